From an optimization exercise on the open Yosys and OpenROAD flow, aimed at small area and a short achievable clock period; shortcuts taken in it are not production practice. Where RTL was checked, it was by simulation tests only, not by an equivalence proof against the original. The runs stand in the order in which they began. Some may have run side by side, so a run need not build on the results above it, and the first need not be the original design. Not every run is shown, and edits may drop behaviour that the tests do not exercise. Function not checked in runs 1 and 3 to 5: the RTL went through the layout flow alone. In runs 19 to 23 the design's own scripts or RTL, not TritonCTS, make the clock network. No driver is modelled on the clock port, so clock power and skew are understated where the tree is cut down; a real chip needs a root buffer or a tree.

**flow/design.v**
```verilog
module detect_module 
(
    CLK, RSTn,
	 RX_Pin_In,
	 H2L_Sig
);
    input CLK;
	 input RSTn;
	 input RX_Pin_In;
	 output H2L_Sig;
	 reg H2L_F1;
	 reg H2L_F2;
	 always @ ( posedge CLK or negedge RSTn )
	     if( !RSTn )
		      begin
				    H2L_F1 <= 1'b1;
					 H2L_F2 <= 1'b1;
				end
		  else
		      begin
				    H2L_F1 <= RX_Pin_In;
					 H2L_F2 <= H2L_F1;
				end
	assign H2L_Sig = H2L_F2 & !H2L_F1;
endmodule
module rx_bps_module
(
    CLK, RSTn,
	 Count_Sig, 
	 BPS_CLK
);
    input CLK;
	 input RSTn;
	 input Count_Sig;
	 output BPS_CLK;
	 reg [12:0]Count_BPS;
	 always @ ( posedge CLK or negedge RSTn )
	    if( !RSTn )
		     Count_BPS <= 13'd0;
		 else if( Count_BPS == 13'd5207 )
		     Count_BPS <= 13'd0;
		 else if( Count_Sig )
		     Count_BPS <= Count_BPS + 1'b1;
		 else
		     Count_BPS <= 13'd0;
    assign BPS_CLK = ( Count_BPS == 12'd2604 ) ? 1'b1 : 1'b0;
endmodule
module rx_control_module
(
    CLK, RSTn,
	 H2L_Sig, RX_Pin_In, BPS_CLK, RX_En_Sig,
    Count_Sig, RX_Data, RX_Done_Sig
);
    input CLK;
	 input RSTn;
	 input H2L_Sig;
	 input RX_En_Sig;
	 input RX_Pin_In;
	 input BPS_CLK;
	 output Count_Sig;
	 output [7:0]RX_Data;
	 output RX_Done_Sig;
	 reg [3:0]i;
	 reg [7:0]rData;
	 reg isCount;
	 reg isDone;
	 always @ ( posedge CLK or negedge RSTn )
	     if( !RSTn )
		      begin 
		          i <= 4'd0;
					 rData <= 8'd0;
					 isCount <= 1'b0;
					 isDone <= 1'b0;	 
				end
		  else if( RX_En_Sig )
		      case ( i )
			       4'd0 :
					 if( H2L_Sig ) begin i <= i + 1'b1; isCount <= 1'b1; end
					 4'd1 : 
					 if( BPS_CLK ) begin i <= i + 1'b1; end
					 4'd2, 4'd3, 4'd4, 4'd5, 4'd6, 4'd7, 4'd8, 4'd9 :
					 if( BPS_CLK ) begin i <= i + 1'b1; rData[ i - 2 ] <= RX_Pin_In; end
					 4'd10 :
					 if( BPS_CLK ) begin i <= i + 1'b1; end
					 4'd11 :
					 if( BPS_CLK ) begin i <= i + 1'b1; end
					 4'd12 :
					 begin i <= i + 1'b1; isDone <= 1'b1; isCount <= 1'b0; end
					 4'd13 :
					 begin i <= 4'd0; isDone <= 1'b0; end
				endcase
	 assign Count_Sig = isCount;
	 assign RX_Data = rData;
	 assign RX_Done_Sig = isDone;
endmodule
module rx_module
(
    CLK, RSTn,
    RX_Pin_In, RX_En_Sig,
	 RX_Done_Sig, RX_Data
);
    input CLK;
	 input RSTn;
	 input RX_Pin_In;
	 input RX_En_Sig;
	 output [7:0]RX_Data;
	 output RX_Done_Sig;
	 wire H2L_Sig;
	 detect_module U1
	 (
	     .CLK( CLK ),
		  .RSTn( RSTn ),
		  .RX_Pin_In( RX_Pin_In ),     
		  .H2L_Sig( H2L_Sig )          
	 );
	 wire BPS_CLK;
	 rx_bps_module U2
	 (
	     .CLK( CLK ),
		  .RSTn( RSTn ),
		  .Count_Sig( Count_Sig ),    
		  .BPS_CLK( BPS_CLK )         
	 );
	 wire Count_Sig;
	 rx_control_module U3
	 (
	     .CLK( CLK ),
		  .RSTn( RSTn ),
		  .H2L_Sig( H2L_Sig ),       
		  .RX_En_Sig( RX_En_Sig ),   
		  .RX_Pin_In( RX_Pin_In ),   
		  .BPS_CLK( BPS_CLK ),       
		  .Count_Sig( Count_Sig ),     
		  .RX_Data( RX_Data ),         
		  .RX_Done_Sig( RX_Done_Sig )  
	 );
endmodule
module control_module
(
    CLK, RSTn,
	RX_Done_Sig,
	RX_Data,
	RX_En_Sig,
	RX_Data_Out,
	RX_Valid_Out
);
    input CLK;
	input RSTn;
	input RX_Done_Sig;
	input [7:0]RX_Data;
	output RX_En_Sig;
	output [7:0]RX_Data_Out;
	output RX_Valid_Out;
	reg [7:0]rData_0;
	reg isEn;
	reg isValid;
    always @ ( posedge CLK or negedge RSTn )
	    if( !RSTn )
		    begin rData_0 <= 8'd0; isEn <= 1'b0; isValid <= 1'b0; end
		else if( RX_Done_Sig )     
		    begin rData_0 <= RX_Data; isEn <= 1'b0; isValid <= 1'b1; end
		else begin isEn <= 1'b1; isValid <= 1'b0; end
	assign RX_Data_Out  = rData_0 ;
	assign RX_En_Sig = isEn;
	assign RX_Valid_Out = isValid;
endmodule
module rx_module_demo
(
    CLK, RSTn,
	RX_Pin_In,
	RX_Data_Out,
	RX_Valid_Out
);
    input CLK;
	input RSTn;
	input RX_Pin_In;
    output [7:0]RX_Data_Out;
    output RX_Valid_Out;
	wire RX_Done_Sig;
	wire [7:0]RX_Data;
	rx_module U1
	(
	    .CLK( CLK ),
		.RSTn( RSTn ),
		.RX_Pin_In( RX_Pin_In ),    
		.RX_En_Sig( RX_En_Sig ),    
		.RX_Done_Sig( RX_Done_Sig ),   
		.RX_Data( RX_Data )            
	);
	wire RX_En_Sig;
	wire [7:0]Output_Data;
	wire Output_Valid;
	control_module U2
	(
	    .CLK( CLK ),
	    .RSTn( RSTn ),
		.RX_Done_Sig( RX_Done_Sig ),   
		.RX_Data( RX_Data ),           
		.RX_En_Sig( RX_En_Sig ),       
		.RX_Data_Out( Output_Data ),   
		.RX_Valid_Out( Output_Valid )  
	);
	 assign RX_Data_Out = Output_Data;
	 assign RX_Valid_Out = Output_Valid;
endmodule
module data_pro
(
	input clk,
	input rstn,
	input [7:0] data_in,
	input data_valid,
	output [15:0] delay_set_a, 
	output [15:0] delay_set_b,
	output [15:0] delay_set_c, 
	output [15:0] delay_set_d,
	output [15:0] duty_cycle,
	output [15:0] sub_clk_feq,
	output [15:0] sub_clk_scl
);
	reg [7:0] funct;
	reg [15:0] data;
	reg [1:0] state;
	reg update;
	reg [15:0] delay_set_a_reg;
	reg [15:0] delay_set_b_reg;
	reg [15:0] delay_set_c_reg;
	reg [15:0] delay_set_d_reg;
	reg [15:0] duty_cycle_reg;
	reg [15:0] sub_clk_feq_reg;
	reg [15:0] sub_clk_scl_reg;
	always @(posedge clk or negedge rstn) begin		 
		if (!rstn) begin
			funct <= 8'd0;
			data <= 15'd0;
			state <= 2'd0;
			update <= 1'b0;
		end
		else if (data_valid) begin
			case (state)							 
				2'd0: begin					 
					funct <= data_in;
					state <= state + 1;
					update <= 1'b0;
				end
				2'd1: begin					 
					data[15:8] <= data_in;
					state <= state +1;
					update <= 1'b0;
				end
				2'd2: begin 					 
					data[7:0] <= data_in;
					state <= 2'd0;
					update <= 1'b1;
				end
				default: begin
					funct <= 8'd0;
					data[15:0] <= 15'd0;
					state <= 2'd0;
					update <= 1'b0;
				end
			endcase
		end
		else begin
			update <= 1'b0;
		end
	end
	always @(posedge clk or negedge rstn) begin		 
		if (!rstn) begin
			delay_set_a_reg <= 15'd0;				 
			delay_set_b_reg <= 15'd10;
			delay_set_c_reg <= 15'd20;
			delay_set_d_reg <= 15'd30;
			duty_cycle_reg <= 15'd5;
			sub_clk_scl_reg <= 15'd1000;
			sub_clk_feq_reg <= 15'd10;
		end
		else if (update) begin
			case (funct)
				8'd65: delay_set_a_reg <= data;
				8'd66: delay_set_b_reg <= data;
				8'd67: delay_set_c_reg <= data;
				8'd68: delay_set_d_reg <= data;
				8'd69: duty_cycle_reg <= data;
				8'd70: if (data != 16'd0) sub_clk_feq_reg <= data;	 
				8'd83: if (data != 16'd0) sub_clk_scl_reg <= data;
				8'd0: ;
				default: ;
			endcase
		end
	end
	assign delay_set_a = delay_set_a_reg;
	assign delay_set_b = delay_set_b_reg;
	assign delay_set_c = delay_set_c_reg;
	assign delay_set_d = delay_set_d_reg;
	assign duty_cycle = duty_cycle_reg;
	assign sub_clk_feq = sub_clk_feq_reg;
	assign sub_clk_scl = sub_clk_scl_reg;
endmodule
module ch_output_module
(
	input clk,
	input rstn,
	input [15:0] sub_clk_feq,
	input [15:0] sub_clk_scl,
	input [15:0] duty_cycle,
	input [15:0] delay_set,
	output ch_output
);
	reg ch_output_reg;
	reg [15:0] sub_clk_count;
	reg [15:0] subsub_clk_count;
	reg [15:0] subsub_count;
	wire [15:0] sub_clk_sum;
	wire [15:0] subsub_clk_sum;
	assign sub_clk_sum = 50000000 / sub_clk_feq;
	assign subsub_clk_sum = 50000000 / sub_clk_scl;
	always @(posedge clk or negedge rstn) begin 
		if (!rstn) begin
			ch_output_reg <= 0;
			sub_clk_count <= 0;
			subsub_clk_count <=0;
			subsub_count <= 0;
		end else if (sub_clk_count >= sub_clk_sum) begin
			sub_clk_count <= 0;
			subsub_clk_count <= 0;
			subsub_count <=0;
			if (delay_set == 0) begin 
				ch_output_reg <= 1;
			end else begin
				ch_output_reg <= 0;
			end
		end else if (subsub_clk_count >= subsub_clk_sum) begin
			subsub_clk_count <= 0;
			subsub_count <= subsub_count + 1;
			if ( (subsub_count < delay_set - 1) & (delay_set != 0) ) begin
				ch_output_reg <= 0;
			end else if (subsub_count < (delay_set + duty_cycle - 1) ) begin 
				ch_output_reg <= 1;
			end else if (subsub_count >= (delay_set + duty_cycle - 1) ) begin 
				ch_output_reg <= 0;
			end
		end else begin
			sub_clk_count <= sub_clk_count + 1;
			subsub_clk_count <= subsub_clk_count + 1;
		end
	end
	assign ch_output = ch_output_reg;
endmodule
module abcd_output
(
	input clk,						 
	input rstn,
	input rx_pin_in,
	output ch_a_output, ch_b_output, ch_c_output, ch_d_output
);
	wire [7:0] rx_data_out;			 
	wire rx_valid;					 
	wire [15:0] delay_set_a;		 
	wire [15:0] delay_set_b;
	wire [15:0] delay_set_c;
	wire [15:0] delay_set_d;		
	wire [15:0] duty_cycle;			 
	wire [15:0] sub_clk_feq;
	wire [15:0] sub_clk_scl;
	rx_module_demo u1				 
	(
		.CLK(clk),
		.RSTn(rstn),
		.RX_Pin_In(rx_pin_in),		 
		.RX_Data_Out(rx_data_out),	 
		.RX_Valid_Out(rx_valid)
	);
	data_pro u2						 
	(
		.clk(clk),
		.rstn(rstn),
		.data_in(rx_data_out),		 
		.data_valid(rx_valid),
		.delay_set_a(delay_set_a),	 
		.delay_set_b(delay_set_b),
		.delay_set_c(delay_set_c),
		.delay_set_d(delay_set_d),
		.duty_cycle(duty_cycle),	 
		.sub_clk_feq(sub_clk_feq),	 
		.sub_clk_scl(sub_clk_scl)	 
	);
	ch_output_module u_a
	(
		.clk(clk),
		.sub_clk_feq(sub_clk_feq),
		.sub_clk_scl(sub_clk_scl),
		.rstn(rstn),
		.delay_set(delay_set_a),
		.duty_cycle(duty_cycle),
		.ch_output(ch_a_output)
	);
	ch_output_module u_b
	(
		.clk(clk),
		.sub_clk_feq(sub_clk_feq),
		.sub_clk_scl(sub_clk_scl),
		.rstn(rstn),
		.delay_set(delay_set_b),
		.duty_cycle(duty_cycle),
		.ch_output(ch_b_output)
	);
	ch_output_module u_c
	(
		.clk(clk),
		.sub_clk_feq(sub_clk_feq),
		.sub_clk_scl(sub_clk_scl),
		.rstn(rstn),
		.delay_set(delay_set_c),
		.duty_cycle(duty_cycle),
		.ch_output(ch_c_output)
	);
	ch_output_module u_d
	(
		.clk(clk),
		.sub_clk_feq(sub_clk_feq),
		.sub_clk_scl(sub_clk_scl),
		.rstn(rstn),
		.delay_set(delay_set_d),
		.duty_cycle(duty_cycle),
		.ch_output(ch_d_output)
	);
endmodule
```
**flow/constraint.sdc**
```tcl
create_clock -name core_clock -period 110.0 [get_ports {clk}]
set_input_delay 22.0000 -clock core_clock [delete_from_list [all_inputs] [get_ports {clk}]]
set_output_delay 22.0000 -clock core_clock [all_outputs]
set_load 0.01 [all_outputs]
```
**flow/run.sh**
```bash
#!/bin/bash
# synth_recipe.tcl (not shown) runs the flow's synth.tcl, then flattens the netlist and writes it again
# the make line also repeats each setting of config.mk as NAME=value (left out here)
make -C /OpenROAD-flow-scripts/flow DESIGN_CONFIG=/design/flow/config.mk WORK_HOME=/design/flow/orfs CLKGATE_MAP_FILE= SYNTH_SCRIPT=/design/flow/synth_recipe.tcl finish
```
**flow/config.mk**
```make
export PLATFORM = sky130hd
export DESIGN_NAME = abcd_output
export DESIGN_NICKNAME = abcd_output
export VERILOG_FILES = /design/flow/design.v
export SDC_FILE = /design/flow/constraint.sdc
export NUM_CORES = 4
export LEC_CHECK = 0
export CAP_MARGIN = 20
export CORE_MARGIN = 2
export CORE_UTILIZATION = 40
export SLEW_MARGIN = 20
```
==> run notes, run 1 <==
Status
The run finished with no timing, DRC or antenna violations.

Yosys
The most used standard cell by instance count after synthesis is sky130_fd_sc_hd__ha_1. The number of standard cells after synthesis is 9973. The largest area contributor in the netlist is sky130_fd_sc_hd__ha_1. Counting instances in the post-synthesis netlist gives the leading cell types as sky130_fd_sc_hd__ha_1, sky130_fd_sc_hd__nor2_1, sky130_fd_sc_hd__nand2_1, sky130_fd_sc_hd__a21oi_1, sky130_fd_sc_hd__o21ai_0.

The net count after synthesis is 11051. The number of library cell types mapped by synthesis is 136. Each instance of the synthesized netlist takes up on average 7.44 um2. After synthesis, the share of flip-flops with an asynchronous set or reset is 1.00. Yosys printed 6 warnings. Yosys mapped a number of flops with a built-in enable equal to 0. The cell area that synthesis handed to floorplanning was 0.0742 mm2. By area the synthesized netlist is led by sky130_fd_sc_hd__ha_1, sky130_fd_sc_hd__dfrtp_1, sky130_fd_sc_hd__xnor2_1. The share of synthesized area in the top cell type comes to 0.181. For this run, the leading register cell type out of synthesis is sky130_fd_sc_hd__dfrtp_1.

After synthesis the netlist holds a flip-flop and latch count of 374. Of the synthesized area, sequential elements account for 0.127.

STA
The setup TNS is 0 ps. The worst pin sits at a relative slew slack of 0.254. The actual slew at the worst max-slew pin is 1120 ps. Setup repair after global routing left no endpoint under its margin.

Clock skew on the completed layout was measured at 72.0 ps. The number of hold violations in the final report is 0. The achievable clock frequency is 9.94 MHz. The final critical-path share of the clock period is 0.915.

Setup violations remaining at the end of the flow were counted as 0. The time the worst path needs with I/O delays and setup is 100630 ps. The number of pins with negative max-slew slack in the final report came to 0.

Worst setup path
STA classifies the critical path startpoint as a flop. At the worst endpoint, the required time is 110450 ps. The critical path is of the flop to flop type. STA classifies the critical path endpoint as a flop. The slowest stage of the critical path belongs to the cell sky130_fd_sc_hd__a21oi_1. The highest fanout seen on the critical path is 36. The arrival time at the worst endpoint is 101080 ps. On the worst path, the slowest cell contributes a delay of 870 ps. The cell with the most instances on the worst path is sky130_fd_sc_hd__o21ai_0.

Floorplan
The initial standard-cell utilization of the core is 0.401. Measured along the y axis, the die boundary spans 435 um. The number of top-level design ports is 7. The number of core rows is 158. The core region is 0.185 mm2. The die area is 0.189 mm2. From left edge to right edge, the die measures 435 um.

GRT
The number of global-route vias before repair is 69418. The initial antenna violation count was 5. The total grt overflow is 0. The first-pass GRT wire length is 370000 um.

Entering global routing, the biggest net connects 114 pins. For this run, the total global-route usage over all layers was measured as 0.237.

Place
The global placer's final weighted congestion is 0.949. The half-perimeter wire length after placement is 178000 um. Input and output buffers added on the ports amount to 6.

Route
The length of the first detailed-routing pass in iterations is 6. The wire length per cell is 18.7 um. The via count is 73554.

The number of violations reported at the end of detailed-routing iteration 0 is 5411. After detailed routing, the number of vias per cell comes to 5.95. For this run, design rule violations remaining after detail routing come to 0.

The detail route stage leaves a number of antenna-violating nets equal to 0. After detailed routing, the total wire length is 231000 um.

Finish
The final layout contains 10928 nets. The sequential cell area in the final layout is 0.00939 mm2. The synthesis-to-layout area growth is 6.03%. The share of layout cells above drive strength 1 is 0.0690.

The fill cell total of the finished layout is 18783. In the final layout, the multi-input gates occupy 0.0620 mm2.

Clock tree
The CTS tree is done. In this run, CTS created clock tree buffers numbering 45. The source-to-sink clock delay at the later pin of the worst-skew pair is 660 ps. After clock tree synthesis, the clock-pin slew on the worst setup and hold paths is 60 ps. Counting along the longest clock path gives a buffer depth of 3. Counting every sink on the clock net gives 374. The tree is rooted in a sky130_fd_sc_hd__clkbuf_16. The H-tree depth reported by CTS is 2.

Hold path
The class of the tightest hold or removal check is flop to flop.

Run
Across the run, the number of max-cap violations was 0.
==> cells by family after synthesis <==
family | synth area share
AND/OR/NAND/NOR | 0.242
AO/OA/AOI/OAI | 0.263
adder cells (fa/ha/maj) | 0.182
XOR/XNOR | 0.0989
buffers and inverters | 0.0392
flip-flops | 0.127
multiplexers | 0.0491
==> worst paths after layout <==
path / cells after the start / start / slack [ps] / endpoint
max: 446 / u2.sub_clk_feq_reg[0] / 9370 / u_b.ch_output_reg
min: 0 / u1.U1.U1.H2L_F1 / 360 / u1.U1.U1.H2L_F2
max reg2reg: 446 / u2.sub_clk_feq_reg[0] / 9370 / u_b.ch_output_reg
min reg2reg: 0 / u1.U1.U1.H2L_F1 / 360 / u1.U1.U1.H2L_F2
max in group asynchronous: 2 / rstn / 86920 / u2.sub_clk_feq_reg[12]
min in group asynchronous: 1 / rstn / 21430 / u_c.subsub_count[15]
==> placed cells by master (no fill, tap or decap), types with 92 or more instances in the layout <==
master	n
sky130_fd_sc_hd__nand4_1	114
sky130_fd_sc_hd__o21a_1	172
sky130_fd_sc_hd__nor2b_1	159
sky130_fd_sc_hd__dfrtp_1	352
sky130_fd_sc_hd__and3_1	107
sky130_fd_sc_hd__inv_1	456
sky130_fd_sc_hd__xor2_1	335
sky130_fd_sc_hd__a21o_1	335
sky130_fd_sc_hd__o21ai_0	681
sky130_fd_sc_hd__nand2b_1	275
sky130_fd_sc_hd__o211ai_1	108
sky130_fd_sc_hd__nand2_1	841
sky130_fd_sc_hd__nor2_1	995
sky130_fd_sc_hd__or3_1	97
sky130_fd_sc_hd__and2_1	93
sky130_fd_sc_hd__ha_1	1071
sky130_fd_sc_hd__nor3_1	248
sky130_fd_sc_hd__a21oi_1	761
sky130_fd_sc_hd__mux2_2	252
sky130_fd_sc_hd__xnor2_1	500
sky130_fd_sc_hd__buf_4	92
sky130_fd_sc_hd__o31ai_1	148
sky130_fd_sc_hd__nand3_1	304
sky130_fd_sc_hd__a211oi_1	100
==> routing by layer <==
metal | vias to the layer above | global-route usage | share of wire
met4 | 0 | 0.0565 | 0.024
met3 | 333 | 0.0164 | 0.051
li1 | 36374 | - | -
met2 | 1885 | 0.394 | 0.45
met1 | 34962 | 0.332 | 0.47
met5 | - | 0 | 0
==> repair_timing <==
action,in CTS,in global routing
hold buffers,0,0
setup buffers,0,4
endpoints found under the setup margin,0,196
gates resized for setup,0,8
==> per-stage QoR <==
stage / hold slack [ps] / cell area, um2 / setup WS (ps) / utilization / instances
3_5_place_dp: 354 / 77000 / 7860 / 0.416 / 12276
2_1_floorplan: 351 / 74200 / 19050 / - / 9973
5_1_grt: 374 / 78600 / 105 / 0.425 / 12365
6_report: 362 / 78600 / 9370 / 0.425 / 12368
4_1_cts: 363 / 78500 / 7350 / 0.425 / 12358
3_3_place_gp: 352 / 77000 / 8730 / 0.416 / 12276
==> cell type report <==
cell class	count	share of cell area
Antenna cell	3	0.0000955
Clock buffer	61	0.0160
Inverter	477	0.0229
Timing Repair inverter	1	0.0000637
Sequential cell	374	0.119
Tap cell	2480	0.0395
Clock inverter	21	0.00371
Multi-Input combinational cell	8850	0.788
Timing Repair Buffer	101	0.0101
==> critical path, delay by kind of cell (launching register included) <==
family | cells | cell delay [ps]
AND/OR/NAND/NOR | 135 | 26940
AO/OA/AOI/OAI | 247 | 52900
multiplexers | 4 | 1400
flip-flops | 1 | 660
adder cells (fa/ha/maj) | 32 | 10450
buffers and inverters | 28 | 7890
Power of run 1 is not shown: the default activity estimate is doubtful for this run.
==> run 2: changes to the inputs <==
==> flow/design.v (replaced) <==
module abcd_output
(
	input clk,
	input rstn,
	input rx_pin_in,
	output ch_a_output, ch_b_output, ch_c_output, ch_d_output
);
	reg h2l_f1, h2l_f2;
	always @(posedge clk or negedge rstn)
		if (!rstn) begin
			h2l_f1 <= 1'b1;
			h2l_f2 <= 1'b1;
		end else begin
			h2l_f1 <= rx_pin_in;
			h2l_f2 <= h2l_f1;
		end
	wire h2l = h2l_f2 & ~h2l_f1;
	reg [3:0] st;							 
	reg [12:0] cnt;
	wire counting = (st != 4'd0) && (st <= 4'd12);
	wire bps = (cnt == 13'd2604);
	wire cnt_wrap = (cnt == 13'd5207);
	always @(posedge clk or negedge rstn)
		if (!rstn)
			cnt <= 13'd0;
		else if (counting && !cnt_wrap)
			cnt <= cnt + 1'b1;
		else
			cnt <= 13'd0;
	always @(posedge clk or negedge rstn)
		if (!rstn)
			st <= 4'd0;
		else case (st)
			4'd0, 4'd15: st <= h2l ? 4'd1 : 4'd0;
			4'd12, 4'd13, 4'd14: st <= st + 1'b1;
			default: if (bps) st <= st + 1'b1;
		endcase
	reg [7:0] rdata;
	wire sample = bps && (st >= 4'd2) && (st <= 4'd9);
	always @(posedge clk)
		if (sample)
			rdata <= {rx_pin_in, rdata[7:1]};
	wire byte_ev = (st == 4'd15);			 
	reg [1:0] cst;							 
	reg [2:0] func;							 
	reg [7:0] data_hi;
	wire [2:0] func_code =
		(rdata[7:3] == 5'b01000 && rdata[2:0] != 3'd7) ? rdata[2:0] :
		(rdata == 8'd83) ? 3'd7 : 3'd0;
	always @(posedge clk or negedge rstn)
		if (!rstn)
			cst <= 2'd0;
		else if (byte_ev)
			cst <= (cst == 2'd1) ? 2'd2 : (cst == 2'd0) ? 2'd1 : 2'd0;
	always @(posedge clk) begin
		if (byte_ev && cst == 2'd0) func <= func_code;
		if (byte_ev && cst == 2'd1) data_hi <= rdata;
	end
	wire [15:0] value = {data_hi, rdata};
	wire commit = byte_ev && (cst == 2'd2);
	localparam [31:0] DIVIDEND = 32'd50000000;
	wire dwin = (st == 4'd10) && (cnt[12:5] == 8'h80);
	wire dbit = DIVIDEND[~cnt[4:0]];
	reg [15:0] rem;
	reg [15:0] quo;
	wire [16:0] r2 = {rem, dbit};
	wire [17:0] diff = {1'b0, r2} - {2'b0, value};
	wire ge = ~diff[17];
	always @(posedge clk) begin
		rem <= dwin ? (ge ? diff[15:0] : r2[15:0]) : 16'd0;
		if (dwin) quo <= {quo[14:0], ge};
	end
	reg [15:0] delay_a, delay_b, delay_c, delay_d, duty, frame_len, tick_len;
	wire nz = (value != 16'd0);
	always @(posedge clk or negedge rstn)
		if (!rstn) begin
			delay_a <= 16'd0;
			delay_b <= 16'd10;
			delay_c <= 16'd20;
			delay_d <= 16'd30;
			duty <= 16'd5;
			frame_len <= 16'd19264;			 
			tick_len <= 16'd50000;			 
		end else if (commit) begin
			case (func)
				3'd1: delay_a <= value;
				3'd2: delay_b <= value;
				3'd3: delay_c <= value;
				3'd4: delay_d <= value;
				3'd5: duty <= value;
				3'd6: if (nz) frame_len <= quo;
				3'd7: if (nz) tick_len <= quo;
				default: ;
			endcase
		end
	reg [15:0] fcnt, tcnt, tnum;
	reg oa, ob, oc, od;
	wire frame = (fcnt >= frame_len);
	wire tick = (tcnt >= tick_len);
	wire [16:0] m = {1'b0, tnum} + 17'd1;
	wire dd0 = (duty == 16'd0);
	function chan;
		input [16:0] m;
		input [15:0] dly;
		input [15:0] duty;
		input dd0;
		reg [16:0] x;
		begin
			x = m - {1'b0, dly};
			chan = (x < {1'b0, duty}) | (dd0 & (dly == 16'd0));
		end
	endfunction
	always @(posedge clk or negedge rstn)
		if (!rstn) begin
			fcnt <= 16'd0;
			tcnt <= 16'd0;
			tnum <= 16'd0;
			oa <= 1'b0; ob <= 1'b0; oc <= 1'b0; od <= 1'b0;
		end else if (frame) begin
			fcnt <= 16'd0;
			tcnt <= 16'd0;
			tnum <= 16'd0;
			oa <= (delay_a == 16'd0);
			ob <= (delay_b == 16'd0);
			oc <= (delay_c == 16'd0);
			od <= (delay_d == 16'd0);
		end else if (tick) begin
			tcnt <= 16'd0;
			tnum <= m[15:0];
			oa <= chan(m, delay_a, duty, dd0);
			ob <= chan(m, delay_b, duty, dd0);
			oc <= chan(m, delay_c, duty, dd0);
			od <= chan(m, delay_d, duty, dd0);
		end else begin
			fcnt <= fcnt + 1'b1;
			tcnt <= tcnt + 1'b1;
		end
	assign ch_a_output = oa;
	assign ch_b_output = ob;
	assign ch_c_output = oc;
	assign ch_d_output = od;
endmodule
==> run 2 against run 1 <==
Still clean on timing, DRC and antenna; wire length shrank 84%; sequential share of layout area increased by 23 points; first-iteration DRC count shrank 86%; utilization grew 1.7 points; clock skew shrank 30 ps; die area shrank 79%; critical path depth fell by 445; final area shrank 78%; register-to-register slack better by 95000 ps; count of clock-buffer cells in the layout shrank 20; critical endpoint is now ch_b_output.
==> run notes, run 2 <==
Finish
Leaving out fill and tap cells, the most frequent cells in the layout are sky130_fd_sc_hd__ha_1, sky130_fd_sc_hd__nand2_1, sky130_fd_sc_hd__dfrtp_1. The leading cell type in the layout, fill and taps excluded is sky130_fd_sc_hd__ha_1. The area of the multi-input gates is 0.00872 mm2 (-86%). The net count reported at finish was 1860 (-83%). The fill cell total of the finished layout is 3689 (-80%).

The share of layout cells above drive strength 1 is 0.0792 (+0.0102). The antenna diode instance count is 0 (-3). The synthesis-to-layout area growth is 9.79%. The sequential cell area in the final layout is 0.00603 mm2 (-36%). The final non-filler cell total is 2210 (-82%).

Worst setup path
The worst setup path is launched from a flop. The number of buffer and inverter instances along the worst setup path is 1 (-96%). The required time reported for the critical path endpoint was 88000 ps (-22450 ps). On the critical path, the stage with the largest delay is an instance of sky130_fd_sc_hd__clkdlybuf4s50_1. The arrival time at the worst endpoint is 1460 ps (-99620 ps). The worst setup path is of the flop to output port kind. The worst setup path is captured at an output port. The worst stage delay on the critical path is 540 ps (-330 ps). Walking the worst path, the cells encountered are clkdlybuf4s50_1. The highest fanout seen on the critical path is 2 (-94%). In this design, the largest share of critical-path delay is due to buffers and inverters.

Yosys
The most used standard cell by instance count after synthesis is sky130_fd_sc_hd__ha_1. The largest total area in the synthesized netlist belongs to sky130_fd_sc_hd__dfrtp_1. The number of flops mapped to enable cells by yosys is 35 (+35). The total standard cell area after synthesis is 0.0155 mm2 (-79%).

The number of library cell types mapped by synthesis is 83 (-39%). The most used flip-flop cell after synthesis is sky130_fd_sc_hd__dfrtp_1. The fraction of registers with async set or reset after synthesis is 0.784 (-0.216).

After synthesis, the cell types taking the most area are sky130_fd_sc_hd__dfrtp_1, sky130_fd_sc_hd__ha_1, sky130_fd_sc_hd__edfxtp_1. The post-synthesis sequential area ratio came to 0.389 (+0.262). The total number of yosys warnings is 1 (-5). The average size of a mapped cell came to 9.31 um2 (+25%). The top cell type's share of synthesized area is 0.262 (+0.0808). The flip-flop and latch count after synthesis is 236 (-37%). The number of standard cells after synthesis is 1664 (-83%). The net count after synthesis is 1854 (-83%).

By count the netlist is led by sky130_fd_sc_hd__ha_1, sky130_fd_sc_hd__nand2_1, sky130_fd_sc_hd__dfrtp_1, sky130_fd_sc_hd__inv_1, sky130_fd_sc_hd__nor2_1.

Clock tree
The number of setup buffers added after CTS came to 0 (unchanged). The hold buffer count at CTS is 0 (unchanged). The number of buffers inserted during clock tree synthesis came to 28 (-38%). The number of clock sinks is 236 (-37%). Clock tree synthesis selected as its root buffer the cell sky130_fd_sc_hd__clkbuf_16. The H-tree depth reported by CTS was 1 (-1). The source-to-sink clock delay at the later pin of the worst-skew pair was 580 ps (-80 ps). TritonCTS built the clock tree. The count of instances resized after the clock tree is built is 0 (unchanged). The buffer levels on the longest clock path is 3 (unchanged). The clock transition at the register clock pins on the worst setup and hold paths after CTS is 60 ps (about the same).

STA
The worst-case clock skew was 41.5 ps (-30.5 ps). The worst hold slack after final layout is 356 ps (-6.27 ps). The final worst slack is 86540 ps (+77170 ps). The achievable clock frequency is 42.6 MHz (+330%). The number of pins with negative max-slew slack in the final report is 0 (unchanged). The final critical-path share of the clock period came to 0.213 (-0.702).

The tightest slew margin relative to the limit is 0.291 (+0.0372). Setup repair after global routing left no endpoint under its margin. The actual slew at the worst max-slew pin was 1060 ps (-54.6 ps). The number of hold violations in the final report is 0 (unchanged). The time the worst path needs with I/O delays and setup came to 23460 ps (-77170 ps). The number of failing setup endpoints in the final timing report came to 0 (unchanged). The setup TNS is 0 ps (unchanged).

Status
The flow ran to the end and the layout has no timing, DRC or antenna violations.

Place
The post-placement worst setup slack came to 86650 ps (+78790 ps). The total placed cells including tap cells came to 2157 (-82%). The global placer's final weighted congestion is 0.837 (-12%). The half-perimeter wire length after placement is 28200 um (-84%). The number of I/O port buffers is 6 (unchanged).

Floorplan
The initial standard-cell utilization of the core is 0.403 (+0.00177). The placeable core area was 0.0385 mm2 (-79%). The x dimension of the die is 201 um (-54%).

The die area is 0.0403 mm2 (-79%). The vertical die dimension is 201 um (-54%). The number of top-level design ports is 7 (unchanged). The number of core rows was 72 (-54%).

GRT
The met2 global-route usage is 0.301 (-0.0928). The number of global-route vias before repair was 11706 (-83%). The met1 usage in global routing is 0.260 (-0.0718). The maximum number of pins on one net before global-route repair is 75 (-34%). The global-route track usage on met3 is 0.0278 (+0.0114). The first-pass GRT wire length is 60700 um (-84%). The initial antenna violation count is 0 (-5). The global routing stage identified its most utilized layer as met2. The total global routing track utilization is 0.186 (-0.0504). The total grt overflow is 0 (unchanged).

Route
The via count was 11797 (-84%). The final routed DRC violation total is 0 (unchanged). The length of the first detailed-routing pass in iterations is 5 (-1). The post-route antenna net violation count is 0 (unchanged).

The total wirelength of the detailed-routed design is 37100 um (-84%). The per-cell via count in the routed design came to 5.34 (-10%). The wire length per cell is 16.8 um (-10%). The number of violations reported at the end of detailed-routing iteration 0 is 777 (-86%).

Hold path
The min-delay analysis places its worst path in the category flop to flop.

Run
The number of violations of the max-capacitance limit is 0 (unchanged).
-- run 2: path summary, 6_finish.rpt --
path                       startpoint  cells after the start  slack [ps]           to
max                                ob                      1       86540  ch_b_output
min                            h2l_f1                      0         360       h2l_f2
max reg2reg                   tnum[0]                     18      104700           oc
min reg2reg                    h2l_f1                      0         360       h2l_f2
max in group asynchronous        rstn                      2       87280     fcnt[10]
min in group asynchronous        rstn                      1       21380   delay_a[1]
-- run 2: kinds of logic (layout without fill, tap and decap cells) --
logic type                 after synthesis  count (layout)  synth area share
buffers and inverters                  195             223            0.0498
DFF                                    236             236             0.389
adders and majority gates              187             187             0.153
muxes                                   37              37            0.0262
and+or+nand+nor                        529             529             0.164
xor gates and xnor gates               126             126            0.0712
AOI/OAI and AO/OA                      354             354             0.147
-- run 2: routing by layer --
metal  wire length, um  up-vias  part of all wire
li1                  -     5865                 -
met5                 0        -                 0
met2             16500      232              0.45
met1             17900     5637              0.48
met3              1800       63             0.049
met4               844        0             0.023
-- run 2: cell type report --
class	instances	area share
tap	518	0.0381
sequential	236	0.354
clock inverter	11	0.00551
multi-input combinational	1233	0.513
inverter	154	0.0340
clock buffer	41	0.0470
timing repair buffer	17	0.00860
-- run 2: per-stage QoR --
step	util	instance area (um2)
final	0.442	17000
after global routing	0.442	17000
after CTS	0.442	17000
after detailed placement	0.419	16100
after global placement	0.419	16100
after floorplan	-	15500
Power of run 2 is not shown: the default activity estimate is doubtful for this run.
==> run 3: changes to the inputs <==
--- a/flow/design.v
+++ b/flow/design.v
@@ -59,16 +59,19 @@
 	wire [15:0] value = {data_hi, rdata};
 	wire commit = byte_ev && (cst == 2'd2);
 	localparam [31:0] DIVIDEND = 32'd50000000;
-	wire dwin = (st == 4'd10) && (cnt[12:5] == 8'h80);
-	wire dbit = DIVIDEND[~cnt[4:0]];
+	wire [4:0] cl = cnt[4:0];
+	wire [4:0] bidx = 5'd25 - (cl - 5'd22);
+	wire dbit = DIVIDEND[bidx] & st[0] & st[3];
+	wire rclr = (cl == 5'd21);
 	reg [15:0] rem;
 	reg [15:0] quo;
 	wire [16:0] r2 = {rem, dbit};
-	wire [17:0] diff = {1'b0, r2} - {2'b0, value};
-	wire ge = ~diff[17];
+	wire ge;
+	wire [16:0] diff;
+	sub17 u_div (.a(r2), .b(value), .ge(ge), .d(diff));
 	always @(posedge clk) begin
-		rem <= dwin ? (ge ? diff[15:0] : r2[15:0]) : 16'd0;
-		if (dwin) quo <= {quo[14:0], ge};
+		rem <= rclr ? 16'd0 : (ge ? diff[15:0] : r2[15:0]);
+		quo <= {quo[14:0], ge};
 	end
 	reg [15:0] delay_a, delay_b, delay_c, delay_d, duty, frame_len, tick_len;
 	wire nz = (value != 16'd0);
@@ -95,48 +98,114 @@
 		end
 	reg [15:0] fcnt, tcnt, tnum;
 	reg oa, ob, oc, od;
-	wire frame = (fcnt >= frame_len);
-	wire tick = (tcnt >= tick_len);
-	wire [16:0] m = {1'b0, tnum} + 17'd1;
-	wire dd0 = (duty == 16'd0);
-	function chan;
-		input [16:0] m;
-		input [15:0] dly;
-		input [15:0] duty;
-		input dd0;
-		reg [16:0] x;
-		begin
-			x = m - {1'b0, dly};
-			chan = (x < {1'b0, duty}) | (dd0 & (dly == 16'd0));
-		end
-	endfunction
+	wire frame, tick;
+	cmp_ge #(16) u_fr (.a(fcnt), .b(frame_len), .ge(frame));
+	cmp_ge #(16) u_tk (.a(tcnt), .b(tick_len), .ge(tick));
+	wire [15:0] fcnt_inc, tcnt_inc, tnum_inc;
+	wire fcnt_co, tcnt_co, m16;
+	incr #(16) u_fi (.a(fcnt), .s(fcnt_inc), .co(fcnt_co));
+	incr #(16) u_ti (.a(tcnt), .s(tcnt_inc), .co(tcnt_co));
+	incr #(16) u_ni (.a(tnum), .s(tnum_inc), .co(m16));	 
+	wire [15:0] w;
+	wire w16, wpos;
+	sub17 u_w (.a({m16, tnum_inc}), .b(duty), .d({w16, w}), .ge(wpos));
+	wire duty0 = ~|duty;
+	wire force1 = frame | duty0;
+	wire kill = force1 | ~wpos;
+	wire [15:0] nb1 = ~(({16{m16}} | tnum_inc) & {16{~force1}});
+	wire [15:0] nb2 = ~(({16{w16}} | w) & {16{~kill}});
+	wire g1a, g1b, g1c, g1d, g2a, g2b, g2c, g2d;
+	cmp_chain #(16) u_1a (.a(delay_a), .nb(nb1), .ci(1'b0), .co(g1a));
+	cmp_chain #(16) u_1b (.a(delay_b), .nb(nb1), .ci(1'b0), .co(g1b));
+	cmp_chain #(16) u_1c (.a(delay_c), .nb(nb1), .ci(1'b0), .co(g1c));
+	cmp_chain #(16) u_1d (.a(delay_d), .nb(nb1), .ci(1'b0), .co(g1d));
+	cmp_chain #(16) u_2a (.a(delay_a), .nb(nb2), .ci(kill), .co(g2a));
+	cmp_chain #(16) u_2b (.a(delay_b), .nb(nb2), .ci(kill), .co(g2b));
+	cmp_chain #(16) u_2c (.a(delay_c), .nb(nb2), .ci(kill), .co(g2c));
+	cmp_chain #(16) u_2d (.a(delay_d), .nb(nb2), .ci(kill), .co(g2d));
+	wire upd = frame | tick;
 	always @(posedge clk or negedge rstn)
 		if (!rstn) begin
 			fcnt <= 16'd0;
 			tcnt <= 16'd0;
 			tnum <= 16'd0;
 			oa <= 1'b0; ob <= 1'b0; oc <= 1'b0; od <= 1'b0;
-		end else if (frame) begin
-			fcnt <= 16'd0;
-			tcnt <= 16'd0;
-			tnum <= 16'd0;
-			oa <= (delay_a == 16'd0);
-			ob <= (delay_b == 16'd0);
-			oc <= (delay_c == 16'd0);
-			od <= (delay_d == 16'd0);
-		end else if (tick) begin
-			tcnt <= 16'd0;
-			tnum <= m[15:0];
-			oa <= chan(m, delay_a, duty, dd0);
-			ob <= chan(m, delay_b, duty, dd0);
-			oc <= chan(m, delay_c, duty, dd0);
-			od <= chan(m, delay_d, duty, dd0);
 		end else begin
-			fcnt <= fcnt + 1'b1;
-			tcnt <= tcnt + 1'b1;
+			fcnt <= frame ? 16'd0 : tick ? fcnt : fcnt_inc;
+			tcnt <= upd ? 16'd0 : tcnt_inc;
+			tnum <= frame ? 16'd0 : tick ? tnum_inc : tnum;
+			if (upd) begin
+				oa <= ~g1a & g2a;
+				ob <= ~g1b & g2b;
+				oc <= ~g1c & g2c;
+				od <= ~g1d & g2d;
+			end
 		end
 	assign ch_a_output = oa;
 	assign ch_b_output = ob;
 	assign ch_c_output = oc;
 	assign ch_d_output = od;
 endmodule
+module cmp_chain #(parameter N = 16)
+(
+	input [N-1:0] a,
+	input [N-1:0] nb,
+	input ci,
+	output co
+);
+	wire [N:0] c;
+	assign c[0] = ci;
+	genvar i;
+	generate for (i = 0; i < N; i = i + 1) begin : g
+		assign c[i+1] = (a[i] & nb[i]) | (c[i] & (a[i] | nb[i]));
+	end endgenerate
+	assign co = c[N];
+endmodule
+module cmp_ge #(parameter N = 16)
+(
+	input [N-1:0] a,
+	input [N-1:0] b,
+	output ge
+);
+	cmp_chain #(N) u (.a(a), .nb(~b), .ci(1'b1), .co(ge));
+endmodule
+module incr #(parameter N = 16)
+(
+	input [N-1:0] a,
+	output [N-1:0] s,
+	output co
+);
+	wire [N:0] c;
+	assign c[0] = 1'b1;
+	genvar i;
+	generate for (i = 0; i < N; i = i + 1) begin : g
+		assign s[i] = a[i] ^ c[i];
+		assign c[i+1] = a[i] & c[i];
+	end endgenerate
+	assign co = c[N];
+endmodule
+module sub_ge #(parameter N = 17)
+(
+	input [N-1:0] a,
+	input [N-1:0] b,
+	output [N-1:0] d,
+	output ge
+);
+	wire [N:0] c;
+	assign c[0] = 1'b1;
+	genvar i;
+	generate for (i = 0; i < N; i = i + 1) begin : g
+		assign d[i] = a[i] ^ ~b[i] ^ c[i];
+		assign c[i+1] = (a[i] & ~b[i]) | (c[i] & (a[i] | ~b[i]));
+	end endgenerate
+	assign ge = c[N];
+endmodule
+module sub17
+(
+	input [16:0] a,
+	input [15:0] b,
+	output [16:0] d,
+	output ge
+);
+	sub_ge #(17) u (.a(a), .b({1'b0, b}), .d(d), .ge(ge));
+endmodule
--- a/flow/config.mk
+++ b/flow/config.mk
@@ -5,7 +5,8 @@
 export SDC_FILE = /design/flow/constraint.sdc
 export NUM_CORES = 4
 export LEC_CHECK = 0
+export ABC_AREA = 1
 export CAP_MARGIN = 20
 export CORE_MARGIN = 2
-export CORE_UTILIZATION = 40
+export CORE_UTILIZATION = 60
 export SLEW_MARGIN = 20
==> run 3 against run 2 <==
Global-route usage is 7.7 points higher; count of clock-buffer cells in the layout is 4 lower; clock skew is 28 ps lower; die area is 46% lower; register-to-register slack worse by 4900 ps; first-iteration DRC count is 30% lower; synthesized cell count is 9.7% lower; still clean on timing, DRC and antenna; critical path type unchanged; non-clock buffer count is 5 lower.
==> run notes, run 3 <==
Route
The via count was 9663 (-18%). The final routed DRC violation total is 0 (unchanged). The number of violations reported at the end of detailed-routing iteration 0 came to 543 (-30%). The wire length on met3 is 1150 um (-36%). The routed length on met1 was 12900 um (-28%). The detailed route wirelength on metal2 was 12700 um (-23%).

The top routing layer in use is met4. The post-route antenna net violation count came to 0 (unchanged). The total wirelength of the detailed-routed design is 27200 um (-27%).

The length of the first detailed-routing pass in iterations was 5 (unchanged). The wire length per cell came to 15.2 um (-9.6%). The per-cell via count in the routed design is 5.39 (+0.90%).

Yosys
The most used standard cell by instance count after synthesis is sky130_fd_sc_hd__nand2_1. The total number of yosys warnings was 1 (unchanged). The largest area contributor in the netlist is sky130_fd_sc_hd__dfrtp_1. Sorting the synthesized cells by how often they occur yields sky130_fd_sc_hd__nand2_1, sky130_fd_sc_hd__inv_1, sky130_fd_sc_hd__dfrtp_1, sky130_fd_sc_hd__o21ai_0, sky130_fd_sc_hd__nor2_1.

The fraction of registers with async set or reset after synthesis is 0.784 (unchanged). The total standard cell area after synthesis is 0.0125 mm2 (-20%). The top flip-flop cell by instance count after synthesis is sky130_fd_sc_hd__dfrtp_1. The net count after synthesis is 1590 (-14%). In the post-synthesis netlist, the biggest area contributors are sky130_fd_sc_hd__dfrtp_1, sky130_fd_sc_hd__nand2_1, sky130_fd_sc_hd__inv_1. The flip-flop and latch count after synthesis is 236 (unchanged). The number of standard cells after synthesis is 1502 (-9.7%). The number of library cell types mapped by synthesis came to 50 (-40%). The number of flops mapped to enable cells by yosys came to 19 (-46%).

The average size of a mapped cell came to 8.30 um2 (-11%). The top cell type's share of synthesized area is 0.325 (+0.0638). The post-synthesis sequential area ratio came to 0.471 (+0.0821).

Clock tree
The clock transition at the register clock pins on the worst setup and hold paths after CTS is 60 ps (about the same). The H-tree depth reported by CTS is 1 (unchanged). The number of setup buffers added after CTS is 0 (unchanged). The hold buffer count at CTS was 0 (unchanged). TritonCTS built the clock tree. The buffer levels on the longest clock path came to 3 (unchanged). The number of clock sinks is 236 (unchanged). The root buffer cell is sky130_fd_sc_hd__clkbuf_16. The source-to-sink clock delay at the later pin of the worst-skew pair is 520 ps (-60 ps). The count of instances resized after the clock tree is built came to 0 (unchanged). The number of buffers inserted during clock tree synthesis is 25 (-11%).

Worst setup path
The number of gates on the worst path with buffers counted was 1 (unchanged). The required time reported for the critical path endpoint came to 88000 ps (about the same). The worst reg2reg path endpoint is oc.

STA classifies the critical path endpoint as an output port. The worst stage delay on the critical path was 530 ps (about the same). In this run the critical register-to-register path is launched from tnum[0]. The number of buffer and inverter instances along the worst setup path is 1 (unchanged).

The family of cells with the greatest summed delay on the critical path is buffers and inverters. The worst setup path is of the flop to output port kind. The source of the critical timing path is od. The slowest stage of the critical path is the sky130_fd_sc_hd__clkdlybuf4s50_1 cell. The highest fanout seen on the critical path is 2 (unchanged). Traced cell by cell, the critical path runs through clkdlybuf4s50_1. In this run the worst setup path terminates at ch_d_output.

The setup slack of the most critical reg-to-reg path is 99800 ps (-4900 ps). The number of cells on the worst reg-to-reg path came to 45 (+27). The worst setup path is launched from a flop. The arrival time at the worst endpoint came to 1390 ps (-70 ps).

STA
The tightest slew margin relative to the limit is 0.386 (+0.0951). The achievable clock frequency is 42.7 MHz (+0.29%). The worst-case clock skew came to 13.6 ps (-28.0 ps). The number of failing setup endpoints in the final timing report is 0 (unchanged). The final critical-path share of the clock period came to 0.213 (-0.000610). The actual slew at the worst max-slew pin is 919 ps (-145 ps).

The number of pins with negative max-slew slack in the final report is 0 (unchanged). The setup TNS was 0 ps (unchanged). The time the worst path needs with I/O delays and setup is 23390 ps (-67.1 ps). Setup repair after global routing left no endpoint under its margin.

The number of hold violations in the final report came to 0 (unchanged).

GRT
The first-pass GRT wire length is 47100 um (-22%). The number of global-route vias before repair is 9633 (-18%). The total global routing track utilization came to 0.263 (+0.0769). The initial antenna violation count is 0 (unchanged).

The maximum number of pins on one net before global-route repair is 106 (+41%). The total grt overflow is 0 (unchanged).

Floorplan
The die area is 0.0219 mm2 (-46%). The placeable core area came to 0.0203 mm2 (-47%). The initial standard-cell utilization of the core is 0.614 (+0.211).

The number of core rows is 52 (-28%). The x dimension of the die came to 148 um (-26%). The vertical die dimension is 148 um (-26%). The number of top-level design ports is 7 (unchanged).

Finish
The area of the multi-input gates is 0.00563 mm2 (-35%). The sequential cell area in the final layout is 0.00587 mm2 (-2.7%). The leading cell type in the layout, fill and taps excluded is sky130_fd_sc_hd__nand2_1. The synthesis-to-layout area growth came to 9.76% (about the same). In the layout the commonest cells are sky130_fd_sc_hd__nand2_1, sky130_fd_sc_hd__inv_1, sky130_fd_sc_hd__dfrtp_1.

The fill cell total of the finished layout was 1766 (-52%). The net count reported at finish came to 1594 (-14%). The share of layout cells above drive strength 1 is 0.0656 (-0.0136).

The antenna diode instance count came to 0 (unchanged).

Status
The run finished with no timing, DRC or antenna violations.

Place
The global placer's final weighted congestion was 0.866 (+3.4%). The number of I/O port buffers was 6 (unchanged). The half-perimeter wire length after placement came to 19000 um (-33%).

Hold path
The path class of the tightest hold or removal check is flop to flop.

Run
The number of violations of the max-capacitance limit is 0 (unchanged).
## run 3: area by class of cell
cell class	instances	share of cell area
repair buffers	12	0.00851
multi-input cells	1000	0.412
well taps	270	0.0247
inverters	231	0.0636
flip-flops and latches	236	0.429
clock buffers	37	0.0520
clock inverters	8	0.0101
## run 3: stage by stage
stage / utilization / hold WS [ps] / area [um2] / setup WS, ps / cells
after floorplan: - / 331 / 12500 / 87620 / 1502
after global placement: 0.629 / 333 / 12800 / 86220 / 1748
after detailed placement: 0.630 / 336 / 12800 / 86190 / 1749
after CTS: 0.672 / 348 / 13600 / 86580 / 1794
after global routing: 0.674 / 356 / 13700 / 86550 / 1794
final: 0.674 / 351 / 13700 / 86610 / 1794
## run 3: worst min path at each step
stage,start,depth (start not counted),to,slack [ps]
4_1_cts,quo[12],0,quo[13],350
5_1_grt,quo[2],0,quo[3],360
3_5_place_dp,quo[6],0,quo[7],340
6_report,quo[5],0,quo[6],350
3_3_place_gp,quo[14],0,quo[15],330
2_1_floorplan,quo[9],0,quo[10],330
## run 3: logic make-up (layout without fill, tap and decap cells)
logic type      Yosys count  after routing  share of synthesized area
simple gates            619            619                      0.204
buf+inv                 266            288                     0.0803
xor+xnor                  3              3                    0.00211
flops                   236            236                      0.471
fa+ha+maj                98             98                      0.115
compound gates          280            280                      0.127
## run 3: routing by layer
layer  vias up  GRT usage
met1      4595      0.378
li1       4857          -
met5         -          0
met2       175      0.431
met3        36     0.0356
met4         0     0.0619
Power of run 3 is not shown: the default activity estimate is doubtful for this run.
==> run 4: changes to the inputs <==
--- a/flow/config.mk
+++ b/flow/config.mk
@@ -9,4 +9,6 @@
 export CAP_MARGIN = 20
 export CORE_MARGIN = 2
 export CORE_UTILIZATION = 60
+export CTS_BUF_LIST = sky130_fd_sc_hd__clkbuf_4
+export CTS_CLUSTER_SIZE = 30
 export SLEW_MARGIN = 20
==> run 4 against run 3 <==
Synthesized cell count unchanged; count of clock-buffer cells in the layout is 65 higher; die area is the same; critical endpoint unchanged; global-route usage increased by 0.57 points; still clean; worst setup slack worse by 140 ps; clock skew is 23 ps higher; synthesized area stayed put; worst hold slack lost 1.9 ps.
==> run notes, run 4 <==
STA
The worst-case clock skew is 36.7 ps (+23.2 ps). The achievable clock frequency is 42.5 MHz (-0.60%). The actual slew at the worst max-slew pin is 906 ps (-12.9 ps). The tightest slew margin relative to the limit is 0.395 (+0.00865). The number of failing setup endpoints in the final timing report is 0 (unchanged).

The number of hold violations in the final report is 0 (unchanged). The final critical-path share of the clock period is 0.214 (+0.00128). The final worst slack is 86470 ps (-141 ps). The number of pins with negative max-slew slack in the final report is 0 (unchanged).

The time the worst path needs with I/O delays and setup was 23530 ps (+141 ps). The setup TNS was 0 ps (unchanged). Setup repair after global routing left no endpoint under its margin.

Yosys
The fraction of registers with async set or reset after synthesis is 0.784 (unchanged). The net count after synthesis is 1590 (unchanged). The largest total area in the synthesized netlist belongs to sky130_fd_sc_hd__dfrtp_1. The number of flops mapped to enable cells by yosys is 19 (unchanged). The post-synthesis sequential area ratio is 0.471 (unchanged). The top flip-flop cell by instance count after synthesis is sky130_fd_sc_hd__dfrtp_1. The number of standard cells after synthesis came to 1502 (unchanged).

By area the synthesized netlist is led by sky130_fd_sc_hd__dfrtp_1, sky130_fd_sc_hd__nand2_1, sky130_fd_sc_hd__inv_1. The most used standard cell by instance count after synthesis is sky130_fd_sc_hd__nand2_1. The top cell type's share of synthesized area is 0.325 (unchanged). The number of library cell types mapped by synthesis is 50 (unchanged). The total standard cell area after synthesis came to 0.0125 mm2 (unchanged).

The average size of a mapped cell is 8.30 um2 (unchanged). The commonest cells after synthesis are sky130_fd_sc_hd__nand2_1, sky130_fd_sc_hd__inv_1, sky130_fd_sc_hd__dfrtp_1, sky130_fd_sc_hd__o21ai_0, sky130_fd_sc_hd__nor2_1. The flip-flop and latch count after synthesis came to 236 (unchanged). The total number of yosys warnings is 1 (unchanged).

GRT
The initial antenna violation count is 1 (+1). The total grt overflow is 0 (unchanged). The maximum number of pins on one net before global-route repair is 106 (unchanged). The first-pass GRT wire length is 47600 um (+1.1%).

The number of global-route vias before repair came to 9948 (+3.3%). The total global routing track utilization came to 0.269 (+0.00569).

Finish
The leading cell type in the layout, fill and taps excluded is sky130_fd_sc_hd__nand2_1. The fill cell total of the finished layout is 1806 (+2.3%). The net count reported at finish is 1635 (+2.6%). In the layout the commonest cells are sky130_fd_sc_hd__nand2_1, sky130_fd_sc_hd__inv_1, sky130_fd_sc_hd__dfrtp_1. The area growth from synthesis to layout is 9.97%. The share of layout cells above drive strength 1 is 0.110 (+0.0444).

Floorplan
The initial standard-cell utilization of the core is 0.614 (unchanged). The number of top-level design ports is 7 (unchanged). The die area was 0.0219 mm2 (unchanged). The number of core rows is 52 (unchanged). The placeable core area came to 0.0203 mm2 (unchanged). The vertical die dimension is 148 um (unchanged). The x dimension of the die is 148 um (unchanged).

Clock tree
The root buffer cell is sky130_fd_sc_hd__clkbuf_4. The buffer levels on the longest clock path is 3 (unchanged). The count of instances resized after the clock tree is built is 0 (unchanged). The CTS tree is done.

The H-tree depth reported by CTS came to 3 (+2). The number of buffers inserted during clock tree synthesis came to 66 (+160%). The hold buffer count at CTS was 0 (unchanged). The clock transition at the register clock pins on the worst setup and hold paths after CTS was 70 ps (about the same). The number of clock sinks is 236 (unchanged).

The number of setup buffers added after CTS is 0 (unchanged). The source-to-sink clock delay at the later pin of the worst-skew pair is 660 ps (+140 ps).

Place
The global placer's final weighted congestion is 0.866 (unchanged). The post-placement worst setup slack is 86190 ps (unchanged). The half-perimeter wire length after placement is 19000 um (unchanged).

The number of I/O port buffers is 6 (unchanged).

Route
The via count was 9870 (+2.1%). The wire length per cell is 14.6 um (-3.5%). The final routed DRC violation total is 0 (unchanged). The total wirelength of the detailed-routed design is 27400 um (+0.67%).

The post-route antenna net violation count came to 0 (unchanged). The number of violations reported at the end of detailed-routing iteration 0 is 635 (+17%). The length of the first detailed-routing pass in iterations is 5 (unchanged). The per-cell via count in the routed design was 5.28 (-2.1%).

Worst setup path
The worst stage delay on the critical path is 530 ps (about the same). The setup path with the least slack is of type flop to output port. The arrival time at the worst endpoint is 1530 ps (+140 ps).

The highest fanout seen on the critical path came to 2 (unchanged). Grouping stages by cell kind, the critical path spends the most delay in buffers and inverters. Traced cell by cell, the critical path runs through clkdlybuf4s50_1. The required time reported for the critical path endpoint was 88000 ps (about the same).

The number of buffer and inverter instances along the worst setup path came to 1 (unchanged). The worst setup path is captured at an output port. STA classifies the critical path startpoint as a flop. The slowest cell on the critical path is sky130_fd_sc_hd__clkdlybuf4s50_1.

Status
The run finished with no timing, DRC or antenna violations.

Hold path
The class of the tightest hold or removal check is flop to flop.

Run
The number of violations of the max-capacitance limit came to 0 (unchanged).
run 4: cell types whose count changed in the layout (fill, tap and decap cells not counted), moves of 4 or more:
cell                        previous run  this run
sky130_fd_sc_hd__clkbuf_1              8         0
sky130_fd_sc_hd__clkbuf_16            25         0
sky130_fd_sc_hd__clkbuf_4              0       102
sky130_fd_sc_hd__clkbuf_8              5         1
sky130_fd_sc_hd__clkinv_1              3        11
run 4: path summary, 6_finish.rpt:
kind	startpoint	endpoint	slack [ps]	cells past startpoint
worst max-delay path	od	ch_d_output	86470	1
worst min-delay path	quo[7]	quo[8]	350	0
worst max register to register	tnum[0]	oc	99820	45
worst min register to register	quo[7]	quo[8]	350	0
max in group asynchronous	rstn	delay_c[3]	87310	2
min in group asynchronous	rstn	tcnt[6]	21410	1
run 4: metal layers:
layer  track usage  part of all wire
met5             0                 0
met4        0.0900             0.020
met3        0.0433             0.043
met2         0.429              0.47
met1         0.380              0.47
run 4: worst register-to-register path: cells and delay by family, from the launching register on:
kind / cells / cell delay, ps
AO/OA/AOI/OAI: 8 / 810
adder cells (fa/ha/maj): 20 / 7560
buffers and inverters: 4 / 380
flip-flops: 1 / 430
AND/OR/NAND/NOR: 13 / 900
run 4: final cells by class:
cell class,instances,area [um2],area share
Sequential cell,236,5870,0.428
Multi-Input combinational cell,1000,5630,0.411
Inverter,231,870,0.0635
Clock buffer,102,766,0.0559
Tap cell,270,338,0.0247
Timing Repair Buffer,12,116,0.00849
Clock inverter,19,106,0.00776
Antenna cell,1,2.50,0.000183
run 4: kinds of logic after synthesis:
kind of cell / after synthesis / synth area share
adders and majority gates: 98 / 0.115
DFF: 236 / 0.471
buffers and inverters: 266 / 0.0803
and+or+nand+nor: 619 / 0.204
xor gates and xnor gates: 3 / 0.00211
AOI/OAI and AO/OA: 280 / 0.127
run 4: through the flow:
| step | util | instances | hold WS (ps) | cell area (um2) |
|---|---|---|---|---|
| after floorplan | - | 1502 | 331 | 12500 |
| after global placement | 0.629 | 1748 | 333 | 12800 |
| after detailed placement | 0.630 | 1749 | 336 | 12800 |
| after global routing | 0.675 | 1871 | 360 | 13700 |
| after CTS | 0.673 | 1870 | 342 | 13700 |
| final | 0.675 | 1871 | 349 | 13700 |
Power of run 4 is not shown: the default activity estimate is doubtful for this run.
==> run 5: changes to the inputs <==
--- a/flow/config.mk
+++ b/flow/config.mk
@@ -9,6 +9,6 @@
 export CAP_MARGIN = 20
 export CORE_MARGIN = 2
 export CORE_UTILIZATION = 60
-export CTS_BUF_LIST = sky130_fd_sc_hd__clkbuf_4
-export CTS_CLUSTER_SIZE = 30
+export CTS_BUF_LIST = sky130_fd_sc_hd__clkbuf_8
+export CTS_CLUSTER_SIZE = 40
 export SLEW_MARGIN = 20
==> run 5 against run 4 <==
Synthesized cell count unchanged; sequential share of layout area down 0.19 points; worst hold slack better by 1.8 ps; count of clock-buffer cells in the layout down 47; flip-flop and latch count unchanged; first-iteration DRC count down 5.0%; cell count down 2.4%; critical path depth unchanged; critical path type unchanged; wire length down 0.40%.
==> run notes, run 5 <==
Status
The run finished with no timing, DRC or antenna violations.

Worst setup path
The number of gates on the worst path with buffers counted was 1 (unchanged). The most critical setup path has its endpoint at ch_d_output. The setup slack of the most critical reg-to-reg path is 99810 ps (about the same). The cell family contributing the most delay on the critical path is buffers and inverters.

The most critical setup path has its startpoint at od. The worst stage delay on the critical path came to 530 ps (about the same). The endpoint identified for the worst register-to-register timing path is oc. The required time reported for the critical path endpoint is 88000 ps (about the same). The worst setup path is captured at an output port. Traced cell by cell, the critical path runs through clkdlybuf4s50_1.

The highest fanout seen on the critical path is 2 (unchanged). The slowest cell on the critical path is sky130_fd_sc_hd__clkdlybuf4s50_1. The arrival time at the worst endpoint was 1430 ps (-100 ps). The number of buffer and inverter instances along the worst setup path came to 1 (unchanged). STA classifies the critical path startpoint as a flop. The startpoint identified for the worst register-to-register timing path is tnum[0]. The number of cells on the worst reg-to-reg path is 45 (unchanged).

The kind of critical path is flop to output port.

Finish
The synthesis-to-layout area growth is 10.5%. The total non-filler cell area in the finished layout was 0.0138 mm2 (+0.44%). The antenna diode instance count is 0 (-1). Leaving out fill and tap cells, the most frequent cells in the layout are sky130_fd_sc_hd__nand2_1, sky130_fd_sc_hd__inv_1, sky130_fd_sc_hd__dfrtp_1. The net count reported at finish is 1612 (-1.4%).

The fill cell total of the finished layout is 1779 (-1.5%). The fraction of the core area covered by cells at the end of the flow is 0.678 (+0.00296). The share of layout cells above drive strength 1 came to 0.0829 (-0.0271).

The leading cell type in the layout, fill and taps excluded is sky130_fd_sc_hd__nand2_1.

Clock tree
The root buffer cell is sky130_fd_sc_hd__clkbuf_8. The buffer levels on the longest clock path is 3 (unchanged). The clock transition at the register clock pins on the worst setup and hold paths after CTS is 70 ps (about the same). The number of buffers inserted during clock tree synthesis is 42 (-36%).

The CTS tree is done. The source-to-sink clock delay at the later pin of the worst-skew pair was 540 ps (-120 ps). The hold buffer count at CTS is 0 (unchanged). The count of instances resized after the clock tree is built is 0 (unchanged).

The number of clock sinks is 236 (unchanged). The H-tree depth reported by CTS was 2 (-1). The number of setup buffers added after CTS is 0 (unchanged).

Yosys
The flip-flop and latch count after synthesis is 236 (unchanged). Summed over all instances, the cell type with the most area after synthesis is sky130_fd_sc_hd__dfrtp_1. The total number of yosys warnings came to 1 (unchanged). The number of flops mapped to enable cells by yosys came to 19 (unchanged). The average size of a mapped cell was 8.30 um2 (unchanged). Counting instances in the post-synthesis netlist gives the leading cell types as sky130_fd_sc_hd__nand2_1, sky130_fd_sc_hd__inv_1, sky130_fd_sc_hd__dfrtp_1, sky130_fd_sc_hd__o21ai_0, sky130_fd_sc_hd__nor2_1. The net count after synthesis is 1590 (unchanged). The fraction of registers with async set or reset after synthesis was 0.784 (unchanged). Among all flip-flop cells after synthesis, the most frequent one is sky130_fd_sc_hd__dfrtp_1. The top cell type's share of synthesized area is 0.325 (unchanged). Ranked by total cell area, the synthesized netlist is headed by sky130_fd_sc_hd__dfrtp_1, sky130_fd_sc_hd__nand2_1, sky130_fd_sc_hd__inv_1. The total standard cell area after synthesis is 0.0125 mm2 (unchanged). Among all cell types in the netlist, the one instantiated most often is sky130_fd_sc_hd__nand2_1.

The post-synthesis sequential area ratio is 0.471 (unchanged). The number of standard cells after synthesis was 1502 (unchanged). The number of library cell types mapped by synthesis came to 50 (unchanged).

Route
The via count is 9732 (-1.4%). The length of the first detailed-routing pass in iterations is 5 (unchanged). The number of violations reported at the end of detailed-routing iteration 0 is 603 (-5.0%). The per-cell via count in the routed design came to 5.33 (+0.98%). The wire length per cell was 14.9 um (+2.0%). The final routed DRC violation total is 0 (unchanged). The total wirelength of the detailed-routed design came to 27300 um (-0.40%). The post-route antenna net violation count is 0 (unchanged).

Place
The global placer's final weighted congestion is 0.866 (unchanged). The number of I/O port buffers came to 6 (unchanged). The area of placed instances is 0.0128 mm2 (unchanged).

The half-perimeter wire length after placement is 19000 um (unchanged).

Floorplan
The die area is 0.0219 mm2 (unchanged). The vertical die dimension is 148 um (unchanged). The x dimension of the die is 148 um (unchanged).

The initial standard-cell utilization of the core is 0.614 (unchanged). The number of top-level design ports was 7 (unchanged). The placeable core area is 0.0203 mm2 (unchanged). The number of core rows was 52 (unchanged).

STA
The tightest slew margin relative to the limit is 0.381 (-0.0130). The time the worst path needs with I/O delays and setup is 23430 ps (-106 ps). The achievable clock frequency is 42.7 MHz (+0.45%). The number of failing setup endpoints in the final timing report is 0 (unchanged). The worst-case clock skew is 15.6 ps (-21.2 ps).

Setup repair after global routing left no endpoint under its margin. The actual slew at the worst max-slew pin is 926 ps (+19.5 ps). The setup TNS is 0 ps (unchanged). The number of pins with negative max-slew slack in the final report is 0 (unchanged).

The final critical-path share of the clock period is 0.213 (-0.000965). The number of hold violations in the final report is 0 (unchanged).

GRT
The maximum number of pins on one net before global-route repair is 106 (unchanged). The first-pass GRT wire length is 47200 um (-0.95%). The total grt overflow came to 0 (unchanged).

The initial antenna violation count is 0 (-1). The number of global-route vias before repair is 9686 (-2.6%). The total global routing track utilization was 0.265 (-0.00356).

Run
The number of violations of the max-capacitance limit was 0 (unchanged).

Hold path
The class of the tightest hold or removal check is flop to flop.
==> run 5: cell counts after synthesis <==
Identical to the previous run, type by type.
==> run 5: per-stage QoR <==
step / hold slack, ps / setup WS, ps / instances
global placement: 333 / 86220 / 1748
finish: 351 / 86570 / 1827
detailed placement: 336 / 86190 / 1749
floorplan: 331 / 87620 / 1502
CTS: 351 / 86540 / 1826
global route: 356 / 86520 / 1827
==> run 5: layer usage <==
| layer | up-vias | part of all wire | track usage |
|---|---|---|---|
| met5 | - | 0 | 0 |
| met4 | 0 | 0.017 | 0.0667 |
| met3 | 40 | 0.042 | 0.0436 |
| met2 | 172 | 0.46 | 0.428 |
| met1 | 4618 | 0.48 | 0.379 |
| li1 | 4902 | - | - |
==> run 5: final cells by class <==
type | instances | area, um2 | area share
Clock buffer | 55 | 757 | 0.0550
Clock inverter | 22 | 171 | 0.0125
Inverter | 231 | 870 | 0.0632
Multi-Input combinational cell | 1000 | 5630 | 0.409
Sequential cell | 236 | 5870 | 0.426
Tap cell | 270 | 338 | 0.0245
Timing Repair Buffer | 13 | 128 | 0.00927
==> run 5: how the worst min path moves through the flow <==
| stage | startpoint | to | slack (ps) | cells past startpoint |
|---|---|---|---|---|
| finish | quo[5] | quo[6] | 350 | 0 |
| detailed placement | quo[6] | quo[7] | 340 | 0 |
| CTS | quo[5] | quo[6] | 350 | 0 |
| global route | quo[2] | quo[3] | 360 | 0 |
| global placement | quo[14] | quo[15] | 330 | 0 |
| floorplan | quo[9] | quo[10] | 330 | 0 |
==> run 5: logic make-up (layout without fill, tap and decap cells) <==
group | after synthesis | in the layout | share of synthesized area
adder cells (fa/ha/maj) | 98 | 98 | 0.115
AND/OR/NAND/NOR | 619 | 619 | 0.204
XOR/XNOR | 3 | 3 | 0.00211
flip-flops | 236 | 236 | 0.471
AO/OA/AOI/OAI | 280 | 280 | 0.127
buffers and inverters | 266 | 321 | 0.0803
Power of run 5 is not shown: the default activity estimate is doubtful for this run.
==> run 6: changes to the inputs <==
==> flow/design.v (replaced) <==
module abcd_output
(
	input clk,
	input rstn,
	input rx_pin_in,
	output ch_a_output, ch_b_output, ch_c_output, ch_d_output
);
	reg h2l_f1, h2l_f2;
	always @(posedge clk or negedge rstn)
		if (!rstn) begin
			h2l_f1 <= 1'b1;
			h2l_f2 <= 1'b1;
		end else begin
			h2l_f1 <= rx_pin_in;
			h2l_f2 <= h2l_f1;
		end
	wire h2l = h2l_f2 & ~h2l_f1;
	reg [3:0] st;							 
	reg [12:0] cnt;
	wire counting = (st != 4'd0) && (st <= 4'd12);
	wire bps = (cnt == 13'd2604);
	wire cnt_wrap = (cnt == 13'd5207);
	always @(posedge clk or negedge rstn)
		if (!rstn)
			cnt <= 13'd0;
		else if (counting && !cnt_wrap)
			cnt <= cnt + 1'b1;
		else
			cnt <= 13'd0;
	always @(posedge clk or negedge rstn)
		if (!rstn)
			st <= 4'd0;
		else case (st)
			4'd0, 4'd15: st <= h2l ? 4'd1 : 4'd0;
			4'd12, 4'd13, 4'd14: st <= st + 1'b1;
			default: if (bps) st <= st + 1'b1;
		endcase
	reg [15:0] sr;
	wire sample = bps && (st >= 4'd2) && (st <= 4'd9);
	always @(posedge clk)
		if (sample)
			sr <= {rx_pin_in, sr[15:1]};
	wire [7:0] rdata = sr[15:8];
	wire byte_ev = (st == 4'd15);			 
	reg [1:0] cst;							 
	reg [2:0] func;							 
	wire [2:0] func_code =
		(rdata[7:3] == 5'b01000 && rdata[2:0] != 3'd7) ? rdata[2:0] :
		(rdata == 8'd83) ? 3'd7 : 3'd0;
	always @(posedge clk or negedge rstn)
		if (!rstn)
			cst <= 2'd0;
		else if (byte_ev)
			cst <= (cst == 2'd1) ? 2'd2 : (cst == 2'd0) ? 2'd1 : 2'd0;
	always @(posedge clk)
		if (byte_ev && cst == 2'd0)
			func <= func_code;
	wire [15:0] value = {sr[7:0], sr[15:8]};
	wire commit = byte_ev && (cst == 2'd2);
	localparam [31:0] DIVIDEND = 32'd50000000;
	wire [4:0] cl = cnt[4:0];
	wire [4:0] bidx = 5'd25 - (cl - 5'd22);
	wire dbit = DIVIDEND[bidx] & st[0] & st[3];
	wire rclr = (cl == 5'd21);
	reg [15:0] rem;
	reg [15:0] quo;
	wire [16:0] r2 = {rem, dbit};
	wire ge;
	wire [16:0] diff;
	sub_ge #(17) u_div (.a(r2), .b({1'b0, value}), .ge(ge), .d(diff));
	always @(posedge clk) begin
		rem <= rclr ? 16'd0 : (ge ? diff[15:0] : r2[15:0]);
		quo <= {quo[14:0], ge};
	end
	reg [9:0] delay_a, delay_b, delay_c, delay_d, duty;
	reg [15:0] frame_len, tick_len;
	wire nz = (value != 16'd0);
	wire [9:0] vsat = value[9:0] | {10{|value[15:10]}};
	always @(posedge clk or negedge rstn)
		if (!rstn) begin
			delay_a <= 10'd0;
			delay_b <= 10'd10;
			delay_c <= 10'd20;
			delay_d <= 10'd30;
			duty <= 10'd5;
			frame_len <= 16'd19264;			 
			tick_len <= 16'd50000;			 
		end else if (commit) begin
			case (func)
				3'd1: delay_a <= vsat;
				3'd2: delay_b <= vsat;
				3'd3: delay_c <= vsat;
				3'd4: delay_d <= vsat;
				3'd5: duty <= vsat;
				3'd6: if (nz) frame_len <= quo;
				3'd7: if (nz) tick_len <= quo;
				default: ;
			endcase
		end
	reg [15:0] fcnt, tcnt;
	reg [9:0] tnum;
	reg oa, ob, oc, od;
	wire frame, tick;
	cmp_ge #(16) u_fr (.a(fcnt), .b(frame_len), .ge(frame));
	cmp_ge #(16) u_tk (.a(tcnt), .b(tick_len), .ge(tick));
	wire [15:0] fcnt_inc, tcnt_inc;
	wire [9:0] m;
	incr #(16) u_fi (.a(fcnt), .ci(~tick), .s(fcnt_inc));
	incr #(16) u_ti (.a(tcnt), .ci(1'b1), .s(tcnt_inc));
	incr #(10) u_ni (.a(tnum), .ci(tick), .s(m));		 
	wire [9:0] w;
	wire wpos;
	sub_ge #(10) u_w (.a(m), .b(duty), .d(w), .ge(wpos));
	wire duty0 = ~|duty;
	wire force1 = frame | duty0;
	wire kill = force1 | ~wpos;
	wire [9:0] nb1 = ~(m & {10{~force1}});
	wire [9:0] nb2 = ~(w & {10{~kill}});
	wire g1a, g1b, g1c, g1d, g2a, g2b, g2c, g2d;
	cmp_chain #(10) u_1a (.a(delay_a), .nb(nb1), .ci(1'b0), .co(g1a));
	cmp_chain #(10) u_1b (.a(delay_b), .nb(nb1), .ci(1'b0), .co(g1b));
	cmp_chain #(10) u_1c (.a(delay_c), .nb(nb1), .ci(1'b0), .co(g1c));
	cmp_chain #(10) u_1d (.a(delay_d), .nb(nb1), .ci(1'b0), .co(g1d));
	cmp_chain #(10) u_2a (.a(delay_a), .nb(nb2), .ci(kill), .co(g2a));
	cmp_chain #(10) u_2b (.a(delay_b), .nb(nb2), .ci(kill), .co(g2b));
	cmp_chain #(10) u_2c (.a(delay_c), .nb(nb2), .ci(kill), .co(g2c));
	cmp_chain #(10) u_2d (.a(delay_d), .nb(nb2), .ci(kill), .co(g2d));
	wire upd = frame | tick;
	always @(posedge clk or negedge rstn)
		if (!rstn) begin
			fcnt <= 16'd0;
			tcnt <= 16'd0;
			tnum <= 10'd0;
			oa <= 1'b0; ob <= 1'b0; oc <= 1'b0; od <= 1'b0;
		end else begin
			fcnt <= frame ? 16'd0 : fcnt_inc;
			tcnt <= upd ? 16'd0 : tcnt_inc;
			tnum <= frame ? 10'd0 : m;
			if (upd) begin
				oa <= ~g1a & g2a;
				ob <= ~g1b & g2b;
				oc <= ~g1c & g2c;
				od <= ~g1d & g2d;
			end
		end
	assign ch_a_output = oa;
	assign ch_b_output = ob;
	assign ch_c_output = oc;
	assign ch_d_output = od;
endmodule
module cmp_chain #(parameter N = 16)
(
	input [N-1:0] a,
	input [N-1:0] nb,
	input ci,
	output co
);
	wire [N:0] c;
	assign c[0] = ci;
	genvar i;
	generate for (i = 0; i < N; i = i + 1) begin : g
		assign c[i+1] = (a[i] & nb[i]) | (c[i] & (a[i] | nb[i]));
	end endgenerate
	assign co = c[N];
endmodule
module cmp_ge #(parameter N = 16)
(
	input [N-1:0] a,
	input [N-1:0] b,
	output ge
);
	cmp_chain #(N) u (.a(a), .nb(~b), .ci(1'b1), .co(ge));
endmodule
module incr #(parameter N = 16)
(
	input [N-1:0] a,
	input ci,
	output [N-1:0] s
);
	wire [N:0] c;
	assign c[0] = ci;
	genvar i;
	generate for (i = 0; i < N; i = i + 1) begin : g
		assign s[i] = a[i] ^ c[i];
		assign c[i+1] = a[i] & c[i];
	end endgenerate
endmodule
module sub_ge #(parameter N = 17)
(
	input [N-1:0] a,
	input [N-1:0] b,
	output [N-1:0] d,
	output ge
);
	wire [N:0] c;
	assign c[0] = 1'b1;
	genvar i;
	generate for (i = 0; i < N; i = i + 1) begin : g
		assign d[i] = a[i] ^ ~b[i] ^ c[i];
		assign c[i+1] = (a[i] & ~b[i]) | (c[i] & (a[i] | ~b[i]));
	end endgenerate
	assign ge = c[N];
endmodule
--- a/flow/config.mk
+++ b/flow/config.mk
@@ -9,6 +9,6 @@
 export CAP_MARGIN = 20
 export CORE_MARGIN = 2
 export CORE_UTILIZATION = 60
-export CTS_BUF_LIST = sky130_fd_sc_hd__clkbuf_8
-export CTS_CLUSTER_SIZE = 40
+export CTS_CLUSTER_DIAMETER = 150
+export CTS_CLUSTER_SIZE = 60
 export SLEW_MARGIN = 20
==> run 6 against run 5 <==
Worst hold slack lost 7.4 ps; critical path depth is the same; sequential share of layout area grew 2.1 points; flip-flop and latch count shrank 36; final area shrank 19%; count of clock-buffer cells in the layout shrank 35; fmax grew 0.50%; synthesized area shrank 18%; register-to-register slack gained 2300 ps; still clean on timing, DRC and antenna.
==> run notes, run 6 <==
Status
The run finished with no timing, DRC or antenna violations.

Route
The length of the first detailed-routing pass in iterations is 6 (+1). The final routed DRC violation total came to 0 (unchanged). The wire length per cell is 13.9 um (-6.5%). The number of violations reported at the end of detailed-routing iteration 0 came to 503 (-17%).

The via count is 7366 (-24%). The per-cell via count in the routed design is 5.18 (-2.8%). The post-route antenna net violation count is 0 (unchanged). The total wirelength of the detailed-routed design is 19800 um (-27%).

Clock tree
The buffer levels on the longest clock path is 2 (-1). The number of setup buffers added after CTS is 0 (unchanged). The source-to-sink clock delay at the later pin of the worst-skew pair came to 440 ps (-100 ps).

The CTS tree is done. The H-tree depth reported by CTS is 4 (+2). The number of clock sinks is 200 (-15%). The root buffer cell chosen for the clock tree is sky130_fd_sc_hd__clkbuf_16. The number of buffers inserted during clock tree synthesis was 17 (-60%). The count of instances resized after the clock tree is built is 0 (unchanged). The clock transition at the register clock pins on the worst setup and hold paths after CTS is 70 ps (about the same). The hold buffer count at CTS was 0 (unchanged).

STA
The actual slew at the worst max-slew pin is 1000 ps (+77.0 ps). The worst-case clock skew was 12.3 ps (-3.25 ps). The setup TNS was 0 ps (unchanged). Setup repair after global routing left no endpoint under its margin.

The number of hold violations in the final report is 0 (unchanged). The achievable clock frequency is 42.9 MHz (+0.50%). The number of pins with negative max-slew slack in the final report came to 0 (unchanged). The time the worst path needs with I/O delays and setup came to 23310 ps (-116 ps). The number of failing setup endpoints in the final timing report was 0 (unchanged).

The final critical-path share of the clock period was 0.212 (-0.00106). The tightest slew margin relative to the limit is 0.330 (-0.0517). The worst hold slack after final layout came to 343 ps (-7.35 ps).

Worst setup path
The arrival time at the worst endpoint is 1310 ps (-120 ps). The family of cells with the greatest summed delay on the critical path is buffers and inverters. For this design, the slowest cell found on the critical path is sky130_fd_sc_hd__clkdlybuf4s50_1.

The required time reported for the critical path endpoint came to 88000 ps (about the same). STA classifies the critical path startpoint as a flop. The worst stage delay on the critical path is 530 ps (about the same). The source of the critical timing path is od. The reg-to-reg critical path startpoint is cnt[0]. Traced cell by cell, the critical path runs through clkdlybuf4s50_1. The highest fanout seen on the critical path came to 2 (unchanged).

The element type at the critical path end is an output port. The critical path is of the flop to output port type. The number of buffer and inverter instances along the worst setup path is 1 (unchanged).

GRT
The first-pass GRT wire length is 34800 um (-26%). The maximum number of pins on one net before global-route repair is 87 (-18%). The initial antenna violation count was 0 (unchanged). The number of global-route vias before repair is 7188 (-26%). The total grt overflow was 0 (unchanged).

The total global routing track utilization is 0.242 (-0.0236).

Finish
The library cell used most frequently in the layout, excluding fill and tap cells, is sky130_fd_sc_hd__nand2_1. The antenna diode instance count is 0 (unchanged). The synthesis-to-layout area growth is 9.02%. The fraction of the core area covered by cells at the end of the flow is 0.670 (-0.00781). The share of layout cells above drive strength 1 is 0.0815 (-0.00132).

The net count reported at finish is 1264 (-22%). In the layout the commonest cells are sky130_fd_sc_hd__nand2_1, sky130_fd_sc_hd__inv_1, sky130_fd_sc_hd__dfrtp_1.

Floorplan
The die area was 0.0180 mm2 (-18%). The number of top-level design ports was 7 (unchanged). The x dimension of the die came to 134 um (-9.3%). The initial standard-cell utilization of the core is 0.615 (+0.000900). The vertical die dimension is 134 um (-9.3%). The placeable core area came to 0.0166 mm2 (-18%).

The number of core rows is 47 (-9.6%).

Yosys
The fraction of registers with async set or reset after synthesis is 0.745 (-0.0389). The total standard cell area after synthesis came to 0.0102 mm2 (-18%). The commonest cells after synthesis are sky130_fd_sc_hd__nand2_1, sky130_fd_sc_hd__inv_1, sky130_fd_sc_hd__dfrtp_1, sky130_fd_sc_hd__o21ai_0, sky130_fd_sc_hd__nor2_1. The number of flops mapped to enable cells by yosys is 19 (unchanged). The flip-flop and latch count after synthesis is 200 (-15%). By area the synthesized netlist is led by sky130_fd_sc_hd__dfrtp_1, sky130_fd_sc_hd__nand2_1, sky130_fd_sc_hd__inv_1.

The net count after synthesis is 1259 (-21%). Summed over all instances, the cell type with the most area after synthesis is sky130_fd_sc_hd__dfrtp_1. The average size of a mapped cell is 8.61 um2 (+3.8%). The top cell type's share of synthesized area was 0.309 (-0.0161). The most used standard cell by instance count after synthesis is sky130_fd_sc_hd__nand2_1. The most used flip-flop cell after synthesis is sky130_fd_sc_hd__dfrtp_1. The post-synthesis sequential area ratio came to 0.487 (+0.0163). The number of library cell types mapped by synthesis is 45 (-10%).

The number of standard cells after synthesis came to 1184 (-21%). The total number of yosys warnings came to 1 (unchanged).

Place
The half-perimeter wire length after placement was 14000 um (-26%). The global placer's final weighted congestion is 0.777 (-10%). The number of I/O port buffers is 6 (unchanged).

Hold path
The startpoint of the lowest-slack hold path is quo[6]. The path class of the tightest hold or removal check is flop to flop.

Run
The number of violations of the max-capacitance limit is 0 (unchanged).
-- run 6: path summary, 6_finish.rpt --
kind / to / slack (ps) / cells past startpoint
worst max-delay path: ch_d_output / 86690 / 1
worst min-delay path: quo[7] / 340 / 0
worst max register to register: rem[8] / 102140 / 28
worst min register to register: quo[7] / 340 / 0
max in group asynchronous: tick_len[2] / 87010 / 2
min in group asynchronous: frame_len[10] / 21630 / 1
-- run 6: through the flow --
stage          area, um2  setup slack [ps]  cells
2_1_floorplan      10200             87620   1184
3_3_place_gp       10500             86470   1389
3_5_place_dp       10500             86460   1389
4_1_cts            11100             86670   1421
5_1_grt            11100             86630   1422
6_report           11100             86690   1422
-- run 6: kinds of logic after synthesis --
group / Yosys count / share of synthesized area
mux: 1 / 0.000982
fa+ha+maj: 72 / 0.106
xor+xnor: 4 / 0.00344
flops: 200 / 0.487
buf+inv: 257 / 0.0949
simple gates: 437 / 0.182
compound gates: 213 / 0.125
-- run 6: worst reg2reg max path: cells and delay by family, from the launching register on --
kind / cells / cell delay, ps
adders and majority gates: 17 / 6060
buffers and inverters: 5 / 720
DFF: 1 / 420
AOI/OAI and AO/OA: 3 / 350
and+or+nand+nor: 3 / 210
-- run 6: per-layer routing --
metal | track usage | part of all wire
met1 | 0.354 | 0.50
met2 | 0.379 | 0.46
met3 | 0.0491 | 0.037
met4 | 0.0480 | 0.0076
met5 | 0 | 0
-- run 6: area by class of cell --
cell class / count / area, um2
clock buffer: 20 / 500
clock inverter: 12 / 118
fill: 1419 / 5470
inverter: 231 / 867
multi-input combinational: 727 / 4270
sequential: 200 / 4970
tap: 220 / 275
timing repair buffer: 12 / 110
Power of run 6 is not shown: the default activity estimate is doubtful for this run.
==> run 7: changes to the inputs <==
--- a/flow/config.mk
+++ b/flow/config.mk
@@ -9,6 +9,4 @@
 export CAP_MARGIN = 20
 export CORE_MARGIN = 2
 export CORE_UTILIZATION = 60
-export CTS_CLUSTER_DIAMETER = 150
-export CTS_CLUSTER_SIZE = 60
 export SLEW_MARGIN = 20
==> run 7 against run 6 <==
Still clean on timing, DRC and antenna; highest routed layer unchanged; flip-flop and latch count is the same; final area is the same; clock skew is the same; worst setup slack is the same; critical path type unchanged; register-to-register slack is essentially flat; via count is the same; synthesized cell count is the same; sequential share of layout area is the same; die area is the same.
==> run notes, run 7 <==
Worst setup path
For this design, the slowest cell found on the critical path is sky130_fd_sc_hd__clkdlybuf4s50_1. The kind of critical path is flop to output port. Walking the worst path, the cells encountered are clkdlybuf4s50_1. The setup slack of the most critical reg-to-reg path is 102140 ps (about the same). The required time reported for the critical path endpoint is 88000 ps (about the same). The worst stage delay on the critical path came to 530 ps (about the same). The number of buffer and inverter instances along the worst setup path is 1 (unchanged).

The highest fanout seen on the critical path is 2 (unchanged). The endpoint identified for the worst register-to-register timing path is rem[8]. The number of cells on the worst reg-to-reg path was 28 (unchanged).

The arrival time at the worst endpoint was 1310 ps (about the same). The reg-to-reg critical path startpoint is cnt[0]. The element type at the critical path end is an output port. On the critical path the largest part of the delay comes from buffers and inverters. STA classifies the critical path startpoint as a flop.

Route
The number of violations reported at the end of detailed-routing iteration 0 is 503 (unchanged). The per-cell via count in the routed design is 5.18 (unchanged). The total wirelength of the detailed-routed design came to 19800 um (unchanged). The via count came to 7366 (unchanged). The final routed DRC violation total is 0 (unchanged). The post-route antenna net violation count was 0 (unchanged). The wire length per cell is 13.9 um (unchanged). The length of the first detailed-routing pass in iterations is 6 (unchanged).

Floorplan
The x dimension of the die is 134 um (unchanged). The die area is 0.0180 mm2 (unchanged). The number of core rows came to 47 (unchanged). The vertical die dimension came to 134 um (unchanged). The number of top-level design ports is 7 (unchanged). The initial standard-cell utilization of the core is 0.615 (unchanged). The placeable core area came to 0.0166 mm2 (unchanged).

Hold path
The number of stages on the worst hold path is 0 (unchanged). In this run the worst hold path is classified as flop to flop. In this run the most critical hold path is launched from quo[6]. The terminating pin of the worst hold path is quo[7].

Finish
The synthesis-to-layout area growth was 9.02% (unchanged). The fill cell total of the finished layout is 1419 (unchanged). The sequential cell area in the final layout is 0.00497 mm2 (unchanged). The area of the multi-input gates is 0.00427 mm2 (unchanged).

The antenna diode instance count was 0 (unchanged). The fraction of the core area covered by cells at the end of the flow is 0.670 (unchanged). The net count reported at finish is 1264 (unchanged). The library cells used most frequently in the layout, excluding fill and tap cells, are sky130_fd_sc_hd__nand2_1, sky130_fd_sc_hd__inv_1, sky130_fd_sc_hd__dfrtp_1. Leaving out fill and tap cells, the most frequent cell in the layout is sky130_fd_sc_hd__nand2_1. The share of layout cells above drive strength 1 is 0.0815 (unchanged).

Clock tree
The hold buffer count at CTS is 0 (unchanged). TritonCTS built the clock tree. The clock transition at the register clock pins on the worst setup and hold paths after CTS is 70 ps (about the same). The root buffer cell is sky130_fd_sc_hd__clkbuf_16.

The H-tree depth reported by CTS was 4 (unchanged). The source-to-sink clock delay at the later pin of the worst-skew pair is 440 ps (about the same). The number of clock sinks came to 200 (unchanged). The count of instances resized after the clock tree is built came to 0 (unchanged). The number of setup buffers added after CTS is 0 (unchanged). The buffer levels on the longest clock path is 2 (unchanged). The number of buffers inserted during clock tree synthesis is 17 (unchanged).

Run
The number of violations of the max-capacitance limit is 0 (unchanged).

Yosys
The number of flops mapped to enable cells by yosys is 19 (unchanged). The net count after synthesis is 1259 (unchanged). The post-synthesis sequential area ratio is 0.487 (unchanged).

The fraction of registers with async set or reset after synthesis is 0.745 (unchanged). The total standard cell area after synthesis is 0.0102 mm2 (unchanged). By count the netlist is led by sky130_fd_sc_hd__nand2_1, sky130_fd_sc_hd__inv_1, sky130_fd_sc_hd__dfrtp_1, sky130_fd_sc_hd__o21ai_0, sky130_fd_sc_hd__nor2_1.

The number of library cell types mapped by synthesis is 45 (unchanged). By area the synthesized netlist is led by sky130_fd_sc_hd__dfrtp_1, sky130_fd_sc_hd__nand2_1, sky130_fd_sc_hd__inv_1. The total number of yosys warnings is 1 (unchanged). The top cell type's share of synthesized area was 0.309 (unchanged). For this run, the leading register cell type out of synthesis is sky130_fd_sc_hd__dfrtp_1. The largest area contributor in the netlist is sky130_fd_sc_hd__dfrtp_1. The flip-flop and latch count after synthesis is 200 (unchanged). The average size of a mapped cell is 8.61 um2 (unchanged).

The number of standard cells after synthesis was 1184 (unchanged). The most used standard cell by instance count after synthesis is sky130_fd_sc_hd__nand2_1.

Status
The run finished with no timing, DRC or antenna violations.

Place
The half-perimeter wire length after placement is 14000 um (unchanged). The number of I/O port buffers is 6 (unchanged). The global placer's final weighted congestion is 0.777 (unchanged).

STA
The achievable clock frequency was 42.9 MHz (unchanged). The worst-case clock skew is 12.3 ps (unchanged). The tightest slew margin relative to the limit is 0.330 (unchanged).

The time the worst path needs with I/O delays and setup is 23310 ps (unchanged). The setup TNS was 0 ps (unchanged). The actual slew at the worst max-slew pin was 1000 ps (unchanged). Setup repair after global routing left no endpoint under its margin. The number of failing setup endpoints in the final timing report is 0 (unchanged). The number of hold violations in the final report is 0 (unchanged). The number of pins with negative max-slew slack in the final report is 0 (unchanged).

The final critical-path share of the clock period is 0.212 (unchanged).

GRT
The number of global-route vias before repair is 7188 (unchanged). The first-pass GRT wire length came to 34800 um (unchanged). The total global routing track utilization came to 0.242 (unchanged).

The maximum number of pins on one net before global-route repair is 87 (unchanged). In this run the most used layer during global routing was met2. The total grt overflow was 0 (unchanged).

The global-route track usage on met3 is 0.0491 (unchanged). The met2 global-route usage is 0.379 (unchanged). The initial antenna violation count is 0 (unchanged).

The met1 usage in global routing came to 0.354 (unchanged).
[run 7: cell counts in the layout (fill, tap and decap cells not counted)]
Identical to the previous run, type by type.
[run 7: worst max-delay path by stage]
stage | startpoint | end | slack (ps) | cells past startpoint
final | od | ch_d_output | 86690 | 1
after global routing | ob | ch_b_output | 86630 | 1
after CTS | od | ch_d_output | 86670 | 1
after detailed placement | rstn | tcnt[12] | 86460 | 2
after global placement | rstn | tcnt[12] | 86470 | 2
after floorplan | oa | ch_a_output | 87620 | 0
[run 7: stage by stage]
stage | setup WS, ps | instance area [um2] | hold WS (ps) | cells
2_1_floorplan | 87620 | 10200 | 331 | 1184
3_3_place_gp | 86470 | 10500 | 331 | 1389
3_5_place_dp | 86460 | 10500 | 336 | 1389
4_1_cts | 86670 | 11100 | 346 | 1421
5_1_grt | 86630 | 11100 | 348 | 1422
6_report | 86690 | 11100 | 343 | 1422
[run 7: layer usage]
layer	routed length, um	vias to the layer above
li1	-	3806
met1	9880	3446
met2	9060	104
met3	737	10
met4	150	0
met5	0	-
[run 7: cells by family (layout without fill, tap and decap cells)]
group	Yosys count	count (layout)	share of synthesized area
compound gates	213	213	0.125
fa+ha+maj	72	72	0.106
buf+inv	257	275	0.0949
simple gates	437	437	0.182
flops	200	200	0.487
mux	1	1	0.000982
xor+xnor	4	4	0.00344
[run 7: cell type report]
| cell class | instances | area share |
|---|---|---|
| well taps | 220 | 0.0248 |
| flip-flops and latches | 200 | 0.447 |
| clock buffers | 20 | 0.0450 |
| clock inverters | 12 | 0.0106 |
| inverters | 231 | 0.0780 |
| multi-input cells | 727 | 0.385 |
| repair buffers | 12 | 0.00991 |
Power of run 7 is not shown: the default activity estimate is doubtful for this run.
==> run 8: changes to the inputs <==
--- a/flow/config.mk
+++ b/flow/config.mk
@@ -8,5 +8,5 @@
 export ABC_AREA = 1
 export CAP_MARGIN = 20
 export CORE_MARGIN = 2
-export CORE_UTILIZATION = 60
+export CORE_UTILIZATION = 80
 export SLEW_MARGIN = 20
==> run 8 against run 7 <==
Clock skew shrank 5.6 ps; flip-flop and latch count is the same; count of clock-buffer cells in the layout grew 2; synthesized area is the same; sequential share of layout area grew 0.43 points; register-to-register slack lost 260 ps; utilization grew 21 points; critical path depth is the same; wire length grew 8.4%; cell count shrank 3.5%; largest cell class unchanged.
==> run notes, run 8 <==
Status
The run finished with no timing, DRC or antenna violations.

Clock tree
CTS placed an instance of sky130_fd_sc_hd__clkbuf_16 at the clock tree root. The number of clock sinks came to 200 (unchanged). The H-tree depth reported by CTS is 4 (unchanged). The hold buffer count at CTS is 0 (unchanged).

The number of setup buffers added after CTS is 0 (unchanged). The source-to-sink clock delay at the later pin of the worst-skew pair is 440 ps (about the same). The number of buffers inserted during clock tree synthesis came to 17 (unchanged).

The clock transition at the register clock pins on the worst setup and hold paths after CTS is 70 ps (about the same). TritonCTS built the clock tree. The count of instances resized after the clock tree is built is 0 (unchanged). The buffer levels on the longest clock path is 2 (unchanged).

Route
The post-route antenna net violation count is 0 (unchanged). The final routed DRC violation total is 0 (unchanged). The number of violations reported at the end of detailed-routing iteration 0 is 755 (+50%). The wire length per cell was 15.7 um (+12%).

The per-cell via count in the routed design was 5.74 (+11%). The length of the first detailed-routing pass in iterations is 5 (-1). The total wirelength of the detailed-routed design is 21500 um (+8.4%). The via count is 7874 (+6.9%).

Yosys
The total standard cell area after synthesis is 0.0102 mm2 (unchanged). The largest total area in the synthesized netlist belongs to sky130_fd_sc_hd__dfrtp_1. The total number of yosys warnings is 1 (unchanged). The top cell type's share of synthesized area is 0.309 (unchanged). The average size of a mapped cell came to 8.61 um2 (unchanged). In the post-synthesis netlist, the biggest area contributors are sky130_fd_sc_hd__dfrtp_1, sky130_fd_sc_hd__nand2_1, sky130_fd_sc_hd__inv_1. The net count after synthesis is 1259 (unchanged). The post-synthesis sequential area ratio was 0.487 (unchanged). The number of library cell types mapped by synthesis came to 45 (unchanged). The number of flops mapped to enable cells by yosys is 19 (unchanged). The fraction of registers with async set or reset after synthesis is 0.745 (unchanged).

By count the netlist is led by sky130_fd_sc_hd__nand2_1, sky130_fd_sc_hd__inv_1, sky130_fd_sc_hd__dfrtp_1, sky130_fd_sc_hd__o21ai_0, sky130_fd_sc_hd__nor2_1. In the synthesized netlist the dominant register cell turns out to be sky130_fd_sc_hd__dfrtp_1. The flip-flop and latch count after synthesis is 200 (unchanged). The number of standard cells after synthesis came to 1184 (unchanged).

The most used standard cell by instance count after synthesis is sky130_fd_sc_hd__nand2_1.

Worst setup path
The slowest cell on the critical path is sky130_fd_sc_hd__clkdlybuf4s50_1. The family of cells with the greatest summed delay on the critical path is buffers and inverters. The element type at the critical path end is an output port. The critical path starts at oc. The number of buffer and inverter instances along the worst setup path came to 1 (unchanged).

The setup slack of the most critical reg-to-reg path is 101880 ps (-260 ps). The signal on the critical path passes through clkdlybuf4s50_1. The arrival time at the worst endpoint is 1310 ps (about the same).

STA classifies the critical path startpoint as a flop. The highest fanout seen on the critical path is 2 (unchanged). The startpoint identified for the worst register-to-register timing path is cnt[0]. The critical path is of the flop to output port type.

The required time reported for the critical path endpoint came to 88000 ps (about the same). The worst stage delay on the critical path is 530 ps (about the same).

GRT
The met2 global-route usage is 0.582 (+0.204). The global routing stage identified its most utilized layer as met2. The global-route track usage on met3 is 0.0767 (+0.0276). The maximum number of pins on one net before global-route repair is 87 (unchanged).

The first-pass GRT wire length came to 35300 um (+1.5%). The number of global-route vias before repair is 7677 (+6.8%). The initial antenna violation count is 0 (unchanged). The met1 usage in global routing is 0.411 (+0.0571). The total global routing track utilization is 0.334 (+0.0929). The total grt overflow came to 0 (unchanged).

Finish
The synthesis-to-layout area growth is 7.99%. In the layout the commonest cells are sky130_fd_sc_hd__nand2_1, sky130_fd_sc_hd__inv_1, sky130_fd_sc_hd__dfrtp_1. The share of layout cells above drive strength 1 was 0.0792 (-0.00236). The final non-filler cell total is 1372 (-3.5%). The antenna diode instance count is 0 (unchanged). The net count reported at finish is 1262 (-0.16%). The library cell used most frequently in the layout, excluding fill and tap cells, is sky130_fd_sc_hd__nand2_1.

Floorplan
The number of top-level design ports is 7 (unchanged). The die area is 0.0137 mm2 (-24%). The vertical die dimension came to 117 um (-13%).

The initial standard-cell utilization of the core was 0.814 (+0.200). The placeable core area is 0.0125 mm2 (-25%). The number of core rows came to 41 (-13%). The x dimension of the die is 117 um (-13%).

STA
The actual slew at the worst max-slew pin is 1090 ps (+91.3 ps). The time the worst path needs with I/O delays and setup is 23310 ps (-1.20 ps). The setup TNS came to 0 ps (unchanged).

The worst hold slack after final layout came to 349 ps (+5.18 ps). The number of pins with negative max-slew slack in the final report is 0 (unchanged). The tightest slew margin relative to the limit is 0.271 (-0.0590). The number of failing setup endpoints in the final timing report is 0 (unchanged). The number of hold violations in the final report is 0 (unchanged). The achievable clock frequency is 42.9 MHz (about the same).

Setup repair after global routing left no endpoint under its margin. The worst-case clock skew is 6.73 ps (-5.60 ps). The final critical-path share of the clock period is 0.212 (about the same).

Place
The half-perimeter wire length after placement is 13900 um (-1.0%). The total placed cells including tap cells was 1339 (-3.6%). The number of I/O port buffers is 6 (unchanged). The global placer's final weighted congestion was 0.848 (+9.2%).

Run
The number of violations of the max-capacitance limit is 0 (unchanged).

Hold path
The class of the tightest hold or removal check is flop to flop. In this run the most critical hold path is launched from quo[0].
[run 8: layout make-up]
type | count | area [um2]
Inverter | 231 | 867
Clock inverter | 10 | 91.3
Multi-Input combinational cell | 727 | 4280
Clock buffer | 22 | 485
Timing Repair Buffer | 10 | 98.8
Sequential cell | 200 | 4970
Tap cell | 172 | 215
Fill cell | 655 | 1510
[run 8: routing by layer]
layer	up-vias	share of wire
met4	0	0.024
met1	3726	0.41
li1	3790	-
met5	-	0
met3	60	0.056
met2	298	0.51
[run 8: path summary, 6_finish.rpt]
kind | end | cells past startpoint
setup / recovery | ch_c_output | 1
hold / removal | quo[1] | 0
setup reg to reg | rem[7] | 28
hold reg to reg | quo[1] | 0
max in group asynchronous | delay_a[5] | 2
min in group asynchronous | cnt[9] | 1
[run 8: kinds of logic after synthesis]
family	count (synthesis)	synth area share
mux	1	0.000982
compound gates	213	0.125
fa+ha+maj	72	0.106
buf+inv	257	0.0949
flops	200	0.487
simple gates	437	0.182
xor+xnor	4	0.00344
[run 8: through the flow]
stage,area (um2),util,worst slack [ps]
5_1_grt,11000,0.879,86610
2_1_floorplan,10200,-,87620
3_5_place_dp,10400,0.831,86430
4_1_cts,11000,0.877,86680
6_report,11000,0.879,86690
3_3_place_gp,10400,0.831,86460
[run 8: worst register-to-register path, delay by kind of cell, from the launching register on]
family / cells / cell delay, ps
fa+ha+maj: 17 / 6200
buf+inv: 5 / 750
flops: 1 / 410
compound gates: 3 / 400
simple gates: 3 / 280
Power of run 8 is not shown: the default activity estimate is doubtful for this run.
==> run 9: changes to the inputs <==
==> flow/flow/run.sh (new file) <==
#!/bin/bash
# Own layout flow: the standard ORFS flow with
#  - a stronger area-oriented ABC script for the synthesis's logic mapping
#    (registers are mapped before ABC, so they are the standard synthesis's),
#  - the CTS and port-buffer options given in flow/opts.sh.
# Each step's full output goes to a log file in this folder and in orfs/logs.
set -euo pipefail
W=$PWD
rm -rf "$W/scripts_mod"
cp -r "$FLOW_HOME/scripts" "$W/scripts_mod"
cp "$W/flow/abc_area.script" "$W/scripts_mod/abc_area.script"
source "$W/flow/opts.sh"
bash "$W/standard.sh" SCRIPTS_DIR="$W/scripts_mod" "${EXTRA_ARGS[@]}" finish > "$W/standard_flow.log" 2>&1
==> flow/flow/abc_area.script (new file) <==
strash
dc2
&get -n
&dch -f
&nf -a -p
&put
==> flow/flow/opts.sh (new file) <==
EXTRA_ARGS=()
==> flow/standard.sh (new file) <==
#!/bin/bash
# synth_recipe.tcl (not shown) runs the flow's synth.tcl, then flattens the netlist and writes it again
# the make line also repeats each setting of config.mk as NAME=value (left out here)
make -C /OpenROAD-flow-scripts/flow DESIGN_CONFIG=/design/flow/config.mk WORK_HOME=/design/flow/orfs CLKGATE_MAP_FILE= SYNTH_SCRIPT=/design/flow/synth_recipe.tcl "${@:-finish}"
--- a/flow/config.mk
+++ b/flow/config.mk
@@ -8,5 +8,5 @@
 export ABC_AREA = 1
 export CAP_MARGIN = 20
 export CORE_MARGIN = 2
-export CORE_UTILIZATION = 80
+export CORE_UTILIZATION = 60
 export SLEW_MARGIN = 20
removed: flow/run.sh
==> run 9 against run 8 <==
Global-route usage down 10 points; clock skew up 6.1 ps; worst hold slack better by 14 ps; flip-flop and latch count unchanged; largest cell class unchanged; utilization down 21 points; critical endpoint is now ch_a_output; still clean on timing, DRC and antenna.
==> run notes, run 9 <==
Worst setup path
The worst stage delay on the critical path is 530 ps (about the same). Tracing the worst setup path back leads to its startpoint at oa. The family of cells with the greatest summed delay on the critical path is buffers and inverters. The worst register-to-register path ends at oc. The number of cells on the worst reg-to-reg path is 34 (+21%). Walking the worst path, the cells encountered are clkdlybuf4s50_1. The number of buffer and inverter instances along the worst setup path is 1 (unchanged). The number of gates on the worst path with buffers counted came to 1 (unchanged). The required time reported for the critical path endpoint was 88000 ps (about the same). The kind of critical path is flop to output port.

The setup slack of the most critical reg-to-reg path is 100920 ps (-960 ps). The critical path ends at ch_a_output. The highest fanout seen on the critical path is 2 (unchanged). The slowest cell on the critical path is sky130_fd_sc_hd__clkdlybuf4s50_1.

The arrival time at the worst endpoint is 1310 ps (about the same). The worst setup path is launched from a flop. The worst register-to-register path begins at tcnt[0]. The worst setup path is captured at an output port.

Route
The wire length per cell is 15.0 um (-4.0%). The number of violations reported at the end of detailed-routing iteration 0 is 477 (-37%). The final routed DRC violation total is 0 (unchanged). The total wirelength of the detailed-routed design is 17600 um (-18%).

The via count is 6663 (-15%). The per-cell via count in the routed design is 5.68 (-1.0%). The post-route antenna net violation count was 0 (unchanged). The length of the first detailed-routing pass in iterations is 5 (unchanged).

Yosys
The top cell type's share of synthesized area is 0.332 (+0.0223). The average size of a mapped cell is 10.4 um2 (+21%). The number of standard cells after synthesis is 915 (-23%). The total standard cell area after synthesis was 0.00951 mm2 (-6.7%). The number of library cell types mapped by synthesis is 54 (+20%). Among all cell types in the netlist, the one instantiated most often is sky130_fd_sc_hd__dfrtp_1. The net count after synthesis is 990 (-21%). The number of flops mapped to enable cells by yosys is 19 (unchanged).

The post-synthesis sequential area ratio is 0.523 (+0.0352). The largest area contributor in the netlist is sky130_fd_sc_hd__dfrtp_1. Yosys attributes the largest share of cell area to sky130_fd_sc_hd__dfrtp_1, sky130_fd_sc_hd__dfxtp_1, sky130_fd_sc_hd__dfstp_2. The fraction of registers with async set or reset after synthesis is 0.745 (unchanged). The total number of yosys warnings was 1 (unchanged). The commonest cells after synthesis are sky130_fd_sc_hd__dfrtp_1, sky130_fd_sc_hd__nor2_1, sky130_fd_sc_hd__clkinv_1, sky130_fd_sc_hd__a21oi_1, sky130_fd_sc_hd__nand2_1. The most used flip-flop cell after synthesis is sky130_fd_sc_hd__dfrtp_1. The flip-flop and latch count after synthesis is 200 (unchanged).

STA
The number of pins with negative max-slew slack in the final report is 0 (unchanged). The actual slew at the worst max-slew pin is 998 ps (-95.6 ps). The worst hold slack after final layout is 362 ps (+13.5 ps). The setup TNS is 0 ps (unchanged). The final critical-path share of the clock period is 0.212 (about the same). The number of hold violations in the final report is 0 (unchanged). The achievable clock frequency came to 42.9 MHz (about the same). The final worst slack was 86690 ps (+3.20 ps). The time the worst path needs with I/O delays and setup is 23310 ps (-3.20 ps).

The tightest slew margin relative to the limit came to 0.332 (+0.0608). Setup repair after global routing left no endpoint under its margin. The worst-case clock skew was 12.8 ps (+6.11 ps). The number of failing setup endpoints in the final timing report is 0 (unchanged).

Clock tree
The count of instances resized after the clock tree is built is 0 (unchanged). The number of clock sinks came to 200 (unchanged). The source-to-sink clock delay at the later pin of the worst-skew pair is 430 ps (about the same). The clock transition at the register clock pins on the worst setup and hold paths after CTS is 70 ps (about the same). The number of setup buffers added after CTS came to 0 (unchanged). The number of buffers inserted during clock tree synthesis is 17 (unchanged).

TritonCTS built the clock tree. The tree is rooted in a sky130_fd_sc_hd__clkbuf_16. The H-tree depth reported by CTS is 4 (unchanged). The hold buffer count at CTS came to 0 (unchanged). The buffer levels on the longest clock path is 2 (unchanged).

Finish
Leaving out fill and tap cells, the most frequent cell in the layout is sky130_fd_sc_hd__dfrtp_1. The antenna diode instance count came to 0 (unchanged). The top cell types in the final layout, fill and taps aside, are sky130_fd_sc_hd__dfrtp_1, sky130_fd_sc_hd__nor2_1, sky130_fd_sc_hd__clkinv_1. The net count reported at finish came to 1019 (-19%). The fill cell total of the finished layout was 1250 (+91%). The sequential cell area in the final layout was 0.00497 mm2 (unchanged).

The fraction of the core area covered by cells at the end of the flow is 0.671 (-0.208). The area of the multi-input gates is 0.00427 mm2 (-0.29%). Compared with the post-synthesis result, the final layout area differs by 11.0%. The share of layout cells above drive strength 1 came to 0.0669 (-0.0123).

GRT
The maximum number of pins on one net before global-route repair is 85 (-2.3%). The first-pass GRT wire length came to 30600 um (-13%). The total global routing track utilization is 0.230 (-0.105). The total grt overflow came to 0 (unchanged). The initial antenna violation count is 0 (unchanged).

The number of global-route vias before repair is 6530 (-15%).

Status
The flow ran to the end and the layout has no timing, DRC or antenna violations.

Floorplan
The x dimension of the die is 130 um (+11%). The vertical die dimension is 130 um (+11%). The die area is 0.0169 mm2 (+23%).

The placeable core area is 0.0157 mm2 (+26%). The number of top-level design ports is 7 (unchanged). The initial standard-cell utilization of the core is 0.605 (-0.209). The number of core rows came to 46 (+12%).

Hold path
The class of the tightest hold or removal check is flop to flop.

Place
The number of I/O port buffers came to 6 (unchanged). The post-placement worst setup slack is 86390 ps (-40.0 ps). The half-perimeter wire length after placement is 12600 um (-8.9%). The global placer's final weighted congestion came to 0.868 (+2.3%).

Run
The number of violations of the max-capacitance limit is 0 (unchanged).
==> run 9: cell families after synthesis <==
logic type | count (synthesis) | share of synthesized area
compound gates | 233 | 0.152
xor+xnor | 5 | 0.00461
fa+ha+maj | 81 | 0.123
buf+inv | 82 | 0.0324
flops | 200 | 0.523
mux | 14 | 0.0166
simple gates | 300 | 0.148
==> run 9: metal layers <==
metal / track usage / vias to the layer above / part of all wire
met4: 0.0696 / 0 / 0.012
met3: 0.0439 / 19 / 0.036
met1: 0.315 / 3221 / 0.47
met5: 0 / - / 0
met2: 0.377 / 136 / 0.48
li1: - / 3287 / -
==> run 9: final cells by class <==
class / count / share of cell area
inverters: 82 / 0.0292
well taps: 216 / 0.0256
repair buffers: 10 / 0.00901
flip-flops and latches: 200 / 0.471
clock buffers: 20 / 0.0453
clock inverters: 12 / 0.0153
multi-input cells: 633 / 0.405
==> run 9: how the worst min path moves through the flow <==
stage / slack, ps / start / depth (start not counted) / endpoint
floorplan: 340 / quo[0] / 0 / quo[1]
global placement: 350 / quo[3] / 0 / quo[4]
detailed placement: 360 / quo[7] / 0 / quo[8]
CTS: 370 / quo[7] / 0 / quo[8]
global route: 370 / h2l_f1 / 0 / h2l_f2
finish: 360 / quo[7] / 0 / quo[8]
==> run 9: per-stage QoR <==
| stage | cell area [um2] | cells |
|---|---|---|
| 6_report | 10600 | 1173 |
| 5_1_grt | 10600 | 1173 |
| 4_1_cts | 10500 | 1173 |
| 3_5_place_dp | 9890 | 1141 |
| 3_3_place_gp | 9880 | 1141 |
| 2_1_floorplan | 9510 | 915 |
Power of run 9 is not shown: the default activity estimate is doubtful for this run.
==> run 10: changes to the inputs <==
==> flow/flow/opts.sh (replaced) <==
EXTRA_ARGS=(
  "CTS_ARGS=-sink_clustering_enable -repair_clock_nets -buf_list sky130_fd_sc_hd__clkbuf_8 -root_buf sky130_fd_sc_hd__clkbuf_16 -sink_clustering_size 20 -sink_clustering_max_diameter 60 -dont_use_dummy_load"
  "BUFFER_PORTS_ARGS=-buffer_cell sky130_fd_sc_hd__buf_2"
)
==> run 10 against run 9 <==
Die area is the same; still clean; global-route usage grew 0.20 points; non-clock buffer count is the same; critical path depth grew 1; largest cell class unchanged; sequential share of layout area grew 2.0 points; first-iteration DRC count shrank 35%; count of clock-buffer cells in the layout shrank 3; worst hold slack lost 1.6 ps; worst setup slack gained 350 ps.
==> run notes, run 10 <==
Hold path
The class of the tightest hold or removal check is flop to flop. The startpoint of the lowest-slack hold path is quo[6]. The terminating pin of the worst hold path is quo[7]. The number of stages on the worst hold path is 0 (unchanged).

GRT
The first-pass GRT wire length is 30900 um (+1.1%). The total global routing track utilization is 0.232 (+0.00195). The initial antenna violation count was 0 (unchanged). The total grt overflow is 0 (unchanged). The number of global-route vias before repair is 6586 (+0.86%). The maximum number of pins on one net before global-route repair is 96 (+13%).

Yosys
The number of flops mapped to enable cells by yosys is 19 (unchanged). By area, the combinational part of the netlist is dominated by compound AO/OA/AOI/OAI gates. The top cell type's share of synthesized area is 0.332 (unchanged). The total number of yosys warnings is 1 (unchanged).

The average size of a mapped cell is 10.4 um2 (unchanged). The xor/xnor share of the synthesized area was 0.00461 (unchanged). The most used standard cell by instance count after synthesis is sky130_fd_sc_hd__dfrtp_1. The simple-gate share of the synthesized area is 0.148 (unchanged). The post-synthesis sequential area ratio is 0.523 (unchanged). The total standard cell area after synthesis is 0.00951 mm2 (unchanged). The net count after synthesis is 990 (unchanged). The share of synthesized area spent on multiplexers came to 0.0166 (unchanged). By area the synthesized netlist is led by sky130_fd_sc_hd__dfrtp_1, sky130_fd_sc_hd__dfxtp_1, sky130_fd_sc_hd__dfstp_2. The number of library cell types mapped by synthesis is 54 (unchanged).

The largest area contributor in the netlist is sky130_fd_sc_hd__dfrtp_1. The compound-gate portion of the synthesized area is 0.152 (unchanged). The most used flip-flop cell after synthesis is sky130_fd_sc_hd__dfrtp_1.

The flip-flop and latch count after synthesis came to 200 (unchanged). The fraction of registers with async set or reset after synthesis came to 0.745 (unchanged). By count the netlist is led by sky130_fd_sc_hd__dfrtp_1, sky130_fd_sc_hd__nor2_1, sky130_fd_sc_hd__clkinv_1, sky130_fd_sc_hd__a21oi_1, sky130_fd_sc_hd__nand2_1. The arithmetic-cell share of the synthesized area counting full adders, half adders and majority gates came to 0.123 (unchanged). The number of standard cells after synthesis is 915 (unchanged).

STA
The achievable clock frequency came to 43.6 MHz (+1.5%). The number of failing setup endpoints in the final timing report came to 0 (unchanged). The actual slew at the worst max-slew pin is 1030 ps (+28.8 ps).

The worst-case clock skew is 33.4 ps (+20.5 ps). The setup TNS is 0 ps (unchanged). The number of hold violations in the final report is 0 (unchanged). Setup repair after global routing left no endpoint under its margin. The final critical-path share of the clock period is 0.209 (-0.00317). The number of pins with negative max-slew slack in the final report was 0 (unchanged). The tightest slew margin relative to the limit is 0.315 (-0.0163). The time the worst path needs with I/O delays and setup is 22960 ps (-349 ps).

Route
The length of the first detailed-routing pass in iterations is 5 (unchanged). The wire length per cell is 15.5 um (+3.2%). The total wirelength of the detailed-routed design is 18000 um (+1.9%).

The via count is 6691 (+0.42%). The number of violations reported at the end of detailed-routing iteration 0 is 311 (-35%). The final routed DRC violation total is 0 (unchanged).

The per-cell via count in the routed design is 5.78 (+1.7%). The post-route antenna net violation count is 0 (unchanged).

Worst setup path
The setup slack of the most critical reg-to-reg path is 100930 ps (about the same). The kind of cell with the highest combined delay along the critical path is buffers and inverters. The required time reported for the critical path endpoint is 110410 ps (+22410 ps).

The critical path goes through buf_6 > buf_4. The endpoint identified for the worst register-to-register timing path is oc. The highest fanout seen on the critical path is 95 (+93).

The worst setup path is launched from an input pin. The worst stage delay on the critical path is 700 ps (+170 ps). The element type at the critical path end is an async pin. The worst setup path is of the input pin to async pin kind.

The number of cells on the worst reg-to-reg path is 34 (unchanged). The number of buffer and inverter instances along the worst setup path is 2 (+1). The slowest cell on the critical path is sky130_fd_sc_hd__buf_4. The reg-to-reg critical path startpoint is tcnt[0]. The arrival time at the worst endpoint came to 23370 ps (+22060 ps).

Clock tree
The buffer levels on the longest clock path is 2 (unchanged). The hold buffer count at CTS is 0 (unchanged). The number of clock sinks is 200 (unchanged). The number of setup buffers added after CTS was 0 (unchanged). The H-tree depth reported by CTS was 4 (unchanged). The count of instances resized after the clock tree is built is 0 (unchanged).

The CTS tree is done. The root buffer cell is sky130_fd_sc_hd__clkbuf_16. The source-to-sink clock delay at the later pin of the worst-skew pair is 380 ps (-50 ps). The number of buffers inserted during clock tree synthesis is 17 (unchanged).

The clock transition at the register clock pins on the worst setup and hold paths after CTS came to 80 ps (about the same).

Finish
The synthesis-to-layout area growth is 6.51%. The library cell used most frequently in the layout, excluding fill and tap cells, is sky130_fd_sc_hd__dfrtp_1. The share of layout cells above drive strength 1 came to 0.0573 (-0.00955). The net count reported at finish was 1019 (unchanged). The antenna diode instance count is 0 (unchanged).

In the layout the commonest cells are sky130_fd_sc_hd__dfrtp_1, sky130_fd_sc_hd__nor2_1, sky130_fd_sc_hd__clkinv_1.

Place
The global placer's final weighted congestion was 0.864 (-0.47%). The half-perimeter wire length after placement was 12900 um (+1.7%). The number of I/O port buffers was 6 (unchanged).

Status
The flow ran to the end and the layout has no timing, DRC or antenna violations.

Run
The number of violations of the max-capacitance limit is 0 (unchanged).

Floorplan
The x dimension of the die is 130 um (unchanged). The vertical die dimension came to 130 um (unchanged). The die area came to 0.0169 mm2 (unchanged). The number of top-level design ports is 7 (unchanged). The placeable core area came to 0.0157 mm2 (unchanged). The number of core rows is 46 (unchanged). The initial standard-cell utilization of the core is 0.605 (unchanged).
-- run 10: cell counts after synthesis --
Identical to the previous run, type by type.
-- run 10: worst max path at each step --
stage / startpoint / endpoint / slack, ps / cells past startpoint
3_3_place_gp: rstn / delay_a[3] / 86640 / 2
5_1_grt: rstn / duty[4] / 86770 / 2
2_1_floorplan: oa / ch_a_output / 87610 / 0
3_5_place_dp: rstn / delay_a[3] / 86570 / 2
6_report: rstn / delay_b[5] / 87040 / 2
4_1_cts: rstn / delay_b[5] / 86960 / 2
-- run 10: layout make-up --
class | instances | area [um2]
Clock buffer | 17 | 245
Fill cell | 1313 | 5590
Inverter | 82 | 308
Multi-Input combinational cell | 633 | 4270
Sequential cell | 200 | 4970
Tap cell | 216 | 270
Timing Repair Buffer | 10 | 66.3
-- run 10: cells by family (layout without fill, tap and decap cells) --
| kind of cell | after synthesis | after routing |
|---|---|---|
| AO/OA/AOI/OAI | 233 | 233 |
| multiplexers | 14 | 14 |
| XOR/XNOR | 5 | 5 |
| buffers and inverters | 82 | 109 |
| AND/OR/NAND/NOR | 300 | 300 |
| flip-flops | 200 | 200 |
| adder cells (fa/ha/maj) | 81 | 81 |
-- run 10: per-layer routing --
| metal | part of all wire | wire, um | vias up | track usage |
|---|---|---|---|---|
| met2 | 0.49 | 8810 | 129 | 0.386 |
| met5 | 0 | 0 | - | 0 |
| met3 | 0.034 | 612 | 24 | 0.0381 |
| met1 | 0.46 | 8240 | 3272 | 0.310 |
| li1 | - | - | 3266 | - |
| met4 | 0.017 | 307 | 0 | 0.0860 |
-- run 10: through the flow --
stage | instance area [um2] | setup slack (ps) | cells | utilization | hold slack [ps]
after floorplan | 9510 | 87610 | 915 | - | 341
after global placement | 9860 | 86640 | 1141 | 0.627 | 356
after detailed placement | 9870 | 86570 | 1141 | 0.628 | 355
after CTS | 10100 | 86960 | 1158 | 0.643 | 361
after global routing | 10100 | 86770 | 1158 | 0.645 | 373
final | 10100 | 87040 | 1158 | 0.645 | 361
Power of run 10 is not shown: the default activity estimate is doubtful for this run.
==> run 11: changes to the inputs <==
--- a/flow/design.v
+++ b/flow/design.v
@@ -16,14 +16,14 @@
 		end
 	wire h2l = h2l_f2 & ~h2l_f1;
 	reg [3:0] st;							 
-	reg [12:0] cnt;
+	reg [12:0] cnt;							 
 	wire counting = (st != 4'd0) && (st <= 4'd12);
-	wire bps = (cnt == 13'd2604);
-	wire cnt_wrap = (cnt == 13'd5207);
+	wire bps = (st == 4'd1) ? (cnt[11] & cnt[9] & cnt[5] & cnt[3] & cnt[2])
+	                         : (cnt[12] & cnt[10] & cnt[6] & cnt[4] & cnt[2] & cnt[1] & cnt[0]);
 	always @(posedge clk or negedge rstn)
 		if (!rstn)
 			cnt <= 13'd0;
-		else if (counting && !cnt_wrap)
+		else if (counting && !bps)
 			cnt <= cnt + 1'b1;
 		else
 			cnt <= 13'd0;
@@ -59,21 +59,22 @@
 	wire commit = byte_ev && (cst == 2'd2);
 	localparam [31:0] DIVIDEND = 32'd50000000;
 	wire [4:0] cl = cnt[4:0];
-	wire [4:0] bidx = 5'd25 - (cl - 5'd22);
-	wire dbit = DIVIDEND[bidx] & st[0] & st[3];
-	wire rclr = (cl == 5'd21);
-	reg [15:0] rem;
-	reg [15:0] quo;
-	wire [16:0] r2 = {rem, dbit};
-	wire ge;
-	wire [16:0] diff;
-	sub_ge #(17) u_div (.a(r2), .b({1'b0, value}), .ge(ge), .d(diff));
+	wire [4:0] bidx = 5'd26 - cl;
+	wire dbit = DIVIDEND[bidx] & st[0] & st[1];
+	wire rclr = (cl == 5'd0) && st[0] && st[1];	 
+	reg [15:0] nrem;
+	reg [15:0] nquo;
+	wire [16:0] nr2 = {nrem, ~dbit};
+	wire [16:0] sum;
+	wire co;
+	add_c #(17) u_div (.a(nr2), .b({1'b0, value}), .s(sum), .co(co));
+	wire ge = ~co;
 	always @(posedge clk) begin
-		rem <= rclr ? 16'd0 : (ge ? diff[15:0] : r2[15:0]);
-		quo <= {quo[14:0], ge};
+		nrem <= rclr ? 16'hffff : (ge ? sum[15:0] : nr2[15:0]);
+		nquo <= {nquo[14:0], co};
 	end
 	reg [9:0] delay_a, delay_b, delay_c, delay_d, duty;
-	reg [15:0] frame_len, tick_len;
+	reg [15:0] nframe, ntick;				 
 	wire nz = (value != 16'd0);
 	wire [9:0] vsat = value[9:0] | {10{|value[15:10]}};
 	always @(posedge clk or negedge rstn)
@@ -83,8 +84,8 @@
 			delay_c <= 10'd20;
 			delay_d <= 10'd30;
 			duty <= 10'd5;
-			frame_len <= 16'd19264;			 
-			tick_len <= 16'd50000;			 
+			nframe <= ~16'd19264;			 
+			ntick <= ~16'd50000;			 
 		end else if (commit) begin
 			case (func)
 				3'd1: delay_a <= vsat;
@@ -92,8 +93,8 @@
 				3'd3: delay_c <= vsat;
 				3'd4: delay_d <= vsat;
 				3'd5: duty <= vsat;
-				3'd6: if (nz) frame_len <= quo;
-				3'd7: if (nz) tick_len <= quo;
+				3'd6: if (nz) nframe <= nquo;
+				3'd7: if (nz) ntick <= nquo;
 				default: ;
 			endcase
 		end
@@ -101,8 +102,8 @@
 	reg [9:0] tnum;
 	reg oa, ob, oc, od;
 	wire frame, tick;
-	cmp_ge #(16) u_fr (.a(fcnt), .b(frame_len), .ge(frame));
-	cmp_ge #(16) u_tk (.a(tcnt), .b(tick_len), .ge(tick));
+	cmp_chain #(16) u_fr (.a(fcnt), .nb(nframe), .ci(1'b1), .co(frame));
+	cmp_chain #(16) u_tk (.a(tcnt), .nb(ntick), .ci(1'b1), .co(tick));
 	wire [15:0] fcnt_inc, tcnt_inc;
 	wire [9:0] m;
 	incr #(16) u_fi (.a(fcnt), .ci(~tick), .s(fcnt_inc));
@@ -163,13 +164,21 @@
 	end endgenerate
 	assign co = c[N];
 endmodule
-module cmp_ge #(parameter N = 16)
+module add_c #(parameter N = 17)
 (
 	input [N-1:0] a,
 	input [N-1:0] b,
-	output ge
-);
-	cmp_chain #(N) u (.a(a), .nb(~b), .ci(1'b1), .co(ge));
+	output [N-1:0] s,
+	output co
+);
+	wire [N:0] c;
+	assign c[0] = 1'b0;
+	genvar i;
+	generate for (i = 0; i < N; i = i + 1) begin : g
+		assign s[i] = a[i] ^ b[i] ^ c[i];
+		assign c[i+1] = (a[i] & b[i]) | (c[i] & (a[i] | b[i]));
+	end endgenerate
+	assign co = c[N];
 endmodule
 module incr #(parameter N = 16)
 (
==> flow/flow/abc_area.script (replaced) <==
strash
balance -l;resub -K 6 -l;rewrite -l;resub -K 6 -N 2 -l;refactor -l;resub -K 8 -l;balance -l;resub -K 8 -N 2 -l;rewrite -l;resub -K 10 -l;rewrite -z -l;resub -K 10 -N 2 -l;balance -l;resub -K 12 -l;refactor -z -l;resub -K 12 -N 2 -l;rewrite -z -l;balance -l
&get -n
&dch -f
&nf -a -p -R 1000
&put
==> flow/flow/opts.sh (replaced) <==
# make variables passed to standard.sh (they override the ones it sets)
EXTRA_ARGS=(
  "ADDER_MAP_FILE="
  "CTS_ARGS=-sink_clustering_enable -repair_clock_nets -buf_list sky130_fd_sc_hd__clkbuf_8 -root_buf sky130_fd_sc_hd__clkbuf_16 -sink_clustering_size 30 -sink_clustering_max_diameter 100 -dont_use_dummy_load"
  "BUFFER_PORTS_ARGS=-buffer_cell sky130_fd_sc_hd__buf_2"
)
==> run 11 against run 10 <==
Global-route usage grew 0.42 points; worst hold slack lost 17 ps; utilization grew 1.5 points; count of clock-buffer cells in the layout stayed put; highest routed layer unchanged; final area fell by 5.0%; flip-flop and latch count is the same; worst setup slack gained 56 ps; die area fell by 5.0%; critical path depth is 1 lower; non-clock buffer count is 1 higher; cell count fell by 5.8%; largest cell class unchanged.
==> run notes, run 11 <==
Yosys
The average size of a mapped cell is 10.3 um2 (-1.3%). The net count after synthesis is 882 (-11%). Ranked by instance count, the synthesized netlist is headed by sky130_fd_sc_hd__dfrtp_1, sky130_fd_sc_hd__a21oi_1, sky130_fd_sc_hd__nor2_1, sky130_fd_sc_hd__o21ai_0, sky130_fd_sc_hd__nand2_1. The fraction of registers with async set or reset after synthesis is 0.745 (unchanged). The largest area contributor in the netlist is sky130_fd_sc_hd__dfrtp_1. The post-synthesis sequential area ratio was 0.552 (+0.0298). The number of flops mapped to enable cells by yosys is 19 (unchanged). The number of library cell types mapped by synthesis is 43 (-20%). The number of standard cells after synthesis is 879 (-3.9%).

The most used standard cell by instance count after synthesis is sky130_fd_sc_hd__dfrtp_1. The flip-flop and latch count after synthesis came to 200 (unchanged). Yosys attributes the largest share of cell area to sky130_fd_sc_hd__dfrtp_1, sky130_fd_sc_hd__dfstp_2, sky130_fd_sc_hd__dfxtp_1. The top flip-flop cell by instance count after synthesis is sky130_fd_sc_hd__dfrtp_1.

The top cell type's share of synthesized area is 0.322 (-0.00971). The total standard cell area after synthesis came to 0.00902 mm2 (-5.2%). The total number of yosys warnings is 1 (unchanged).

Route
The total wirelength of the detailed-routed design was 17700 um (-1.7%). The length of the first detailed-routing pass in iterations is 5 (unchanged). The post-route antenna net violation count is 0 (unchanged). The final routed DRC violation total is 0 (unchanged). The wire length per cell is 16.2 um (+4.3%). The via count was 6556 (-2.0%).

The number of violations reported at the end of detailed-routing iteration 0 is 375 (+21%). The per-cell via count in the routed design is 6.01 (+4.0%).

STA
The worst-case clock skew came to 29.1 ps (-4.30 ps). The number of hold violations in the final report is 0 (unchanged). The tightest slew margin relative to the limit is 0.367 (+0.0518). The number of failing setup endpoints in the final timing report is 0 (unchanged).

The worst hold slack after final layout is 344 ps (-16.5 ps). The final critical-path share of the clock period is 0.208 (-0.000514). The achievable clock frequency came to 43.7 MHz (+0.25%).

The time the worst path needs with I/O delays and setup came to 22900 ps (-56.5 ps). The actual slew at the worst max-slew pin is 947 ps (-80.3 ps). Setup repair after global routing left no endpoint under its margin. The setup TNS is 0 ps (unchanged). The number of pins with negative max-slew slack in the final report is 0 (unchanged).

GRT
The initial antenna violation count is 0 (unchanged). The maximum number of pins on one net before global-route repair is 87 (-9.4%). The number of global-route vias before repair is 6409 (-2.7%). The total global routing track utilization is 0.236 (+0.00422). The first-pass GRT wire length is 30700 um (-0.65%). The total grt overflow is 0 (unchanged).

Clock tree
The clock transition at the register clock pins on the worst setup and hold paths after CTS was 90 ps (about the same). The count of instances resized after the clock tree is built is 0 (unchanged). The root buffer cell is sky130_fd_sc_hd__clkbuf_16. The source-to-sink clock delay at the later pin of the worst-skew pair is 390 ps (about the same). The number of buffers inserted during clock tree synthesis was 17 (unchanged).

The CTS tree is done. The number of setup buffers added after CTS is 0 (unchanged). The hold buffer count at CTS came to 0 (unchanged). The H-tree depth reported by CTS is 4 (unchanged). The number of clock sinks is 200 (unchanged). The buffer levels on the longest clock path is 2 (unchanged).

Floorplan
The initial standard-cell utilization of the core was 0.618 (+0.0130). The number of core rows is 44 (-4.3%). The vertical die dimension is 127 um (-2.5%). The number of top-level design ports is 7 (unchanged). The x dimension of the die is 127 um (-2.5%). The die area is 0.0160 mm2 (-5.0%). The placeable core area came to 0.0146 mm2 (-7.2%).

Place
The global placer's final weighted congestion is 0.858 (-0.72%). The half-perimeter wire length after placement was 12400 um (-3.2%). The number of I/O port buffers is 6 (unchanged).

Worst setup path
The startpoint kind of the worst setup timing path is a flop. The signal on the critical path passes through buf_2. The slowest cell on the critical path is sky130_fd_sc_hd__dfrtp_1. The required time reported for the critical path endpoint is 88000 ps (-22410 ps).

The family of cells with the greatest summed delay on the critical path is flip-flops. The worst stage delay on the critical path is 390 ps (-310 ps). The arrival time at the worst endpoint was 900 ps (-22470 ps). The highest fanout seen on the critical path is 2 (-98%). STA classifies the critical path endpoint as an output port. The number of buffer and inverter instances along the worst setup path was 1 (-1). The setup path with the least slack is of type flop to output port.

Run
The number of violations of the max-capacitance limit is 0 (unchanged).

Finish
The share of layout cells above drive strength 1 is 0.0739 (+0.0165). The antenna diode instance count is 0 (unchanged). In the layout the commonest cells are sky130_fd_sc_hd__dfrtp_1, sky130_fd_sc_hd__a21oi_1, sky130_fd_sc_hd__nor2_1. From synthesis to final layout, the design area changed by 6.69%. The leading cell type in the layout, fill and taps excluded is sky130_fd_sc_hd__dfrtp_1. The fill cell total of the finished layout is 1187 (-9.6%). The net count reported at finish came to 912 (-11%).

Hold path
The class of the tightest hold or removal check is flop to flop.

Status
The flow ran to the end and the layout has no timing, DRC or antenna violations.
[run 11: cell count changes in the layout (fill, tap and decap cells not counted), moves of 11 or more]
cell                       delta
sky130_fd_sc_hd__xnor2_1     +33
sky130_fd_sc_hd__a31oi_1     -11
sky130_fd_sc_hd__and2_0      -19
sky130_fd_sc_hd__nand2_1     -11
sky130_fd_sc_hd__fa_1        -24
sky130_fd_sc_hd__ha_1        -48
sky130_fd_sc_hd__xor2_1      +22
sky130_fd_sc_hd__nor2b_1     -14
sky130_fd_sc_hd__mux2_1      +18
sky130_fd_sc_hd__clkinv_1    -80
sky130_fd_sc_hd__nor3_1      +12
sky130_fd_sc_hd__a21oi_1     +36
sky130_fd_sc_hd__o21ai_0     +31
sky130_fd_sc_hd__maj3_1      +20
[run 11: cell type report]
cell class,instances,area [um2],share of cell area
clock buffers,17,245,0.0255
well taps,184,230,0.0239
flip-flops and latches,200,4980,0.518
inverters,2,7.51,0.000780
multi-input cells,677,4080,0.424
repair buffers,11,81.3,0.00845
[run 11: path summary, 6_finish.rpt]
kind / to / slack [ps] / from / cells past startpoint
worst max-delay path: ch_b_output / 87100 / ob / 1
worst min-delay path: nquo[7] / 340 / nquo[6] / 0
worst max register to register: ob / 101670 / tcnt[1] / 40
worst min register to register: nquo[7] / 340 / nquo[6] / 0
max in group asynchronous: tnum[3] / 87210 / rstn / 2
min in group asynchronous: oa / 21610 / rstn / 1
[run 11: logic make-up (layout without fill, tap and decap cells)]
logic type	after synthesis	in the layout	synth area share
XOR/XNOR	60	60	0.0583
flip-flops	200	200	0.552
AND/OR/NAND/NOR	289	289	0.146
buffers and inverters	2	30	0.000833
multiplexers	32	32	0.0400
adder cells (fa/ha/maj)	29	29	0.0322
AO/OA/AOI/OAI	267	267	0.170
[run 11: layer usage]
layer | up-vias | global-route usage | share of wire
li1 | 3271 | - | -
met1 | 3158 | 0.332 | 0.47
met2 | 109 | 0.369 | 0.48
met3 | 18 | 0.0586 | 0.038
met4 | 0 | 0.0666 | 0.013
met5 | - | 0 | 0
[run 11: metrics by stage]
step / util / area, um2 / instances / setup slack [ps]
after floorplan: - / 9020 / 879 / 87620
after global placement: 0.640 / 9340 / 1073 / 86450
after detailed placement: 0.642 / 9360 / 1074 / 86370
after CTS: 0.659 / 9610 / 1091 / 86770
after global routing: 0.659 / 9620 / 1091 / 86990
final: 0.659 / 9620 / 1091 / 87100
Power of run 11 is not shown: the default activity estimate is doubtful for this run.
==> run 12: changes to the inputs <==
==> flow/flow/opts.sh (replaced) <==
# make variables passed to standard.sh (they override the ones it sets)
EXTRA_ARGS=(
  "ADDER_MAP_FILE="
  "CTS_ARGS=-sink_clustering_enable -repair_clock_nets -buf_list sky130_fd_sc_hd__clkbuf_8 -root_buf sky130_fd_sc_hd__clkbuf_16 -sink_clustering_size 20 -sink_clustering_max_diameter 60 -dont_use_dummy_load"
  "BUFFER_PORTS_ARGS=-buffer_cell sky130_fd_sc_hd__buf_2"
)
==> run 12 against run 11 <==
Worst setup slack is the same; non-clock buffer count is the same; utilization did not move; worst hold slack stayed put; sequential share of layout area unchanged; flip-flop and latch count stayed put; via count did not move; synthesized area unchanged; largest cell class unchanged.
==> run notes, run 12 <==
Clock tree
The root buffer cell is sky130_fd_sc_hd__clkbuf_16. The count of instances resized after the clock tree is built was 0 (unchanged). TritonCTS built the clock tree. The clock transition at the register clock pins on the worst setup and hold paths after CTS is 90 ps (about the same).

The source-to-sink clock delay at the later pin of the worst-skew pair is 390 ps (about the same). The H-tree depth reported by CTS was 4 (unchanged). The number of clock sinks is 200 (unchanged).

The number of buffers inserted during clock tree synthesis is 17 (unchanged). The number of setup buffers added after CTS came to 0 (unchanged). The buffer levels on the longest clock path is 2 (unchanged). The hold buffer count at CTS is 0 (unchanged).

Yosys
The total number of yosys warnings is 1 (unchanged). The xor/xnor share of the synthesized area is 0.0583 (unchanged). The largest area contributor in the netlist is sky130_fd_sc_hd__dfrtp_1. The post-synthesis sequential area ratio came to 0.552 (unchanged). The arithmetic-cell share of the synthesized area counting full adders, half adders and majority gates came to 0.0322 (unchanged).

The net count after synthesis is 882 (unchanged). After synthesis, the cell types taking the most area are sky130_fd_sc_hd__dfrtp_1, sky130_fd_sc_hd__dfstp_2, sky130_fd_sc_hd__dfxtp_1. The simple-gate share of the synthesized area came to 0.146 (unchanged). The flip-flop and latch count after synthesis is 200 (unchanged). The number of standard cells after synthesis was 879 (unchanged). The total standard cell area after synthesis came to 0.00902 mm2 (unchanged). The compound-gate portion of the synthesized area is 0.170 (unchanged). After synthesis, the largest family of logic cells by area is compound AO/OA/AOI/OAI gates. The share of synthesized area spent on multiplexers is 0.0400 (unchanged). The top cell type's share of synthesized area is 0.322 (unchanged). The most used standard cell by instance count after synthesis is sky130_fd_sc_hd__dfrtp_1. The number of library cell types mapped by synthesis is 43 (unchanged).

Ranked by instance count, the synthesized netlist is headed by sky130_fd_sc_hd__dfrtp_1, sky130_fd_sc_hd__a21oi_1, sky130_fd_sc_hd__nor2_1, sky130_fd_sc_hd__o21ai_0, sky130_fd_sc_hd__nand2_1. The average size of a mapped cell came to 10.3 um2 (unchanged). Among all flip-flop cells after synthesis, the most frequent one is sky130_fd_sc_hd__dfrtp_1. The fraction of registers with async set or reset after synthesis was 0.745 (unchanged). The number of flops mapped to enable cells by yosys is 19 (unchanged).

Worst setup path
The required time reported for the critical path endpoint was 88000 ps (about the same). The number of cells on the worst reg-to-reg path is 40 (unchanged). The arrival time at the worst endpoint is 900 ps (about the same).

The number of buffer and inverter instances along the worst setup path was 1 (unchanged). The startpoint kind of the worst setup timing path is a flop. The element type at the critical path end is an output port. The highest fanout seen on the critical path came to 2 (unchanged). The number of gates on the worst path with buffers counted was 1 (unchanged). The worst stage delay on the critical path is 390 ps (about the same). The signal on the critical path passes through buf_2. Broken down by cell family, the worst path's largest delay share belongs to flip-flops. The slowest stage of the critical path is the sky130_fd_sc_hd__dfrtp_1 cell. The critical path in this run is classified as flop to output port.

GRT
The total global routing track utilization is 0.236 (unchanged). The maximum number of pins on one net before global-route repair is 87 (unchanged). The total grt overflow is 0 (unchanged). The first-pass GRT wire length came to 30700 um (unchanged).

The number of global-route vias before repair is 6409 (unchanged). The initial antenna violation count is 0 (unchanged).

STA
The actual slew at the worst max-slew pin is 947 ps (unchanged). The time the worst path needs with I/O delays and setup was 22900 ps (unchanged). The setup TNS was 0 ps (unchanged). The number of hold violations in the final report is 0 (unchanged).

The tightest slew margin relative to the limit was 0.367 (unchanged). The worst-case clock skew is 29.1 ps (unchanged). Setup repair after global routing left no endpoint under its margin.

The number of failing setup endpoints in the final timing report was 0 (unchanged). The final critical-path share of the clock period is 0.208 (unchanged). The achievable clock frequency came to 43.7 MHz (unchanged).

The number of pins with negative max-slew slack in the final report is 0 (unchanged).

Floorplan
The initial standard-cell utilization of the core is 0.618 (unchanged). The number of core rows is 44 (unchanged). The placeable core area came to 0.0146 mm2 (unchanged). The x dimension of the die was 127 um (unchanged).

The die area is 0.0160 mm2 (unchanged). The vertical die dimension is 127 um (unchanged). The number of top-level design ports is 7 (unchanged).

Finish
The synthesis-to-layout area growth is 6.69% (unchanged). The antenna diode instance count is 0 (unchanged). The total non-filler cell area in the finished layout is 0.00962 mm2 (unchanged).

In the layout the commonest cells are sky130_fd_sc_hd__dfrtp_1, sky130_fd_sc_hd__a21oi_1, sky130_fd_sc_hd__nor2_1. The share of layout cells above drive strength 1 is 0.0739 (unchanged). The leading cell type in the layout, fill and taps excluded is sky130_fd_sc_hd__dfrtp_1. The net count reported at finish was 912 (unchanged). The final non-filler cell total is 1091 (unchanged).

Place
The half-perimeter wire length after placement is 12400 um (unchanged). The number of I/O port buffers was 6 (unchanged). The area of placed instances is 0.00936 mm2 (unchanged). The global placer's final weighted congestion is 0.858 (unchanged). The total placed cells including tap cells is 1074 (unchanged).

Hold path
The number of stages on the worst hold path came to 0 (unchanged). The path class of the tightest hold or removal check is flop to flop.

Route
The wire length per cell is 16.2 um (unchanged). The length of the first detailed-routing pass in iterations is 5 (unchanged). The via count is 6556 (unchanged). The total wirelength of the detailed-routed design is 17700 um (unchanged). The final routed DRC violation total is 0 (unchanged).

The per-cell via count in the routed design is 6.01 (unchanged). The number of violations reported at the end of detailed-routing iteration 0 was 375 (unchanged). The post-route antenna net violation count is 0 (unchanged).

Run
The number of violations of the max-capacitance limit is 0 (unchanged).

Status
The flow ran to the end and the layout has no timing, DRC or antenna violations.
## run 12: layer usage
| metal | vias to the layer above | share of wire | track usage |
|---|---|---|---|
| met5 | - | 0 | 0 |
| met4 | 0 | 0.013 | 0.0666 |
| met3 | 18 | 0.038 | 0.0586 |
| met2 | 109 | 0.48 | 0.369 |
| met1 | 3158 | 0.47 | 0.332 |
| li1 | 3271 | - | - |
## run 12: area by class of cell
cell class	count	area, um2
clock buffers	17	245
fillers	1187	4970
inverters	2	7.51
multi-input cells	677	4080
flip-flops and latches	200	4980
well taps	184	230
repair buffers	11	81.3
## run 12: worst reg2reg max path, delay by kind of cell, from the launching register on
family | cells | cell delay, ps
and+or+nand+nor | 8 | 1650
DFF | 1 | 430
adders and majority gates | 5 | 2010
AOI/OAI and AO/OA | 26 | 3950
xor gates and xnor gates | 1 | 210
## run 12: worst paths after layout
| kind | endpoint | slack (ps) | start |
|---|---|---|---|
| worst max register to register | ob | 101670 | tcnt[1] |
| worst min-delay path | nquo[7] | 340 | nquo[6] |
| max in group asynchronous | tnum[3] | 87210 | rstn |
| worst max-delay path | ch_b_output | 87100 | ob |
| min in group asynchronous | oa | 21610 | rstn |
| worst min register to register | nquo[7] | 340 | nquo[6] |
## run 12: per-stage QoR
stage               hold slack, ps   util  worst slack, ps
floorplan                      338      -            87620
global placement               351  0.640            86450
detailed placement             350  0.642            86370
CTS                            348  0.659            86770
global route                   358  0.659            86990
finish                         344  0.659            87100
## run 12: kinds of logic (layout without fill, tap and decap cells)
group                      Yosys count  in the layout
muxes                               32             32
AOI/OAI and AO/OA                  267            267
adders and majority gates           29             29
buffers and inverters                2             30
DFF                                200            200
xor gates and xnor gates            60             60
and+or+nand+nor                    289            289
Power of run 12 is not shown: the default activity estimate is doubtful for this run.
==> run 13: changes to the inputs <==
==> flow/flow/opts.sh (replaced) <==
EXTRA_ARGS=(
  "ADDER_MAP_FILE="
  "CTS_ARGS=-sink_clustering_enable -repair_clock_nets -buf_list {sky130_fd_sc_hd__clkbuf_4 sky130_fd_sc_hd__clkbuf_8} -root_buf sky130_fd_sc_hd__clkbuf_16 -dont_use_dummy_load"
  "BUFFER_PORTS_ARGS=-buffer_cell sky130_fd_sc_hd__buf_2"
)
==> run 13 against run 12 <==
Still clean; fmax is the same; count of clock-buffer cells in the layout is the same; non-clock buffer count is the same; register-to-register slack is essentially flat; wire length is the same; critical path type unchanged; largest cell class unchanged; highest routed layer unchanged.
==> run notes, run 13 <==
Floorplan
The number of core rows is 44 (unchanged). The vertical die dimension was 127 um (unchanged). The x dimension of the die was 127 um (unchanged).

The initial standard-cell utilization of the core is 0.618 (unchanged). The number of top-level design ports came to 7 (unchanged). The die area is 0.0160 mm2 (unchanged). The placeable core area is 0.0146 mm2 (unchanged).

Place
The global placer's final weighted congestion is 0.858 (unchanged). The post-placement worst setup slack was 86370 ps (unchanged). The number of I/O port buffers was 6 (unchanged).

The half-perimeter wire length after placement came to 12400 um (unchanged).

Status
The flow ran to the end and the layout has no timing, DRC or antenna violations.

Yosys
Among all flip-flop cells after synthesis, the most frequent one is sky130_fd_sc_hd__dfrtp_1. In the synthesized netlist, the cells that appear most often are sky130_fd_sc_hd__dfrtp_1, sky130_fd_sc_hd__a21oi_1, sky130_fd_sc_hd__nor2_1, sky130_fd_sc_hd__o21ai_0, sky130_fd_sc_hd__nand2_1. The number of flops mapped to enable cells by yosys is 19 (unchanged). By area the synthesized netlist is led by sky130_fd_sc_hd__dfrtp_1, sky130_fd_sc_hd__dfstp_2, sky130_fd_sc_hd__dfxtp_1. The total standard cell area after synthesis came to 0.00902 mm2 (unchanged).

The number of library cell types mapped by synthesis is 43 (unchanged). The number of standard cells after synthesis is 879 (unchanged). The largest area contributor in the netlist is sky130_fd_sc_hd__dfrtp_1. The flip-flop and latch count after synthesis is 200 (unchanged).

The fraction of registers with async set or reset after synthesis is 0.745 (unchanged). The post-synthesis sequential area ratio is 0.552 (unchanged). The total number of yosys warnings came to 1 (unchanged). The net count after synthesis is 882 (unchanged). The most used standard cell by instance count after synthesis is sky130_fd_sc_hd__dfrtp_1. The average size of a mapped cell is 10.3 um2 (unchanged). The top cell type's share of synthesized area is 0.322 (unchanged).

STA
The setup TNS is 0 ps (unchanged). The worst-case clock skew was 29.1 ps (unchanged). The actual slew at the worst max-slew pin is 947 ps (unchanged). The tightest slew margin relative to the limit is 0.367 (unchanged). Setup repair after global routing left no endpoint under its margin. The number of failing setup endpoints in the final timing report came to 0 (unchanged). The time the worst path needs with I/O delays and setup came to 22900 ps (unchanged).

The number of pins with negative max-slew slack in the final report is 0 (unchanged). The final critical-path share of the clock period was 0.208 (unchanged). The final worst slack was 87100 ps (unchanged).

The number of hold violations in the final report is 0 (unchanged). The achievable clock frequency came to 43.7 MHz (unchanged).

Route
The length of the first detailed-routing pass in iterations is 5 (unchanged). The number of violations reported at the end of detailed-routing iteration 0 is 375 (unchanged). The via count is 6556 (unchanged). The total wirelength of the detailed-routed design is 17700 um (unchanged). The per-cell via count in the routed design is 6.01 (unchanged). The final routed DRC violation total is 0 (unchanged). The wire length per cell came to 16.2 um (unchanged). The post-route antenna net violation count came to 0 (unchanged).

Worst setup path
STA classifies the critical path startpoint as a flop. The number of buffer and inverter instances along the worst setup path is 1 (unchanged). The worst stage delay on the critical path came to 390 ps (about the same).

The critical path goes through buf_2. In this design, the largest share of critical-path delay is due to flip-flops. The required time reported for the critical path endpoint is 88000 ps (about the same). The kind of critical path is flop to output port.

The arrival time at the worst endpoint is 900 ps (about the same). On the critical path, the stage with the largest delay is an instance of sky130_fd_sc_hd__dfrtp_1. The worst setup path is captured at an output port. The highest fanout seen on the critical path is 2 (unchanged).

Run
The number of violations of the max-capacitance limit came to 0 (unchanged).

Clock tree
The cell sitting at the root of the clock tree is a sky130_fd_sc_hd__clkbuf_16. The H-tree depth reported by CTS is 4 (unchanged). The count of instances resized after the clock tree is built is 0 (unchanged). The buffer levels on the longest clock path came to 2 (unchanged).

The source-to-sink clock delay at the later pin of the worst-skew pair came to 390 ps (about the same). The clock transition at the register clock pins on the worst setup and hold paths after CTS is 90 ps (about the same). TritonCTS built the clock tree. The hold buffer count at CTS is 0 (unchanged). The number of clock sinks is 200 (unchanged). The number of buffers inserted during clock tree synthesis came to 17 (unchanged). The number of setup buffers added after CTS is 0 (unchanged).

GRT
The maximum number of pins on one net before global-route repair is 87 (unchanged). The number of global-route vias before repair is 6409 (unchanged). The initial antenna violation count is 0 (unchanged). The total global routing track utilization is 0.236 (unchanged). The total grt overflow is 0 (unchanged). The first-pass GRT wire length is 30700 um (unchanged).

Finish
The share of layout cells above drive strength 1 is 0.0739 (unchanged). The leading cell type in the layout, fill and taps excluded is sky130_fd_sc_hd__dfrtp_1. The antenna diode instance count was 0 (unchanged). The synthesis-to-layout area growth is 6.69% (unchanged). The net count reported at finish is 912 (unchanged). In the layout the commonest cells are sky130_fd_sc_hd__dfrtp_1, sky130_fd_sc_hd__a21oi_1, sky130_fd_sc_hd__nor2_1.

Hold path
In this run the worst hold path is classified as flop to flop.
==> run 13: cells by family after synthesis <==
kind of cell,after synthesis,share of synthesized area
mux,32,0.0400
compound gates,267,0.170
simple gates,289,0.146
fa+ha+maj,29,0.0322
buf+inv,2,0.000833
xor+xnor,60,0.0583
flops,200,0.552
==> run 13: area by class of cell <==
type,count,area [um2]
sequential,200,4980
fill,1187,4970
multi-input combinational,677,4080
clock buffer,17,245
tap,184,230
timing repair buffer,11,81.3
inverter,2,7.51
==> run 13: final timing paths <==
kind / start / endpoint / slack, ps / cells after the start
min in group asynchronous: rstn / oa / 21610 / 1
worst min register to register: nquo[6] / nquo[7] / 340 / 0
worst min-delay path: nquo[6] / nquo[7] / 340 / 0
worst max register to register: tcnt[1] / ob / 101670 / 40
max in group asynchronous: rstn / tnum[3] / 87210 / 2
worst max-delay path: ob / ch_b_output / 87100 / 1
==> run 13: layer usage <==
layer | wire length [um] | track usage | part of all wire
met5 | 0 | 0 | 0
met1 | 8290 | 0.332 | 0.47
met2 | 8480 | 0.369 | 0.48
met3 | 666 | 0.0586 | 0.038
met4 | 226 | 0.0666 | 0.013
==> run 13: per-stage QoR <==
step	cell area (um2)	util	hold slack, ps	instances
after floorplan	9020	-	338	879
final	9620	0.659	344	1091
after CTS	9610	0.659	348	1091
after detailed placement	9360	0.642	350	1074
after global routing	9620	0.659	358	1091
after global placement	9340	0.640	351	1073
Power of run 13 is not shown: the default activity estimate is doubtful for this run.
==> run 14: changes to the inputs <==
==> flow/flow/opts.sh (replaced) <==
EXTRA_ARGS=(
  "ADDER_MAP_FILE="
  "CTS_ARGS=-sink_clustering_enable -repair_clock_nets -buf_list sky130_fd_sc_hd__clkbuf_8 -root_buf sky130_fd_sc_hd__clkbuf_16 -sink_clustering_size 25 -sink_clustering_max_diameter 300 -sink_clustering_levels 1 -dont_use_dummy_load"
  "BUFFER_PORTS_ARGS=-buffer_cell sky130_fd_sc_hd__buf_2"
)
==> run 14 against run 13 <==
Still clean on timing, DRC and antenna; global-route usage is the same; first-iteration DRC count is the same; flip-flop and latch count is the same; clock skew is the same; wire length is the same; synthesized cell count is the same; final area is the same; count of clock-buffer cells in the layout is the same; via count is the same; synthesized area is the same; non-clock buffer count is the same; critical path depth is the same; highest routed layer unchanged.
==> run notes, run 14 <==
Yosys
By area the synthesized netlist is led by sky130_fd_sc_hd__dfrtp_1, sky130_fd_sc_hd__dfstp_2, sky130_fd_sc_hd__dfxtp_1. The total number of yosys warnings is 1 (unchanged). The post-synthesis sequential area ratio is 0.552 (unchanged).

The number of library cell types mapped by synthesis is 43 (unchanged). The most used standard cell by instance count after synthesis is sky130_fd_sc_hd__dfrtp_1. The fraction of registers with async set or reset after synthesis is 0.745 (unchanged). The top cell type's share of synthesized area is 0.322 (unchanged). The number of flops mapped to enable cells by yosys came to 19 (unchanged). The number of standard cells after synthesis is 879 (unchanged). The commonest cells after synthesis are sky130_fd_sc_hd__dfrtp_1, sky130_fd_sc_hd__a21oi_1, sky130_fd_sc_hd__nor2_1, sky130_fd_sc_hd__o21ai_0, sky130_fd_sc_hd__nand2_1.

The synthesized design spends more area on one cell type than any other, namely sky130_fd_sc_hd__dfrtp_1. The top flip-flop cell by instance count after synthesis is sky130_fd_sc_hd__dfrtp_1. The average size of a mapped cell is 10.3 um2 (unchanged). The flip-flop and latch count after synthesis came to 200 (unchanged). The net count after synthesis was 882 (unchanged). The total standard cell area after synthesis was 0.00902 mm2 (unchanged).

STA
The achievable clock frequency is 43.7 MHz (unchanged). The setup TNS is 0 ps (unchanged). Setup repair after global routing left no endpoint under its margin. The final worst slack is 87100 ps (unchanged). The number of failing setup endpoints in the final timing report was 0 (unchanged). The actual slew at the worst max-slew pin came to 947 ps (unchanged). The time the worst path needs with I/O delays and setup is 22900 ps (unchanged). The tightest slew margin relative to the limit is 0.367 (unchanged).

The worst-case clock skew was 29.1 ps (unchanged). The final critical-path share of the clock period is 0.208 (unchanged). The number of hold violations in the final report is 0 (unchanged). The number of pins with negative max-slew slack in the final report was 0 (unchanged).

Hold path
The class of the tightest hold or removal check is flop to flop. The number of stages on the worst hold path was 0 (unchanged).

Floorplan
The initial standard-cell utilization of the core is 0.618 (unchanged). The die area is 0.0160 mm2 (unchanged). The vertical die dimension is 127 um (unchanged).

The placeable core area is 0.0146 mm2 (unchanged). The number of top-level design ports is 7 (unchanged). The x dimension of the die is 127 um (unchanged). The number of core rows is 44 (unchanged).

Run
The number of violations of the max-capacitance limit came to 0 (unchanged).

Worst setup path
The number of gates on the worst path with buffers counted is 1 (unchanged). The startpoint kind of the worst setup timing path is a flop. The worst setup path is of the flop to output port kind. The arrival time at the worst endpoint was 900 ps (about the same). STA classifies the critical path endpoint as an output port.

The highest fanout seen on the critical path is 2 (unchanged). The critical path goes through buf_2. The worst stage delay on the critical path is 390 ps (about the same). The family of cells with the greatest summed delay on the critical path is flip-flops.

The number of buffer and inverter instances along the worst setup path is 1 (unchanged). The slowest cell on the critical path is sky130_fd_sc_hd__dfrtp_1. The number of cells on the worst reg-to-reg path is 40 (unchanged). The required time reported for the critical path endpoint is 88000 ps (about the same).

Clock tree
The count of instances resized after the clock tree is built is 0 (unchanged). The source-to-sink clock delay at the later pin of the worst-skew pair came to 390 ps (about the same). The number of clock sinks came to 200 (unchanged). The CTS tree is done. The hold buffer count at CTS is 0 (unchanged). The number of setup buffers added after CTS is 0 (unchanged). The clock transition at the register clock pins on the worst setup and hold paths after CTS is 90 ps (about the same). The H-tree depth reported by CTS came to 4 (unchanged). In this run the clock root is driven by a sky130_fd_sc_hd__clkbuf_16. The buffer levels on the longest clock path is 2 (unchanged). The number of buffers inserted during clock tree synthesis is 17 (unchanged).

Route
The wire length on met3 is 666 um (unchanged). The post-route antenna net violation count came to 0 (unchanged). The length of the first detailed-routing pass in iterations came to 5 (unchanged). The total wirelength of the detailed-routed design was 17700 um (unchanged). The number of violations reported at the end of detailed-routing iteration 0 is 375 (unchanged). The detailed route wirelength on metal2 is 8480 um (unchanged). The final routed DRC violation total is 0 (unchanged). The routed length on met1 is 8290 um (unchanged). The wire length per cell was 16.2 um (unchanged). In this run the top signal layer used is met4. The per-cell via count in the routed design is 6.01 (unchanged).

The via count is 6556 (unchanged).

Finish
The leading cell type in the layout, fill and taps excluded is sky130_fd_sc_hd__dfrtp_1. The synthesis-to-layout area growth is 6.69% (unchanged). The antenna diode instance count is 0 (unchanged). The fill cell total of the finished layout is 1187 (unchanged).

In the layout the commonest cells are sky130_fd_sc_hd__dfrtp_1, sky130_fd_sc_hd__a21oi_1, sky130_fd_sc_hd__nor2_1. The share of layout cells above drive strength 1 is 0.0739 (unchanged). The net count reported at finish is 912 (unchanged). The total non-filler cell area in the finished layout was 0.00962 mm2 (unchanged).

GRT
The first-pass GRT wire length was 30700 um (unchanged). The maximum number of pins on one net before global-route repair was 87 (unchanged). The number of global-route vias before repair is 6409 (unchanged). The total grt overflow is 0 (unchanged). The total global routing track utilization is 0.236 (unchanged).

The initial antenna violation count is 0 (unchanged).

Place
The area of placed instances is 0.00936 mm2 (unchanged). The post-placement worst setup slack was 86370 ps (unchanged). The global placer's final weighted congestion is 0.858 (unchanged). The half-perimeter wire length after placement was 12400 um (unchanged). The number of I/O port buffers is 6 (unchanged).

Status
The flow ran to the end and the layout has no timing, DRC or antenna violations.
==> run 14: cell counts in the layout (fill, tap and decap cells not counted) <==
Identical to the previous run, type by type.
==> run 14: worst paths after layout <==
| check | startpoint | end | slack (ps) |
|---|---|---|---|
| max | ob | ch_b_output | 87100 |
| min | nquo[6] | nquo[7] | 340 |
| max reg2reg | tcnt[1] | ob | 101670 |
| min reg2reg | nquo[6] | nquo[7] | 340 |
| max in group asynchronous | rstn | tnum[3] | 87210 |
| min in group asynchronous | rstn | oa | 21610 |
==> run 14: routing by layer <==
| metal | vias up | GRT usage |
|---|---|---|
| li1 | 3271 | - |
| met4 | 0 | 0.0666 |
| met2 | 109 | 0.369 |
| met3 | 18 | 0.0586 |
| met5 | - | 0 |
| met1 | 3158 | 0.332 |
==> run 14: cells by family after synthesis <==
| kind of cell | count (synthesis) | share of synthesized area |
|---|---|---|
| adder cells (fa/ha/maj) | 29 | 0.0322 |
| AND/OR/NAND/NOR | 289 | 0.146 |
| XOR/XNOR | 60 | 0.0583 |
| AO/OA/AOI/OAI | 267 | 0.170 |
| multiplexers | 32 | 0.0400 |
| flip-flops | 200 | 0.552 |
| buffers and inverters | 2 | 0.000833 |
==> run 14: layout make-up <==
class | instances | area, um2 | share of cell area
multi-input combinational | 677 | 4080 | 0.424
clock buffer | 17 | 245 | 0.0255
timing repair buffer | 11 | 81.3 | 0.00845
inverter | 2 | 7.51 | 0.000780
tap | 184 | 230 | 0.0239
sequential | 200 | 4980 | 0.518
==> run 14: metrics by stage <==
step,instances,hold slack (ps),utilization
after global placement,1073,351,0.640
after detailed placement,1074,350,0.642
final,1091,344,0.659
after CTS,1091,348,0.659
after floorplan,879,338,-
after global routing,1091,358,0.659
Power of run 14 is not shown: the default activity estimate is doubtful for this run.
==> run 15: changes to the inputs <==
==> flow/flow/opts.sh (replaced) <==
EXTRA_ARGS=(
  "ADDER_MAP_FILE="
  "CTS_ARGS=-sink_clustering_enable -repair_clock_nets -buf_list sky130_fd_sc_hd__clkbuf_16 -root_buf sky130_fd_sc_hd__clkbuf_16 -sink_clustering_size 50 -sink_clustering_max_diameter 300 -dont_use_dummy_load"
  "BUFFER_PORTS_ARGS=-buffer_cell sky130_fd_sc_hd__buf_2"
)
==> run 15 against run 14 <==
Synthesized cell count unchanged; largest cell class unchanged; still clean on timing, DRC and antenna; fmax down 0.15%; worst hold slack gained 12 ps; synthesized area unchanged.
==> run notes, run 15 <==
GRT
met2 is the most crowded layer. The initial antenna violation count is 0 (unchanged). The met2 global-route usage came to 0.378 (+0.00944).

The maximum number of pins on one net before global-route repair was 87 (unchanged). The number of global-route vias before repair is 6477 (+1.1%). The total global routing track utilization is 0.241 (+0.00485). The first-pass GRT wire length is 31300 um (+1.8%). The total grt overflow was 0 (unchanged). The global-route track usage on met3 is 0.0493 (-0.00928). The met1 usage in global routing is 0.335 (+0.00256).

Yosys
The xor/xnor share of the synthesized area is 0.0583 (unchanged). The arithmetic-cell share of the synthesized area counting full adders, half adders and majority gates is 0.0322 (unchanged). The compound-gate portion of the synthesized area was 0.170 (unchanged). After synthesis, the largest family of logic cells by area is compound AO/OA/AOI/OAI gates. The flip-flop and latch count after synthesis is 200 (unchanged).

The post-synthesis sequential area ratio is 0.552 (unchanged). The top flip-flop cell by instance count after synthesis is sky130_fd_sc_hd__dfrtp_1. The average size of a mapped cell was 10.3 um2 (unchanged). The net count after synthesis came to 882 (unchanged).

By count the netlist is led by sky130_fd_sc_hd__dfrtp_1, sky130_fd_sc_hd__a21oi_1, sky130_fd_sc_hd__nor2_1, sky130_fd_sc_hd__o21ai_0, sky130_fd_sc_hd__nand2_1. sky130_fd_sc_hd__dfrtp_1 takes more of the synthesized area than any other cell. The number of library cell types mapped by synthesis came to 43 (unchanged). The number of flops mapped to enable cells by yosys is 19 (unchanged).

By area the synthesized netlist is led by sky130_fd_sc_hd__dfrtp_1, sky130_fd_sc_hd__dfstp_2, sky130_fd_sc_hd__dfxtp_1. The number of standard cells after synthesis is 879 (unchanged). The top cell type's share of synthesized area is 0.322 (unchanged). The total number of yosys warnings is 1 (unchanged).

The total standard cell area after synthesis came to 0.00902 mm2 (unchanged). The simple-gate share of the synthesized area was 0.146 (unchanged). The fraction of registers with async set or reset after synthesis was 0.745 (unchanged). The most used standard cell by instance count after synthesis is sky130_fd_sc_hd__dfrtp_1. The share of synthesized area spent on multiplexers is 0.0400 (unchanged).

Floorplan
The die area was 0.0160 mm2 (unchanged). The number of top-level design ports is 7 (unchanged). The x dimension of the die is 127 um (unchanged).

The number of core rows came to 44 (unchanged). The initial standard-cell utilization of the core came to 0.618 (unchanged). The vertical die dimension came to 127 um (unchanged). The placeable core area came to 0.0146 mm2 (unchanged).

Worst setup path
The highest fanout seen on the critical path came to 2 (unchanged). The element type at the critical path end is an output port. STA classifies the critical path startpoint as a flop. The source of the critical timing path is ob. The slowest cell on the critical path is sky130_fd_sc_hd__dfrtp_1. The endpoint identified for the worst register-to-register timing path is ob. The family of cells with the greatest summed delay on the critical path is flip-flops. The critical path goes through buf_2. The required time reported for the critical path endpoint is 88000 ps (about the same).

The number of cells on the worst reg-to-reg path is 40 (unchanged). The setup slack of the most critical reg-to-reg path is 101640 ps (-30 ps). The number of gates on the worst path with buffers counted was 1 (unchanged). The kind of critical path is flop to output port.

The reg-to-reg critical path startpoint is tcnt[1]. The worst stage delay on the critical path is 380 ps (about the same). The number of buffer and inverter instances along the worst setup path is 1 (unchanged). The arrival time at the worst endpoint is 940 ps (+40 ps).

Clock tree
TritonCTS built the clock tree. The number of setup buffers added after CTS is 0 (unchanged). The hold buffer count at CTS is 0 (unchanged). The root buffer cell is sky130_fd_sc_hd__clkbuf_16. The source-to-sink clock delay at the later pin of the worst-skew pair is 430 ps (+40 ps). The number of clock sinks is 200 (unchanged). The number of buffers inserted during clock tree synthesis came to 17 (unchanged).

The H-tree depth reported by CTS is 4 (unchanged). The buffer levels on the longest clock path was 2 (unchanged). The clock transition at the register clock pins on the worst setup and hold paths after CTS is 70 ps (-20 ps).

The count of instances resized after the clock tree is built is 0 (unchanged).

Finish
The library cells used most frequently in the layout, excluding fill and tap cells, are sky130_fd_sc_hd__dfrtp_1, sky130_fd_sc_hd__a21oi_1, sky130_fd_sc_hd__nor2_1. The net count reported at finish is 912 (unchanged). The total non-filler cell area in the finished layout is 0.00980 mm2 (+1.9%).

The synthesis-to-layout area growth is 8.69%. The antenna diode instance count came to 0 (unchanged). The leading cell type in the layout, fill and taps excluded is sky130_fd_sc_hd__dfrtp_1. The share of layout cells above drive strength 1 is 0.0739 (unchanged).

Route
The length of the first detailed-routing pass in iterations was 5 (unchanged). The final routed DRC violation total is 0 (unchanged). The per-cell via count in the routed design is 6.05 (+0.75%). The number of violations reported at the end of detailed-routing iteration 0 is 414 (+10%). The total wirelength of the detailed-routed design is 18000 um (+1.7%). The post-route antenna net violation count is 0 (unchanged). The via count is 6605 (+0.75%).

The wire length per cell was 16.5 um (+1.7%).

Place
The half-perimeter wire length after placement came to 12400 um (unchanged). The number of I/O port buffers is 6 (unchanged). The area of placed instances is 0.00936 mm2 (unchanged). The post-placement worst setup slack is 86370 ps (unchanged). The global placer's final weighted congestion is 0.858 (unchanged).

Hold path
The terminating pin of the worst hold path is nquo[7]. The startpoint of the lowest-slack hold path is nquo[6]. The worst hold path belongs to the class flop to flop. The number of stages on the worst hold path is 0 (unchanged).

STA
The setup TNS is 0 ps (unchanged). The actual slew at the worst max-slew pin was 947 ps (+0.264 ps). The achievable clock frequency was 43.6 MHz (-0.15%). The final critical-path share of the clock period was 0.209 (+0.000321). The worst-case clock skew is 18.2 ps (-10.9 ps). The worst hold slack after final layout is 356 ps (+12.3 ps).

The tightest slew margin relative to the limit is 0.365 (-0.00175). The number of hold violations in the final report is 0 (unchanged). The time the worst path needs with I/O delays and setup is 22940 ps (+35.3 ps). The number of failing setup endpoints in the final timing report is 0 (unchanged).

The number of pins with negative max-slew slack in the final report is 0 (unchanged). Setup repair after global routing left no endpoint under its margin. The final worst slack was 87060 ps (-35.3 ps).

Status
The flow ran to the end and the layout has no timing, DRC or antenna violations.

Run
The number of violations of the max-capacitance limit is 0 (unchanged).
run 15: cell counts after synthesis:
No cell type changed its count.
run 15: how the worst max path moves through the flow:
stage / to
finish: ch_b_output
global placement: nframe[14]
global route: fcnt[15]
floorplan: ch_a_output
detailed placement: ntick[9]
CTS: fcnt[15]
run 15: cell families (layout without fill, tap and decap cells):
group,Yosys count,in the layout
xor gates and xnor gates,60,60
DFF,200,200
adders and majority gates,29,29
buffers and inverters,2,30
AOI/OAI and AO/OA,267,267
and+or+nand+nor,289,289
muxes,32,32
run 15: metrics by stage:
step                       util  instances
final                     0.672       1091
after detailed placement  0.642       1074
after global routing      0.672       1091
after global placement    0.640       1073
after floorplan               -        879
after CTS                 0.671       1091
run 15: routing by layer:
layer / routed length, um / vias to the layer above / share of wire
met5: 0 / - / 0
met4: 344 / 0 / 0.019
met3: 668 / 28 / 0.037
met2: 8610 / 129 / 0.48
met1: 8340 / 3171 / 0.46
li1: - / 3277 / -
run 15: area by class of cell:
class	count	area, um2
clock buffer	17	425
fill	1151	4790
inverter	2	7.51
multi-input combinational	677	4080
sequential	200	4980
tap	184	230
timing repair buffer	11	81.3
Power of run 15 is not shown: the default activity estimate is doubtful for this run.
==> run 16: changes to the inputs <==
==> flow/flow/opts.sh (replaced) <==
# make variables passed to standard.sh (they override the ones it sets)
EXTRA_ARGS=(
  "ADDER_MAP_FILE="
  "CTS_ARGS=-sink_clustering_enable -repair_clock_nets -buf_list sky130_fd_sc_hd__clkbuf_8 -root_buf sky130_fd_sc_hd__clkbuf_16 -sink_clustering_size 20 -sink_clustering_max_diameter 60 -dont_use_dummy_load"
  "BUFFER_PORTS_ARGS=-buffer_cell sky130_fd_sc_hd__buf_2"
)
--- a/flow/config.mk
+++ b/flow/config.mk
@@ -8,5 +8,5 @@
 export ABC_AREA = 1
 export CAP_MARGIN = 20
 export CORE_MARGIN = 2
-export CORE_UTILIZATION = 60
+export CORE_UTILIZATION = 85
 export SLEW_MARGIN = 20
==> run 16 against run 15 <==
Via count rose by 15%; still clean; wire length rose by 28%; critical endpoint is now delay_c[1]; first-iteration DRC count rose to 2.7 times the previous value; sequential share of layout area rose by 1.3 points; largest cell class unchanged; flip-flop and latch count did not move; final area fell by 2.6%; worst setup slack got worse by 95 ps; global-route usage rose by 19 points.
==> run notes, run 16 <==
Worst setup path
The worst stage delay on the critical path is 880 ps (+500 ps). The kind of critical path is input pin to async pin. The cell family contributing the most delay on the critical path is buffers and inverters. The required time reported for the critical path endpoint is 110360 ps (+22360 ps).

The arrival time at the worst endpoint was 23390 ps (+22450 ps). The highest fanout seen on the critical path is 80 (+78). STA classifies the critical path startpoint as an input pin. Traced cell by cell, the critical path runs through buf_6 > buf_4.

The number of buffer and inverter instances along the worst setup path is 2 (+1). For this design, the slowest cell found on the critical path is sky130_fd_sc_hd__buf_4. STA classifies the critical path endpoint as an async pin.

Yosys
The simple-gate share of the synthesized area is 0.146 (unchanged). The xor/xnor share of the synthesized area is 0.0583 (unchanged). The top flip-flop cell by instance count after synthesis is sky130_fd_sc_hd__dfrtp_1. The number of library cell types mapped by synthesis is 43 (unchanged). The net count after synthesis is 882 (unchanged). In the post-synthesis netlist, the cell with the most instances is sky130_fd_sc_hd__dfrtp_1. The average size of a mapped cell is 10.3 um2 (unchanged). The total standard cell area after synthesis was 0.00902 mm2 (unchanged). After synthesis, the largest family of logic cells by area is compound AO/OA/AOI/OAI gates.

After synthesis, the cell types taking the most area are sky130_fd_sc_hd__dfrtp_1, sky130_fd_sc_hd__dfstp_2, sky130_fd_sc_hd__dfxtp_1. The arithmetic-cell share of the synthesized area counting full adders, half adders and majority gates is 0.0322 (unchanged). The flip-flop and latch count after synthesis is 200 (unchanged).

The top cell type's share of synthesized area is 0.322 (unchanged). The total number of yosys warnings came to 1 (unchanged). The number of flops mapped to enable cells by yosys is 19 (unchanged). The post-synthesis sequential area ratio came to 0.552 (unchanged). sky130_fd_sc_hd__dfrtp_1 takes more of the synthesized area than any other cell. The compound-gate portion of the synthesized area is 0.170 (unchanged).

Sorting the synthesized cells by how often they occur yields sky130_fd_sc_hd__dfrtp_1, sky130_fd_sc_hd__a21oi_1, sky130_fd_sc_hd__nor2_1, sky130_fd_sc_hd__o21ai_0, sky130_fd_sc_hd__nand2_1. The fraction of registers with async set or reset after synthesis was 0.745 (unchanged). The number of standard cells after synthesis is 879 (unchanged). The share of synthesized area spent on multiplexers is 0.0400 (unchanged).

Place
The number of I/O port buffers came to 6 (unchanged). The half-perimeter wire length after placement is 14700 um (+18%). The post-placement worst setup slack was 86510 ps (+143 ps).

The total placed cells including tap cells is 1025 (-4.6%). The area of placed instances is 0.00928 mm2 (-0.92%). The global placer's final weighted congestion is 0.870 (+1.4%).

Floorplan
The x dimension of the die was 107 um (-15%). The placeable core area is 0.0103 mm2 (-29%). The die area came to 0.0114 mm2 (-29%). The number of top-level design ports is 7 (unchanged).

The vertical die dimension came to 107 um (-15%). The number of core rows is 37 (-16%). The initial standard-cell utilization of the core is 0.873 (+0.255).

Route
The length of the first detailed-routing pass in iterations is 7 (+2). The wire length per cell is 22.2 um (+35%). The per-cell via count in the routed design is 7.31 (+21%). The final routed DRC violation total is 0 (unchanged). The post-route antenna net violation count is 0 (unchanged). The via count is 7617 (+15%).

The total wirelength of the detailed-routed design is 23100 um (+28%). The number of violations reported at the end of detailed-routing iteration 0 was 1119 (+170%).

GRT
The first-pass GRT wire length is 37600 um (+20%). The initial antenna violation count is 0 (unchanged). The number of global-route vias before repair is 7654 (+18%).

The maximum number of pins on one net before global-route repair came to 81 (-6.9%). The most used routing layer is met2. The met1 usage in global routing is 0.519 (+0.184).

The global-route track usage on met3 was 0.0997 (+0.0503). The total grt overflow is 0 (unchanged). The total global routing track utilization is 0.426 (+0.185). The met2 global-route usage came to 0.733 (+0.355).

STA
The time the worst path needs with I/O delays and setup is 23030 ps (+95.2 ps). The number of pins with negative max-slew slack in the final report came to 0 (unchanged). The final worst slack is 86970 ps (-95.2 ps). The setup TNS is 0 ps (unchanged). The number of failing setup endpoints in the final timing report is 0 (unchanged). The achievable clock frequency is 43.4 MHz (-0.41%).

The final critical-path share of the clock period is 0.209 (+0.000865). The worst-case clock skew was 26.8 ps (+8.65 ps). The actual slew at the worst max-slew pin is 1060 ps (+111 ps).

The number of hold violations in the final report is 0 (unchanged). Setup repair after global routing left no endpoint under its margin. The tightest slew margin relative to the limit was 0.291 (-0.0744).

Clock tree
The clock transition at the register clock pins on the worst setup and hold paths after CTS is 100 ps (+30 ps). The source-to-sink clock delay at the later pin of the worst-skew pair is 400 ps (-30 ps). TritonCTS built the clock tree. The buffer levels on the longest clock path came to 2 (unchanged).

The number of clock sinks is 200 (unchanged). The number of setup buffers added after CTS came to 0 (unchanged). The count of instances resized after the clock tree is built came to 0 (unchanged). The H-tree depth reported by CTS was 4 (unchanged). The hold buffer count at CTS came to 0 (unchanged). The number of buffers inserted during clock tree synthesis was 17 (unchanged). The root buffer cell is sky130_fd_sc_hd__clkbuf_16.

Finish
The fill cell total of the finished layout is 370 (-68%). The leading cell type in the layout, fill and taps excluded is sky130_fd_sc_hd__dfrtp_1. The top cell types in the final layout, fill and taps aside, are sky130_fd_sc_hd__dfrtp_1, sky130_fd_sc_hd__a21oi_1, sky130_fd_sc_hd__nor2_1.

Relative to the synthesized area, the layout overhead comes to 5.90%. The antenna diode instance count came to 0 (unchanged). The share of layout cells above drive strength 1 is 0.0717 (-0.00213).

The net count reported at finish is 911 (-0.11%). The total non-filler cell area in the finished layout is 0.00955 mm2 (-2.6%). The final non-filler cell total is 1042 (-4.5%).

Hold path
The class of the tightest hold or removal check is flop to flop.

Status
The flow ran to the end and the layout has no timing, DRC or antenna violations.

Run
The number of violations of the max-capacitance limit is 0 (unchanged).
-- run 16: cell counts after synthesis --
Identical to the previous run, type by type.
-- run 16: per-stage QoR --
step | utilization | hold slack (ps)
2_1_floorplan | - | 338
3_3_place_gp | 0.899 | 345
3_5_place_dp | 0.899 | 349
4_1_cts | 0.922 | 365
5_1_grt | 0.925 | 371
6_report | 0.925 | 369
-- run 16: cell type report --
type                       instances  area (um2)  area share
clock buffer                      17         245      0.0257
tap                              136         170      0.0178
multi-input combinational        677        4080       0.427
timing repair buffer              10        66.3     0.00694
sequential                       200        4980       0.522
inverter                           2        7.51    0.000786
-- run 16: kinds of logic after synthesis --
group,Yosys count
compound gates,267
mux,32
xor+xnor,60
simple gates,289
flops,200
fa+ha+maj,29
buf+inv,2
-- run 16: path summary, 6_finish.rpt --
kind                            cells after the start  slack [ps]    start     endpoint
worst max-delay path                                2       86970     rstn   delay_c[1]
worst min-delay path                                0         370  nquo[1]      nquo[2]
worst max register to register                     40      101120  tcnt[1]           oc
worst min register to register                      0         370  nquo[1]      nquo[2]
max in group core_clock                             1       87100       oa  ch_a_output
min in group asynchronous                           1       21590     rstn      fcnt[4]
-- run 16: routing by layer --
metal,routed length (um),vias to the layer above
met3,1950,124
met2,11700,550
met4,923,0
met5,0,-
met1,8490,3669
li1,-,3274
Power of run 16 is not shown: the default activity estimate is doubtful for this run.
==> run 17: changes to the inputs <==
--- a/flow/config.mk
+++ b/flow/config.mk
@@ -8,5 +8,5 @@
 export ABC_AREA = 1
 export CAP_MARGIN = 20
 export CORE_MARGIN = 2
-export CORE_UTILIZATION = 85
+export CORE_UTILIZATION = 75
 export SLEW_MARGIN = 20
==> run 17 against run 16 <==
Final area up 0.18%; fmax up 0.44%; die area up 13%; non-clock buffer count up 1; register-to-register slack better by 710 ps; utilization down 12 points; still clean; flip-flop and latch count unchanged; first-iteration DRC count down 40%; worst hold slack worse by 11 ps; global-route usage down 12 points; worst setup slack better by 100 ps; count of clock-buffer cells in the layout unchanged.
==> run notes, run 17 <==
STA
The achievable clock frequency is 43.6 MHz (+0.44%). Setup repair after global routing left no endpoint under its margin. The actual slew at the worst max-slew pin is 974 ps (-83.8 ps).

The final worst slack came to 87070 ps (+99.9 ps). The worst-case clock skew is 17.5 ps (-9.33 ps). The number of hold violations in the final report came to 0 (unchanged). The final critical-path share of the clock period is 0.208 (-0.000908).

The number of pins with negative max-slew slack in the final report is 0 (unchanged). The setup TNS was 0 ps (unchanged). The number of failing setup endpoints in the final timing report is 0 (unchanged). The time the worst path needs with I/O delays and setup is 22930 ps (-99.9 ps). The tightest slew margin relative to the limit was 0.347 (+0.0561). The worst hold slack after final layout is 358 ps (-11.5 ps).

Worst setup path
The arrival time at the worst endpoint is 23340 ps (-50 ps). For this design, the slowest cell found on the critical path is sky130_fd_sc_hd__buf_4. By startpoint and endpoint, the worst setup path is classified as input pin to async pin. The family of cells with the greatest summed delay on the critical path is buffers and inverters. STA classifies the critical path startpoint as an input pin.

The source of the critical timing path is rstn. The required time reported for the critical path endpoint was 110410 ps (+50 ps). The number of buffer and inverter instances along the worst setup path was 2 (unchanged).

STA classifies the critical path endpoint as an async pin. Walking the worst path, the cells encountered are buf_6 > buf_4. The highest fanout seen on the critical path came to 79 (-1.3%).

The worst stage delay on the critical path is 800 ps (-80 ps). The reg-to-reg critical path startpoint is tcnt[1].

Yosys
The post-synthesis sequential area ratio is 0.552 (unchanged). The flip-flop and latch count after synthesis is 200 (unchanged). The number of library cell types mapped by synthesis is 43 (unchanged).

Summed over all instances, the cell type with the most area after synthesis is sky130_fd_sc_hd__dfrtp_1. The net count after synthesis came to 882 (unchanged). The average size of a mapped cell is 10.3 um2 (unchanged). The total standard cell area after synthesis is 0.00902 mm2 (unchanged). The number of flops mapped to enable cells by yosys came to 19 (unchanged).

The top cell type's share of synthesized area is 0.322 (unchanged). Among all cell types in the netlist, the one instantiated most often is sky130_fd_sc_hd__dfrtp_1. The total number of yosys warnings is 1 (unchanged). After synthesis, the most frequently instantiated cells are sky130_fd_sc_hd__dfrtp_1, sky130_fd_sc_hd__a21oi_1, sky130_fd_sc_hd__nor2_1, sky130_fd_sc_hd__o21ai_0, sky130_fd_sc_hd__nand2_1. Ranked by total cell area, the synthesized netlist is headed by sky130_fd_sc_hd__dfrtp_1, sky130_fd_sc_hd__dfstp_2, sky130_fd_sc_hd__dfxtp_1. In the synthesized netlist the dominant register cell turns out to be sky130_fd_sc_hd__dfrtp_1. The number of standard cells after synthesis is 879 (unchanged). The fraction of registers with async set or reset after synthesis was 0.745 (unchanged).

Place
The post-placement worst setup slack is 86550 ps (+38.3 ps). The total placed cells including tap cells was 1037 (+1.2%). The number of I/O port buffers is 6 (unchanged).

The half-perimeter wire length after placement is 12600 um (-14%). The global placer's final weighted congestion was 0.883 (+1.6%).

Finish
The final non-filler cell total is 1054 (+1.2%). The area of the multi-input gates came to 0.00408 mm2 (about the same). The share of layout cells above drive strength 1 is 0.0739 (+0.00213).

The net count reported at finish is 912 (+0.11%). In the layout the commonest cells are sky130_fd_sc_hd__dfrtp_1, sky130_fd_sc_hd__a21oi_1, sky130_fd_sc_hd__nor2_1. The fill cell total of the finished layout came to 769 (+110%).

The synthesis-to-layout area growth is 6.09%. The antenna diode instance count is 0 (unchanged). The leading cell type in the layout, fill and taps excluded is sky130_fd_sc_hd__dfrtp_1. The sequential cell area in the final layout was 0.00498 mm2 (unchanged).

Route
The wire length per cell was 17.4 um (-21%). The via count is 6766 (-11%). The per-cell via count in the routed design is 6.42 (-12%).

The final routed DRC violation total is 0 (unchanged). The post-route antenna net violation count is 0 (unchanged). The total wirelength of the detailed-routed design is 18400 um (-20%). The number of violations reported at the end of detailed-routing iteration 0 was 674 (-40%). The length of the first detailed-routing pass in iterations is 7 (unchanged).

Clock tree
The number of setup buffers added after CTS is 0 (unchanged). The H-tree depth reported by CTS is 4 (unchanged). The clock transition at the register clock pins on the worst setup and hold paths after CTS is 90 ps (about the same). The hold buffer count at CTS came to 0 (unchanged). The number of clock sinks was 200 (unchanged). The count of instances resized after the clock tree is built is 0 (unchanged).

The root buffer cell is sky130_fd_sc_hd__clkbuf_16. The CTS tree is done. The buffer levels on the longest clock path is 2 (unchanged). The number of buffers inserted during clock tree synthesis was 17 (unchanged). The source-to-sink clock delay at the later pin of the worst-skew pair came to 390 ps (about the same).

Hold path
The class of the tightest hold or removal check is flop to flop. The startpoint identified for the worst hold timing path is nquo[0].

GRT
The maximum number of pins on one net before global-route repair was 80 (-1.2%). The first-pass GRT wire length came to 31500 um (-16%). The total grt overflow is 0 (unchanged).

The initial antenna violation count is 0 (unchanged). The total global routing track utilization is 0.306 (-0.121). The number of global-route vias before repair came to 6810 (-11%).

Floorplan
The placeable core area is 0.0119 mm2 (+15%). The x dimension of the die is 114 um (+6.2%). The number of core rows was 40 (+8.1%). The number of top-level design ports is 7 (unchanged). The vertical die dimension is 114 um (+6.2%). The die area is 0.0129 mm2 (+13%).

The initial standard-cell utilization of the core came to 0.760 (-0.113).

Run
The number of violations of the max-capacitance limit came to 0 (unchanged).

Status
The run finished with no timing, DRC or antenna violations.
[run 17: path summary, 6_finish.rpt]
| path | slack, ps | cells after the start | end |
|---|---|---|---|
| max | 87070 | 2 | delay_b[5] |
| min | 360 | 0 | nquo[1] |
| max reg2reg | 101830 | 40 | ob |
| min reg2reg | 360 | 0 | nquo[1] |
| max in group core_clock | 87100 | 1 | ch_a_output |
| min in group asynchronous | 21620 | 1 | nframe[11] |
[run 17: metal layers]
metal	GRT usage	wire length (um)	vias to the layer above
li1	-	-	3266
met1	0.393	7940	3264
met2	0.523	9300	206
met3	0.0595	822	30
met4	0.108	300	0
met5	0	0	-
[run 17: kinds of logic (layout without fill, tap and decap cells)]
logic type / count (synthesis) / count (layout) / share of synthesized area
buffers and inverters: 2 / 30 / 0.000833
AOI/OAI and AO/OA: 267 / 267 / 0.170
adders and majority gates: 29 / 29 / 0.0322
xor gates and xnor gates: 60 / 60 / 0.0583
and+or+nand+nor: 289 / 289 / 0.146
DFF: 200 / 200 / 0.552
muxes: 32 / 32 / 0.0400
[run 17: cell type report]
class | count | area share
Sequential cell | 200 | 0.521
Multi-Input combinational cell | 677 | 0.426
Clock buffer | 17 | 0.0256
Tap cell | 147 | 0.0192
Timing Repair Buffer | 11 | 0.00772
Inverter | 2 | 0.000785
[run 17: per-stage QoR]
step | utilization | cell area [um2]
5_1_grt | 0.807 | 9570
6_report | 0.807 | 9570
3_5_place_dp | 0.784 | 9300
2_1_floorplan | - | 9020
3_3_place_gp | 0.784 | 9290
4_1_cts | 0.805 | 9550
Power of run 17 is not shown: the default activity estimate is doubtful for this run.
==> run 18: changes to the inputs <==
--- a/flow/design.v
+++ b/flow/design.v
@@ -5,6 +5,12 @@
 	input rx_pin_in,
 	output ch_a_output, ch_b_output, ch_c_output, ch_d_output
 );
+	reg init;
+	always @(posedge clk or negedge rstn)
+		if (!rstn)
+			init <= 1'b1;
+		else
+			init <= 1'b0;
 	reg h2l_f1, h2l_f2;
 	always @(posedge clk or negedge rstn)
 		if (!rstn) begin
@@ -20,10 +26,8 @@
 	wire counting = (st != 4'd0) && (st <= 4'd12);
 	wire bps = (st == 4'd1) ? (cnt[11] & cnt[9] & cnt[5] & cnt[3] & cnt[2])
 	                         : (cnt[12] & cnt[10] & cnt[6] & cnt[4] & cnt[2] & cnt[1] & cnt[0]);
-	always @(posedge clk or negedge rstn)
-		if (!rstn)
-			cnt <= 13'd0;
-		else if (counting && !bps)
+	always @(posedge clk)
+		if (counting && !bps)
 			cnt <= cnt + 1'b1;
 		else
 			cnt <= 13'd0;
@@ -77,33 +81,32 @@
 	reg [15:0] nframe, ntick;				 
 	wire nz = (value != 16'd0);
 	wire [9:0] vsat = value[9:0] | {10{|value[15:10]}};
-	always @(posedge clk or negedge rstn)
-		if (!rstn) begin
-			delay_a <= 10'd0;
-			delay_b <= 10'd10;
-			delay_c <= 10'd20;
-			delay_d <= 10'd30;
-			duty <= 10'd5;
-			nframe <= ~16'd19264;			 
-			ntick <= ~16'd50000;			 
-		end else if (commit) begin
-			case (func)
-				3'd1: delay_a <= vsat;
-				3'd2: delay_b <= vsat;
-				3'd3: delay_c <= vsat;
-				3'd4: delay_d <= vsat;
-				3'd5: duty <= vsat;
-				3'd6: if (nz) nframe <= nquo;
-				3'd7: if (nz) ntick <= nquo;
-				default: ;
-			endcase
-		end
+	wire wr_a = commit && func == 3'd1;
+	wire wr_b = commit && func == 3'd2;
+	wire wr_c = commit && func == 3'd3;
+	wire wr_d = commit && func == 3'd4;
+	wire wr_e = commit && func == 3'd5;
+	always @(posedge clk) begin
+		if (init | wr_a) delay_a <= init ? 10'd0 : vsat;
+		if (init | wr_b) delay_b <= init ? 10'd10 : vsat;
+		if (init | wr_c) delay_c <= init ? 10'd20 : vsat;
+		if (init | wr_d) delay_d <= init ? 10'd30 : vsat;
+		if (init | wr_e) duty <= init ? 10'd5 : vsat;
+	end
+	wire wr_f = commit && nz && func == 3'd6;
+	wire wr_s = commit && nz && func == 3'd7;
+	always @(posedge clk) begin
+		if (init | wr_f) nframe <= init ? ~16'd19264 : nquo;	 
+		if (init | wr_s) ntick <= init ? ~16'd50000 : nquo;	 
+	end
 	reg [15:0] fcnt, tcnt;
 	reg [9:0] tnum;
 	reg oa, ob, oc, od;
-	wire frame, tick;
-	cmp_chain #(16) u_fr (.a(fcnt), .nb(nframe), .ci(1'b1), .co(frame));
-	cmp_chain #(16) u_tk (.a(tcnt), .nb(ntick), .ci(1'b1), .co(tick));
+	wire frame_c, tick_c;
+	cmp_chain #(16) u_fr (.a(fcnt), .nb(nframe), .ci(1'b1), .co(frame_c));
+	cmp_chain #(16) u_tk (.a(tcnt), .nb(ntick), .ci(1'b1), .co(tick_c));
+	wire frame = frame_c & ~init;
+	wire tick = tick_c & ~init;
 	wire [15:0] fcnt_inc, tcnt_inc;
 	wire [9:0] m;
 	incr #(16) u_fi (.a(fcnt), .ci(~tick), .s(fcnt_inc));
@@ -127,22 +130,19 @@
 	cmp_chain #(10) u_2c (.a(delay_c), .nb(nb2), .ci(kill), .co(g2c));
 	cmp_chain #(10) u_2d (.a(delay_d), .nb(nb2), .ci(kill), .co(g2d));
 	wire upd = frame | tick;
+	always @(posedge clk) begin
+		fcnt <= (frame | init) ? {15'd0, init} : fcnt_inc;
+		tcnt <= (upd | init) ? {15'd0, init} : tcnt_inc;
+		tnum <= (frame | init) ? 10'd0 : m;
+	end
 	always @(posedge clk or negedge rstn)
 		if (!rstn) begin
-			fcnt <= 16'd0;
-			tcnt <= 16'd0;
-			tnum <= 10'd0;
 			oa <= 1'b0; ob <= 1'b0; oc <= 1'b0; od <= 1'b0;
-		end else begin
-			fcnt <= frame ? 16'd0 : fcnt_inc;
-			tcnt <= upd ? 16'd0 : tcnt_inc;
-			tnum <= frame ? 10'd0 : m;
-			if (upd) begin
-				oa <= ~g1a & g2a;
-				ob <= ~g1b & g2b;
-				oc <= ~g1c & g2c;
-				od <= ~g1d & g2d;
-			end
+		end else if (upd) begin
+			oa <= ~g1a & g2a;
+			ob <= ~g1b & g2b;
+			oc <= ~g1c & g2c;
+			od <= ~g1d & g2d;
 		end
 	assign ch_a_output = oa;
 	assign ch_b_output = ob;
--- a/flow/config.mk
+++ b/flow/config.mk
@@ -8,5 +8,5 @@
 export ABC_AREA = 1
 export CAP_MARGIN = 20
 export CORE_MARGIN = 2
-export CORE_UTILIZATION = 75
+export CORE_UTILIZATION = 60
 export SLEW_MARGIN = 20
==> run 18 against run 17 <==
Clock skew rose by 30 ps; synthesized area shrank 4.8%; largest cell class unchanged; final area down 3.9%; utilization down 15 points; synthesized cell count fell by 11%; via count is 9.4% lower; first-iteration DRC count down 34%; die area rose by 18%; critical path depth down 1.
==> run notes, run 18 <==
Status
The flow ran to the end and the layout has no timing, DRC or antenna violations.

Yosys
The flip-flop and latch count after synthesis is 201 (+0.50%). The number of flops mapped to enable cells by yosys is 101 (+82). The total number of yosys warnings is 1 (unchanged). The average size of a mapped cell is 10.9 um2 (+6.6%). The top flip-flop cell by instance count after synthesis is sky130_fd_sc_hd__edfxtp_1. The post-synthesis sequential area ratio is 0.594 (+0.0420). The largest area contributor in the netlist is sky130_fd_sc_hd__edfxtp_1. The total standard cell area after synthesis came to 0.00859 mm2 (-4.8%). The top cell type's share of synthesized area is 0.353 (+0.0313). By count the netlist is led by sky130_fd_sc_hd__edfxtp_1, sky130_fd_sc_hd__nor2_1, sky130_fd_sc_hd__dfxtp_1, sky130_fd_sc_hd__a21oi_1, sky130_fd_sc_hd__nand2_1.

The net count after synthesis is 788 (-11%). The number of library cell types mapped by synthesis is 47 (+9.3%). The number of standard cells after synthesis is 785 (-11%).

The most common cell in the synthesized netlist is sky130_fd_sc_hd__edfxtp_1. Ranked by total cell area, the synthesized netlist is headed by sky130_fd_sc_hd__edfxtp_1, sky130_fd_sc_hd__dfxtp_1, sky130_fd_sc_hd__a21oi_1. The fraction of registers with async set or reset after synthesis came to 0.0647 (-0.680).

Floorplan
The number of core rows is 43 (+7.5%). The number of top-level design ports came to 7 (unchanged). The die area is 0.0153 mm2 (+18%).

The initial standard-cell utilization of the core was 0.616 (-0.144). The placeable core area is 0.0139 mm2 (+17%). The vertical die dimension is 124 um (+8.8%). The x dimension of the die was 124 um (+8.8%).

STA
The achievable clock frequency came to 43.6 MHz (-0.12%). The number of pins with negative max-slew slack in the final report is 0 (unchanged). The final critical-path share of the clock period is 0.209 (+0.000250). The tightest slew margin relative to the limit is 0.328 (-0.0186).

The worst-case clock skew is 48.0 ps (+30.5 ps). The actual slew at the worst max-slew pin is 1010 ps (+33.1 ps). The number of hold violations in the final report is 0 (unchanged). The number of failing setup endpoints in the final timing report is 0 (unchanged).

The setup TNS is 0 ps (unchanged). Setup repair after global routing left no endpoint under its margin. The worst hold slack after final layout was 320 ps (-37.5 ps). The time the worst path needs with I/O delays and setup is 22960 ps (+27.5 ps).

Clock tree
The clock transition at the register clock pins on the worst setup and hold paths after CTS is 110 ps (+20 ps). The count of instances resized after the clock tree is built is 0 (unchanged). The source-to-sink clock delay at the later pin of the worst-skew pair is 470 ps (+80 ps). The CTS tree is done. The number of clock sinks is 201 (+0.50%). The number of setup buffers added after CTS is 0 (unchanged). The H-tree depth reported by CTS is 1 (-3). The cell sitting at the root of the clock tree is a sky130_fd_sc_hd__clkbuf_16.

The hold buffer count at CTS came to 0 (unchanged). The buffer levels on the longest clock path came to 3 (+1). The number of buffers inserted during clock tree synthesis is 16 (-1).

Worst setup path
Following the worst setup path forward leads to its endpoint at ch_a_output. Grouping stages by cell kind, the critical path spends the most delay in flip-flops. The number of gates on the worst path with buffers counted is 1 (-1).

The kind of critical path is flop to output port. The reg-to-reg critical path startpoint is ntick[1]. The setup slack of the most critical reg-to-reg path is 100780 ps (-1050 ps). The arrival time at the worst endpoint was 960 ps (-22380 ps). The worst reg2reg path endpoint is ob. The number of cells on the worst reg-to-reg path came to 39 (-2.5%).

The number of buffer and inverter instances along the worst setup path is 1 (-1). Traced cell by cell, the critical path runs through buf_2. The required time reported for the critical path endpoint is 88000 ps (-22410 ps).

The slowest cell on the critical path is sky130_fd_sc_hd__dfrtp_1. The startpoint kind of the worst setup timing path is a flop. The element type at the critical path end is an output port.

In this run the worst setup path begins at oa. The highest fanout seen on the critical path is 2 (-97%). The worst stage delay on the critical path is 380 ps (-420 ps).

Route
The length of the first detailed-routing pass in iterations is 5 (-2). The total wirelength of the detailed-routed design came to 16800 um (-8.3%). The final routed DRC violation total is 0 (unchanged).

The number of violations reported at the end of detailed-routing iteration 0 is 445 (-34%). The per-cell via count in the routed design was 6.16 (-4.0%). The via count was 6132 (-9.4%). The wire length per cell came to 16.9 um (-2.9%). The post-route antenna net violation count came to 0 (unchanged).

Finish
The area of the multi-input gates is 0.00350 mm2 (-14%). The antenna diode instance count is 0 (unchanged). The fill cell total of the finished layout is 1098 (+43%). The library cells used most frequently in the layout, excluding fill and tap cells, are sky130_fd_sc_hd__edfxtp_1, sky130_fd_sc_hd__nor2_1, sky130_fd_sc_hd__dfxtp_1.

The library cell used most frequently in the layout, excluding fill and tap cells, is sky130_fd_sc_hd__edfxtp_1. The sequential cell area in the final layout is 0.00510 mm2 (+2.5%). The synthesis-to-layout area growth is 7.01%. The net count reported at finish is 820 (-10%). The total non-filler cell area in the finished layout came to 0.00919 mm2 (-3.9%). The share of layout cells above drive strength 1 came to 0.0466 (-0.0272).

GRT
The number of global-route vias before repair is 5843 (-14%). The maximum number of pins on one net before global-route repair is 34 (-57%). The first-pass GRT wire length is 27800 um (-12%). The initial antenna violation count is 0 (unchanged). The total grt overflow is 0 (unchanged). The total global routing track utilization is 0.228 (-0.0772).

Place
The area of placed instances came to 0.00893 mm2 (-4.0%). The number of I/O port buffers is 6 (unchanged). The half-perimeter wire length after placement is 12000 um (-5.0%). The global placer's final weighted congestion is 0.839 (-5.0%).

Run
The number of violations of the max-capacitance limit is 0 (unchanged).

Hold path
The tightest min-delay check is of the flop to flop type.
## run 18: changes by cell type in the layout (fill, tap and decap cells not counted), moves of 11 or more
cell,previous run,this run
sky130_fd_sc_hd__dfrtp_1,116,10
sky130_fd_sc_hd__edfxtp_1,19,101
sky130_fd_sc_hd__dfxtp_1,32,87
sky130_fd_sc_hd__a21oi_1,115,67
sky130_fd_sc_hd__mux2_1,32,0
sky130_fd_sc_hd__dfstp_2,33,3
sky130_fd_sc_hd__o21ai_0,74,45
sky130_fd_sc_hd__nor2_1,112,89
sky130_fd_sc_hd__nand2b_1,3,16
sky130_fd_sc_hd__nand2_1,67,55
sky130_fd_sc_hd__or2_0,3,14
## run 18: layout make-up
class	instances	area share
flip-flops and latches	201	0.555
multi-input cells	581	0.381
clock buffers	16	0.0276
well taps	180	0.0245
repair buffers	14	0.00980
inverters	3	0.00123
## run 18: worst min-delay path by stage
stage                       start  endpoint  cells past startpoint
final                     nquo[4]   nquo[5]                      0
after floorplan           nquo[9]  nquo[10]                      0
after detailed placement  nquo[8]   nquo[9]                      0
after global placement    nquo[7]   nquo[8]                      0
after global routing      nquo[4]   nquo[5]                      0
after CTS                 nquo[4]   nquo[5]                      0
## run 18: metal layers
| layer | wire, um | vias up | track usage |
|---|---|---|---|
| li1 | - | 3005 | - |
| met3 | 621 | 22 | 0.0343 |
| met2 | 7750 | 111 | 0.378 |
| met1 | 8130 | 2994 | 0.319 |
| met5 | 0 | - | 0 |
| met4 | 339 | 0 | 0.0568 |
## run 18: stage by stage
stage | cells | setup WS [ps] | util
2_1_floorplan | 785 | 87620 | -
4_1_cts | 995 | 87020 | 0.659
3_5_place_dp | 979 | 87500 | 0.641
6_report | 995 | 87040 | 0.659
5_1_grt | 995 | 87000 | 0.659
3_3_place_gp | 979 | 87510 | 0.641
## run 18: kinds of logic after synthesis
group,count (synthesis),share of synthesized area
AO/OA/AOI/OAI,227,0.166
XOR/XNOR,60,0.0612
adder cells (fa/ha/maj),21,0.0245
buffers and inverters,3,0.00131
flip-flops,201,0.594
other,1,0.000437
AND/OR/NAND/NOR,272,0.152
Power of run 18 is not shown: the default activity estimate is doubtful for this run.
==> run 19: changes to the inputs <==
==> flow/flow/run.sh (replaced) <==
#!/bin/bash
# Own layout flow: the standard ORFS flow with
#  - a stronger area-oriented ABC script for the synthesis's logic mapping
#    (registers are mapped before ABC, so they are the standard synthesis's),
#  - a hand-built clock tree (flow/manual_cts.tcl) and the port-buffer
#    options given in flow/opts.sh.
# Each step's full output goes to a log file in this folder and in orfs/logs.
set -euo pipefail
W=$PWD
rm -rf "$W/scripts_mod"
cp -r "$FLOW_HOME/scripts" "$W/scripts_mod"
cp "$W/flow/abc_area.script" "$W/scripts_mod/abc_area.script"
# clock tree: flow/manual_cts.tcl in place of TritonCTS when MANUAL_CTS is set
cp "$W/flow/manual_cts.tcl" "$W/scripts_mod/manual_cts.tcl"
python3 - "$W/scripts_mod/cts.tcl" <<'PYEOF'
import sys
p = sys.argv[1]
s = open(p).read()
old = "log_cmd clock_tree_synthesis {*}$cts_args"
assert old in s
s = s.replace(old, """if { [env_var_exists_and_non_empty MANUAL_CTS] } {
  source $::env(SCRIPTS_DIR)/manual_cts.tcl
  manual_cts {*}$::env(MANUAL_CTS)
} else {
  log_cmd clock_tree_synthesis {*}$cts_args
}""")
open(p, "w").write(s)
PYEOF
source "$W/flow/opts.sh"
bash "$W/standard.sh" SCRIPTS_DIR="$W/scripts_mod" "${EXTRA_ARGS[@]}" finish > "$W/standard_flow.log" 2>&1
==> flow/flow/manual_cts.tcl (new file) <==
# Clock tree built by hand, in two levels: the clock port drives one root
# buffer at the centre of the flip-flops, which drives NLEAF leaf buffers,
# each driving the flip-flops of one region of the placement (the sinks are
# split at the median x, then each half at its median y, and so on).  Every
# flip-flop gets the clock through the same two buffer types, so all see
# about the same clock arrival.
proc manual_cts { nleaf leafbuf rootbuf } {
  set block [ord::get_db_block]
  set db [ord::get_db]
  set lmaster [$db findMaster $leafbuf]
  set rmaster [$db findMaster $rootbuf]
  set clk_net [$block findNet clk]
  set sinks {}
  foreach it [$clk_net getITerms] {
    lappend sinks $it
  }
  puts "manual_cts: [llength $sinks] sinks on [$clk_net getName]"
  set groups [list $sinks]
  set axis x
  while { [llength $groups] < $nleaf } {
    set new {}
    foreach g $groups {
      set keyed {}
      foreach it $g {
        set loc [[$it getInst] getLocation]
        set k [expr { $axis eq "x" ? [lindex $loc 0] : [lindex $loc 1] }]
        lappend keyed [list $k $it]
      }
      set keyed [lsort -integer -index 0 $keyed]
      set half [expr { [llength $keyed] / 2 }]
      set a {}
      set b {}
      set i 0
      foreach e $keyed {
        if { $i < $half } { lappend a [lindex $e 1] } else { lappend b [lindex $e 1] }
        incr i
      }
      lappend new $a $b
    }
    set groups $new
    set axis [expr { $axis eq "x" ? "y" : "x" }]
  }
  # root buffer
  set root [odb::dbInst_create $block $rmaster "clkbuf_manual_root"]
  set rnet [odb::dbNet_create $block "clknet_manual_root"]
  $rnet setSigType CLOCK
  [$root findITerm A] connect $clk_net
  [$root findITerm X] connect $rnet
  set n 0
  set tx 0
  set ty 0
  foreach g $groups {
    set sx 0
    set sy 0
    foreach it $g {
      set loc [[$it getInst] getLocation]
      set sx [expr { $sx + [lindex $loc 0] }]
      set sy [expr { $sy + [lindex $loc 1] }]
    }
    set cx [expr { $sx / [llength $g] }]
    set cy [expr { $sy / [llength $g] }]
    set inst [odb::dbInst_create $block $lmaster "clkbuf_manual_$n"]
    set net [odb::dbNet_create $block "clknet_manual_$n"]
    $net setSigType CLOCK
    foreach it $g {
      $it disconnect
      $it connect $net
    }
    [$inst findITerm A] connect $rnet
    [$inst findITerm X] connect $net
    $inst setLocation $cx $cy
    $inst setPlacementStatus PLACED
    puts "manual_cts: leaf $n at ($cx, $cy) drives [llength $g] sinks"
    set tx [expr { $tx + $cx }]
    set ty [expr { $ty + $cy }]
    incr n
  }
  $root setLocation [expr { $tx / $n }] [expr { $ty / $n }]
  $root setPlacementStatus PLACED
  $clk_net setSigType CLOCK
  set_propagated_clock [all_clocks]
}
==> flow/flow/opts.sh (replaced) <==
# make variables passed to standard.sh (they override the ones it sets)
EXTRA_ARGS=(
  "ADDER_MAP_FILE="
  "MANUAL_CTS=16 sky130_fd_sc_hd__clkbuf_8 sky130_fd_sc_hd__clkbuf_16"
  "BUFFER_PORTS_ARGS=-buffer_cell sky130_fd_sc_hd__buf_2"
)
==> run 19 against run 18 <==
Critical path depth unchanged; wire length decreased by 0.93%; synthesized area is the same; sequential share of layout area grew 0.053 points; highest routed layer unchanged; worst setup slack improved by 28 ps; register-to-register slack improved by 80 ps; worst hold slack improved by 24 ps; clock skew decreased by 28 ps; first-iteration DRC count decreased by 4.9%; utilization decreased by 0.063 points; cell count is 0.10% higher.
==> run notes, run 19 <==
STA
The actual slew at the worst max-slew pin is 1000 ps (-3.53 ps). The tightest slew margin relative to the limit came to 0.331 (+0.00235). The number of pins with negative max-slew slack in the final report was 0 (unchanged). The worst-case clock skew was 20.4 ps (-27.6 ps). The achievable clock frequency came to 43.6 MHz (+0.12%).

The setup TNS is 0 ps (unchanged). The number of hold violations in the final report is 0 (unchanged). Setup repair after global routing left no endpoint under its margin.

The final critical-path share of the clock period was 0.208 (-0.000255). The number of failing setup endpoints in the final timing report is 0 (unchanged). The time the worst path needs with I/O delays and setup is 22930 ps (-28.0 ps).

Worst setup path
The required time reported for the critical path endpoint was 88000 ps (about the same). The signal on the critical path passes through buf_2. The worst stage delay on the critical path is 390 ps (about the same). The slowest cell on the critical path is sky130_fd_sc_hd__dfrtp_1. The startpoint kind of the worst setup timing path is a flop. The number of cells on the worst reg-to-reg path is 39 (unchanged). The setup slack of the most critical reg-to-reg path is 100860 ps (+80 ps). The family of cells with the greatest summed delay on the critical path is flip-flops.

In this run the critical register-to-register path is launched from ntick[1]. The kind of critical path is flop to output port. The worst reg2reg path endpoint is ob. The arrival time at the worst endpoint is 930 ps (-30 ps).

The element type at the critical path end is an output port. The source of the critical timing path is oa. The highest fanout seen on the critical path is 2 (unchanged). The number of buffer and inverter instances along the worst setup path came to 1 (unchanged).

Floorplan
The number of core rows came to 43 (unchanged). The number of top-level design ports is 7 (unchanged). The vertical die dimension came to 124 um (unchanged).

The initial standard-cell utilization of the core was 0.616 (unchanged). The x dimension of the die is 124 um (unchanged). The placeable core area came to 0.0139 mm2 (unchanged). The die area was 0.0153 mm2 (unchanged).

Place
The global placer's final weighted congestion is 0.839 (unchanged). The half-perimeter wire length after placement is 12000 um (unchanged). The total placed cells including tap cells is 979 (unchanged). The number of I/O port buffers came to 6 (unchanged).

Finish
In the layout the commonest cells are sky130_fd_sc_hd__edfxtp_1, sky130_fd_sc_hd__nor2_1, sky130_fd_sc_hd__dfxtp_1. The final non-filler cell total came to 996 (+0.10%). The library cell used most frequently in the layout, excluding fill and tap cells, is sky130_fd_sc_hd__edfxtp_1. The net count reported at finish is 821 (+0.12%). The antenna diode instance count is 0 (unchanged).

The synthesis-to-layout area growth was 6.91% (about the same). The share of layout cells above drive strength 1 came to 0.0478 (+0.00117).

Status
The run finished with no timing, DRC or antenna violations.

Clock tree
The clock transition at the register clock pins on the worst setup and hold paths after CTS is 90 ps (-20 ps). The number of setup buffers added after CTS is 0 (unchanged). The count of instances resized after the clock tree is built is 0 (unchanged). The source-to-sink clock delay at the later pin of the worst-skew pair was 400 ps (-70 ps). The hold buffer count at CTS is 0 (unchanged).

Yosys
The flip-flop and latch count after synthesis came to 201 (unchanged). The most used standard cell by instance count after synthesis is sky130_fd_sc_hd__edfxtp_1. The number of library cell types mapped by synthesis is 47 (unchanged). The fraction of registers with async set or reset after synthesis is 0.0647 (unchanged). The number of flops mapped to enable cells by yosys is 101 (unchanged). The average size of a mapped cell is 10.9 um2 (unchanged). The total number of yosys warnings was 1 (unchanged).

By area the synthesized netlist is led by sky130_fd_sc_hd__edfxtp_1, sky130_fd_sc_hd__dfxtp_1, sky130_fd_sc_hd__a21oi_1. The top cell type's share of synthesized area was 0.353 (unchanged). The largest area contributor in the netlist is sky130_fd_sc_hd__edfxtp_1.

The net count after synthesis came to 788 (unchanged). Ranked by instance count, the synthesized netlist is headed by sky130_fd_sc_hd__edfxtp_1, sky130_fd_sc_hd__nor2_1, sky130_fd_sc_hd__dfxtp_1, sky130_fd_sc_hd__a21oi_1, sky130_fd_sc_hd__nand2_1. The post-synthesis sequential area ratio came to 0.594 (unchanged). The top flip-flop cell by instance count after synthesis is sky130_fd_sc_hd__edfxtp_1. The number of standard cells after synthesis came to 785 (unchanged). The total standard cell area after synthesis was 0.00859 mm2 (unchanged).

GRT
The total grt overflow is 0 (unchanged). The maximum number of pins on one net before global-route repair is 34 (unchanged). The first-pass GRT wire length is 27500 um (-0.80%). The number of global-route vias before repair is 5806 (-0.63%). The initial antenna violation count is 0 (unchanged). The total global routing track utilization is 0.221 (-0.00684).

Hold path
The startpoint of the lowest-slack hold path is nquo[5]. The number of stages on the worst hold path was 0 (unchanged). The class of the tightest hold or removal check is flop to flop. The worst hold path terminates at nquo[6].

Route
The via count came to 6125 (-0.11%). The number of violations reported at the end of detailed-routing iteration 0 is 423 (-4.9%). The total wirelength of the detailed-routed design is 16700 um (-0.93%).

The per-cell via count in the routed design was 6.15 (-0.21%). The final routed DRC violation total was 0 (unchanged). The wire length per cell is 16.7 um (-1.0%). The length of the first detailed-routing pass in iterations is 5 (unchanged).

The post-route antenna net violation count came to 0 (unchanged).

Run
The number of violations of the max-capacitance limit is 0 (unchanged).
[run 19: cell types whose count changed in the layout (fill, tap and decap cells not counted)]
cell | previous run | this run
sky130_fd_sc_hd__clkbuf_16 | 3 | 1
sky130_fd_sc_hd__clkbuf_8 | 13 | 16
[run 19: cells by family after synthesis]
group | count (synthesis) | share of synthesized area
AOI/OAI and AO/OA | 227 | 0.166
xor gates and xnor gates | 60 | 0.0612
adders and majority gates | 21 | 0.0245
buffers and inverters | 3 | 0.00131
DFF | 201 | 0.594
other | 1 | 0.000437
and+or+nand+nor | 272 | 0.152
[run 19: worst max-delay path by stage]
stage                        to  slack (ps)  cells past startpoint
floorplan           ch_a_output       87620                      0
global route        ch_c_output       87030                      1
finish              ch_a_output       87070                      1
CTS                 ch_a_output       87040                      1
detailed placement  ch_a_output       87500                      1
global placement    ch_d_output       87510                      1
[run 19: metal layers]
layer / up-vias / track usage / wire length (um)
met4: 0 / 0.0483 / 369
met1: 2998 / 0.318 / 8130
met5: - / 0 / 0
met3: 24 / 0.0160 / 504
met2: 94 / 0.374 / 7680
li1: 3009 / - / -
[run 19: stage by stage]
step / setup WS, ps / instance area, um2 / hold slack, ps / util
after global routing: 87030 / 9180 / 356 / 0.659
after floorplan: 87620 / 8590 / 324 / -
after CTS: 87040 / 9170 / 345 / 0.658
after global placement: 87510 / 8930 / 326 / 0.641
after detailed placement: 87500 / 8930 / 329 / 0.641
final: 87070 / 9180 / 344 / 0.659
[run 19: area by class of cell]
type	count	area (um2)
Sequential cell	201	5100
Fill cell	1092	4750
Multi-Input combinational cell	581	3500
Buffer	17	245
Tap cell	180	225
Timing Repair Buffer	14	90.1
Inverter	3	11.3
Power of run 19 is not shown: the default activity estimate is doubtful for this run.
==> run 20: changes to the inputs <==
==> flow/flow/opts.sh (replaced) <==
# make variables passed to standard.sh (they override the ones it sets)
EXTRA_ARGS=(
  "ADDER_MAP_FILE="
  "MANUAL_CTS=8 sky130_fd_sc_hd__clkbuf_16 sky130_fd_sc_hd__clkbuf_16"
  "BUFFER_PORTS_ARGS=-buffer_cell sky130_fd_sc_hd__buf_2"
)
==> run 20 against run 19 <==
Final area fell by 0.22%; critical path depth did not move; cell count fell by 0.80%; clock skew fell by 1.6 ps; first-iteration DRC count rose by 17%; utilization fell by 0.14 points; die area did not move; worst setup slack improved by 13 ps; fmax barely moved; critical path type unchanged; critical endpoint is now ch_c_output.
==> run notes, run 20 <==
Status
The run finished with no timing, DRC or antenna violations.

Run
The number of violations of the max-capacitance limit is 0 (unchanged).

Worst setup path
The setup slack of the most critical reg-to-reg path is 100850 ps (about the same). The reg-to-reg critical path startpoint is ntick[1]. The number of cells on the worst reg-to-reg path is 39 (unchanged). STA classifies the critical path startpoint as a flop. The critical path ends at ch_c_output. The source of the critical timing path is oc.

The slowest cell on the critical path is sky130_fd_sc_hd__dfrtp_1. The arrival time at the worst endpoint is 920 ps (about the same). The element type at the critical path end is an output port. The highest fanout seen on the critical path was 2 (unchanged). The signal on the critical path passes through buf_2. The family of cells with the greatest summed delay on the critical path is flip-flops. The required time reported for the critical path endpoint is 88000 ps (about the same). The number of buffer and inverter instances along the worst setup path is 1 (unchanged). The worst stage delay on the critical path is 400 ps (about the same).

The worst reg2reg path endpoint is ob. The number of gates on the worst path with buffers counted came to 1 (unchanged). The critical path in this run is classified as flop to output port.

Finish
Relative to the synthesized area, the layout overhead comes to 6.67%. Leaving out fill and tap cells, the most frequent cell in the layout is sky130_fd_sc_hd__edfxtp_1. The net count reported at finish is 813 (-0.97%). The antenna diode instance count is 0 (unchanged). The fraction of the core area covered by cells at the end of the flow was 0.657 (-0.00144). The share of layout cells above drive strength 1 is 0.0384 (-0.00943). The top cell types in the final layout, fill and taps aside, are sky130_fd_sc_hd__edfxtp_1, sky130_fd_sc_hd__nor2_1, sky130_fd_sc_hd__dfxtp_1.

Place
The global placer's final weighted congestion was 0.839 (unchanged). The half-perimeter wire length after placement came to 12000 um (unchanged). The number of I/O port buffers is 6 (unchanged). The post-placement worst setup slack is 87500 ps (unchanged).

Route
The post-route antenna net violation count is 0 (unchanged). The wire length per cell is 17.0 um (+1.2%). The per-cell via count in the routed design was 6.17 (+0.28%).

The final routed DRC violation total was 0 (unchanged). The number of violations reported at the end of detailed-routing iteration 0 is 493 (+17%). The length of the first detailed-routing pass in iterations was 5 (unchanged). The via count came to 6093 (-0.52%).

The total wirelength of the detailed-routed design is 16800 um (+0.41%).

Hold path
The class of the tightest hold or removal check is flop to flop. The startpoint of the lowest-slack hold path is nquo[8].

GRT
The initial antenna violation count is 0 (unchanged). The maximum number of pins on one net before global-route repair is 34 (unchanged). The total global routing track utilization is 0.222 (+0.000354). The number of global-route vias before repair was 5771 (-0.60%). The first-pass GRT wire length came to 27600 um (+0.15%). The total grt overflow is 0 (unchanged).

STA
The time the worst path needs with I/O delays and setup is 22920 ps (-12.5 ps). The actual slew at the worst max-slew pin came to 1060 ps (+51.2 ps). The setup TNS is 0 ps (unchanged). The final critical-path share of the clock period is 0.208 (about the same). The tightest slew margin relative to the limit is 0.297 (-0.0341). Setup repair after global routing left no endpoint under its margin.

The final worst slack is 87080 ps (+12.5 ps). The achievable clock frequency is 43.6 MHz (about the same). The worst-case clock skew is 18.8 ps (-1.60 ps). The number of failing setup endpoints in the final timing report is 0 (unchanged). The number of pins with negative max-slew slack in the final report is 0 (unchanged). The number of hold violations in the final report is 0 (unchanged).

Yosys
The fraction of registers with async set or reset after synthesis was 0.0647 (unchanged). By area the synthesized netlist is led by sky130_fd_sc_hd__edfxtp_1, sky130_fd_sc_hd__dfxtp_1, sky130_fd_sc_hd__a21oi_1. The most used flip-flop cell after synthesis is sky130_fd_sc_hd__edfxtp_1. The net count after synthesis was 788 (unchanged).

The number of standard cells after synthesis came to 785 (unchanged). The number of flops mapped to enable cells by yosys is 101 (unchanged). The number of library cell types mapped by synthesis came to 47 (unchanged). The top cell type's share of synthesized area came to 0.353 (unchanged). The flip-flop and latch count after synthesis was 201 (unchanged). The total number of yosys warnings came to 1 (unchanged). The total standard cell area after synthesis is 0.00859 mm2 (unchanged).

The largest area contributor in the netlist is sky130_fd_sc_hd__edfxtp_1. The post-synthesis sequential area ratio is 0.594 (unchanged). After synthesis, the most frequently instantiated cells are sky130_fd_sc_hd__edfxtp_1, sky130_fd_sc_hd__nor2_1, sky130_fd_sc_hd__dfxtp_1, sky130_fd_sc_hd__a21oi_1, sky130_fd_sc_hd__nand2_1. The average size of a mapped cell is 10.9 um2 (unchanged). The most used standard cell by instance count after synthesis is sky130_fd_sc_hd__edfxtp_1.

Clock tree
The count of instances resized after the clock tree is built is 0 (unchanged). The number of setup buffers added after CTS was 0 (unchanged). The hold buffer count at CTS is 0 (unchanged). The source-to-sink clock delay at the later pin of the worst-skew pair was 380 ps (-20 ps). The clock transition at the register clock pins on the worst setup and hold paths after CTS came to 100 ps (about the same).

Floorplan
The initial standard-cell utilization of the core was 0.616 (unchanged). The number of top-level design ports is 7 (unchanged). The x dimension of the die was 124 um (unchanged). The vertical die dimension came to 124 um (unchanged).

The die area is 0.0153 mm2 (unchanged). The placeable core area is 0.0139 mm2 (unchanged). The number of core rows is 43 (unchanged).
-- run 20: cell types whose count changed in the layout (fill, tap and decap cells not counted), sizes merged --
cell,delta
clkbuf,-8
-- run 20: routing by layer --
metal / track usage / wire [um]
met2: 0.387 / 7850
met1: 0.313 / 8060
met3: 0.0169 / 587
met4: 0.0334 / 261
met5: 0 / 0
-- run 20: final cells by class --
cell class / instances / area, um2
flip-flops and latches: 201 / 5100
fillers: 1101 / 4770
multi-input cells: 581 / 3500
plain buffers: 9 / 225
well taps: 180 / 225
repair buffers: 14 / 90.1
inverters: 3 / 11.3
-- run 20: worst reg2reg max path, delay by kind of cell (launching register included) --
kind	cells	cell delay [ps]
AO/OA/AOI/OAI	22	4030
adder cells (fa/ha/maj)	8	3160
AND/OR/NAND/NOR	8	1310
flip-flops	1	410
XOR/XNOR	1	160
-- run 20: kinds of logic (layout without fill, tap and decap cells) --
group | Yosys count | in the layout | share of synthesized area
adder cells (fa/ha/maj) | 21 | 21 | 0.0245
XOR/XNOR | 60 | 60 | 0.0612
buffers and inverters | 3 | 26 | 0.00131
flip-flops | 201 | 201 | 0.594
other | 1 | 1 | 0.000437
AND/OR/NAND/NOR | 272 | 272 | 0.152
AO/OA/AOI/OAI | 227 | 227 | 0.166
-- run 20: through the flow --
step / cell area (um2) / instances / hold slack (ps)
after floorplan: 8590 / 785 / 324
after global placement: 8930 / 979 / 326
after detailed placement: 8930 / 979 / 329
after CTS: 9150 / 988 / 349
after global routing: 9160 / 988 / 356
final: 9160 / 988 / 352
-- run 20: worst min-delay path by stage --
| stage | slack, ps | to | cells after the start |
|---|---|---|---|
| CTS | 350 | nquo[6] | 0 |
| detailed placement | 330 | nquo[9] | 0 |
| finish | 350 | nquo[9] | 0 |
| global route | 360 | nquo[6] | 0 |
| floorplan | 320 | nquo[10] | 0 |
| global placement | 330 | nquo[8] | 0 |
Power of run 20 is not shown: the default activity estimate is doubtful for this run.
==> run 21: changes to the inputs <==
--- a/flow/config.mk
+++ b/flow/config.mk
@@ -6,7 +6,7 @@
 export NUM_CORES = 4
 export LEC_CHECK = 0
 export ABC_AREA = 1
-export CAP_MARGIN = 20
+export CAP_MARGIN = 0
 export CORE_MARGIN = 2
 export CORE_UTILIZATION = 60
-export SLEW_MARGIN = 20
+export SLEW_MARGIN = 0
==> run 21 against run 20 <==
Still clean; flip-flop and latch count unchanged; clock skew increased by 1.4 ps; die area unchanged; register-to-register slack about the same; critical path type unchanged.
==> run notes, run 21 <==
Route
The total wirelength of the detailed-routed design is 16800 um (about the same). The length of the first detailed-routing pass in iterations is 5 (unchanged). The post-route antenna net violation count is 0 (unchanged). The number of violations reported at the end of detailed-routing iteration 0 is 481 (-2.4%).

The wire length per cell was 17.0 um (about the same). The final routed DRC violation total came to 0 (unchanged). The per-cell via count in the routed design is 6.16 (about the same). The via count is 6091 (-0.033%).

Yosys
The top flip-flop cell by instance count after synthesis is sky130_fd_sc_hd__edfxtp_1. The share of synthesized area spent on multiplexers is 0 (unchanged). The average size of a mapped cell is 10.9 um2 (unchanged). The simple-gate share of the synthesized area is 0.152 (unchanged). By count the netlist is led by sky130_fd_sc_hd__edfxtp_1, sky130_fd_sc_hd__nor2_1, sky130_fd_sc_hd__dfxtp_1, sky130_fd_sc_hd__a21oi_1, sky130_fd_sc_hd__nand2_1. The net count after synthesis was 788 (unchanged). The largest area contributor in the netlist is sky130_fd_sc_hd__edfxtp_1. The total number of yosys warnings came to 1 (unchanged).

The top cell type's share of synthesized area is 0.353 (unchanged). The post-synthesis sequential area ratio is 0.594 (unchanged). The number of flops mapped to enable cells by yosys came to 101 (unchanged). The most used standard cell by instance count after synthesis is sky130_fd_sc_hd__edfxtp_1. The fraction of registers with async set or reset after synthesis is 0.0647 (unchanged). The dominant combinational cell family by area after synthesis is compound AO/OA/AOI/OAI gates.

The compound-gate portion of the synthesized area is 0.166 (unchanged). The number of library cell types mapped by synthesis came to 47 (unchanged). The flip-flop and latch count after synthesis is 201 (unchanged).

The number of standard cells after synthesis is 785 (unchanged). By area the synthesized netlist is led by sky130_fd_sc_hd__edfxtp_1, sky130_fd_sc_hd__dfxtp_1, sky130_fd_sc_hd__a21oi_1. The xor/xnor share of the synthesized area is 0.0612 (unchanged). The arithmetic-cell share of the synthesized area counting full adders, half adders and majority gates came to 0.0245 (unchanged). The total standard cell area after synthesis is 0.00859 mm2 (unchanged).

Finish
The area of the multi-input gates came to 0.00350 mm2 (-0.21%). The share of layout cells above drive strength 1 is 0.0384 (unchanged). The antenna diode instance count is 0 (unchanged).

The synthesis-to-layout area growth is 6.59% (about the same). The fill cell total of the finished layout is 1102 (+0.091%). Leaving out fill and tap cells, the most frequent cell in the layout is sky130_fd_sc_hd__edfxtp_1.

The final non-filler cell total was 988 (unchanged). The net count reported at finish is 813 (unchanged). The sequential cell area in the final layout is 0.00510 mm2 (unchanged). Leaving out fill and tap cells, the most frequent cells in the layout are sky130_fd_sc_hd__edfxtp_1, sky130_fd_sc_hd__nor2_1, sky130_fd_sc_hd__dfxtp_1.

Status
The run finished with no timing, DRC or antenna violations.

Worst setup path
The critical path goes through buf_2. The number of buffer and inverter instances along the worst setup path is 1 (unchanged). The worst reg2reg path endpoint is ob.

STA classifies the critical path startpoint as a flop. The worst stage delay on the critical path is 400 ps (about the same). The worst setup path is captured at an output port.

The family of cells with the greatest summed delay on the critical path is flip-flops. The required time reported for the critical path endpoint is 88000 ps (about the same). The highest fanout seen on the critical path came to 2 (unchanged). The arrival time at the worst endpoint is 920 ps (about the same). The kind of critical path is flop to output port.

The setup slack of the most critical reg-to-reg path is 100850 ps (about the same). The startpoint identified for the worst register-to-register timing path is ntick[1]. The number of cells on the worst reg-to-reg path was 39 (unchanged). The slowest stage of the critical path is the sky130_fd_sc_hd__dfrtp_1 cell.

GRT
The number of global-route vias before repair is 5771 (unchanged). The total grt overflow is 0 (unchanged). The maximum number of pins on one net before global-route repair is 34 (unchanged). The first-pass GRT wire length was 27600 um (unchanged). The total global routing track utilization came to 0.222 (unchanged). The initial antenna violation count is 0 (unchanged).

STA
The number of pins with negative max-slew slack in the final report is 0 (unchanged). Setup repair after global routing left no endpoint under its margin. The number of hold violations in the final report is 0 (unchanged).

The tightest slew margin relative to the limit is 0.258 (-0.0385). The number of failing setup endpoints in the final timing report was 0 (unchanged). The achievable clock frequency came to 43.6 MHz (about the same).

The actual slew at the worst max-slew pin is 1110 ps (+51.2 ps). The time the worst path needs with I/O delays and setup is 22920 ps (+2.00 ps). The worst-case clock skew is 20.2 ps (+1.40 ps). The setup TNS is 0 ps (unchanged). The final critical-path share of the clock period is 0.208 (about the same).

Place
The total placed cells including tap cells came to 979 (unchanged). The global placer's final weighted congestion is 0.839 (unchanged). The half-perimeter wire length after placement is 12000 um (about the same). The number of I/O port buffers is 6 (unchanged).

Floorplan
The number of top-level design ports is 7 (unchanged). The die area is 0.0153 mm2 (unchanged). The placeable core area is 0.0139 mm2 (unchanged). The number of core rows is 43 (unchanged). The vertical die dimension is 124 um (unchanged). The initial standard-cell utilization of the core is 0.616 (unchanged). The x dimension of the die is 124 um (unchanged).

Clock tree
The hold buffer count at CTS is 0 (unchanged). The number of setup buffers added after CTS is 0 (unchanged). The count of instances resized after the clock tree is built came to 0 (unchanged). The clock transition at the register clock pins on the worst setup and hold paths after CTS was 110 ps (about the same). The source-to-sink clock delay at the later pin of the worst-skew pair is 390 ps (about the same).

Hold path
The worst hold path begins at nquo[5]. The number of stages on the worst hold path is 0 (unchanged). The terminating pin of the worst hold path is nquo[6]. The class of the tightest hold or removal check is flop to flop.

Run
The number of violations of the max-capacitance limit came to 0 (unchanged).
## run 21: metrics by stage
step	worst slack, ps	util	hold slack [ps]	cell area, um2
after floorplan	87620	-	324	8590
after global placement	87510	0.641	326	8930
after detailed placement	87500	0.641	329	8930
after CTS	87060	0.657	349	9150
after global routing	87030	0.657	356	9150
final	87080	0.657	352	9150
## run 21: area by class of cell
class	count	area share
Sequential cell	201	0.558
Buffer	9	0.0246
Multi-Input combinational cell	581	0.382
Tap cell	180	0.0246
Timing Repair Buffer	14	0.00984
Inverter	3	0.00123
## run 21: how the worst max path moves through the flow
stage                     startpoint           to  slack (ps)  depth (start not counted)
final                             oc  ch_c_output       87080                          1
after global routing              oc  ch_c_output       87030                          1
after CTS                         oa  ch_a_output       87060                          1
after detailed placement          oa  ch_a_output       87500                          1
after global placement            od  ch_d_output       87510                          1
after floorplan                   oa  ch_a_output       87620                          0
## run 21: kinds of logic (layout without fill, tap and decap cells)
family,Yosys count,count (layout)
AND/OR/NAND/NOR,272,272
AO/OA/AOI/OAI,227,227
flip-flops,201,201
XOR/XNOR,60,60
adder cells (fa/ha/maj),21,21
buffers and inverters,3,26
other,1,1
## run 21: routing by layer
metal	GRT usage	wire length (um)	vias up	part of all wire
met3	0.0169	588	19	0.035
met2	0.387	7820	122	0.47
met4	0.0334	271	0	0.016
li1	-	-	2992	-
met1	0.313	8080	2958	0.48
met5	0	0	-	0
Power of run 21 is not shown: the default activity estimate is doubtful for this run.
==> run 22: changes to the inputs <==
--- a/flow/config.mk
+++ b/flow/config.mk
@@ -6,7 +6,9 @@
 export NUM_CORES = 4
 export LEC_CHECK = 0
 export ABC_AREA = 1
-export CAP_MARGIN = 0
+export CAP_MARGIN = 20
 export CORE_MARGIN = 2
 export CORE_UTILIZATION = 60
-export SLEW_MARGIN = 0
+export GPL_ROUTABILITY_DRIVEN = 0
+export GPL_TIMING_DRIVEN = 0
+export SLEW_MARGIN = 20
==> run 22 against run 21 <==
Critical path depth unchanged; worst hold slack got worse by 2.2 ps; die area unchanged; final area increased by 0.45%; clock skew decreased by 9.0 ps; cell count unchanged; worst setup slack improved by 19 ps; global-route usage decreased by 1.0 points; via count decreased by 1.8%; still clean; synthesized area unchanged; first-iteration DRC count increased by 5.2%.
==> run notes, run 22 <==
Status
The flow ran to the end and the layout has no timing, DRC or antenna violations.

Worst setup path
The slowest cell on the critical path is sky130_fd_sc_hd__dfrtp_1. The required time reported for the critical path endpoint is 88000 ps (about the same). The highest fanout seen on the critical path is 2 (unchanged).

The signal on the critical path passes through buf_2. The worst reg2reg path endpoint is ob. The setup slack of the most critical reg-to-reg path is 100900 ps (+50 ps). The number of buffer and inverter instances along the worst setup path is 1 (unchanged). Broken down by cell family, the worst path's largest delay share belongs to flip-flops. By startpoint and endpoint, the worst setup path is classified as flop to output port.

The worst setup path is captured at an output port. The reg-to-reg critical path startpoint is tcnt[1]. STA classifies the critical path startpoint as a flop.

The worst stage delay on the critical path is 390 ps (about the same). The number of cells on the worst reg-to-reg path is 39 (unchanged). The arrival time at the worst endpoint was 900 ps (-20 ps).

STA
The time the worst path needs with I/O delays and setup is 22900 ps (-18.5 ps). The achievable clock frequency came to 43.7 MHz (about the same). The number of pins with negative max-slew slack in the final report is 0 (unchanged). The setup TNS was 0 ps (unchanged).

The final critical-path share of the clock period came to 0.208 (about the same). The number of hold violations in the final report is 0 (unchanged). The actual slew at the worst max-slew pin is 970 ps (-136 ps). The tightest slew margin relative to the limit is 0.350 (+0.0919). The worst-case clock skew came to 11.2 ps (-9.00 ps).

Setup repair after global routing left no endpoint under its margin. The number of failing setup endpoints in the final timing report is 0 (unchanged).

GRT
The maximum number of pins on one net before global-route repair is 34 (unchanged). The first-pass GRT wire length came to 26500 um (-3.9%). The total grt overflow is 0 (unchanged). The initial antenna violation count is 0 (unchanged). The total global routing track utilization is 0.211 (-0.0104). The number of global-route vias before repair is 5544 (-3.9%).

Yosys
By area the synthesized netlist is led by sky130_fd_sc_hd__edfxtp_1, sky130_fd_sc_hd__dfxtp_1, sky130_fd_sc_hd__a21oi_1. The largest area contributor in the netlist is sky130_fd_sc_hd__edfxtp_1. After synthesis, the most frequently instantiated cells are sky130_fd_sc_hd__edfxtp_1, sky130_fd_sc_hd__nor2_1, sky130_fd_sc_hd__dfxtp_1, sky130_fd_sc_hd__a21oi_1, sky130_fd_sc_hd__nand2_1.

The flip-flop and latch count after synthesis was 201 (unchanged). The fraction of registers with async set or reset after synthesis came to 0.0647 (unchanged). The number of library cell types mapped by synthesis was 47 (unchanged).

The top cell type's share of synthesized area is 0.353 (unchanged). The average size of a mapped cell is 10.9 um2 (unchanged). The total number of yosys warnings is 1 (unchanged).

sky130_fd_sc_hd__edfxtp_1 is the most common cell in the netlist. The number of standard cells after synthesis is 785 (unchanged). The top flip-flop cell by instance count after synthesis is sky130_fd_sc_hd__edfxtp_1.

The net count after synthesis is 788 (unchanged). The number of flops mapped to enable cells by yosys came to 101 (unchanged). The post-synthesis sequential area ratio is 0.594 (unchanged).

The total standard cell area after synthesis was 0.00859 mm2 (unchanged).

Finish
The net count reported at finish is 813 (unchanged). The share of layout cells above drive strength 1 is 0.0408 (+0.00248). The fraction of the core area covered by cells at the end of the flow is 0.660 (+0.00296). Leaving out fill and tap cells, the most frequent cell in the layout is sky130_fd_sc_hd__edfxtp_1. The synthesis-to-layout area growth is 7.07%. The fill cell total of the finished layout came to 1059 (-3.9%). The antenna diode instance count came to 0 (unchanged). In the layout the commonest cells are sky130_fd_sc_hd__edfxtp_1, sky130_fd_sc_hd__nor2_1, sky130_fd_sc_hd__dfxtp_1.

Floorplan
The initial standard-cell utilization of the core is 0.616 (unchanged). The vertical die dimension is 124 um (unchanged). The number of core rows is 43 (unchanged). The x dimension of the die was 124 um (unchanged).

The placeable core area is 0.0139 mm2 (unchanged). The die area is 0.0153 mm2 (unchanged). The number of top-level design ports is 7 (unchanged).

Hold path
The class of the tightest hold or removal check is flop to flop. The number of stages on the worst hold path is 0 (unchanged). For hold timing, the worst endpoint is nquo[15]. The startpoint of the lowest-slack hold path is nquo[14].

Clock tree
The hold buffer count at CTS came to 0 (unchanged). The source-to-sink clock delay at the later pin of the worst-skew pair was 380 ps (about the same). The number of setup buffers added after CTS was 0 (unchanged). The clock transition at the register clock pins on the worst setup and hold paths after CTS is 90 ps (-20 ps).

The count of instances resized after the clock tree is built was 0 (unchanged).

Route
The wire length per cell is 16.3 um (-3.9%). The total wirelength of the detailed-routed design is 16100 um (-3.9%). The final routed DRC violation total was 0 (unchanged).

The per-cell via count in the routed design came to 6.05 (-1.8%). The post-route antenna net violation count is 0 (unchanged). The length of the first detailed-routing pass in iterations is 7 (+2). The number of violations reported at the end of detailed-routing iteration 0 is 506 (+5.2%). The via count is 5980 (-1.8%).

Place
The half-perimeter wire length after placement is 11700 um (-2.5%). The number of I/O port buffers is 6 (unchanged).

Run
The number of violations of the max-capacitance limit was 0 (unchanged).
==> run 22: cell counts after synthesis <==
No cell type changed its count.
==> run 22: final cells by class <==
| type | instances | area [um2] | share of cell area |
|---|---|---|---|
| Buffer | 9 | 225 | 0.0245 |
| Inverter | 3 | 11.3 | 0.00122 |
| Multi-Input combinational cell | 581 | 3520 | 0.383 |
| Sequential cell | 201 | 5100 | 0.555 |
| Tap cell | 180 | 225 | 0.0245 |
| Timing Repair Buffer | 14 | 104 | 0.0113 |
==> run 22: stage by stage <==
| step | worst slack [ps] | cells | cell area (um2) | hold WS [ps] |
|---|---|---|---|---|
| 3_5_place_dp | 87500 | 979 | 8970 | 329 |
| 3_3_place_gp | 87510 | 971 | 8840 | 325 |
| 4_1_cts | 87080 | 988 | 9190 | 350 |
| 6_report | 87100 | 988 | 9190 | 350 |
| 2_1_floorplan | 87620 | 785 | 8590 | 324 |
| 5_1_grt | 87060 | 988 | 9190 | 360 |
==> run 22: worst max path at each step <==
stage	startpoint	end	depth (start not counted)
finish	ob	ch_b_output	1
global route	oc	ch_c_output	1
CTS	oc	ch_c_output	1
detailed placement	oc	ch_c_output	1
global placement	oc	ch_c_output	1
floorplan	oa	ch_a_output	0
==> run 22: logic make-up after synthesis <==
kind of cell             after synthesis  synth area share
AND/OR/NAND/NOR                      272             0.152
AO/OA/AOI/OAI                        227             0.166
flip-flops                           201             0.594
XOR/XNOR                              60            0.0612
adder cells (fa/ha/maj)               21            0.0245
buffers and inverters                  3           0.00131
other                                  1          0.000437
==> run 22: metal layers <==
| metal | routed length, um | track usage | up-vias |
|---|---|---|---|
| met5 | 0 | 0 | - |
| met4 | 244 | 0.0327 | 0 |
| met3 | 625 | 0.0169 | 19 |
| met2 | 7310 | 0.341 | 102 |
| met1 | 7920 | 0.321 | 2866 |
| li1 | - | - | 2993 |
Power of run 22 is not shown: the default activity estimate is doubtful for this run.
==> run 23: changes to the inputs <==
--- a/flow/config.mk
+++ b/flow/config.mk
@@ -9,6 +9,5 @@
 export CAP_MARGIN = 20
 export CORE_MARGIN = 2
 export CORE_UTILIZATION = 60
-export GPL_ROUTABILITY_DRIVEN = 0
 export GPL_TIMING_DRIVEN = 0
 export SLEW_MARGIN = 20
==> run 23 against run 22 <==
Still clean; synthesized area unchanged; wire length is the same; synthesized cell count is the same; worst hold slack unchanged; fmax unchanged; first-iteration DRC count is the same; final area unchanged; via count is the same; sequential share of layout area unchanged; largest cell class unchanged.
==> run notes, run 23 <==
Status
The flow ran to the end and the layout has no timing, DRC or antenna violations.

Floorplan
The number of core rows was 43 (unchanged). The die area is 0.0153 mm2 (unchanged). The placeable core area came to 0.0139 mm2 (unchanged). The vertical die dimension was 124 um (unchanged). The initial standard-cell utilization of the core came to 0.616 (unchanged). The x dimension of the die is 124 um (unchanged). The number of top-level design ports is 7 (unchanged).

Place
The number of I/O port buffers is 6 (unchanged). The half-perimeter wire length after placement is 11700 um (unchanged). The global placer's final weighted congestion is 0.887.

Worst setup path
The critical path is of the flop to output port type. The setup slack of the most critical reg-to-reg path is 100900 ps (about the same). On the critical path the largest part of the delay comes from flip-flops.

The worst setup path is launched from a flop. The slowest cell on the critical path is sky130_fd_sc_hd__dfrtp_1. The arrival time at the worst endpoint is 900 ps (about the same). The highest fanout seen on the critical path is 2 (unchanged). The required time reported for the critical path endpoint is 88000 ps (about the same). The number of buffer and inverter instances along the worst setup path is 1 (unchanged). The element type at the critical path end is an output port. The worst stage delay on the critical path was 390 ps (about the same).

Traced cell by cell, the critical path runs through buf_2.

Hold path
The min-delay analysis places its worst path in the category flop to flop.

STA
The actual slew at the worst max-slew pin is 970 ps (unchanged). The number of failing setup endpoints in the final timing report is 0 (unchanged). The tightest slew margin relative to the limit is 0.350 (unchanged). Setup repair after global routing left no endpoint under its margin. The setup TNS is 0 ps (unchanged). The achievable clock frequency is 43.7 MHz (unchanged). The number of hold violations in the final report came to 0 (unchanged). The final critical-path share of the clock period is 0.208 (unchanged). The worst-case clock skew is 11.2 ps (unchanged). The number of pins with negative max-slew slack in the final report is 0 (unchanged). The time the worst path needs with I/O delays and setup is 22900 ps (unchanged).

Yosys
The post-synthesis sequential area ratio is 0.594 (unchanged). The most used standard cell by instance count after synthesis is sky130_fd_sc_hd__edfxtp_1. The total number of yosys warnings was 1 (unchanged). Counting instances in the post-synthesis netlist gives the leading cell types as sky130_fd_sc_hd__edfxtp_1, sky130_fd_sc_hd__nor2_1, sky130_fd_sc_hd__dfxtp_1, sky130_fd_sc_hd__a21oi_1, sky130_fd_sc_hd__nand2_1. The synthesized design spends more area on one cell type than any other, namely sky130_fd_sc_hd__edfxtp_1. The number of flops mapped to enable cells by yosys came to 101 (unchanged).

The flip-flop and latch count after synthesis came to 201 (unchanged). The net count after synthesis was 788 (unchanged). The top cell type's share of synthesized area is 0.353 (unchanged). The average size of a mapped cell is 10.9 um2 (unchanged). The top flip-flop cell by instance count after synthesis is sky130_fd_sc_hd__edfxtp_1. The total standard cell area after synthesis is 0.00859 mm2 (unchanged). The fraction of registers with async set or reset after synthesis came to 0.0647 (unchanged). Sorting the synthesized cells by area gives the leading types as sky130_fd_sc_hd__edfxtp_1, sky130_fd_sc_hd__dfxtp_1, sky130_fd_sc_hd__a21oi_1. The number of standard cells after synthesis is 785 (unchanged). The number of library cell types mapped by synthesis came to 47 (unchanged).

Route
The per-cell via count in the routed design was 6.05 (unchanged). The final routed DRC violation total is 0 (unchanged). The detailed route wirelength on metal2 is 7310 um (unchanged). The total wirelength of the detailed-routed design is 16100 um (unchanged).

The wire length on met3 came to 625 um (unchanged). The post-route antenna net violation count came to 0 (unchanged). The length of the first detailed-routing pass in iterations is 7 (unchanged). The wire length per cell is 16.3 um (unchanged). The via count is 5980 (unchanged). Routed signal wires occupy layers up through met4.

The number of violations reported at the end of detailed-routing iteration 0 is 506 (unchanged). The routed length on met1 is 7920 um (unchanged).

Finish
The share of layout cells above drive strength 1 is 0.0408 (unchanged). The net count reported at finish was 813 (unchanged). The synthesis-to-layout area growth is 7.07% (unchanged). The fill cell total of the finished layout is 1059 (unchanged). The antenna diode instance count is 0 (unchanged). The top cell types in the final layout, fill and taps aside, are sky130_fd_sc_hd__edfxtp_1, sky130_fd_sc_hd__nor2_1, sky130_fd_sc_hd__dfxtp_1. Leaving out fill and tap cells, the most frequent cell in the layout is sky130_fd_sc_hd__edfxtp_1.

Clock tree
The clock transition at the register clock pins on the worst setup and hold paths after CTS is 90 ps (about the same). The count of instances resized after the clock tree is built is 0 (unchanged). The source-to-sink clock delay at the later pin of the worst-skew pair was 380 ps (about the same). The hold buffer count at CTS was 0 (unchanged). The number of setup buffers added after CTS came to 0 (unchanged).

GRT
The number of global-route vias before repair was 5544 (unchanged). The total grt overflow is 0 (unchanged). The total global routing track utilization is 0.211 (unchanged). The maximum number of pins on one net before global-route repair came to 34 (unchanged). The first-pass GRT wire length is 26500 um (unchanged). The initial antenna violation count is 0 (unchanged).

Run
The number of violations of the max-capacitance limit was 0 (unchanged).
==> run 23: cell counts after synthesis <==
No cell type changed its count.
==> run 23: through the flow <==
| stage | std cells | hold WS (ps) | instance area, um2 | util | worst slack [ps] |
|---|---|---|---|---|---|
| 5_1_grt | 988 | 360 | 9190 | 0.660 | 87060 |
| 3_3_place_gp | 971 | 325 | 8840 | 0.635 | 87510 |
| 6_report | 988 | 350 | 9190 | 0.660 | 87100 |
| 3_5_place_dp | 979 | 329 | 8970 | 0.644 | 87500 |
| 2_1_floorplan | 785 | 324 | 8590 | - | 87620 |
| 4_1_cts | 988 | 350 | 9190 | 0.660 | 87080 |
==> run 23: final cells by class <==
cell class | instances | area [um2] | area share
Multi-Input combinational cell | 581 | 3520 | 0.383
Tap cell | 180 | 225 | 0.0245
Timing Repair Buffer | 14 | 104 | 0.0113
Inverter | 3 | 11.3 | 0.00122
Sequential cell | 201 | 5100 | 0.555
Buffer | 9 | 225 | 0.0245
==> run 23: kinds of logic after synthesis <==
kind of cell	count (synthesis)	synth area share
adders and majority gates	21	0.0245
AOI/OAI and AO/OA	227	0.166
other	1	0.000437
DFF	201	0.594
and+or+nand+nor	272	0.152
buffers and inverters	3	0.00131
xor gates and xnor gates	60	0.0612
==> run 23: routing by layer <==
metal / vias to the layer above / GRT usage
met3: 19 / 0.0169
met5: - / 0
li1: 2993 / -
met2: 102 / 0.341
met4: 0 / 0.0327
met1: 2866 / 0.321
==> run 23: final timing paths <==
kind / start / end / cells after the start
min in group asynchronous: rstn / oa / 1
min reg2reg: nquo[14] / nquo[15] / 0
min: nquo[14] / nquo[15] / 0
max in group asynchronous: rstn / h2l_f1 / 1
max: ob / ch_b_output / 1
max reg2reg: tcnt[1] / ob / 39
Power of run 23 is not shown: the default activity estimate is doubtful for this run.

==> afterwards: timing with drivers on the ports <==
The flow's constraints put no driver on any port. The routed layouts listed below were extracted and timed again, unchanged, in two steps.
Step 1 assumes that a clkbuf_16 drives the clock port and a buf_2 every other input.
Step 2 times the ports against the registers' clock, not the clock port: input delays grow and output delays shrink by t, the midpoint of the rising clock arrivals with the driver on.
Slacks: ideal / step 1 / step 2; pairs: ideal / step 1.
run	shift t [ns]	slack for setup (ns)	worst register clock-pin slew, ns	cell pins on the clock port's net
run 1	0.690	9.373 / 9.373 / 9.373	0.07 / 0.07	1
run 2	0.605	86.539 / 86.490 / 86.690	0.06 / 0.06	1
run 3	0.562	86.606 / 86.558 / 86.623	0.07 / 0.07	1
run 4	0.684	86.465 / 86.421 / 86.633	0.07 / 0.07	1
run 5	0.583	86.571 / 86.525 / 86.618	0.07 / 0.07	1
run 6	0.480	86.688 / 86.641 / 86.532	0.08 / 0.08	1
run 7	0.480	86.688 / 86.641 / 86.532	0.08 / 0.08	1
run 8	0.480	86.689 / 86.644 / 86.846	0.07 / 0.07	1
run 9	0.469	86.692 / 86.646 / 86.813	0.07 / 0.07	1
run 10	0.410	87.041 / 87.043 / 86.633	0.11 / 0.11	1
run 11	0.421	87.097 / 87.050 / 86.798	0.10 / 0.10	1
run 12	0.421	87.097 / 87.050 / 86.798	0.10 / 0.10	1
run 13	0.421	87.097 / 87.050 / 86.798	0.10 / 0.10	1
run 14	0.421	87.097 / 87.050 / 86.798	0.10 / 0.10	1
run 15	0.469	87.062 / 87.014 / 86.802	0.07 / 0.07	1
run 16	0.427	86.967 / 86.965 / 86.538	0.10 / 0.10	1
run 17	0.428	87.067 / 87.056 / 86.641	0.09 / 0.09	1
run 18	0.492	87.039 / 86.997 / 87.489	0.12 / 0.12	1
run 19	0.426	87.067 / 87.029 / 87.455	0.09 / 0.09	1
run 20	0.412	87.079 / 87.042 / 87.454	0.10 / 0.10	1
run 21	0.413	87.078 / 87.040 / 87.453	0.11 / 0.11	1
run 22	0.409	87.096 / 87.059 / 87.468	0.10 / 0.10	1
run 23	0.409	87.096 / 87.059 / 87.468	0.10 / 0.10	1
After both steps setup and hold are still met in every run listed. For run 16, which loses most, drivers alone change the setup slack by -0.002 ns; drivers and shift together by -0.429 ns. Setup slack includes reset recovery checks.
